Background: an optimization exercise with open tools, aiming at small area. Do not read the settings as production practice. At most, simulation tests tie the RTL to the original design; equivalence was not proved. The runs stand in the order in which they began. Some may have run side by side, so a run need not build on the results above it, and the first need not be the original design. Some runs may be left out. An edit can pass the tests and still lose a function that they never use. The RTL of runs 1 and 3 to 6 was laid out without a check of its function. Power is estimated from default activity; no workload was simulated.

===== flow/config.mk =====
export PLATFORM = sky130hd
export DESIGN_NAME = cpsd_top
export DESIGN_NICKNAME = cpsd_top
export VERILOG_FILES = /design/flow/design.v
export SDC_FILE = /design/flow/constraint.sdc
export NUM_CORES = 4
export LEC_CHECK = 0
export CAP_MARGIN = 20
export CORE_MARGIN = 2
export CORE_UTILIZATION = 30
export PLACE_DENSITY = 0.4
export SLEW_MARGIN = 20

===== flow/constraint.sdc =====
create_clock -name core_clock -period 120.0 [get_ports {clk}]
set_input_delay 24.0000 -clock core_clock [delete_from_list [all_inputs] [get_ports {clk}]]
set_output_delay 24.0000 -clock core_clock [all_outputs]
set_load 0.01 [all_outputs]

===== flow/design.v =====
module shift_register
 #(parameter DATA_WIDTH = 16,
   parameter NB_OF_REGS = 1)
 (
  input rstn,
  input en,
  input clk,
  input [DATA_WIDTH - 1 : 0] xin,
  output [DATA_WIDTH - 1 : 0] y
 );
  reg [DATA_WIDTH - 1 : 0] sr [NB_OF_REGS - 1 : 0];
  integer i;
  always @(posedge clk or negedge rstn)
  begin
    if (!rstn)
    begin
      for (i = 0; i < NB_OF_REGS; i++)
        sr[i] <= 0;
    end
    else if(rstn && en)
    begin
      sr[0] <= xin;
      for (i = 0; i < NB_OF_REGS - 1; i++)
        sr[i + 1] <= sr[i];
    end
  end
  assign y = (rstn && en) ? sr[NB_OF_REGS - 1] : {DATA_WIDTH{1'b0}};
endmodule
module space_vector
  #(parameter DATA_WIDTH = 16,
    parameter d = 5
  )
  (
    input rstn,
    input en,
    input clk,
    input [DATA_WIDTH - 1 : 0] xin,
    input qrs,
    output [DATA_WIDTH - 1 : 0] vx,
    output [DATA_WIDTH - 1 : 0] vy
  );
  reg [DATA_WIDTH - 1 : 0] sr [d - 1 : 0];
  integer i;
  always @(posedge clk or negedge rstn)
  begin
    if (!rstn)
    begin
      for (i = 0; i < d; i++)
        sr[i] <= 0;
    end
    else if (rstn && en)
    begin
      sr[0] <= xin;
      for (i = 0; i < d - 1; i++)
        sr[i + 1] <= sr[i];
    end
  end
  assign vx = (rstn && en) ? sr[d - 1] : {DATA_WIDTH{1'b0}};
  assign vy = (rstn && en) ? sr[0] : {DATA_WIDTH{1'b0}};
endmodule
module quantization
  #(parameter DATA_WIDTH = 16,
    parameter d = 5,
    parameter L = 6
  )
  (
    input rstn,
    input en,
    input clk,
    input signed [DATA_WIDTH - 1 : 0] M,
    input signed [DATA_WIDTH - 1 : 0] vx,
    input signed [DATA_WIDTH - 1 : 0] vy,
    output [DATA_WIDTH - 1 : 0] vqx,
    output [DATA_WIDTH - 1 : 0] vqy
  );
  wire signed [DATA_WIDTH - 1 : 0] xin_array [1 : 0];
  reg signed [DATA_WIDTH - 1 : 0] y_array [1 : 0];
  integer i;
  wire signed [DATA_WIDTH - 1 : 0] vx_sat = (vx > M) ? M : ((vx < -M) ? -M : vx);
  wire signed [DATA_WIDTH - 1 : 0] vy_sat = (vy > M) ? M : ((vy < -M) ? -M : vy);
  assign {xin_array[1], xin_array[0]} = {vx_sat, vy_sat};
  wire signed [DATA_WIDTH - 1 : 0] xin_array_0 = xin_array[0];
  wire signed [DATA_WIDTH - 1 : 0] xin_array_1 = xin_array[1];
  wire signed [DATA_WIDTH - 1 : 0] y_array_0 = y_array[0];
  wire signed [DATA_WIDTH - 1 : 0] y_array_1 = y_array[1];
  always @(posedge clk or negedge rstn)
  begin
    if (!rstn)
    begin
      for (i = 0; i < 2; i++)
        y_array[i] <= 0;
    end
    else if (rstn && en)
    begin
      for (i = 0; i < 2; i++)
        y_array[i] <= ((xin_array[i] + M) * L + M) / (2 * (M + 1));
    end
  end
  assign vqx = (rstn && en) ? y_array[0] : {DATA_WIDTH{1'b0}};
  assign vqy = (rstn && en) ? y_array[1] : {DATA_WIDTH{1'b0}};
endmodule
module shiftable_memory
  #(parameter DATA_WIDTH = 16,
    parameter MEM_CAPACITY = 49
  )
  (
    input rstn,
    input en,
    input clk,
    input [DATA_WIDTH - 1 : 0] A,
    input shiftA,
    input [DATA_WIDTH - 1 : 0] WDB,
    input WEB,
    input clrB,
    output reg [DATA_WIDTH - 1 : 0] RDA,
    output reg [DATA_WIDTH - 1 : 0] RDB
  );
  reg [DATA_WIDTH - 1 : 0] memA [MEM_CAPACITY - 1 : 0];
  reg [DATA_WIDTH - 1 : 0] memB [MEM_CAPACITY - 1 : 0];
  integer i;
  always @(posedge clk or negedge rstn)
  begin
    if (!rstn)
    begin
      for (i = 0; i < MEM_CAPACITY; i++)
      begin
        memA[i] <= 0;
        memB[i] <= 0;
      end
    end
    else if (rstn && en)
    begin
      if (shiftA)
      begin
        for (i = 0; i < MEM_CAPACITY; i++)
          memA[i] <= memB[i];
      end
      if (clrB)
      begin
        for (i = 0; i < MEM_CAPACITY; i++)
          memB[i] <= 0;
      end
      else if (WEB)
        memB[A] <= WDB;
    end
  end
  always @(*)
  begin
    RDA = memA[A];
    RDB = memB[A];
  end
endmodule
module memory
  #(parameter DATA_WIDTH = 16,
    parameter L = 6)
  (
    input rstn,
    input en,
    input clk,
    input clr,
    input [DATA_WIDTH - 1 : 0] A,
    input WE,
    input [DATA_WIDTH - 1 : 0] WD,
    output [DATA_WIDTH - 1 : 0] RD
  );
  localparam TOTAL_ELEMENTS = (L + 1) * (L + 1);
  reg [DATA_WIDTH - 1 : 0] mem [TOTAL_ELEMENTS - 1 : 0];
  integer i;
  always @(posedge clk or negedge rstn)
  begin
    if (!rstn)
    begin
      for (i = 0; i < TOTAL_ELEMENTS; i++)
        mem[i] <= 0;
    end
    else if (rstn && en)
    begin
      if (clr)
      begin
        for (i = 0; i < TOTAL_ELEMENTS; i++)
          mem[i] <= 0;
      end
      else if (WE)
        mem[A] <= WD;
    end
  end
  assign RD = (rstn && en) ? mem[A] : {DATA_WIDTH{1'b0}};
endmodule
module adder
  #(parameter DATA_WIDTH = 16)
  (
    input rstn,
    input en,
    input [DATA_WIDTH - 1 : 0] a,
    input [DATA_WIDTH - 1 : 0] b,
    output [DATA_WIDTH - 1 : 0] y
  );
  assign y = (rstn && en) ? (a + b) : {DATA_WIDTH{1'b0}};
endmodule
module sub
  #(parameter DATA_WIDTH = 16)
  (
    input rstn,
    input en,
    input [DATA_WIDTH - 1 : 0] a,
    input [DATA_WIDTH - 1 : 0] b,
    output [DATA_WIDTH - 1 : 0] y
  );
  wire signed [DATA_WIDTH - 1 : 0] c;
  assign c = (rstn && en) ? (a - b) : {DATA_WIDTH{1'b0}};
  assign y = (rstn && en) ? ((c < 0) ? -c : c) : {DATA_WIDTH{1'b0}};
endmodule
module psm
  #(parameter DATA_WIDTH = 16,
    parameter L = 6
  )
  (
    input rstn,
    input en,
    input clk,
    input [DATA_WIDTH - 1 : 0] vqx,
    input [DATA_WIDTH - 1 : 0] vqy,
    input [DATA_WIDTH - 1 : 0] thrh,
    input qrs,
    input cv1_flag,
    input test_phase,
    output reg [DATA_WIDTH - 1 : 0] CPSD
  );
  localparam TOTAL_ELEMENTS = (L + 1) * (L + 1);
  localparam INDEX_BIT_WIDTH = $clog2(TOTAL_ELEMENTS);
  wire [DATA_WIDTH - 1 : 0] A;
  wire shiftA;
  wire [DATA_WIDTH - 1 : 0] RPSM;
  wire [DATA_WIDTH - 1 : 0] EPSM;
  wire [DATA_WIDTH - 1 : 0] DPSM;
  wire [DATA_WIDTH - 1 : 0] EPSM_Next;
  wire [DATA_WIDTH - 1 : 0] DPSM_Next;
  reg signed [DATA_WIDTH - 1 : 0] thr_counter;
  reg signed [DATA_WIDTH - 1 : 0] non_zero_counter;
  reg [DATA_WIDTH - 1 : 0] CV1;
  reg [DATA_WIDTH - 1 : 0] CVn;
  assign A = vqx * (L + 1) + vqy;
  shiftable_memory
  #(.DATA_WIDTH(DATA_WIDTH),
    .MEM_CAPACITY(TOTAL_ELEMENTS)
  )
  MEM_REPSM
  (
    .rstn(rstn),
    .en(en),
    .clk(clk),
    .A(A),
    .shiftA(shiftA),
    .WDB(EPSM_Next),
    .WEB(1'b1),
    .clrB(qrs),
    .RDA(RPSM),
    .RDB(EPSM)
  );
  adder
  #(.DATA_WIDTH(DATA_WIDTH))
  ADDER_EPSM
  (
    .rstn(rstn),
    .en(en),
    .a(EPSM),
    .b({{(DATA_WIDTH - 1){1'b0}} , 1'b1}),
    .y(EPSM_Next)
  );
  sub
  #(.DATA_WIDTH(DATA_WIDTH))
  SUB_DPSM
  (
    .rstn(rstn),
    .en(en),
    .a(RPSM),
    .b(EPSM_Next),
    .y(DPSM_Next)
  );
  memory
  #(.DATA_WIDTH(DATA_WIDTH))
  MEM_DPSM
  (
    .rstn(rstn),
    .en(en),
    .clk(clk),
    .clr(qrs),
    .A(A),
    .WE(1'b1),
    .WD(DPSM_Next),
    .RD(DPSM)
  );
  always @(posedge clk or negedge rstn)
  begin
    if (!rstn)
    begin
      thr_counter <= 0;
    end
    else if (rstn && en)
    begin
      if (!test_phase)
      begin
        if (qrs)
          thr_counter <= 0;
        else if (DPSM >= thrh && DPSM_Next < thrh)
          thr_counter <= thr_counter + 1;
        else if (DPSM < thrh && DPSM_Next >= thrh && thr_counter != 0)
          thr_counter <= thr_counter - 1;
      end
    end
  end
  assign shiftA = (rstn && en && !test_phase && qrs && thr_counter == 0) ? 1 : 0;
  always @(posedge clk or negedge rstn)
  begin
    if (!rstn)
    begin
      non_zero_counter <= 0;
    end
    else if (rstn && en)
    begin
      if (test_phase)
      begin
        if (qrs)
          non_zero_counter <= 0;
        else if (DPSM == 0 && DPSM_Next != 0)
          non_zero_counter <= non_zero_counter + 1;
        else if (DPSM != 0 && DPSM_Next == 0)
          non_zero_counter <= non_zero_counter - 1;
      end
    end
  end
  always @(posedge clk or negedge rstn)
  begin
    if (!rstn)
    begin
      CV1 <= 1;
      CVn <= 0;
    end
    else if (rstn && en)
    begin
      if (test_phase)
        if (qrs)
          if (cv1_flag)
            CV1 <= (non_zero_counter == 0) ? (non_zero_counter + 1) : non_zero_counter;
          else
            CVn <= non_zero_counter;
    end
  end
  always @(posedge clk or negedge rstn)
  begin
    if (!rstn)
    begin
      CPSD <= {DATA_WIDTH{1'b0}};
    end
    else if (rstn && en)
    begin
      if (!cv1_flag)
        if (qrs)
          CPSD <= CVn / CV1;
    end
  end
endmodule
module thresholding
  #(parameter DATA_WIDTH = 16)
  (
    input rstn,
    input en,
    input clk,
    input [DATA_WIDTH - 1 : 0] xin,
    input [DATA_WIDTH - 1 : 0] thr1,
    input [DATA_WIDTH - 1 : 0] thr2,
    output normal,
    output AF,
    output VF
  );
  assign normal = (rstn && en) ? ((xin <= thr1 ? 1'b1 : 1'b0)) : 1'b0;
  assign AF = (rstn && en) ? (((xin > thr1 && xin <= thr2) ? 1'b1 : 1'b0)) : 1'b0;
  assign VF = (rstn && en) ? ((xin > thr2 ? 1'b1 : 1'b0)) : 1'b0;
endmodule
module timer
  #(parameter PERIOD = 8000)
  (
    input rstn,
    input en,
    input clk,
    input start,
    output update_flag
  );
  reg [31 : 0] counter;
  always @(posedge clk or negedge rstn)
  begin
    if (!rstn)
    begin
      counter <= 0;
    end
    else if (rstn && en)
    begin
      if (start == 1)
        counter <= 1;
      if (counter != 0)
        counter <= counter + 1;
      if (counter == PERIOD)
        counter <= 0;
    end
  end
  assign update_flag = (rstn && en && (counter == PERIOD)) ? 1'b1 : 1'b0;
endmodule
module control_unit
  #(parameter DATA_WIDTH = 16)
  (
    input rstn,
    input en,
    input clk,
    input qrs,
    input start,
    input timer_update_flag,
    output reg timer_trigger,
    output reg [1 : 0] which_phase,
    output reg cv1_flag
  );
  localparam STATE_START = 2'b00;
  localparam STATE_TRAINING = 2'b01;
  localparam STATE_TEST = 2'b10;
  localparam STATE_BIT_WIDTH = 2;
  reg [STATE_BIT_WIDTH - 1 : 0] state;
  reg [1 : 0] qrs_counter;
  always @(posedge clk or negedge rstn)
  begin
    if (!rstn)
    begin
      state <= STATE_START;
    end
    else if (rstn && en)
    begin
      case (state)
        STATE_START:
        begin
          if (start == 1)
          begin
            state <= STATE_TRAINING;
          end
        end
        STATE_TRAINING:
        begin
          if (timer_update_flag == 1)
            state <= STATE_TEST;
        end
        STATE_TEST:
        begin
        end
      endcase
    end
  end
  always @(posedge clk or negedge rstn)
  begin
    if (!rstn)
    begin
      timer_trigger <= 0;
    end
    else if (rstn && en)
    begin
      case (state)
        STATE_START:
        begin
          if (start == 1)
          begin
            timer_trigger <= 1;
          end
        end
        default:
          timer_trigger <= 0;
      endcase
    end
  end
  always @(*)
  begin
    case (state)
      STATE_TRAINING: which_phase = 2'b10;
      STATE_TEST:     which_phase = 2'b01;
      default:        which_phase = 2'b00;
    endcase
  end
  always @(posedge clk or negedge rstn)
  begin
    if (!rstn)
    begin
      cv1_flag <= 1;
    end
    else if (rstn && en)
    begin
      case (state)
      STATE_TEST:
      begin
        if (qrs)
          cv1_flag <= 0;
      end
      endcase
    end
  end
endmodule
module cpsd_top
  #(parameter DATA_WIDTH = 16)
  (
    input rstn,
    input en,
    input clk,
    input start,
    input [DATA_WIDTH - 1 : 0] xin,
    input [DATA_WIDTH - 1 : 0] max,
    input qrs,
    output normal,
    output AF,
    output VF,
    output [DATA_WIDTH - 1 : 0] cpsd
  );
  parameter ALIGNED_SHIFT = 30;
  parameter D = 6;
  parameter L = 6;
  parameter NB_DEMUX_OUPUTS = 2;
  parameter PERIOD_8000MS = 1600;
  wire [DATA_WIDTH - 1 : 0] sr_out;
  wire [DATA_WIDTH - 1 : 0] vector_x;
  wire [DATA_WIDTH - 1 : 0] vector_y;
  wire [DATA_WIDTH - 1 : 0] vector_norm_x;
  wire [DATA_WIDTH - 1 : 0] vector_norm_y;
  wire [NB_DEMUX_OUPUTS - 1 : 0] which_phase;
  wire cv1_flag;
  wire [DATA_WIDTH - 1 : 0] cpsd_n;
  wire [DATA_WIDTH - 1 : 0] thr1 = 5;
  wire [DATA_WIDTH - 1 : 0] thr2 = 10;
  wire [DATA_WIDTH - 1 : 0] thrh = 3;
  wire timer_trigger;
  wire timer_update_flag;
  shift_register
  #(
    .DATA_WIDTH(DATA_WIDTH),
    .NB_OF_REGS(ALIGNED_SHIFT)
  )
  SR1
  (
    .rstn(rstn),
    .en(en),
    .clk(clk),
    .xin(xin),
    .y(sr_out)
  );
  space_vector
  #(.DATA_WIDTH(DATA_WIDTH),
    .d(D)
  )
  SV
  (
    .rstn(rstn),
    .en(en),
    .clk(clk),
    .xin(sr_out),
    .qrs(qrs),
    .vx(vector_x),
    .vy(vector_y)
  );
  quantization
  #(.DATA_WIDTH(DATA_WIDTH),
    .d(D),
    .L(L)
  )
  NORM
  (
    .rstn(rstn),
    .en(en),
    .clk(clk),
    .M(max),
    .vx(vector_x),
    .vy(vector_y),
    .vqx(vector_norm_x),
    .vqy(vector_norm_y)
  );
  psm
  #(.DATA_WIDTH(DATA_WIDTH),
    .L(L)
  )
  PSM
  (
    .rstn(rstn),
    .en(en),
    .clk(clk),
    .vqx(vector_norm_x),
    .vqy(vector_norm_y),
    .thrh(thrh),
    .qrs(qrs),
    .cv1_flag(cv1_flag),
    .test_phase(which_phase[0]),
    .CPSD(cpsd_n)
  );
  thresholding
  #(.DATA_WIDTH(DATA_WIDTH))
  THR
  (
    .rstn(rstn),
    .en(en),
    .clk(clk),
    .xin(cpsd_n),
    .thr1(thr1),
    .thr2(thr2),
    .normal(normal),
    .AF(AF),
    .VF(VF)
  );
  assign cpsd = cpsd_n;
  timer
  #(.PERIOD(PERIOD_8000MS))
  TIMER_8S
  (
    .rstn(rstn),
    .en(en),
    .clk(clk),
    .start(timer_trigger),
    .update_flag(timer_update_flag)
  );
  control_unit
  #(.DATA_WIDTH(DATA_WIDTH))
  CU
  (
    .rstn(rstn),
    .en(en),
    .clk(clk),
    .qrs(qrs),
    .start(start),
    .timer_update_flag(timer_update_flag),
    .timer_trigger(timer_trigger),
    .which_phase(which_phase),
    .cv1_flag(cv1_flag)
  );
endmodule

===== flow/run.sh =====
#!/bin/bash
# synth_recipe.tcl (not shown) runs the flow's synth.tcl, then flattens the netlist and writes it again
# the make line also repeats each setting of config.mk as NAME=value (left out here)
make -C /OpenROAD-flow-scripts/flow DESIGN_CONFIG=/design/flow/config.mk WORK_HOME=/design/flow/orfs CLKGATE_MAP_FILE= SYNTH_SCRIPT=/design/flow/synth_recipe.tcl finish

==> results of run 1 <==
==> final cells by class <==
type,count,share of cell area [%]
clock inverter,94,0.595
tap,8642,4.74
inverter,450,0.743
multi-input combinational,17590,50.5
timing repair buffer,1443,4.99
clock buffer,553,4.80
sequential,3056,33.5
antenna,37,0.0406
==> critical path, delay by kind of cell <==
kind                     cells  cell delay [ps]
buffers and inverters       46             7730
AO/OA/AOI/OAI              282            56190
AND/OR/NAND/NOR             70            12130
adder cells (fa/ha/maj)     40            12280
XOR/XNOR                     2              470
multiplexers                 4             1080
==> cell families after synthesis <==
kind of cell	Yosys count	synth area share [%]
fa+ha+maj	1412	9.10
mux	1109	6.33
xor+xnor	753	3.41
simple gates	7964	18.3
buf+inv	1724	3.37
other cells	1	0.00192
compound gates	6109	20.3
flops	3056	39.2
==> registers in the layout, indices dropped and copies added (netlist names), 32 cells and up <==
signal / cells
PSM.MEM_DPSM.mem: 784
SR1.sr: 480
SV.sr: 96
PSM.MEM_REPSM.memA: 784
PSM.MEM_REPSM.memB: 784
TIMER_8S.counter: 32
==> timing repair <==
| action | 4_1_cts | 5_1_grt |
|---|---|---|
| setup endpoints to repair | 0 | 12 |
| buffers inserted | 0 | 19 |
| gates resized for setup | 0 | 166 |
==> worst min path at each step <==
stage	startpoint	end	slack, ps	cells after the start
finish	SR1.sr[19][6]$_DFFE_PN0N_	SR1.sr[20][6]$_DFFE_PN0N_	440	2
global route	SR1.sr[23][11]$_DFFE_PN0N_	SR1.sr[24][11]$_DFFE_PN0N_	460	2
CTS	SR1.sr[23][0]$_DFFE_PN0N_	SR1.sr[24][0]$_DFFE_PN0N_	440	2
detailed placement	SR1.sr[16][2]$_DFFE_PN0N_	SR1.sr[17][2]$_DFFE_PN0N_	450	2
global placement	SR1.sr[17][15]$_DFFE_PN0N_	SR1.sr[18][15]$_DFFE_PN0N_	450	2
floorplan	SR1.sr[9][0]$_DFFE_PN0N_	SR1.sr[10][0]$_DFFE_PN0N_	440	2
==> cell usage in the layout (no fill, tap or decap), types with 161 or more instances in the layout <==
cell | netlist | layout
dfrtp_1 | 3054 | 3054
a22o_1 | 368 | 368
inv_1 | 446 | 437
conb_1 | 1 | 240
nand2_1 | 4051 | 4025
nor2b_1 | 161 | 161
mux2_2 | 996 | 996
nor2_1 | 1140 | 1084
a21o_1 | 318 | 316
xor2_1 | 269 | 267
a21oi_1 | 911 | 858
nand3_1 | 693 | 688
ha_1 | 1394 | 1393
nand4_1 | 291 | 291
xnor2_1 | 478 | 467
buf_4 | 12 | 1352
and3_1 | 168 | 165
nor3_1 | 645 | 617
a22oi_1 | 555 | 554
clkbuf_16 | 0 | 370
o21a_1 | 510 | 509
o31ai_1 | 179 | 169
o21ai_0 | 2094 | 2066
==> routing by layer <==
layer | up-vias | routed length [um]
li1 | 81455 | -
met1 | 90532 | 415000
met2 | 6302 | 397000
met3 | 1340 | 61400
met4 | 24 | 34900
met5 | - | 145
==> metrics by stage <==
step,util [%],std cells
2_1_floorplan,-,22367
3_3_place_gp,33.1,31156
3_5_place_dp,33.1,31159
4_1_cts,35.0,31806
5_1_grt,35.1,31830
6_report,35.1,31865
==> notes.md, run 1 <==
DR WL/cell=28.5 um; reg2reg start=SV.sr[0][1]$_DFFE_PN0N_; Setup crit end kind=flop; count leader, synth=nand2_1; CP max FO=33; Post-Syn Area=195000 sq um; Mapped Avg Cell Area=8.82 sq um; gpl congestion=0.915; CP arrival=114260 ps; crit path capture=NORM.y_array[0][4]$_DFFE_PN0N_; Max clock buf depth=4; port buffer count=55; number of global-route vias before repair=173349; pre-CTS setup slack=267 ps; CP max stage cell=or4b_2; Placed Area=215000 sq um; top cell type's share of synthesized area=39.1%; largest cells by area after synthesis=dfrtp_1 39%, ha_1 8.9%, nand2_1 7.8%; filler instances=67379; initial antenna violation count=100; clock latency (worst-skew pair)=1040 ps; TritonCTS Buffers=362; Setup violations, final=0; first-pass GRT wire length=1300000 um; Design Area, Final=228000 sq um; Yosys reg bits=3056; status=no timing/DRC/antenna violations; Most Crowded Layer GR=met2; Post-DRT Antenna Nets=0; hold crit path type=reg2reg; CTS Root Cell=clkbuf_16; register area=76500 sq um; critical path class=in2reg; Die W=811 um; core area=649000 sq um; Vias/cell=5.64; Vias=179653; sequential-to-total area share from yosys stat=39.2%; crit path from=max[1]; area occupied by multi-input gates=115000 sq um; Distinct cells, synth=117; layout cell share with drive strength beyond 1=15.0%; die area=657000 sq um; EDFF count, synth=0; # DRC=0; worst setup margin=6560 ps; setup TNS=0 ps; Hold Buf Count CTS=0; period utilization=94.5%; Worst slew margin=14.4%; Peak Freq=8.82 MHz; CP Data Required Time=120820 ps; Setup Skew=128 ps; Slew Limit Fails=0; GR Util met1=38.2%; Reg2Reg Capture Point=NORM.y_array[0][4]$_DFFE_PN0N_; drt total wl=908000 um; HPWL after detailed placement=623000 um; CP max stage delay=740 ps; Yosys top cell by area=dfrtp_1; Congestion Overflow GR=0; ys async rst share=100%; 1st-pass router iterations=6; row cnt=296; H-tree depth=5; largest net degree at the start of global routing=209; Initial Util=30.1%; Final Net Count=24349; r2r setup slk=30360 ps; Sink Count=3056; CTS tree=built; Most used DFF post-synth=dfrtp_1; synth-to-layout area growth=16.8%; Tmin final=113440 ps; synth cell count leaders=4051 x nand2_1, 3054 x dfrtp_1, 2094 x o21ai_0; final hold vios=0; global-route usage over all layers=26.7%; final hold slack=439 ps; Worst Max-Slew Pin Slew=1270 ps; drt initial violations=18305; IO Pins=56; R2R cell count=441; Post-Synthesis Cells=22128; met2 GRT Util=41.3%; maxcap violations=0; crit-path most repeated cell=o21a_1; CP Launch Type=primary input; Worst-path clk slew=60 ps; met3 Resource Use GR=3.63%; die height=811 um; number of synthesis warnings=14
Power of run 1 is not shown: default switching activity piles up to over one toggle a cycle in this logic, so the estimate is an artifact.
==> run 2, diff against run 1 <==
==> flow/design.v (replaced) <==
module cpsd_top
  #(parameter DATA_WIDTH = 16)
  (
    input rstn,
    input en,
    input clk,
    input start,
    input [DATA_WIDTH - 1 : 0] xin,
    input [DATA_WIDTH - 1 : 0] max,
    input qrs,
    output normal,
    output AF,
    output VF,
    output [DATA_WIDTH - 1 : 0] cpsd
  );
  localparam DL = 36;    
  localparam KW = 10;    
  localparam NC = 49;    
  integer i;
  reg [15:0] dl [0 : DL - 1];
  always @(posedge clk)
  begin
    if (en)
    begin
      dl[0] <= xin;
      for (i = 1; i < DL; i = i + 1)
        dl[i] <= dl[i - 1];
    end
  end
  reg [5:0] vcnt;
  always @(posedge clk or negedge rstn)
  begin
    if (!rstn)
      vcnt <= 0;
    else if (en && vcnt != DL)
      vcnt <= vcnt + 1'b1;
  end
  wire vy_valid = (vcnt >= DL - 5);
  wire vx_valid = (vcnt == DL);
  function [18:0] add19;    
    input [18:0] a;
    input [18:0] b;
    input ci;
    integer n;
    reg cy;
    begin
      cy = ci;
      for (n = 0; n < 19; n = n + 1)
      begin
        add19[n] = a[n] ^ b[n] ^ cy;
        cy = (a[n] & b[n]) | (a[n] & cy) | (b[n] & cy);
      end
    end
  endfunction
  function gt18;            
    input [17:0] a;
    input [17:0] b;
    integer n;
    reg cy;
    begin
      cy = 1'b0;
      for (n = 0; n < 18; n = n + 1)
        cy = (a[n] & ~b[n]) | (a[n] & cy) | (~b[n] & cy);
      gt18 = cy;
    end
  endfunction
  wire [14:0] m = max[14:0];
  wire [18:0] t1 = {4'b0, m};                                   
  wire [18:0] t3 = add19({3'b0, m, 1'b1}, {4'b0, m}, 1'b1);     
  wire [18:0] t5 = add19({2'b0, m, 2'b11}, {4'b0, m}, 1'b1);    
  wire [2:0] qm = (m == 0) ? 3'd0 : (m == 1) ? 3'd3 : (m < 4) ? 3'd4 :
                  (m < 12) ? 3'd5 : 3'd6;                       
  function [2:0] quant;
    input [15:0] x;
    input [18:0] t1, t3, t5;
    input [2:0] qm;
    reg [18:0] x19, z;
    reg [17:0] v;
    reg [1:0] n;
    reg [2:0] qc;
    begin
      x19 = {{3{x[15]}}, x};
      z = add19({x19[16:0], 2'b00}, add19({x19[17:0], 1'b0}, 19'h7fff9, 1'b0), 1'b0);
      v = z[17:0] ^ {18{z[18]}};
      n[1] = gt18(v, t3[17:0]);
      n[0] = gt18(v, n[1] ? t5[17:0] : t1[17:0]);
      qc = z[18] ? 3'd3 - n : 3'd3 + n;
      quant = (qc < qm) ? qc : qm;
    end
  endfunction
  wire [2:0] q0 = quant(16'd0, t1, t3, t5, qm);
  wire [2:0] qy_n = vy_valid ? quant(dl[DL - 6], t1, t3, t5, qm) : q0;
  wire [2:0] qx_n = vx_valid ? quant(dl[DL - 1], t1, t3, t5, qm) : q0;
  reg [2:0] qa;    
  reg [2:0] qb;    
  always @(posedge clk or negedge rstn)
  begin
    if (!rstn)
    begin
      qa <= 0;
      qb <= 0;
    end
    else if (en)
    begin
      qa <= qy_n;
      qb <= qx_n;
    end
  end
  reg [10:0] c;
  wire test = (c == 11'd1602);
  always @(posedge clk or negedge rstn)
  begin
    if (!rstn)
      c <= 0;
    else if (en)
    begin
      if (c == 0)
      begin
        if (start)
          c <= 1;
      end
      else if (!test)
        c <= c + 1'b1;
    end
  end
  reg cv1_flag;
  always @(posedge clk or negedge rstn)
  begin
    if (!rstn)
      cv1_flag <= 1'b1;
    else if (en && test && qrs)
      cv1_flag <= 1'b0;
  end
  reg kpend;       
  reg rvalid;      
  reg [KW - 1 : 0] km [0 : NC - 1];
  reg [KW - 1 : 0] rm [0 : NC - 1];
  reg [KW - 1 : 0] krow [0 : 6];
  reg [KW - 1 : 0] rrow [0 : 6];
  reg [KW - 1 : 0] kA_raw;
  reg [KW - 1 : 0] rA_raw;
  integer r, s;
  always @(*)
  begin
    for (r = 0; r < 7; r = r + 1)
    begin
      krow[r] = {KW{1'bx}};
      rrow[r] = {KW{1'bx}};
      for (s = 0; s < 7; s = s + 1)
        if (qb == s)
        begin
          krow[r] = km[r * 7 + s];
          rrow[r] = rm[r * 7 + s];
        end
    end
    kA_raw = {KW{1'bx}};
    rA_raw = {KW{1'bx}};
    for (r = 0; r < 7; r = r + 1)
      if (qa == r)
      begin
        kA_raw = krow[r];
        rA_raw = rrow[r];
      end
  end
  wire [KW - 1 : 0] kA = kpend ? {KW{1'b0}} : kA_raw;
  wire [KW - 1 : 0] rA = rvalid ? rA_raw : {KW{1'b0}};
  wire [KW - 1 : 0] kN = kA + 1'b1;
  wire [KW : 0] e = {1'b0, rA} - {1'b0, kA};
  wire k0 = (kA == 0);
  wire thr_fall = !k0 && (e == 3);
  wire thr_rise = (k0 && rA >= 4) || (e == {(KW + 1){1'b1}} - 1'b1);
  wire nz_inc = (k0 && rA != 1) || (e == 0);
  wire nz_dec = !k0 && (e == 1);
  reg [5:0] thr;
  wire copy = !test && qrs && (thr == 0);
  always @(posedge clk or negedge rstn)
  begin
    if (!rstn)
      thr <= 0;
    else if (en && !test)
    begin
      if (qrs)
        thr <= 0;
      else if (thr_fall)
        thr <= thr + 1'b1;
      else if (thr_rise && thr != 0)
        thr <= thr - 1'b1;
    end
  end
  always @(posedge clk or negedge rstn)
  begin
    if (!rstn)
    begin
      kpend <= 1'b1;
      rvalid <= 1'b0;
    end
    else if (en)
    begin
      kpend <= 1'b0;
      if (copy)
        rvalid <= !kpend;
    end
  end
  wire kclr = qrs || kpend;
  wire [5:0] a = qa * 7 + qb;
  always @(posedge clk)
  begin
    if (en)
    begin
      for (i = 0; i < NC; i = i + 1)
      begin
        if (!qrs && a == i)
          km[i] <= kN;
        else if (kclr)
          km[i] <= 0;
        if (copy)
          rm[i] <= km[i];
      end
    end
  end
  reg signed [6:0] nz;
  reg [6:0] cv1;         
  reg [5:0] cvn;
  reg [5:0] cpsd_r;
  always @(posedge clk or negedge rstn)
  begin
    if (!rstn)
      nz <= 0;
    else if (en && test)
    begin
      if (qrs)
        nz <= 0;
      else if (nz_inc)
        nz <= nz + 1'b1;
      else if (nz_dec)
        nz <= nz - 1'b1;
    end
  end
  always @(posedge clk or negedge rstn)
  begin
    if (!rstn)
    begin
      cv1 <= 7'd1;
      cvn <= 6'd0;
    end
    else if (en && test && qrs)
    begin
      if (cv1_flag)
        cv1 <= (nz == 0) ? 7'd1 : nz;
      else
        cvn <= nz[5:0];
    end
  end
  wire [5:0] quo = cv1[6] ? 6'd0 : (cvn / cv1[5:0]);
  always @(posedge clk or negedge rstn)
  begin
    if (!rstn)
      cpsd_r <= 0;
    else if (en && !cv1_flag && qrs)
      cpsd_r <= quo;
  end
  assign cpsd = {10'd0, cpsd_r};
  wire act = rstn && en;
  assign normal = act && (cpsd_r <= 5);
  assign AF = act && (cpsd_r > 5) && (cpsd_r <= 10);
  assign VF = act && (cpsd_r > 10);
endmodule
--- a/flow/config.mk
+++ b/flow/config.mk
@@ -7,2 +7,3 @@
 export LEC_CHECK = 0
+export ABC_AREA = 1
 export CAP_MARGIN = 20
==> notes.md, run 2 <==
top cell type's share of synthesized area=68.3% (was 39.1%); die height=481 um (was 811 um); DR WL/cell=19.5 um (was 28.5 um); VDD IR max=0.0000390 V; # DRC=0 (unchanged); 1st-pass router iterations=5 (was 6); drt total wl=168000 um (was 908000 um); CP arrival=25710 ps (was 114260 ps); Die W=481 um (was 811 um); hold crit path type=reg2reg (unchanged); Initial Util=30.1% (about the same); maxcap violations=0 (unchanged); Post-Synthesis Cells=5440 (was 22128); clock latency (worst-skew pair)=840 ps (was 1040 ps); synth cell count leaders=1556 x edfxtp_1, 792 x nand2_1, 767 x nor2_1 (was 4051 x nand2_1, 3054 x dfrtp_1, 2094 x o21ai_0); total chip power=1700 uW; critical path class=in2out (was in2reg); Most used DFF post-synth=edfxtp_1 (was dfrtp_1); combinational family with the most area after synthesis=simple AND/OR/NAND/NOR gates (was compound AO/OA/AOI/OAI gates); Vias/cell=4.65 (was 5.64); Sink Count=1614 (was 3056); Worst slew margin=25.5% (was 14.4%); H-tree depth=4 (was 5); setup TNS=0 ps (unchanged); Yosys top cell by area=edfxtp_1 (was dfrtp_1); Final Net Count=5635 (was 24349); largest net degree at the start of global routing=172 (was 209); number of global-route vias before repair=39405 (was 173349); ys async rst share=3.59% (was 100%); Post-Syn Area=68400 sq um (was 195000 sq um); Synth Area in Simple Gates=11.0% (was 18.3%); count leader, synth=edfxtp_1 (was nand2_1); Vias=40000 (was 179653); HPWL after detailed placement=103000 um (was 623000 um); Worst-path clk slew=60 ps (about the same); Peak Freq=20.1 MHz (was 8.82 MHz); Post-DRT Antenna Nets=0 (unchanged); Sw Ratio=35.6%; Worst Max-Slew Pin Slew=1110 ps (was 1270 ps); CTS Root Cell=clkbuf_16 (unchanged); Largest Register=dl; initial antenna violation count=1 (was 100); post-synthesis xor/xnor area fraction=1.58% (was 3.41%); drt initial violations=2830 (was 18305); Slew Limit Fails=0 (unchanged); row cnt=175 (was 296); gpl congestion=0.815 (was 0.915); Max clock buf depth=3 (was 4); most frequent cells in the layout=1556 x edfxtp_1, 788 x nand2_1, 763 x nor2_1, 453 x o21ai_0, 253 x inv_1 (was 4025 x nand2_1, 3054 x dfrtp_1, 2066 x o21ai_0, 1393 x ha_1, 1352 x buf_4); switching power=607 uW; Setup violations, final=0 (unchanged); status=no timing/DRC/antenna violations (unchanged); RSZ-0062 raised after global routing=no; post-CTS setup repair buffer count=0 (unchanged); global-route usage over all layers=14.4% (was 26.7%); sequential share of power=41.1%; synth-to-layout area growth=14.3% (was 16.8%); compound-gate portion of the synthesized area=8.75% (was 20.3%); Comb power frac=26.9%; Hold Buf Count CTS=0 (unchanged); Yosys reg bits=1614 (was 3056); largest cells by area after synthesis=edfxtp_1 68%, nand2_1 4.3%, nor2_1 4.2% (was dfrtp_1 39%, ha_1 8.9%, nand2_1 7.8%); Synth Area in Adders=3.32% (was 9.10%); first-pass GRT wire length=253000 um (was 1300000 um); CP max FO=59 (was 33); final hold vios=0 (unchanged); IO Pins=56 (unchanged); utilization after layout=34.4% (was 35.1%); CP Launch Type=primary input (unchanged); CTS-repair resized insts=0 (unchanged); sequential-to-total area share from yosys stat=70.5% (was 39.2%); number of synthesis warnings=6 (was 14); period utilization=41.4% (was 94.5%); P_leak=0.0279 uW; TritonCTS Buffers=182 (was 362); Setup Skew=49.8 ps (was 128 ps); die area=232000 sq um (was 657000 sq um); Distinct cells, synth=63 (was 117); filler instances=22213 (was 67379); core area=227000 sq um (was 649000 sq um); port buffer count=44 (was 55); Congestion Overflow GR=0 (unchanged); biggest regs=dl (576), km (490), rm (490) (was PSM.MEM_DPSM.mem (784), PSM.MEM_REPSM.memA (784), PSM.MEM_REPSM.memB (784)); max FFs per register=576; CTS tree=built (unchanged); EDFF count, synth=1556 (was 0); Mapped Avg Cell Area=12.6 sq um (was 8.82 sq um); Setup crit end kind=output port (was flop); Tmin final=49710 ps (was 113440 ps); commonest non-fill, non-tap cell in the layout=edfxtp_1 (was nand2_1); Power per Cell Area=21.8 nW/um^2; power share of the clock group=32.0%; CP Data Required Time=96000 ps (was 120820 ps); layout cell share with drive strength beyond 1=8.48% (was 15.0%); internal power=1100 uW; final hold slack=406 ps (was 439 ps); multiplexer share of the synthesized area=1.45% (was 6.33%)
run 2: metrics by stage:
stage | instances | cell area, sq um | setup WS [ps]
after global routing | 8602 | 78100 | 70080
after detailed placement | 8260 | 72200 | 70250
final | 8602 | 78100 | 70290
after floorplan | 5449 | 68400 | 71020
after CTS | 8599 | 78100 | 70230
after global placement | 8260 | 72200 | 70240
run 2: logic make-up after synthesis:
family / count (synthesis)
simple gates: 1839
flops: 1614
compound gates: 1000
buf+inv: 604
fa+ha+maj: 162
xor+xnor: 121
mux: 99
other cells: 1
run 2: worst paths after layout:
path / start / endpoint / slack [ps] / cells past startpoint
min in group asynchronous: rstn / thr[2]$_DFFE_PN0P_ / 23340 / 2
hold / removal: dl[1][1]$_DFFE_PP_ / dl[2][1]$_DFFE_PP_ / 410 / 0
setup / recovery: rstn / AF / 70290 / 5
setup reg to reg: qb[0]$_DFFE_PN0P_ / km[4][8]$_SDFFCE_PN0P_ / 110190 / 27
hold reg to reg: dl[1][1]$_DFFE_PP_ / dl[2][1]$_DFFE_PP_ / 410 / 0
max in group asynchronous: rstn / cpsd_r[1]$_DFFE_PN0P_ / 96140 / 2
run 2: layout make-up:
| type | instances | area [sq um] | area share [%] |
|---|---|---|---|
| Clock inverter | 115 | 1150 | 1.48 |
| Inverter | 273 | 1040 | 1.33 |
| Antenna cell | 2 | 5.00 | 0.00640 |
| Tap cell | 3009 | 3760 | 4.82 |
| Timing Repair Buffer | 134 | 1200 | 1.53 |
| Clock buffer | 224 | 4740 | 6.07 |
| Sequential cell | 1614 | 48200 | 61.7 |
| Multi-Input combinational cell | 3231 | 18100 | 23.1 |
run 2: per-layer routing:
| layer | wire, um | part of all wire (%) | global-route usage (%) | vias to the layer above |
|---|---|---|---|---|
| met2 | 77200 | 46 | 23.0 | 672 |
| met1 | 80200 | 48 | 20.3 | 19730 |
| li1 | - | - | - | 19396 |
| met4 | 3580 | 2.1 | 3.90 | 0 |
| met3 | 6590 | 3.9 | 2.26 | 202 |
| met5 | 0 | 0 | 0 | - |
run 2: worst max-delay path, cell delays in order:
cell	delay, ps
buf_2	80
buf_4	590
nand2_1	210
nor3b_1	230
clkdlybuf4s50_1	560
run 2: power by group through the flow:
stage	Combinational [uW]	Sequential, uW	Clock (uW)
2_1_floorplan	263	713	0
3_3_place_gp	460	710	0
3_5_place_dp	462	712	0
4_1_cts	464	700	566
5_1_grt	501	705	587
6_report	458	700	545
==> run 3, diff against run 2 <==
--- a/flow/design.v
+++ b/flow/design.v
@@ -135,8 +135,13 @@
   reg rvalid;      
-  reg [KW - 1 : 0] km [0 : NC - 1];
-  reg [KW - 1 : 0] rm [0 : NC - 1];
-  reg [KW - 1 : 0] krow [0 : 6];
-  reg [KW - 1 : 0] rrow [0 : 6];
-  reg [KW - 1 : 0] kA_raw;
-  reg [KW - 1 : 0] rA_raw;
+  reg [7:0] klo [0 : NC - 1];
+  reg [5:0] ksa [0 : 2];
+  reg [1:0] ksh [0 : 2];
+  reg [7:0] rlo [0 : NC - 1];
+  reg [5:0] rsa [0 : 2];
+  reg [1:0] rsh [0 : 2];
+  wire [5:0] qab = {qa, qb};
+  reg [7:0] krow [0 : 6];
+  reg [7:0] rrow [0 : 6];
+  reg [7:0] kloA;
+  reg [7:0] rloA;
   integer r, s;
@@ -146,4 +151,4 @@
     begin
-      krow[r] = {KW{1'bx}};
-      rrow[r] = {KW{1'bx}};
+      krow[r] = 8'bx;
+      rrow[r] = 8'bx;
       for (s = 0; s < 7; s = s + 1)
@@ -151,8 +156,8 @@
         begin
-          krow[r] = km[r * 7 + s];
-          rrow[r] = rm[r * 7 + s];
+          krow[r] = klo[r * 7 + s];
+          rrow[r] = rlo[r * 7 + s];
         end
     end
-    kA_raw = {KW{1'bx}};
-    rA_raw = {KW{1'bx}};
+    kloA = 8'bx;
+    rloA = 8'bx;
     for (r = 0; r < 7; r = r + 1)
@@ -160,8 +165,22 @@
       begin
-        kA_raw = krow[r];
-        rA_raw = rrow[r];
-      end
-  end
-  wire [KW - 1 : 0] kA = kpend ? {KW{1'b0}} : kA_raw;
-  wire [KW - 1 : 0] rA = rvalid ? rA_raw : {KW{1'b0}};
+        kloA = krow[r];
+        rloA = rrow[r];
+      end
+  end
+  wire [2:0] kmatch;
+  wire [2:0] rmatch;
+  genvar g;
+  generate
+    for (g = 0; g < 3; g = g + 1)
+    begin : slot_match
+      assign kmatch[g] = (ksh[g] != 0) && (ksa[g] == qab);
+      assign rmatch[g] = (rsh[g] != 0) && (rsa[g] == qab);
+    end
+  endgenerate
+  wire [1:0] khA = (kmatch[0] ? ksh[0] : 2'd0) | (kmatch[1] ? ksh[1] : 2'd0) |
+                   (kmatch[2] ? ksh[2] : 2'd0);
+  wire [1:0] rhA = (rmatch[0] ? rsh[0] : 2'd0) | (rmatch[1] ? rsh[1] : 2'd0) |
+                   (rmatch[2] ? rsh[2] : 2'd0);
+  wire [KW - 1 : 0] kA = kpend ? {KW{1'b0}} : {khA, kloA};
+  wire [KW - 1 : 0] rA = rvalid ? {rhA, rloA} : {KW{1'b0}};
   wire [KW - 1 : 0] kN = kA + 1'b1;
@@ -204,3 +223,7 @@
   wire kclr = qrs || kpend;
-  wire [5:0] a = qa * 7 + qb;
+  wire [7:0] wbus = kclr ? 8'd0 : kN[7:0];
+  wire wrap = !kclr && (kloA == 8'hff);
+  wire [2:0] kfree = {ksh[2] == 0, ksh[1] == 0, ksh[0] == 0};
+  wire [2:0] kalloc = (kmatch != 0) ? 3'b000 :
+                      kfree[0] ? 3'b001 : kfree[1] ? 3'b010 : kfree[2] ? 3'b100 : 3'b000;
   always @(posedge clk)
@@ -211,8 +234,23 @@
       begin
-        if (!qrs && a == i)
-          km[i] <= kN;
-        else if (kclr)
-          km[i] <= 0;
+        if (kclr || qab == (i / 7) * 8 + (i % 7))
+          klo[i] <= (i == 0) ? (wbus | {7'd0, kpend && !qrs}) : wbus;
         if (copy)
-          rm[i] <= km[i];
+          rlo[i] <= klo[i];
+      end
+      for (i = 0; i < 3; i = i + 1)
+      begin
+        if (kclr)
+          ksh[i] <= 2'd0;
+        else if (wrap && kmatch[i])
+          ksh[i] <= ksh[i] + 1'b1;
+        else if (wrap && kalloc[i])
+        begin
+          ksh[i] <= 2'd1;
+          ksa[i] <= qab;
+        end
+        if (copy)
+        begin
+          rsh[i] <= ksh[i];
+          rsa[i] <= ksa[i];
+        end
       end
--- a/flow/config.mk
+++ b/flow/config.mk
@@ -10,4 +10,6 @@
 export CORE_MARGIN = 2
-export CORE_UTILIZATION = 30
-export PLACE_DENSITY = 0.4
+export CORE_UTILIZATION = 45
+export CTS_BUF_LIST = sky130_fd_sc_hd__clkbuf_2
+export CTS_CLUSTER_SIZE = 40
+export PLACE_DENSITY = 0.55
 export SLEW_MARGIN = 20
==> notes.md, run 3 <==
status=no timing/DRC/antenna violations (unchanged); drt total wl=127000 um (was 168000 um); core area=133000 sq um (was 227000 sq um); Sink Count=1466 (was 1614); # DRC=0 (unchanged); Peak Freq=20.1 MHz (about the same); synth cell count leaders=1408 x edfxtp_1, 812 x nand2_1, 316 x o21ai_0 (was 1556 x edfxtp_1, 792 x nand2_1, 767 x nor2_1); maxcap violations=0 (unchanged); hold_sp=dl[5][3]$_DFFE_PP_ (was dl[1][1]$_DFFE_PP_); CTS tree=built (unchanged); Placed Area=62700 sq um (was 72200 sq um); setup TNS=0 ps (unchanged); final hold slack=310 ps (was 406 ps); Setup crit end kind=output port (unchanged); clock latency (worst-skew pair)=1670 ps (was 840 ps); CTS Root Cell=clkbuf_2 (was clkbuf_16); Die W=370 um (was 481 um); global-route usage over all layers=18.6% (was 14.4%); Reg2Reg Capture Point=thr[5]$_DFFE_PN0P_ (was km[4][8]$_SDFFCE_PN0P_); Largest Register=dl (unchanged); CP max FO=59 (unchanged); layout cell share with drive strength beyond 1=16.0% (was 8.48%); Max clock buf depth=4 (was 3); EDFF count, synth=1408 (was 1556); Placed Cells=6168 (was 8260); CP Data Required Time=96000 ps (about the same); max FFs per register=576 (unchanged); critical path class=in2out (unchanged); DR WL/cell=18.6 um (was 19.5 um); Hold EP=dl[6][3]$_DFFE_PP_ (was dl[2][1]$_DFFE_PP_); Post-Syn Area=60200 sq um (was 68400 sq um); period utilization=41.4% (about the same); largest net degree at the start of global routing=179 (was 172); Setup violations, final=0 (unchanged); CTS-repair resized insts=0 (unchanged); Yosys reg bits=1466 (was 1614); top cell type's share of synthesized area=70.3% (was 68.3%); Worst-path clk slew=100 ps (was 60 ps); count leader, synth=edfxtp_1 (unchanged); P_leak=0.0245 uW (was 0.0279 uW); IO Pins=56 (unchanged); Post-DRT Antenna Nets=0 (unchanged); Design Area, Final=65900 sq um (was 78100 sq um); number of synthesis warnings=10 (was 6); biggest regs=dl (576), klo (392), rlo (392) (was dl (576), km (490), rm (490)); die height=370 um (was 481 um); Initial Util=45.2% (was 30.1%); CP Launch Type=primary input (unchanged); Vias=35682 (was 40000); initial antenna violation count=3 (was 1); Yosys top cell by area=edfxtp_1 (unchanged); Vias/cell=5.24 (was 4.65); most frequent cells in the layout=1408 x edfxtp_1, 812 x nand2_1, 562 x clkbuf_2, 316 x o21ai_0, 265 x nand3_1 (was 1556 x edfxtp_1, 788 x nand2_1, 763 x nor2_1, 453 x o21ai_0, 253 x inv_1); sequential-to-total area share from yosys stat=72.7% (was 70.5%); largest cells by area after synthesis=edfxtp_1 70%, nand2_1 5.1%, o21ai_0 2.6% (was edfxtp_1 68%, nand2_1 4.3%, nor2_1 4.2%); CP arrival=25700 ps (was 25710 ps); H-tree depth=5 (was 4); 1st-pass router iterations=7 (was 5); Post-Synthesis Cells=4478 (was 5440); Distinct cells, synth=66 (was 63); hold crit path type=reg2reg (unchanged); Worst Max-Slew Pin Slew=1140 ps (was 1110 ps); Worst slew margin=24.0% (was 25.5%); Slew Limit Fails=0 (unchanged); Setup Skew=208 ps (was 49.8 ps); synth-to-layout area growth=9.60% (was 14.3%); hold path depth=0 (unchanged); final hold vios=0 (unchanged); post-route insts no fill=6814 (was 8602); die area=137000 sq um (was 232000 sq um); r2r setup slk=109980 ps (was 110190 ps); filler instances=11715 (was 22213); total chip power=1300 uW (was 1700 uW); drt initial violations=2918 (was 2830); R2R cell count=42 (was 27); row cnt=134 (was 175); ys async rst share=3.96% (was 3.59%); Final Net Count=4971 (was 5635); first-pass GRT wire length=197000 um (was 253000 um); TritonCTS Buffers=385 (was 182); Power per Cell Area=19.7 nW/um^2 (was 21.8 nW/um^2); Tmin final=49700 ps (was 49710 ps); Congestion Overflow GR=0 (unchanged); gpl congestion=0.868 (was 0.815); Hold Buf Count CTS=0 (unchanged); Most used DFF post-synth=edfxtp_1 (unchanged); Mapped Avg Cell Area=13.4 sq um (was 12.6 sq um); VDD IR max=0.0000178 V (was 0.0000390 V); port buffer count=44 (unchanged); number of global-route vias before repair=35503 (was 39405); reg2reg start=qb[0]$_DFFE_PN0P_ (unchanged); commonest non-fill, non-tap cell in the layout=edfxtp_1 (unchanged); RSZ-0062 raised after global routing=no (unchanged); post-CTS setup repair buffer count=0 (unchanged); HPWL after detailed placement=73900 um (was 103000 um)
## run 3: changes by cell type after synthesis, moves of 37 or more
cell / previous run / this run
mux2i_1: 99 / 3
nor2_1: 767 / 168
o21ai_0: 453 / 316
a311oi_1: 41 / 4
nand3_1: 143 / 265
a211oi_1: 74 / 30
edfxtp_1: 1556 / 1408
clkbuf_1: 274 / 161
## run 3: where the power goes
part	switching [uW]	internal [uW]	leakage, uW
combinational	206	78.2	0.00791
clock	193	129	0.00253
sequential	23.2	669	0.0141
## run 3: layout make-up
| type | count | area, sq um | area share (%) |
|---|---|---|---|
| multi-input combinational | 2529 | 14600 | 22.2 |
| inverter | 286 | 1090 | 1.66 |
| clock inverter | 74 | 368 | 0.558 |
| tap | 1768 | 2210 | 3.35 |
| timing repair buffer | 119 | 1050 | 1.60 |
| sequential | 1466 | 43700 | 66.3 |
| antenna | 10 | 25.0 | 0.0379 |
| clock buffer | 562 | 2810 | 4.26 |
## run 3: worst max-delay path by stage
stage          cells past startpoint  to  slack (ps)  from
2_1_floorplan                      3  AF       71270    en
3_3_place_gp                       5  AF       70270  rstn
3_5_place_dp                       5  AF       70240  rstn
4_1_cts                            5  AF       70230  rstn
5_1_grt                            5  AF       70070  rstn
6_report                           5  AF       70300  rstn
## run 3: metal layers
layer | share of wire (%) | up-vias | global-route usage [%]
met1 | 44 | 17166 | 25.4
met4 | 2.7 | 0 | 7.27
met5 | 0 | - | 0
li1 | - | 17120 | -
met2 | 47 | 1131 | 29.3
met3 | 6.7 | 265 | 4.00
## run 3: critical path, cell delays in order
cell and delay (ps):
buf_2 70, buf_4 590, nand2_1 200, nor3b_1 250, clkdlybuf4s50_1 570
## run 3: per-stage QoR
stage / utilization [%] / worst slack, ps
global route: 49.5 / 70070
CTS: 49.5 / 70230
finish: 49.5 / 70300
detailed placement: 47.1 / 70240
floorplan: - / 71270
global placement: 47.1 / 70270
## run 3: cells by family (layout without fill, tap and decap cells)
kind of cell	after synthesis	after routing	synth area share, %
other	1	20	0.00623
DFF	1466	1466	72.7
AOI/OAI and AO/OA	827	827	8.37
xor gates and xnor gates	135	135	2.14
adders and majority gates	147	147	3.41
and+or+nand+nor	1406	1406	10.1
muxes	4	4	0.0686
buffers and inverters	492	1041	3.26
==> run 4, diff against run 3 <==
--- a/flow/config.mk
+++ b/flow/config.mk
@@ -10,6 +10,5 @@
 export CORE_MARGIN = 2
-export CORE_UTILIZATION = 45
-export CTS_BUF_LIST = sky130_fd_sc_hd__clkbuf_2
-export CTS_CLUSTER_SIZE = 40
-export PLACE_DENSITY = 0.55
+export CORE_UTILIZATION = 60
+export CTS_BUF_LIST = sky130_fd_sc_hd__clkbuf_4
+export PLACE_DENSITY = 0.7
 export SLEW_MARGIN = 20
==> notes.md, run 4 <==
CP max FO=59 (unchanged); Initial Util=60.3% (was 45.2%); status=no timing/DRC/antenna violations (unchanged); EDFF count, synth=1408 (unchanged); die height=321 um (was 370 um); Congestion Overflow GR=0 (unchanged); Most used DFF post-synth=edfxtp_1 (unchanged); initial antenna violation count=4 (was 3); row cnt=116 (was 134); Post-DRT Antenna Nets=0 (unchanged); largest net degree at the start of global routing=113 (was 179); CP Launch Type=primary input (unchanged); die area=103000 sq um (was 137000 sq um); critical path class=in2out (unchanged); Worst-path clk slew=60 ps (was 100 ps); Distinct cells, synth=66 (unchanged); sequential-to-total area share from yosys stat=72.7% (unchanged); max FFs per register=576 (unchanged); Worst Max-Slew Pin Slew=1180 ps (was 1140 ps); layout cell share with drive strength beyond 1=15.7% (was 16.0%); CTS-repair resized insts=0 (unchanged); ys async rst share=3.96% (unchanged); Die W=321 um (was 370 um); Tmin final=49650 ps (was 49700 ps); port buffer count=44 (unchanged); Cell Chain, Critical Path=buf_2 > buf_4 > nand2_1 > nor3b_1 > clkdlybuf4s50_1 (unchanged); VDD IR max=0.0000202 V (was 0.0000178 V); number of synthesis warnings=10 (unchanged); Setup crit end kind=output port (unchanged); CTS tree=built (unchanged); Yosys top cell by area=edfxtp_1 (unchanged); final hold vios=0 (unchanged); Design Area, Final=66700 sq um (was 65900 sq um); synth cell count leaders=1408 x edfxtp_1, 812 x nand2_1, 316 x o21ai_0 (unchanged); setup TNS=0 ps (unchanged); drt initial violations=3872 (was 2918); Peak Freq=20.1 MHz (about the same); Mapped Avg Cell Area=13.4 sq um (unchanged); Final Net Count=4957 (was 4971); H-tree depth=5 (unchanged); IO Pins=56 (unchanged); Setup Skew=169 ps (was 208 ps); global-route usage over all layers=23.9% (was 18.6%); TritonCTS Buffers=380 (was 385); Hold Buf Count CTS=0 (unchanged); Slew Limit Fails=0 (unchanged); CTS Root Cell=clkbuf_4 (was clkbuf_2); RSZ-0062 raised after global routing=no (unchanged); Power per Cell Area=20.7 nW/um^2 (was 19.7 nW/um^2); Largest Register=dl (unchanged); CP arrival=25650 ps (was 25700 ps); Sink Count=1466 (unchanged); # DRC=0 (unchanged); largest cells by area after synthesis=edfxtp_1 70%, nand2_1 5.1%, o21ai_0 2.6% (unchanged); Placed Area=62100 sq um (was 62700 sq um); Max clock buf depth=4 (unchanged); maxcap violations=0 (unchanged); CP Data Required Time=96000 ps (about the same); biggest regs=dl (576), klo (392), rlo (392) (unchanged); Setup violations, final=0 (unchanged); commonest non-fill, non-tap cell in the layout=edfxtp_1 (unchanged); P_leak=0.0247 uW (was 0.0245 uW); DR WL/cell=19.2 um (was 18.6 um); clock latency (worst-skew pair)=1240 ps (was 1670 ps); HPWL after detailed placement=72000 um (was 73900 um); first-pass GRT wire length=190000 um (was 197000 um); Worst slew margin=21.4% (was 24.0%); 1st-pass router iterations=6 (was 7); Vias=35883 (was 35682); synth-to-layout area growth=10.8% (was 9.60%); Post-Syn Area=60200 sq um (unchanged); most frequent cells in the layout=1408 x edfxtp_1, 812 x nand2_1, 551 x clkbuf_4, 316 x o21ai_0, 265 x nand3_1 (was 1408 x edfxtp_1, 812 x nand2_1, 562 x clkbuf_2, 316 x o21ai_0, 265 x nand3_1); period utilization=41.4% (about the same); hold crit path type=reg2reg (unchanged); Vias/cell=5.68 (was 5.24); post-CTS setup repair buffer count=0 (unchanged); CP max stage cell=buf_4 (unchanged); top cell type's share of synthesized area=70.3% (unchanged); CP max stage delay=570 ps (was 590 ps); core area=99700 sq um (was 133000 sq um); count leader, synth=edfxtp_1 (unchanged); Yosys reg bits=1466 (unchanged); number of global-route vias before repair=35822 (was 35503); drt total wl=121000 um (was 127000 um); Post-Synthesis Cells=4478 (unchanged); gpl congestion=0.888 (was 0.868)
-- run 4: cell types whose count changed in the layout (fill, tap and decap cells not counted), sizes merged --
cell / delta
bufinv: +2
clkbuf: -11
buf: -9
diode: +1
clkinv: -8
-- run 4: kinds of logic after synthesis --
kind of cell	synth area share, %
AND/OR/NAND/NOR	10.1
adder cells (fa/ha/maj)	3.41
other	0.00623
buffers and inverters	3.26
XOR/XNOR	2.14
flip-flops	72.7
AO/OA/AOI/OAI	8.37
multiplexers	0.0686
-- run 4: stage by stage --
stage / utilization (%) / total power, uW / setup slack (ps) / hold slack, ps / std cells
floorplan: - / 878 / 71270 / 400 / 4487
global placement: 62.2 / 971 / 70300 / 400 / 5686
detailed placement: 62.2 / 981 / 70290 / 405 / 5687
CTS: 66.8 / 1390 / 70280 / 340 / 6306
global route: 66.9 / 1450 / 70080 / 346 / 6318
finish: 66.9 / 1380 / 70350 / 355 / 6319
-- run 4: report_power, final --
| group | leakage (uW) | internal, uW | switching [uW] | total (uW) |
|---|---|---|---|---|
| logic | 0.00786 | 77.8 | 203 | 281 |
| registers | 0.0141 | 670 | 24.3 | 695 |
| clock network | 0.00274 | 219 | 184 | 402 |
-- run 4: final cells by class --
cell class / instances / area, sq um
repair buffers: 110 / 990
fillers: 7086 / 33000
clock buffers: 551 / 4140
well taps: 1298 / 1620
diodes: 11 / 27.5
multi-input cells: 2529 / 14700
clock inverters: 68 / 415
inverters: 286 / 1090
flip-flops and latches: 1466 / 43700
-- run 4: path summary, 6_finish.rpt --
check                                          from             endpoint  slack [ps]  cells after the start
worst min register to register  dl[24][7]$_DFFE_PP_  dl[25][7]$_DFFE_PP_         350                      0
worst min-delay path            dl[24][7]$_DFFE_PP_  dl[25][7]$_DFFE_PP_         350                      0
min in group asynchronous                      rstn    nz[6]$_DFFE_PN0P_       23010                      2
max in group asynchronous                      rstn    nz[0]$_DFFE_PN0P_       96490                      2
worst max-delay path                           rstn                   AF       70350                      5
worst max register to register    qb[1]$_DFFE_PN0P_   thr[5]$_DFFE_PN0P_      110480                     43
-- run 4: critical path, delay by kind of cell --
family,cells,cell delay (ps)
buffers and inverters,3,1210
and+or+nand+nor,2,430
-- run 4: layer usage --
layer | vias to the layer above | GRT usage [%] | part of all wire (%)
met5 | - | 0 | 0
met4 | 0 | 10.3 | 2.9
met2 | 1350 | 37.8 | 47
met1 | 17207 | 32.0 | 41
met3 | 242 | 5.75 | 8.3
li1 | 17084 | - | -
==> run 5, diff against run 4 <==
--- a/flow/design.v
+++ b/flow/design.v
@@ -19,3 +19,32 @@
   integer i;
-  reg [15:0] dl [0 : DL - 1];
+  function [15:0] add16;
+    input [15:0] a;
+    input [15:0] b;
+    input ci;
+    integer n;
+    reg cy;
+    begin
+      cy = ci;
+      for (n = 0; n < 16; n = n + 1)
+      begin
+        add16[n] = a[n] ^ b[n] ^ cy;
+        cy = (a[n] & b[n]) | (a[n] & cy) | (b[n] & cy);
+      end
+    end
+  endfunction
+  function [15:0] inc16;
+    input [15:0] a;
+    integer n;
+    reg cy;
+    begin
+      cy = 1'b1;
+      for (n = 0; n < 16; n = n + 1)
+      begin
+        inc16[n] = a[n] ^ cy;
+        cy = a[n] & cy;
+      end
+    end
+  endfunction
+  reg [15:0] dl [0 : DL - 6];
+  reg [18:0] zl [0 : 4];
   always @(posedge clk)
@@ -25,4 +54,7 @@
       dl[0] <= xin;
-      for (i = 1; i < DL; i = i + 1)
+      for (i = 1; i < DL - 5; i = i + 1)
         dl[i] <= dl[i - 1];
+      zl[0] <= zv(dl[DL - 6]);
+      for (i = 1; i < 5; i = i + 1)
+        zl[i] <= zl[i - 1];
     end
@@ -35,5 +67,5 @@
     else if (en && vcnt != DL)
-      vcnt <= vcnt + 1'b1;
+      vcnt <= inc16({10'd0, vcnt});
   end
-  wire vy_valid = (vcnt >= DL - 5);
+  wire vy_valid = vcnt[5] | (&vcnt[4:0]);    
   wire vx_valid = (vcnt == DL);
@@ -72,8 +104,15 @@
                   (m < 12) ? 3'd5 : 3'd6;                       
-  function [2:0] quant;
+  function [18:0] zv;
     input [15:0] x;
+    reg [18:0] x19, z;
+    begin
+      x19 = {{3{x[15]}}, x};
+      z = add19({x19[16:0], 2'b00}, add19({x19[17:0], 1'b0}, 19'h7fff9, 1'b0), 1'b0);
+      zv = {z[18], z[17:0] ^ {18{z[18]}}};
+    end
+  endfunction
+  function [2:0] quant;
+    input [18:0] sv;
     input [18:0] t1, t3, t5;
     input [2:0] qm;
-    reg [18:0] x19, z;
-    reg [17:0] v;
     reg [1:0] n;
@@ -81,8 +120,5 @@
     begin
-      x19 = {{3{x[15]}}, x};
-      z = add19({x19[16:0], 2'b00}, add19({x19[17:0], 1'b0}, 19'h7fff9, 1'b0), 1'b0);
-      v = z[17:0] ^ {18{z[18]}};
-      n[1] = gt18(v, t3[17:0]);
-      n[0] = gt18(v, n[1] ? t5[17:0] : t1[17:0]);
-      qc = z[18] ? 3'd3 - n : 3'd3 + n;
+      n[1] = gt18(sv[17:0], t3[17:0]);
+      n[0] = gt18(sv[17:0], n[1] ? t5[17:0] : t1[17:0]);
+      qc = sv[18] ? 3'd3 - n : 3'd3 + n;
       quant = (qc < qm) ? qc : qm;
@@ -90,5 +126,5 @@
   endfunction
-  wire [2:0] q0 = quant(16'd0, t1, t3, t5, qm);
-  wire [2:0] qy_n = vy_valid ? quant(dl[DL - 6], t1, t3, t5, qm) : q0;
-  wire [2:0] qx_n = vx_valid ? quant(dl[DL - 1], t1, t3, t5, qm) : q0;
+  wire [2:0] q0 = quant({1'b1, 18'd6}, t1, t3, t5, qm);    
+  wire [2:0] qy_n = vy_valid ? quant(zv(dl[DL - 6]), t1, t3, t5, qm) : q0;
+  wire [2:0] qx_n = vx_valid ? quant(zl[4], t1, t3, t5, qm) : q0;
   reg [2:0] qa;    
@@ -122,3 +158,3 @@
       else if (!test)
-        c <= c + 1'b1;
+        c <= inc16({5'd0, c});
     end
@@ -142,28 +178,15 @@
   wire [5:0] qab = {qa, qb};
-  reg [7:0] krow [0 : 6];
-  reg [7:0] rrow [0 : 6];
+  reg [NC - 1 : 0] sel;
   reg [7:0] kloA;
   reg [7:0] rloA;
-  integer r, s;
   always @(*)
   begin
-    for (r = 0; r < 7; r = r + 1)
-    begin
-      krow[r] = 8'bx;
-      rrow[r] = 8'bx;
-      for (s = 0; s < 7; s = s + 1)
-        if (qb == s)
-        begin
-          krow[r] = klo[r * 7 + s];
-          rrow[r] = rlo[r * 7 + s];
-        end
+    kloA = 8'd0;
+    rloA = 8'd0;
+    for (i = 0; i < NC; i = i + 1)
+    begin
+      sel[i] = (qa == i / 7) && (qb == i % 7);
+      kloA = kloA | (klo[i] & {8{sel[i]}});
+      rloA = rloA | (rlo[i] & {8{sel[i]}});
     end
-    kloA = 8'bx;
-    rloA = 8'bx;
-    for (r = 0; r < 7; r = r + 1)
-      if (qa == r)
-      begin
-        kloA = krow[r];
-        rloA = rrow[r];
-      end
   end
@@ -185,7 +208,7 @@
   wire [KW - 1 : 0] rA = rvalid ? {rhA, rloA} : {KW{1'b0}};
-  wire [KW - 1 : 0] kN = kA + 1'b1;
-  wire [KW : 0] e = {1'b0, rA} - {1'b0, kA};
+  wire [KW - 1 : 0] kN = inc16({6'd0, kA});
+  wire [KW : 0] e = add16({5'd0, rA}, ~{5'd0, kA}, 1'b1);
   wire k0 = (kA == 0);
   wire thr_fall = !k0 && (e == 3);
-  wire thr_rise = (k0 && rA >= 4) || (e == {(KW + 1){1'b1}} - 1'b1);
+  wire thr_rise = (k0 && rA[KW - 1 : 2] != 0) || (e == {(KW + 1){1'b1}} - 1'b1);
   wire nz_inc = (k0 && rA != 1) || (e == 0);
@@ -203,5 +226,5 @@
       else if (thr_fall)
-        thr <= thr + 1'b1;
+        thr <= inc16({10'd0, thr});
       else if (thr_rise && thr != 0)
-        thr <= thr - 1'b1;
+        thr <= add16({10'd0, thr}, 16'hffff, 1'b0);
     end
@@ -234,3 +257,3 @@
       begin
-        if (kclr || qab == (i / 7) * 8 + (i % 7))
+        if (kclr || sel[i])
           klo[i] <= (i == 0) ? (wbus | {7'd0, kpend && !qrs}) : wbus;
@@ -258,6 +281,11 @@
   end
-  reg signed [6:0] nz;
-  reg [6:0] cv1;         
-  reg [5:0] cvn;
+  reg [6:0] nz;
+  reg [5:0] nq;
+  reg [5:0] cv1m1;       
+  reg cv1neg;
+  reg [5:0] cvq;         
   reg [5:0] cpsd_r;
+  wire nz0 = (nz == 0);
+  wire nwrap = !cv1_flag && !cv1neg && (nz[5:0] == cv1m1);
+  wire nborrow = !cv1_flag && nz0;
   always @(posedge clk or negedge rstn)
@@ -265,3 +293,6 @@
     if (!rstn)
+    begin
       nz <= 0;
+      nq <= 0;
+    end
     else if (en && test)
@@ -269,7 +300,18 @@
       if (qrs)
+      begin
         nz <= 0;
+        nq <= 0;
+      end
       else if (nz_inc)
-        nz <= nz + 1'b1;
+      begin
+        nz <= nwrap ? 7'd0 : inc16({9'd0, nz});
+        if (nwrap)
+          nq <= inc16({10'd0, nq});
+      end
       else if (nz_dec)
-        nz <= nz - 1'b1;
+      begin
+        nz <= nborrow ? {1'b0, cv1m1} : add16({9'd0, nz}, 16'hffff, 1'b0);
+        if (nborrow)
+          nq <= add16({10'd0, nq}, 16'hffff, 1'b0);
+      end
     end
@@ -280,4 +322,5 @@
     begin
-      cv1 <= 7'd1;
-      cvn <= 6'd0;
+      cv1m1 <= 6'd0;
+      cv1neg <= 1'b0;
+      cvq <= 6'd0;
     end
@@ -286,8 +329,10 @@
       if (cv1_flag)
-        cv1 <= (nz == 0) ? 7'd1 : nz;
+      begin
+        cv1neg <= nz[6];
+        cv1m1 <= nz0 ? 6'd0 : add16({10'd0, nz[5:0]}, 16'hffff, 1'b0);
+      end
       else
-        cvn <= nz[5:0];
+        cvq <= nq;
     end
   end
-  wire [5:0] quo = cv1[6] ? 6'd0 : (cvn / cv1[5:0]);
   always @(posedge clk or negedge rstn)
@@ -297,3 +342,3 @@
     else if (en && !cv1_flag && qrs)
-      cpsd_r <= quo;
+      cpsd_r <= cvq;
   end
@@ -301,5 +346,7 @@
   wire act = rstn && en;
-  assign normal = act && (cpsd_r <= 5);
-  assign AF = act && (cpsd_r > 5) && (cpsd_r <= 10);
-  assign VF = act && (cpsd_r > 10);
+  wire le5 = (cpsd_r[5:3] == 0) && !(cpsd_r[2] && cpsd_r[1]);
+  wire gt10 = (cpsd_r[5:4] != 0) || (cpsd_r[3] && (cpsd_r[2] || (cpsd_r[1] && cpsd_r[0])));
+  assign normal = act && le5;
+  assign AF = act && !le5 && !gt10;
+  assign VF = act && gt10;
 endmodule
--- a/flow/config.mk
+++ b/flow/config.mk
@@ -10,5 +10,7 @@
 export CORE_MARGIN = 2
-export CORE_UTILIZATION = 60
-export CTS_BUF_LIST = sky130_fd_sc_hd__clkbuf_4
-export PLACE_DENSITY = 0.7
+export CORE_UTILIZATION = 55
+export CTS_BUF_LIST = sky130_fd_sc_hd__clkbuf_8
+export CTS_CLUSTER_DIAMETER = 60
+export CTS_CLUSTER_SIZE = 16
+export PLACE_DENSITY = 0.65
 export SLEW_MARGIN = 20
==> notes.md, run 5 <==
CP max FO=65 (was 59); P_leak=0.0220 uW (was 0.0247 uW); 1st-pass router iterations=6 (unchanged); RSZ-0062 raised after global routing=no (unchanged); HPWL after detailed placement=76800 um (was 72000 um); Worst-path clk slew=90 ps (was 60 ps); DR WL/cell=22.2 um (was 19.2 um); register area=44300 sq um (was 43700 sq um); die height=326 um (was 321 um); Final Net Count=4060 (was 4957); reg2reg start=qb[0]$_DFFE_PN0P_ (was qb[1]$_DFFE_PN0P_); CTS-repair resized insts=0 (unchanged); Vias=30536 (was 35883); port buffer count=44 (unchanged); Tmin final=49820 ps (was 49650 ps); hold_sp=dl[9][15]$_DFFE_PP_ (was dl[24][7]$_DFFE_PP_); Cell Chain, Critical Path=buf_2 > buf_4 > nand2_1 > nor4_1 > clkdlybuf4s50_1 (was buf_2 > buf_4 > nand2_1 > nor3b_1 > clkdlybuf4s50_1); Initial Util=55.7% (was 60.3%); Worst slew margin=17.8% (was 21.4%); synth-to-layout area growth=7.83% (was 10.8%); count leader, synth=edfxtp_1 (unchanged); CP Data Required Time=96000 ps (about the same); initial antenna violation count=1 (was 4); Reg2Reg Capture Point=nz[5]$_DFFE_PN0P_ (was thr[5]$_DFFE_PN0P_); Die W=326 um (was 321 um); synth cell count leaders=1423 x edfxtp_1, 708 x nand2_1, 228 x inv_1 (was 1408 x edfxtp_1, 812 x nand2_1, 316 x o21ai_0); Most used DFF post-synth=edfxtp_1 (unchanged); Vias/cell=5.75 (was 5.68); CP max stage cell=buf_4 (unchanged); number of synthesis warnings=9 (was 10); VDD IR max=0.0000168 V (was 0.0000202 V); layout cell share with drive strength beyond 1=8.43% (was 15.7%); Setup Skew=51.6 ps (was 169 ps); Worst Max-Slew Pin Slew=1220 ps (was 1180 ps); ys async rst share=4.30% (was 3.96%); first-pass GRT wire length=177000 um (was 190000 um); commonest non-fill, non-tap cell in the layout=edfxtp_1 (unchanged); core area=102000 sq um (was 99700 sq um); largest net degree at the start of global routing=179 (was 113); sequential-to-total area share from yosys stat=77.9% (was 72.7%); biggest regs=dl (496), klo (392), rlo (392) (was dl (576), klo (392), rlo (392)); critical path class=in2out (unchanged); TritonCTS Buffers=111 (was 380); gpl congestion=0.952 (was 0.888); Congestion Overflow GR=0 (unchanged); # DRC=0 (unchanged); die area=106000 sq um (was 103000 sq um); Post-Synthesis Cells=3733 (was 4478); largest cells by area after synthesis=edfxtp_1 75%, nand2_1 4.7%, dfrtp_1 2.7% (was edfxtp_1 70%, nand2_1 5.1%, o21ai_0 2.6%); CTS tree=built (unchanged); Peak Freq=20.1 MHz (about the same); status=no timing/DRC/antenna violations (unchanged); number of global-route vias before repair=28969 (was 35822); period utilization=41.5% (was 41.4%); Hold Buf Count CTS=0 (unchanged); Sink Count=1487 (was 1466); Hold EP=dl[10][15]$_DFFE_PP_ (was dl[25][7]$_DFFE_PP_); Design Area, Final=61400 sq um (was 66700 sq um); CP arrival=25820 ps (was 25650 ps); Yosys top cell by area=edfxtp_1 (unchanged); CP max stage delay=630 ps (was 570 ps); area occupied by multi-input gates=11300 sq um (was 14700 sq um); R2R cell count=34 (was 43); hold crit path type=reg2reg (unchanged); row cnt=117 (was 116); Post-Syn Area=56900 sq um (was 60200 sq um); filler instances=7744 (was 7086); drt total wl=118000 um (was 121000 um); maxcap violations=0 (unchanged); final hold vios=0 (unchanged); Crit path max-delay family=buffers and inverters (unchanged); top cell type's share of synthesized area=75.1% (was 70.3%); r2r setup slk=109130 ps (was 110480 ps); hold path depth=0 (unchanged); H-tree depth=3 (was 5); post-CTS setup repair buffer count=0 (unchanged); clock latency (worst-skew pair)=820 ps (was 1240 ps); Buffers & Inverters on Critical Path=3 (unchanged); setup TNS=0 ps (unchanged); Slew Limit Fails=0 (unchanged); Placed Area=59400 sq um (was 62100 sq um); Largest Register=dl (unchanged); Mapped Avg Cell Area=15.2 sq um (was 13.4 sq um); max FFs per register=496 (was 576); drt initial violations=3415 (was 3872); Setup violations, final=0 (unchanged); Max clock buf depth=3 (was 4); global-route usage over all layers=22.1% (was 23.9%); EDFF count, synth=1423 (was 1408); utilization after layout=60.1% (was 66.9%); CTS Root Cell=clkbuf_8 (was clkbuf_4); Post-DRT Antenna Nets=0 (unchanged); most frequent cells in the layout=1423 x edfxtp_1, 708 x nand2_1, 239 x inv_1, 208 x nor2_1, 114 x clkbuf_8 (was 1408 x edfxtp_1, 812 x nand2_1, 551 x clkbuf_4, 316 x o21ai_0, 265 x nand3_1); CP Launch Type=primary input (unchanged); Setup crit end kind=output port (unchanged); IO Pins=56 (unchanged); Distinct cells, synth=63 (was 66); Power per Cell Area=18.6 nW/um^2 (was 20.7 nW/um^2); Yosys reg bits=1487 (was 1466)
-- run 5: report_power, final --
group	switching [uW]	internal, uW	total [uW]	leakage (uW)
sequential	27.0	668	695	0.0143
clock	156	93.4	250	0.00101
combinational	144	54.5	198	0.00662
-- run 5: worst reg2reg max path: cells and delay by family, from the launching register on --
family | cells | cell delay [ps]
AOI/OAI and AO/OA | 11 | 3810
adders and majority gates | 7 | 3170
and+or+nand+nor | 10 | 2090
buffers and inverters | 6 | 1190
DFF | 1 | 530
-- run 5: how the worst max path moves through the flow --
| stage | slack, ps | end | from | cells past startpoint |
|---|---|---|---|---|
| 2_1_floorplan | 65350 | rvalid$_DFFE_PN0P_ | en | 4 |
| 5_1_grt | 69920 | normal | rstn | 5 |
| 6_report | 70180 | normal | rstn | 5 |
| 3_5_place_dp | 70110 | normal | rstn | 5 |
| 3_3_place_gp | 70150 | normal | rstn | 5 |
| 4_1_cts | 70110 | normal | rstn | 5 |
-- run 5: per-stage QoR --
stage               setup slack (ps)  power, uW  std cells  hold WS (ps)
floorplan                      65350        831       3742           400
global placement               70150        893       5144           400
detailed placement             70110        902       5146           405
CTS                            70110       1150       5302           412
global route                   69920       1190       5305           409
finish                         70180       1140       5306           402
-- run 5: area by class of cell --
cell class / count / area share, %
flip-flops and latches: 1487 / 72.3
multi-input cells: 1902 / 18.4
well taps: 1368 / 2.79
clock buffers: 114 / 2.56
repair buffers: 130 / 1.87
inverters: 261 / 1.60
clock inverters: 42 / 0.546
diodes: 2 / 0.00816
-- run 5: kinds of logic after synthesis --
group,Yosys count,share of synthesized area [%]
AO/OA/AOI/OAI,432,5.46
buffers and inverters,353,2.49
adder cells (fa/ha/maj),130,3.31
other,1,0.00659
XOR/XNOR,70,1.25
flip-flops,1487,77.9
multiplexers,2,0.0396
AND/OR/NAND/NOR,1258,9.53
-- run 5: layer usage --
layer / GRT usage, % / vias to the layer above / wire, um
met5: 0 / - / 0
met4: 6.22 / 0 / 3290
met3: 4.18 / 198 / 9920
met2: 33.8 / 1143 / 53600
met1: 32.7 / 15186 / 51100
li1: - / 14009 / -
==> run 6, diff against run 5 <==
--- a/flow/config.mk
+++ b/flow/config.mk
@@ -11,5 +11,5 @@
 export CORE_UTILIZATION = 55
-export CTS_BUF_LIST = sky130_fd_sc_hd__clkbuf_8
-export CTS_CLUSTER_DIAMETER = 60
-export CTS_CLUSTER_SIZE = 16
+export CTS_BUF_LIST = sky130_fd_sc_hd__clkbuf_16
+export CTS_CLUSTER_DIAMETER = 80
+export CTS_CLUSTER_SIZE = 26
 export PLACE_DENSITY = 0.65
==> notes.md, run 6 <==
VDD IR max=0.0000166 V (was 0.0000168 V); Mapped Avg Cell Area=15.2 sq um (unchanged); met2 WL=54200 um (was 53600 um); gpl congestion=0.952 (unchanged); status=no timing/DRC/antenna violations (unchanged); CTS-repair resized insts=0 (unchanged); Routed met1 length=50800 um (was 51100 um); row cnt=117 (unchanged); Worst Max-Slew Pin Slew=1210 ps (was 1220 ps); routed length on met3=9570 um (was 9920 um); ys async rst share=4.30% (unchanged); CTS Root Cell=clkbuf_16 (was clkbuf_8); EDFF count, synth=1423 (unchanged); die area=106000 sq um (unchanged); most frequent cells in the layout=1423 x edfxtp_1, 708 x nand2_1, 230 x inv_1, 208 x nor2_1, 113 x nand3_1 (was 1423 x edfxtp_1, 708 x nand2_1, 239 x inv_1, 208 x nor2_1, 114 x clkbuf_8); maxcap violations=0 (unchanged); Setup crit end kind=output port (unchanged); number of synthesis warnings=9 (unchanged); Placed Cells=5146 (unchanged); Final Net Count=4020 (was 4060); biggest regs=dl (496), klo (392), rlo (392) (unchanged); CP Launch Type=primary input (unchanged); # DRC=0 (unchanged); top cell type's share of synthesized area=75.1% (unchanged); CP arrival=25830 ps (was 25820 ps); Yosys reg bits=1487 (unchanged); ANT cells=0 (was 2); max FFs per register=496 (unchanged); commonest non-fill, non-tap cell in the layout=edfxtp_1 (unchanged); critical path class=in2out (unchanged); port buffer count=44 (unchanged); Most used DFF post-synth=edfxtp_1 (unchanged); hold crit path type=reg2reg (unchanged); initial antenna violation count=2 (was 1); R2R cell count=34 (unchanged); largest net degree at the start of global routing=179 (unchanged); Die W=326 um (unchanged); largest cells by area after synthesis=edfxtp_1 75%, nand2_1 4.7%, dfrtp_1 2.7% (unchanged); Vias/cell=5.82 (was 5.75); filler instances=7695 (was 7744); reg2reg start=qb[0]$_DFFE_PN0P_ (unchanged); core area=102000 sq um (unchanged); Sink Count=1487 (unchanged); Slew Limit Fails=0 (unchanged); synth-to-layout area growth=8.09% (was 7.83%); hold path depth=0 (unchanged); first-pass GRT wire length=176000 um (was 177000 um); Tmin final=49830 ps (was 49820 ps); count leader, synth=edfxtp_1 (unchanged); final hold vios=0 (unchanged); Vias=30517 (was 30536); Distinct cells, synth=63 (unchanged); post-CTS setup repair buffer count=0 (unchanged); RSZ-0062 raised after global routing=no (unchanged); global-route usage over all layers=22.0% (was 22.1%); CP max stage cell=buf_4 (unchanged); Post-DRT Antenna Nets=0 (unchanged); IO Pins=56 (unchanged); Post-Synthesis Cells=3733 (unchanged); Hold EP=dl[5][2]$_DFFE_PP_ (was dl[10][15]$_DFFE_PP_); period utilization=41.5% (about the same); Worst slew margin=18.4% (was 17.8%); Cell Chain, Critical Path=buf_2 > buf_4 > nand2_1 > nor4_1 > clkdlybuf4s50_1 (unchanged); CTS tree=built (unchanged); Crit path max-delay family=buffers and inverters (unchanged); Hold Buf Count CTS=0 (unchanged); die height=326 um (unchanged); Design Area, Final=61500 sq um (was 61400 sq um); layout cell share with drive strength beyond 1=7.30% (was 8.43%); Max clock buf depth=3 (unchanged); Reg2Reg Capture Point=nz[5]$_DFFE_PN0P_ (unchanged); P_leak=0.0220 uW (about the same); CP Data Required Time=96000 ps (about the same); Setup Skew=36.4 ps (was 51.6 ps); Worst-path clk slew=90 ps (about the same); HPWL after detailed placement=76800 um (unchanged); setup TNS=0 ps (unchanged); Peak Freq=20.1 MHz (about the same); number of global-route vias before repair=28579 (was 28969); Placed Area=59400 sq um (unchanged); Largest Register=dl (unchanged); Setup violations, final=0 (unchanged); DR top layer=met4 (unchanged); CP max FO=65 (unchanged); clock latency (worst-skew pair)=690 ps (was 820 ps); DR WL/cell=22.4 um (was 22.2 um); Post-Syn Area=56900 sq um (unchanged); total chip power=1160 uW (was 1140 uW); CP max stage delay=640 ps (was 630 ps); post-route insts no fill=5243 (was 5306); Yosys top cell by area=edfxtp_1 (unchanged); drt initial violations=3602 (was 3415); Congestion Overflow GR=0 (unchanged); sequential-to-total area share from yosys stat=77.9% (unchanged); r2r setup slk=109170 ps (was 109130 ps); 1st-pass router iterations=6 (unchanged); Buffers & Inverters on Critical Path=3 (unchanged); drt total wl=118000 um (about the same); Initial Util=55.7% (unchanged); Power per Cell Area=18.9 nW/um^2 (was 18.6 nW/um^2); TritonCTS Buffers=71 (was 111); H-tree depth=3 (unchanged); synth cell count leaders=1423 x edfxtp_1, 708 x nand2_1, 228 x inv_1 (unchanged); final hold slack=413 ps (was 402 ps); hold_sp=dl[4][2]$_DFFE_PP_ (was dl[9][15]$_DFFE_PP_)
[run 6: cell counts after synthesis]
Identical to the previous run, type by type.
[run 6: logic make-up (layout without fill, tap and decap cells)]
logic type	Yosys count	count (layout)	synth area share [%]
flip-flops	1487	1487	77.9
adder cells (fa/ha/maj)	130	130	3.31
multiplexers	2	2	0.0396
other	1	10	0.00659
XOR/XNOR	70	70	1.25
buffers and inverters	353	486	2.49
AO/OA/AOI/OAI	432	432	5.46
AND/OR/NAND/NOR	1258	1258	9.53
[run 6: final cells by class]
| class | count | area, sq um | share of cell area, % |
|---|---|---|---|
| clock buffer | 72 | 1800 | 2.93 |
| timing repair buffer | 130 | 1150 | 1.87 |
| clock inverter | 23 | 255 | 0.415 |
| inverter | 261 | 980 | 1.59 |
| tap | 1368 | 1710 | 2.78 |
| sequential | 1487 | 44300 | 72.1 |
| multi-input combinational | 1902 | 11300 | 18.3 |
[run 6: per-layer routing]
metal / vias to the layer above / GRT usage (%)
li1: 13917 / -
met1: 15281 / 33.3
met2: 1153 / 34.1
met3: 166 / 3.01
met4: 0 / 5.74
met5: - / 0
[run 6: how the worst max path moves through the flow]
stage	from	end	slack [ps]	depth (start not counted)
6_report	rstn	normal	70170	5
5_1_grt	rstn	normal	69920	5
4_1_cts	rstn	normal	70110	5
3_5_place_dp	rstn	normal	70110	5
3_3_place_gp	rstn	normal	70150	5
2_1_floorplan	en	rvalid$_DFFE_PN0P_	65350	4
[run 6: power breakdown]
part | leakage [uW] | total [uW] | internal [uW] | switching, uW
combinational | 0.00662 | 198 | 54.4 | 143
sequential | 0.0143 | 695 | 668 | 27.0
clock | 0.00101 | 269 | 112 | 157
total | 0.0220 | 1160 | 834 | 327
[run 6: stage by stage]
stage / setup WS [ps] / util (%)
global route: 69920 / 60.2
floorplan: 65350 / -
global placement: 70150 / 58.1
detailed placement: 70110 / 58.2
finish: 70170 / 60.2
CTS: 70110 / 60.2
==> run 7, diff against run 6 <==
--- a/flow/design.v
+++ b/flow/design.v
@@ -48,3 +48,3 @@
   reg [15:0] dl [0 : DL - 6];
-  reg [18:0] zl [0 : 4];
+  reg [17:0] zl [0 : 4];
   always @(posedge clk)
@@ -56,3 +56,3 @@
         dl[i] <= dl[i - 1];
-      zl[0] <= zv(dl[DL - 6]);
+      zl[0] <= zvq[18:1];
       for (i = 1; i < 5; i = i + 1)
@@ -127,4 +127,5 @@
   wire [2:0] q0 = quant({1'b1, 18'd6}, t1, t3, t5, qm);    
-  wire [2:0] qy_n = vy_valid ? quant(zv(dl[DL - 6]), t1, t3, t5, qm) : q0;
-  wire [2:0] qx_n = vx_valid ? quant(zl[4], t1, t3, t5, qm) : q0;
+  wire [18:0] zvq = zv(dl[DL - 6]);
+  wire [2:0] qy_n = vy_valid ? quant(zvq, t1, t3, t5, qm) : q0;
+  wire [2:0] qx_n = vx_valid ? quant({zl[4], !zl[4][17]}, t1, t3, t5, qm) : q0;
   reg [2:0] qa;    
@@ -215,3 +216,4 @@
   wire nz_dec = !k0 && (e == 1);
-  reg [5:0] thr;
+  reg [6:0] cnt;
+  wire [5:0] thr = cnt[5:0];
   wire copy = !test && qrs && (thr == 0);
@@ -220,16 +222,2 @@
     if (!rstn)
-      thr <= 0;
-    else if (en && !test)
-    begin
-      if (qrs)
-        thr <= 0;
-      else if (thr_fall)
-        thr <= inc16({10'd0, thr});
-      else if (thr_rise && thr != 0)
-        thr <= add16({10'd0, thr}, 16'hffff, 1'b0);
-    end
-  end
-  always @(posedge clk or negedge rstn)
-  begin
-    if (!rstn)
     begin
@@ -281,3 +269,3 @@
   end
-  reg [6:0] nz;
+  wire [6:0] nz = cnt;
   reg [5:0] nq;
@@ -288,4 +276,6 @@
   wire nz0 = (nz == 0);
-  wire nwrap = !cv1_flag && !cv1neg && (nz[5:0] == cv1m1);
-  wire nborrow = !cv1_flag && nz0;
+  wire nwrap = test && !cv1_flag && !cv1neg && (nz[5:0] == cv1m1);
+  wire nborrow = test && !cv1_flag && nz0;
+  wire cinc = test ? nz_inc : thr_fall;
+  wire cdec = test ? nz_dec : (thr_rise && thr != 0);
   always @(posedge clk or negedge rstn)
@@ -293,6 +283,17 @@
     if (!rstn)
+      cnt <= 0;
+    else if (en)
     begin
-      nz <= 0;
-      nq <= 0;
+      if (qrs || c == 11'd1601)
+        cnt <= 0;
+      else if (cinc)
+        cnt <= nwrap ? 7'd0 : inc16({9'd0, cnt});
+      else if (cdec)
+        cnt <= nborrow ? {1'b0, cv1m1} : add16({9'd0, cnt}, 16'hffff, 1'b0);
     end
+  end
+  always @(posedge clk or negedge rstn)
+  begin
+    if (!rstn)
+      nq <= 0;
     else if (en && test)
@@ -300,18 +301,7 @@
       if (qrs)
-      begin
-        nz <= 0;
         nq <= 0;
-      end
-      else if (nz_inc)
-      begin
-        nz <= nwrap ? 7'd0 : inc16({9'd0, nz});
-        if (nwrap)
-          nq <= inc16({10'd0, nq});
-      end
-      else if (nz_dec)
-      begin
-        nz <= nborrow ? {1'b0, cv1m1} : add16({9'd0, nz}, 16'hffff, 1'b0);
-        if (nborrow)
-          nq <= add16({10'd0, nq}, 16'hffff, 1'b0);
-      end
+      else if (nz_inc && nwrap)
+        nq <= inc16({10'd0, nq});
+      else if (nz_dec && nborrow)
+        nq <= add16({10'd0, nq}, 16'hffff, 1'b0);
     end
--- a/flow/config.mk
+++ b/flow/config.mk
@@ -11,5 +11,5 @@
 export CORE_UTILIZATION = 55
-export CTS_BUF_LIST = sky130_fd_sc_hd__clkbuf_16
-export CTS_CLUSTER_DIAMETER = 80
-export CTS_CLUSTER_SIZE = 26
+export CTS_BUF_LIST = sky130_fd_sc_hd__clkbuf_8
+export CTS_CLUSTER_DIAMETER = 60
+export CTS_CLUSTER_SIZE = 16
 export PLACE_DENSITY = 0.65
==> notes.md, run 7 <==
Hold Buf Count CTS=0 (unchanged); Peak Freq=20.1 MHz (about the same); max FFs per register=496 (unchanged); Post-Syn Area=56500 sq um (was 56900 sq um); CP arrival=25780 ps (was 25830 ps); drt initial violations=2982 (was 3602); met3 Resource Use GR=5.77% (was 3.01%); core area=102000 sq um (about the same); Initial Util=55.5% (was 55.7%); drt total wl=112000 um (was 118000 um); maxcap violations=0 (unchanged); Final Net Count=4007 (was 4020); hold_sp=dl[25][0]$_DFFE_PP_ (was dl[4][2]$_DFFE_PP_); R2R cell count=44 (was 34); layout cell share with drive strength beyond 1=8.23% (was 7.30%); CP max FO=59 (was 65); Worst Max-Slew Pin Slew=1170 ps (was 1210 ps); CTS-repair resized insts=0 (unchanged); Most used DFF post-synth=edfxtp_1 (unchanged); period utilization=41.5% (about the same); Most Crowded Layer GR=met2 (unchanged); most frequent cells in the layout=1418 x edfxtp_1, 670 x nand2_1, 234 x inv_1, 206 x nor2_1, 122 x nand3_1 (was 1423 x edfxtp_1, 708 x nand2_1, 230 x inv_1, 208 x nor2_1, 113 x nand3_1); H-tree depth=3 (unchanged); synth-to-layout area growth=8.22% (was 8.09%); Mapped Avg Cell Area=15.3 sq um (was 15.2 sq um); Hold EP=dl[26][0]$_DFFE_PP_ (was dl[5][2]$_DFFE_PP_); top cell type's share of synthesized area=75.4% (was 75.1%); sequential share of power=60.3% (was 59.8%); sequential-to-total area share from yosys stat=77.9% (about the same); largest net degree at the start of global routing=182 (was 179); # DRC=0 (unchanged); Die W=325 um (was 326 um); Vias=29887 (was 30517); count leader, synth=edfxtp_1 (unchanged); Slew Limit Fails=0 (unchanged); Worst-path clk slew=90 ps (about the same); die area=105000 sq um (was 106000 sq um); ys async rst share=3.93% (was 4.30%); number of synthesis warnings=9 (unchanged); Sw Ratio=27.8% (was 28.2%); Power per Cell Area=18.5 nW/um^2 (was 18.9 nW/um^2); largest cells by area after synthesis=edfxtp_1 75%, nand2_1 4.5%, dfrtp_1 2.5% (was edfxtp_1 75%, nand2_1 4.7%, dfrtp_1 2.7%); Setup Skew=59.6 ps (was 36.4 ps); Setup crit end kind=output port (unchanged); Yosys reg bits=1476 (was 1487); filler instances=7707 (was 7695); Sink Count=1476 (was 1487); TritonCTS Buffers=113 (was 71); Max clock buf depth=3 (unchanged); biggest regs=dl (496), klo (392), rlo (392) (unchanged); die height=325 um (was 326 um); Tmin final=49780 ps (was 49830 ps); Reg2Reg Capture Point=cnt[0]$_DFFE_PN0P_ (was nz[5]$_DFFE_PN0P_); power share of the clock group=23.6% (was 23.2%); GR Util met1=29.5% (was 33.3%); reg2reg start=qb[0]$_DFFE_PN0P_ (unchanged); final hold vios=0 (unchanged); P_leak=0.0219 uW (was 0.0220 uW); EDFF count, synth=1418 (was 1423); Comb power frac=16.1% (was 17.0%); met2 GRT Util=33.0% (was 34.1%); switching power=314 uW (was 327 uW); port buffer count=44 (unchanged); first-pass GRT wire length=170000 um (was 176000 um); total chip power=1130 uW (was 1160 uW); Setup violations, final=0 (unchanged); hold path depth=0 (unchanged); CTS tree=built (unchanged); status=no timing/DRC/antenna violations (unchanged); commonest non-fill, non-tap cell in the layout=edfxtp_1 (unchanged); CP Data Required Time=96000 ps (about the same); row cnt=117 (unchanged); Post-DRT Antenna Nets=0 (unchanged); Distinct cells, synth=64 (was 63); global-route usage over all layers=21.2% (was 22.0%); critical path class=in2out (unchanged); IO Pins=56 (unchanged); number of global-route vias before repair=29010 (was 28579); DR WL/cell=21.4 um (was 22.4 um); internal power=815 uW (was 834 uW); setup TNS=0 ps (unchanged); 1st-pass router iterations=6 (unchanged); Post-Synthesis Cells=3690 (was 3733); hold crit path type=reg2reg (unchanged); initial antenna violation count=3 (was 2); post-CTS setup repair buffer count=0 (unchanged); RSZ-0062 raised after global routing=no (unchanged); HPWL after detailed placement=72100 um (was 76800 um); synth cell count leaders=1418 x edfxtp_1, 670 x nand2_1, 232 x inv_1 (was 1423 x edfxtp_1, 708 x nand2_1, 228 x inv_1); VDD IR max=0.0000117 V (was 0.0000166 V); CTS Root Cell=clkbuf_8 (was clkbuf_16); Yosys top cell by area=edfxtp_1 (unchanged); Worst slew margin=21.4% (was 18.4%); gpl congestion=0.869 (was 0.952); Vias/cell=5.68 (was 5.82); clock latency (worst-skew pair)=820 ps (was 690 ps); Largest Register=dl (unchanged); CP Launch Type=primary input (unchanged); Congestion Overflow GR=0 (unchanged); r2r setup slk=107520 ps (was 109170 ps)
run 7: cell count changes in the layout (fill, tap and decap cells not counted), moves of 9 or more:
cell	before	now
a21oi_1	78	67
a221oi_1	92	102
buf_4	81	71
clkbuf_16	72	0
clkbuf_8	0	113
inv_2	23	8
nand2_1	708	670
nand3_1	113	122
nand4_1	93	78
run 7: per-layer routing:
metal,share of wire (%),up-vias,wire [um]
met4,3.0,4,3350
met1,42,14774,47200
met5,0.029,-,32
li1,-,13891,-
met2,46,1033,51700
met3,9.0,185,10100
run 7: power groups by stage:
stage	clock, uW	combinational [uW]	sequential (uW)
after floorplan	0	110	692
after global placement	0	175	690
after detailed placement	0	180	693
after CTS	274	181	681
after global routing	291	202	687
final	266	182	681
run 7: area by class of cell:
class,count,area [sq um],share of cell area (%)
antenna,1,2.50,0.00409
clock inverter,49,566,0.925
multi-input combinational,1876,11200,18.3
clock buffer,113,1560,2.54
timing repair buffer,124,1130,1.86
sequential,1476,44000,72.0
inverter,252,953,1.56
tap,1368,1710,2.80
run 7: per-stage QoR:
| stage | util, % | worst slack (ps) | cells | cell area, sq um | hold WS (ps) |
|---|---|---|---|---|---|
| floorplan | - | 71160 | 3699 | 56500 | 400 |
| global placement | 57.8 | 70180 | 5090 | 58900 | 400 |
| finish | 60.0 | 70220 | 5259 | 61100 | 400 |
| detailed placement | 57.9 | 70170 | 5093 | 59000 | 405 |
| CTS | 60.0 | 70170 | 5255 | 61100 | 393 |
| global route | 60.0 | 69930 | 5259 | 61100 | 398 |
run 7: kinds of logic after synthesis:
logic type      synth area share, %
mux                          0.0554
compound gates                 5.78
flops                          77.9
simple gates                   9.31
fa+ha+maj                      3.26
buf+inv                        2.46
xor+xnor                       1.18
other cells                 0.00664
run 7: worst max-delay path, stage by stage:
cell,delay (ps)
buf_2,70
buf_4,610
nand2_1,200
nor4_1,290
clkdlybuf4s50_1,590
run 7: worst max-delay path by stage:
| stage | startpoint | endpoint | slack [ps] | cells past startpoint |
|---|---|---|---|---|
| floorplan | en | normal | 71160 | 3 |
| global placement | rstn | normal | 70180 | 5 |
| detailed placement | rstn | normal | 70170 | 5 |
| CTS | rstn | normal | 70170 | 5 |
| global route | rstn | normal | 69930 | 5 |
| finish | rstn | normal | 70220 | 5 |
==> run 8, diff against run 7 <==
==> flow/flow/run.sh (new file) <==
#!/bin/bash
# Own layout flow: the standard flow (standard.sh) with three changes.
#  1. Technology mapping: ABC maps the logic with an area-oriented script
#     (flow/abc_map.script) instead of the default one. Everything before
#     that step is the standard synthesis, so the registers are the same.
#  2. Clock tree: leaf clusters of up to 16 sinks driven by clkbuf_8, and no
#     dummy loads.
#  3. Port buffers: buf_1 instead of the default delay buffer.
# Each tool's output goes to its own log: flow_make.log (make), and ORFS's
# per-step logs under orfs/logs.
set -euo pipefail
W=$(pwd)
ORIG=$(grep -o 'SYNTH_SCRIPT=[^ ]*' standard.sh | head -1 | cut -d= -f2 | tr -d "'")
cat > "$W/own_synth.tcl" <<EOF
proc abc {args} {
  set i [lsearch -exact \$args -script]
  if {\$i >= 0} { lset args [expr {\$i + 1}] $W/flow/abc_map.script }
  yosys abc {*}\$args
}
source $ORIG
EOF
bash standard.sh \
  "SYNTH_SCRIPT=$W/own_synth.tcl" \
  "CTS_ARGS=-sink_clustering_enable -repair_clock_nets -sink_clustering_size 16 -sink_clustering_max_diameter 60 -buf_list sky130_fd_sc_hd__clkbuf_8 -dont_use_dummy_load" \
  "BUFFER_PORTS_ARGS=-buffer_cell sky130_fd_sc_hd__buf_1" \
  finish > "$W/flow_make.log" 2>&1
==> flow/flow/abc_map.script (new file) <==
strash
dc2
dc2
&get -n
&dch -f
&nf -a -R 1000
&put
==> flow/standard.sh (new file) <==
#!/bin/bash
# synth_recipe.tcl (not shown) runs the flow's synth.tcl, then flattens the netlist and writes it again
# the make line also repeats each setting of config.mk as NAME=value (left out here)
make -C /OpenROAD-flow-scripts/flow DESIGN_CONFIG=/design/flow/config.mk WORK_HOME=/design/flow/orfs CLKGATE_MAP_FILE= SYNTH_SCRIPT=/design/flow/synth_recipe.tcl "${@:-finish}"
removed: flow/run.sh
==> notes.md, run 8 <==
status=no timing/DRC/antenna violations (unchanged); Worst Max-Slew Pin Slew=1290 ps (was 1170 ps); HPWL after detailed placement=83600 um (was 72100 um); crit path capture=normal (unchanged); Yosys top cell by area=edfxtp_1 (unchanged); IO Pins=56 (unchanged); maxcap violations=0 (unchanged); # DRC=0 (unchanged); Worst-path clk slew=90 ps (about the same); Peak Freq=20.1 MHz (about the same); RSZ-0062 raised after global routing=no (unchanged); internal power=801 uW (was 815 uW); sequential-to-total area share from yosys stat=81.3% (was 77.9%); post-CTS setup repair buffer count=0 (unchanged); Sw Ratio=28.1% (was 27.8%); Post-DRT Antenna Nets=0 (unchanged); Initial Util=55.3% (was 55.5%); Hold Buf Count CTS=0 (unchanged); biggest regs=dl (496), klo (392), rlo (392) (unchanged); commonest non-fill, non-tap cell in the layout=edfxtp_1 (unchanged); Slew Limit Fails=0 (unchanged); layout cell share with drive strength beyond 1=6.92% (was 8.23%); H-tree depth=3 (unchanged); Setup crit end kind=output port (unchanged); synth-to-layout area growth=7.45% (was 8.22%); drt total wl=141000 um (was 112000 um); Tmin final=49640 ps (was 49780 ps); Distinct cells, synth=63 (was 64); EDFF count, synth=1418 (unchanged); r2r setup slk=108250 ps (was 107520 ps); setup TNS=0 ps (unchanged); global-route usage over all layers=27.7% (was 21.2%); Final Net Count=3274 (was 4007); CTS tree=built (unchanged); Setup Skew=109 ps (was 59.6 ps); switching power=313 uW (was 314 uW); TritonCTS Buffers=114 (was 113); Congestion Overflow GR=0 (unchanged); ys async rst share=3.93% (unchanged); Die W=318 um (was 325 um); Power per Cell Area=19.1 nW/um^2 (was 18.5 nW/um^2); CTS-repair resized insts=0 (unchanged); first-pass GRT wire length=200000 um (was 170000 um); Worst slew margin=14.1% (was 21.4%); number of global-route vias before repair=29197 (was 29010); Setup violations, final=0 (unchanged); final hold vios=0 (unchanged); P_leak=0.0192 uW (was 0.0219 uW); gpl congestion=0.959 (was 0.869); initial antenna violation count=3 (unchanged); 1st-pass router iterations=9 (was 6); row cnt=115 (was 117); crit path from=en (was rstn); Largest Register=dl (unchanged); Vias/cell=6.79 (was 5.68); count leader, synth=edfxtp_1 (unchanged); Most used DFF post-synth=edfxtp_1 (unchanged); CP Launch Type=primary input (unchanged); CP max FO=56 (was 59); synth cell count leaders=1418 x edfxtp_1, 176 x a222oi_1, 132 x nor2_1 (was 1418 x edfxtp_1, 670 x nand2_1, 232 x inv_1); number of synthesis warnings=9 (unchanged); drt initial violations=6017 (was 2982); sequential share of power=62.5% (was 60.3%); most frequent cells in the layout=1418 x edfxtp_1, 176 x a222oi_1, 128 x nor2_1, 126 x nand2_1, 114 x clkbuf_8 (was 1418 x edfxtp_1, 670 x nand2_1, 234 x inv_1, 206 x nor2_1, 122 x nand3_1); power share of the clock group=20.9% (was 23.6%); Sink Count=1476 (unchanged); period utilization=41.4% (was 41.5%); clock latency (worst-skew pair)=830 ps (was 820 ps); final hold slack=360 ps (was 400 ps); CP arrival=25640 ps (was 25780 ps); largest net degree at the start of global routing=197 (was 182); largest cells by area after synthesis=edfxtp_1 79%, a222oi_1 3.3%, dfrtp_1 2.6% (was edfxtp_1 75%, nand2_1 4.5%, dfrtp_1 2.5%); Mapped Avg Cell Area=18.9 sq um (was 15.3 sq um); core area=98000 sq um (was 102000 sq um); Comb power frac=16.6% (was 16.1%); CP Data Required Time=96000 ps (about the same); Max clock buf depth=3 (unchanged); die height=318 um (was 325 um); VDD IR max=0.0000103 V (was 0.0000117 V); CTS Root Cell=clkbuf_8 (unchanged); Yosys reg bits=1476 (unchanged); Reg2Reg Capture Point=qa[0]$_DFFE_PN0P_ (was cnt[0]$_DFFE_PN0P_); hold crit path type=reg2reg (unchanged); die area=101000 sq um (was 105000 sq um); critical path class=in2out (unchanged); max FFs per register=496 (unchanged); Vias=29871 (was 29887); Post-Synthesis Cells=2870 (was 3690); R2R cell count=62 (was 44); DR WL/cell=32.0 um (was 21.4 um); reg2reg start=dl[30][2]$_DFFE_PP_ (was qb[0]$_DFFE_PN0P_); Post-Syn Area=54200 sq um (was 56500 sq um); top cell type's share of synthesized area=78.6% (was 75.4%); port buffer count=44 (unchanged)
[run 8: cell count changes after synthesis, moves of 34 or more]
| cell | delta |
|---|---|
| a221oi_1 | -74 |
| a222oi_1 | +176 |
| a22o_1 | -57 |
| a22oi_1 | +101 |
| clkbuf_1 | -76 |
| clkinv_1 | +79 |
| inv_1 | -232 |
| nand2_1 | -544 |
| nand3_1 | -76 |
| nor2_1 | -83 |
| o21a_1 | +53 |
| o21ai_0 | -34 |
[run 8: routing by layer]
layer  wire (um)  global-route usage, %  part of all wire, %  vias to the layer above
met2       59700                   39.9                   42                     2289
li1            -                      -                    -                    12291
met1       49700                   36.9                   35                    14771
met5           0                      0                    0                        -
met3       22500                   10.6                   16                      520
met4        8580                   14.0                  6.1                        0
[run 8: metrics by stage]
stage                     power, uW  worst slack [ps]  cells  cell area (sq um)  util, %
after global placement          875             70410   4278              56600     57.7
after floorplan                 819             65690   2879              54200        -
after CTS                      1110             70390   4392              58200     59.3
after detailed placement        884             70370   4278              56600     57.7
final                          1110             70360   4399              58200     59.4
after global routing           1150             70300   4397              58200     59.4
[run 8: how the worst min path moves through the flow]
stage,end,cells after the start,start,slack [ps]
2_1_floorplan,dl[10][0]$_DFFE_PP_,0,dl[9][0]$_DFFE_PP_,400
3_3_place_gp,zl[2][8]$_DFFE_PP_,0,zl[1][8]$_DFFE_PP_,400
3_5_place_dp,dl[10][6]$_DFFE_PP_,0,dl[9][6]$_DFFE_PP_,400
4_1_cts,dl[5][2]$_DFFE_PP_,0,dl[4][2]$_DFFE_PP_,360
5_1_grt,dl[5][2]$_DFFE_PP_,0,dl[4][2]$_DFFE_PP_,360
6_report,dl[5][2]$_DFFE_PP_,0,dl[4][2]$_DFFE_PP_,360
[run 8: critical path, cell delays in order]
cell and delay (ps):
clkbuf_4 520, buf_4 630, and3_1 270, buf_1 150
[run 8: area by class of cell]
type | instances | area, sq um
well taps | 1287 | 1610
inverters | 92 | 345
diodes | 4 | 10.0
flip-flops and latches | 1476 | 44000
multi-input cells | 1301 | 9820
repair buffers | 125 | 836
fillers | 7066 | 39800
clock buffers | 114 | 1570
[run 8: power groups by stage]
| stage | clock network (uW) | logic, uW | registers (uW) |
|---|---|---|---|
| global placement | 0 | 172 | 703 |
| CTS | 238 | 178 | 695 |
| global route | 255 | 198 | 702 |
| detailed placement | 0 | 178 | 706 |
| floorplan | 0 | 104 | 714 |
| finish | 232 | 185 | 696 |
[run 8: kinds of logic (layout without fill, tap and decap cells)]
family	after synthesis	in the layout	synth area share [%]
flip-flops	1476	1476	81.3
AO/OA/AOI/OAI	610	610	8.91
AND/OR/NAND/NOR	464	464	4.11
adder cells (fa/ha/maj)	134	134	3.53
buffers and inverters	102	331	0.776
XOR/XNOR	67	67	1.08
multiplexers	16	16	0.323
other	1	14	0.00692
==> run 9, diff against run 8 <==
--- a/flow/flow/run.sh
+++ b/flow/flow/run.sh
@@ -8,2 +8,4 @@
 #  3. Port buffers: buf_1 instead of the default delay buffer.
+#  4. No separate full/half-adder extraction before ABC (ADDER_MAP_FILE
+#     empty): ABC maps the adders with the rest of the logic.
 # Each tool's output goes to its own log: flow_make.log (make), and ORFS's
@@ -25,2 +27,3 @@
   "BUFFER_PORTS_ARGS=-buffer_cell sky130_fd_sc_hd__buf_1" \
+  "ADDER_MAP_FILE=" \
   finish > "$W/flow_make.log" 2>&1
==> notes.md, run 9 <==
status=no timing/DRC/antenna violations (unchanged); Crit path max-delay family=buffers and inverters (unchanged); RSZ-0062 raised after global routing=no (unchanged); hold path depth=0 (unchanged); clock latency (worst-skew pair)=820 ps (was 830 ps); Setup crit end kind=output port (unchanged); final hold slack=396 ps (was 360 ps); 1st-pass router iterations=9 (unchanged); Distinct cells, synth=60 (was 63); Peak Freq=20.3 MHz (was 20.1 MHz); Setup Skew=124 ps (was 109 ps); Max clock buf depth=3 (unchanged); Hold EP=zl[3][10]$_DFFE_PP_ (was dl[5][2]$_DFFE_PP_); post-route insts no fill=4487 (was 4399); CP arrival=25280 ps (was 25640 ps); Post-Synthesis Cells=2957 (was 2870); Post-DRT Antenna Nets=0 (unchanged); Cell Chain, Critical Path=clkbuf_2 > buf_4 > nand2_1 > nor3_1 > buf_1 (was clkbuf_4 > buf_4 > and3_1 > buf_1); CTS tree=built (unchanged); largest cells by area after synthesis=edfxtp_1 79%, a222oi_1 3.2%, dfrtp_1 2.6% (was edfxtp_1 79%, a222oi_1 3.3%, dfrtp_1 2.6%); hold_sp=zl[2][10]$_DFFE_PP_ (was dl[4][2]$_DFFE_PP_); biggest regs=dl (496), klo (392), rlo (392) (unchanged); hold crit path type=reg2reg (unchanged); Initial Util=55.5% (was 55.3%); Vias/cell=6.71 (was 6.79); pre-CTS setup slack=70670 ps (was 70370 ps); sequential-to-total area share from yosys stat=82.1% (was 81.3%); R2R cell count=62 (unchanged); Tmin final=49280 ps (was 49640 ps); TritonCTS Buffers=110 (was 114); period utilization=41.1% (was 41.4%); CP max stage cell=buf_4 (unchanged); Congestion Overflow GR=0 (unchanged); Final Net Count=3247 (was 3274); count leader, synth=edfxtp_1 (unchanged); core area=96700 sq um (was 98000 sq um); CP Launch Type=primary input (unchanged); ys async rst share=3.93% (unchanged); drt total wl=136000 um (was 141000 um); EDFF count, synth=1418 (unchanged); port buffer count=44 (unchanged); VDD IR max=0.0000131 V (was 0.0000103 V); gpl congestion=0.934 (was 0.959); Sink Count=1476 (unchanged); number of global-route vias before repair=28463 (was 29197); CP Data Required Time=96000 ps (about the same); reg2reg start=dl[30][2]$_DFFE_PP_ (unchanged); HPWL after detailed placement=81100 um (was 83600 um); top cell type's share of synthesized area=79.4% (was 78.6%); filler instances=6962 (was 7066); CTS-repair resized insts=0 (unchanged); drt initial violations=5769 (was 6017); worst setup margin=70720 ps (was 70360 ps); Die W=316 um (was 318 um); post-CTS setup repair buffer count=0 (unchanged); Hold Buf Count CTS=0 (unchanged); commonest non-fill, non-tap cell in the layout=edfxtp_1 (unchanged); Slew Limit Fails=0 (unchanged); Most used DFF post-synth=edfxtp_1 (unchanged); crit path from=rstn (was en); Power per Cell Area=19.3 nW/um^2 (was 19.1 nW/um^2); Setup violations, final=0 (unchanged); DR WL/cell=30.4 um (was 32.0 um); P_leak=0.0189 uW (was 0.0192 uW); Vias=30098 (was 29871); first-pass GRT wire length=194000 um (was 200000 um); CP max stage delay=550 ps (was 630 ps); global-route usage over all layers=27.2% (was 27.7%); Largest Register=dl (unchanged); Worst Max-Slew Pin Slew=1260 ps (was 1290 ps); maxcap violations=0 (unchanged); number of synthesis warnings=9 (unchanged); max FFs per register=496 (unchanged); Buffers & Inverters on Critical Path=3 (unchanged); Reg2Reg Capture Point=qa[0]$_DFFE_PN0P_ (unchanged); IO Pins=56 (unchanged); CP max FO=60 (was 56); Worst slew margin=16.0% (was 14.1%); synth-to-layout area growth=7.97% (was 7.45%); synth cell count leaders=1418 x edfxtp_1, 242 x nor2_1, 169 x a222oi_1 (was 1418 x edfxtp_1, 176 x a222oi_1, 132 x nor2_1); Placed Area=56400 sq um (was 56600 sq um); critical path class=in2out (unchanged); die area=100000 sq um (was 101000 sq um); largest net degree at the start of global routing=204 (was 197); Mapped Avg Cell Area=18.1 sq um (was 18.9 sq um); Design Area, Final=57900 sq um (was 58200 sq um); Post-Syn Area=53600 sq um (was 54200 sq um); CTS Root Cell=clkbuf_8 (unchanged); H-tree depth=3 (unchanged); Worst-path clk slew=90 ps (about the same); layout cell share with drive strength beyond 1=8.48% (was 6.92%); final hold vios=0 (unchanged); # DRC=0 (unchanged); row cnt=114 (was 115); Yosys reg bits=1476 (unchanged); initial antenna violation count=3 (unchanged); die height=316 um (was 318 um); Yosys top cell by area=edfxtp_1 (unchanged); Placed Cells=4374 (was 4278); r2r setup slk=108540 ps (was 108250 ps); most frequent cells in the layout=1418 x edfxtp_1, 194 x nor2_1, 169 x a222oi_1, 139 x nand2_1, 110 x clkbuf_8 (was 1418 x edfxtp_1, 176 x a222oi_1, 128 x nor2_1, 126 x nand2_1, 114 x clkbuf_8); setup TNS=0 ps (unchanged)
==> run 9: cell types whose count changed in the layout (fill, tap and decap cells not counted), sizes merged, moves of 25 or more <==
| cell | change |
|---|---|
| clkinv | -47 |
| o21a | -43 |
| nor2 | +110 |
| ha | -93 |
| xnor2 | +38 |
| fa | -34 |
| maj3 | +25 |
==> run 9: report_power, final <==
group	switching, uW	internal, uW	leakage [uW]
sequential	32.6	663	0.0143
clock	146	81.6	0.000791
combinational	139	57.5	0.00387
==> run 9: metrics by stage <==
stage          utilization [%]  total power, uW
6_report                  59.9             1120
5_1_grt                   59.9             1160
4_1_cts                   59.9             1120
3_5_place_dp              58.3              896
3_3_place_gp              58.2              887
2_1_floorplan                -              837
==> run 9: layout make-up <==
cell class              instances  area (sq um)  area share [%]
diodes                          3          7.51          0.0130
clock buffers                 110          1510            2.61
inverters                      45           169           0.292
multi-input cells            1435          9650            16.7
flip-flops and latches       1476         44000            76.0
well taps                    1276          1600            2.76
repair buffers                142           955            1.65
==> run 9: cell families after synthesis <==
kind of cell / count (synthesis) / share of synthesized area, %
AO/OA/AOI/OAI: 588 / 8.47
XOR/XNOR: 123 / 2.01
AND/OR/NAND/NOR: 643 / 5.62
flip-flops: 1476 / 82.1
other: 1 / 0.00699
buffers and inverters: 55 / 0.455
adder cells (fa/ha/maj): 32 / 0.597
multiplexers: 39 / 0.760
==> run 9: worst max path at each step <==
| stage | cells past startpoint | endpoint |
|---|---|---|
| 5_1_grt | 5 | AF |
| 4_1_cts | 5 | AF |
| 6_report | 5 | AF |
| 3_3_place_gp | 5 | AF |
| 3_5_place_dp | 5 | AF |
| 2_1_floorplan | 3 | rvalid$_DFFE_PN0P_ |
==> run 9: metal layers <==
layer,vias to the layer above,global-route usage (%),part of all wire [%],wire length (um)
met5,-,0,0.020,27
met4,4,12.3,5.6,7580
met3,449,10.1,15,20800
met2,2146,40.2,44,59700
met1,14950,36.4,35,48400
li1,12549,-,-,-
==> run 10, diff against run 9 <==
--- a/flow/design.v
+++ b/flow/design.v
@@ -102,4 +102,6 @@
   wire [18:0] t5 = add19({2'b0, m, 2'b11}, {4'b0, m}, 1'b1);    
-  wire [2:0] qm = (m == 0) ? 3'd0 : (m == 1) ? 3'd3 : (m < 4) ? 3'd4 :
-                  (m < 12) ? 3'd5 : 3'd6;                       
+  wire m_lt4 = (m[14:2] == 0);
+  wire m_lt12 = (m[14:4] == 0) && !(m[3] && m[2]);
+  wire [2:0] qm = (m == 0) ? 3'd0 : (m == 1) ? 3'd3 : m_lt4 ? 3'd4 :
+                  m_lt12 ? 3'd5 : 3'd6;                         
   function [18:0] zv;
==> notes.md, run 10 <==
final hold vios=0 (unchanged); filler instances=7079 (was 6962); row cnt=114 (unchanged); internal power=787 uW (was 802 uW); sequential share of power=62.8% (was 62.1%); clock latency (worst-skew pair)=840 ps (was 820 ps); initial antenna violation count=1 (was 3); Final Net Count=3209 (was 3247); CP max FO=60 (unchanged); Yosys top cell by area=edfxtp_1 (unchanged); layout cell share with drive strength beyond 1=8.55% (was 8.48%); Initial Util=55.4% (was 55.5%); CP max stage delay=580 ps (was 550 ps); max FFs per register=496 (unchanged); sequential-to-total area share from yosys stat=82.4% (was 82.1%); drt total wl=135000 um (was 136000 um); CP Launch Type=primary input (unchanged); Max clock buf depth=3 (unchanged); power share of the clock group=21.1% (was 20.3%); synth-to-layout area growth=8.03% (was 7.97%); Sw Ratio=27.5% (was 28.4%); post-route insts no fill=4451 (was 4487); Peak Freq=20.3 MHz (about the same); critical path class=in2out (unchanged); hold crit path type=reg2reg (unchanged); Yosys reg bits=1476 (unchanged); core area=96400 sq um (was 96700 sq um); Power per Cell Area=18.8 nW/um^2 (was 19.3 nW/um^2); Vias=29993 (was 30098); 1st-pass router iterations=10 (was 9); number of synthesis warnings=9 (unchanged); compound-gate portion of the synthesized area=8.27% (was 8.47%); global-route usage over all layers=27.0% (was 27.2%); setup TNS=0 ps (unchanged); Worst Max-Slew Pin Slew=1360 ps (was 1260 ps); Vias/cell=6.74 (was 6.71); Sink Count=1476 (unchanged); GR Util met1=36.6% (was 36.4%); ys async rst share=3.93% (unchanged); biggest regs=dl (496), klo (392), rlo (392) (unchanged); top cell type's share of synthesized area=79.7% (was 79.4%); post-synthesis xor/xnor area fraction=2.08% (was 2.01%); port buffer count=44 (unchanged); CTS-repair resized insts=0 (unchanged); Crit path max-delay family=buffers and inverters (unchanged); synth cell count leaders=1418 x edfxtp_1, 263 x nor2_1, 170 x a222oi_1 (was 1418 x edfxtp_1, 242 x nor2_1, 169 x a222oi_1); P_leak=0.0189 uW (about the same); Worst-path clk slew=90 ps (about the same); most frequent cells in the layout=1418 x edfxtp_1, 212 x nor2_1, 170 x a222oi_1, 121 x nand2_1, 111 x clkbuf_8 (was 1418 x edfxtp_1, 194 x nor2_1, 169 x a222oi_1, 139 x nand2_1, 110 x clkbuf_8); count leader, synth=edfxtp_1 (unchanged); die area=99600 sq um (was 100000 sq um); die height=316 um (about the same); Placed Cells=4334 (was 4374); CTS Root Cell=clkbuf_8 (unchanged); Post-Synthesis Cells=2920 (was 2957); period utilization=41.0% (was 41.1%); IO Pins=56 (unchanged); status=no timing/DRC/antenna violations (unchanged); area occupied by multi-input gates=9460 sq um (was 9650 sq um); pre-CTS setup slack=70730 ps (was 70670 ps); HPWL after detailed placement=79700 um (was 81100 um); combinational family with the most area after synthesis=compound AO/OA/AOI/OAI gates (unchanged); Setup Skew=148 ps (was 124 ps); Die W=316 um (about the same); worst setup margin=70770 ps (was 70720 ps); met3 Resource Use GR=8.63% (was 10.1%); multiplexer share of the synthesized area=0.801% (was 0.760%); Cell Chain, Critical Path=clkbuf_2 > buf_4 > nand2_1 > nor3_1 > buf_1 (unchanged); CP Data Required Time=96000 ps (about the same); register area=44000 sq um (unchanged); TritonCTS Buffers=111 (was 110); first-pass GRT wire length=192000 um (was 194000 um); Worst slew margin=9.10% (was 16.0%); DR WL/cell=30.3 um (was 30.4 um); H-tree depth=3 (unchanged); met2 GRT Util=40.0% (was 40.2%); Design Area, Final=57700 sq um (was 57900 sq um); Placed Area=56100 sq um (was 56400 sq um); CTS tree=built (unchanged); largest net degree at the start of global routing=193 (was 204); CP arrival=25230 ps (was 25280 ps); Comb power frac=16.1% (was 17.6%); RSZ-0062 raised after global routing=no (unchanged); drt initial violations=6038 (was 5769); Synth Area in Simple Gates=5.41% (was 5.62%); CP max stage cell=buf_4 (unchanged); # DRC=0 (unchanged); number of global-route vias before repair=28499 (was 28463); maxcap violations=0 (unchanged); Most Crowded Layer GR=met2 (unchanged); Mapped Avg Cell Area=18.3 sq um (was 18.1 sq um); Hold Buf Count CTS=0 (unchanged); Congestion Overflow GR=0 (unchanged); Distinct cells, synth=58 (was 60); Tmin final=49230 ps (was 49280 ps); Post-Syn Area=53400 sq um (was 53600 sq um); VDD IR max=0.0000132 V (was 0.0000131 V); Synth Area in Adders=0.581% (was 0.597%); Setup crit end kind=output port (unchanged); Buffers & Inverters on Critical Path=3 (unchanged); Slew Limit Fails=0 (unchanged); largest cells by area after synthesis=edfxtp_1 80%, a222oi_1 3.2%, dfrtp_1 2.6% (was edfxtp_1 79%, a222oi_1 3.2%, dfrtp_1 2.6%); Post-DRT Antenna Nets=0 (unchanged); Largest Register=dl (unchanged); switching power=298 uW (was 318 uW); gpl congestion=0.944 (was 0.934); EDFF count, synth=1418 (unchanged); Most used DFF post-synth=edfxtp_1 (unchanged); post-CTS setup repair buffer count=0 (unchanged); Setup violations, final=0 (unchanged); commonest non-fill, non-tap cell in the layout=edfxtp_1 (unchanged)
[run 10: logic make-up after synthesis]
logic type,Yosys count
flip-flops,1476
XOR/XNOR,127
multiplexers,41
buffers and inverters,50
AO/OA/AOI/OAI,568
other,1
adder cells (fa/ha/maj),31
AND/OR/NAND/NOR,626
[run 10: layer usage]
metal / wire, um / up-vias
met5: 136 / -
met4: 8240 / 2
met3: 20000 / 461
met2: 58600 / 2180
met1: 47900 / 14924
li1: - / 12426
[run 10: path summary, 6_finish.rpt]
check,startpoint,depth (start not counted),slack [ps],endpoint
setup / recovery,rstn,5,70770,AF
hold / removal,dl[25][15]$_DFFE_PP_,0,310,dl[26][15]$_DFFE_PP_
setup reg to reg,dl[30][2]$_DFFE_PP_,60,108120,qa[1]$_DFFE_PN0P_
hold reg to reg,dl[25][15]$_DFFE_PP_,0,310,dl[26][15]$_DFFE_PP_
max in group asynchronous,rstn,2,96060,cnt[5]$_DFFE_PN0P_
min in group asynchronous,rstn,2,23380,vcnt[4]$_DFFE_PN0P_
[run 10: stage by stage]
| step | utilization (%) | power, uW | hold slack (ps) |
|---|---|---|---|
| after floorplan | - | 810 | 400 |
| after CTS | 59.8 | 1080 | 291 |
| final | 59.9 | 1080 | 310 |
| after global placement | 58.1 | 853 | 400 |
| after global routing | 59.8 | 1120 | 304 |
| after detailed placement | 58.2 | 861 | 405 |
[run 10: final cells by class]
class | instances | area share (%)
diodes | 5 | 0.0217
multi-input cells | 1403 | 16.4
repair buffers | 140 | 1.62
clock buffers | 111 | 2.65
well taps | 1276 | 2.77
flip-flops and latches | 1476 | 76.3
inverters | 40 | 0.260
[run 10: power by group through the flow]
stage | Combinational [uW] | Sequential [uW] | Clock [uW]
floorplan | 105 | 704 | 0
global placement | 165 | 688 | 0
detailed placement | 170 | 691 | 0
CTS | 171 | 680 | 234
global route | 186 | 686 | 251
finish | 175 | 681 | 229
==> run 11, diff against run 10 <==
--- a/flow/config.mk
+++ b/flow/config.mk
@@ -14,2 +14,3 @@
 export CTS_CLUSTER_SIZE = 16
+export GPL_TIMING_DRIVEN = 0
 export PLACE_DENSITY = 0.65
==> notes.md, run 11 <==
maxcap violations=0 (unchanged); CP arrival=25990 ps (was 25230 ps); Post-Syn Area=53400 sq um (unchanged); Most used DFF post-synth=edfxtp_1 (unchanged); DR WL/cell=30.6 um (was 30.3 um); clock latency (worst-skew pair)=850 ps (was 840 ps); Mapped Avg Cell Area=18.3 sq um (unchanged); final hold vios=0 (unchanged); CP Data Required Time=96000 ps (about the same); r2r setup slk=108320 ps (was 108120 ps); global-route usage over all layers=27.7% (was 27.0%); crit path capture=AF (unchanged); post-CTS setup repair buffer count=0 (unchanged); P_leak=0.0197 uW (was 0.0189 uW); Distinct cells, synth=58 (unchanged); Sink Count=1476 (unchanged); largest cells by area after synthesis=edfxtp_1 80%, a222oi_1 3.2%, dfrtp_1 2.6% (unchanged); Yosys top cell by area=edfxtp_1 (unchanged); Final Net Count=3280 (was 3209); Buffers & Inverters on Critical Path=6 (was 3); layout cell share with drive strength beyond 1=12.3% (was 8.55%); Congestion Overflow GR=0 (unchanged); Hold Buf Count CTS=0 (unchanged); number of global-route vias before repair=29233 (was 28499); H-tree depth=3 (unchanged); gpl congestion=0.907 (was 0.944); 1st-pass router iterations=9 (was 10); pre-CTS setup slack=69940 ps (was 70730 ps); port buffer count=44 (unchanged); Post-Synthesis Cells=2920 (unchanged); Setup Skew=127 ps (was 148 ps); Slew Limit Fails=0 (unchanged); TritonCTS Buffers=110 (was 111); Yosys reg bits=1476 (unchanged); Vias/cell=6.73 (was 6.74); setup TNS=0 ps (unchanged); hold crit path type=reg2reg (unchanged); most frequent cells in the layout=1418 x edfxtp_1, 170 x a222oi_1, 162 x nor2_1, 121 x nand2_1, 110 x clkbuf_8 (was 1418 x edfxtp_1, 212 x nor2_1, 170 x a222oi_1, 121 x nand2_1, 111 x clkbuf_8); Worst Max-Slew Pin Slew=1160 ps (was 1360 ps); drt initial violations=6325 (was 6038); die height=316 um (unchanged); crit path from=en (was rstn); commonest non-fill, non-tap cell in the layout=edfxtp_1 (unchanged); CTS tree=built (unchanged); EDFF count, synth=1418 (unchanged); Power per Cell Area=18.4 nW/um^2 (was 18.8 nW/um^2); Largest Register=dl (unchanged); CTS Root Cell=clkbuf_8 (unchanged); CP max FO=39 (was 60); largest net degree at the start of global routing=61 (was 193); Worst-path clk slew=90 ps (about the same); hold path depth=0 (unchanged); VDD IR max=0.0000122 V (was 0.0000132 V); CP Launch Type=primary input (unchanged); period utilization=41.7% (was 41.0%); IO Pins=56 (unchanged); Peak Freq=20.0 MHz (was 20.3 MHz); synth cell count leaders=1418 x edfxtp_1, 263 x nor2_1, 170 x a222oi_1 (unchanged); Die W=316 um (unchanged); Reg2Reg Capture Point=qa[1]$_DFFE_PN0P_ (unchanged); die area=99600 sq um (unchanged); Crit path max-delay family=buffers and inverters (unchanged); HPWL after detailed placement=91100 um (was 79700 um); R2R cell count=60 (unchanged); # DRC=0 (unchanged); RSZ-0062 raised after global routing=no (unchanged); status=no timing/DRC/antenna violations (unchanged); critical path class=in2out (unchanged); Tmin final=49990 ps (was 49230 ps); row cnt=114 (unchanged); synth-to-layout area growth=12.3% (was 8.03%); number of synthesis warnings=9 (unchanged); ys async rst share=3.93% (unchanged); Setup crit end kind=output port (unchanged); reg2reg start=dl[30][2]$_DFFE_PP_ (unchanged); initial antenna violation count=1 (unchanged); drt total wl=138000 um (was 135000 um); Worst path depth=8 (was 5); CP max stage cell=buf_2 (was buf_4); Initial Util=55.4% (unchanged); Setup violations, final=0 (unchanged); Max clock buf depth=3 (unchanged); worst setup margin=70010 ps (was 70770 ps); first-pass GRT wire length=197000 um (was 192000 um); core area=96400 sq um (unchanged); biggest regs=dl (496), klo (392), rlo (392) (unchanged); CTS-repair resized insts=0 (unchanged); Vias=30421 (was 29993); filler instances=6710 (was 7079); Cell Chain, Critical Path=buf_2 > buf_16 > buf_12 > buf_12 > buf_12 > nand2_1 > nor3_1 > buf_1 (was clkbuf_2 > buf_4 > nand2_1 > nor3_1 > buf_1); top cell type's share of synthesized area=79.7% (unchanged); crit-path most repeated cell=buf_12; Worst slew margin=22.2% (was 9.10%); CP max stage delay=450 ps (was 580 ps); count leader, synth=edfxtp_1 (unchanged); max FFs per register=496 (unchanged); Post-DRT Antenna Nets=0 (unchanged); sequential-to-total area share from yosys stat=82.4% (unchanged); utilization after layout=62.2% (was 59.9%)
[run 11: cell types whose count changed in the layout (fill, tap and decap cells not counted), moves of 16 or more]
cell    previous run  this run
buf_12             2        31
buf_8              2        23
buf_4             89        55
nor2_1           212       162
buf_6              2        18
nor2_4            16        75
buf_16             0        38
[run 11: cells by family after synthesis]
logic type,count (synthesis),share of synthesized area (%)
xor gates and xnor gates,127,2.08
and+or+nand+nor,626,5.41
DFF,1476,82.4
buffers and inverters,50,0.422
AOI/OAI and AO/OA,568,8.27
other,1,0.00702
adders and majority gates,31,0.581
muxes,41,0.801
[run 11: per-layer routing]
| metal | vias up | part of all wire, % | GRT usage, % |
|---|---|---|---|
| li1 | 12599 | - | - |
| met1 | 14963 | 35 | 36.5 |
| met2 | 2360 | 44 | 41.0 |
| met3 | 499 | 16 | 10.1 |
| met4 | 0 | 6.0 | 13.9 |
| met5 | - | 0 | 0 |
[run 11: how the worst min path moves through the flow]
stage,startpoint,endpoint,slack [ps]
finish,dl[11][2]$_DFFE_PP_,dl[12][2]$_DFFE_PP_,350
global route,klo[39][7]$_DFFE_PP_,rlo[39][7]$_DFFE_PP_,370
CTS,klo[39][7]$_DFFE_PP_,rlo[39][7]$_DFFE_PP_,340
detailed placement,dl[9][6]$_DFFE_PP_,dl[10][6]$_DFFE_PP_,400
global placement,dl[1][3]$_DFFE_PP_,dl[2][3]$_DFFE_PP_,400
floorplan,dl[9][0]$_DFFE_PP_,dl[10][0]$_DFFE_PP_,400
[run 11: power breakdown]
part | internal [uW] | switching, uW
Clock | 81.6 | 148
Combinational | 64.4 | 131
Sequential | 652 | 29.2
Total | 798 | 308
[run 11: area by class of cell]
cell class | instances | area, sq um | share of cell area, %
timing repair buffer | 202 | 2740 | 4.56
multi-input combinational | 1403 | 9900 | 16.5
sequential | 1476 | 44000 | 73.4
tap | 1276 | 1600 | 2.66
buffer | 10 | 75.1 | 0.125
clock buffer | 110 | 1510 | 2.52
antenna | 2 | 5.00 | 0.00834
inverter | 40 | 155 | 0.259
[run 11: metrics by stage]
step	hold slack [ps]	instances	total power, uW	instance area [sq um]
final	355	4519	1110	60000
after global routing	369	4518	1140	60000
after CTS	345	4517	1100	60000
after detailed placement	405	4407	881	58500
after global placement	400	4249	899	55200
after floorplan	400	2929	810	53500
==> run 12, diff against run 11 <==
--- a/flow/config.mk
+++ b/flow/config.mk
@@ -10,3 +10,3 @@
 export CORE_MARGIN = 2
-export CORE_UTILIZATION = 55
+export CORE_UTILIZATION = 48
 export CTS_BUF_LIST = sky130_fd_sc_hd__clkbuf_8
@@ -14,4 +14,3 @@
 export CTS_CLUSTER_SIZE = 16
-export GPL_TIMING_DRIVEN = 0
-export PLACE_DENSITY = 0.65
+export PLACE_DENSITY = 0.6
 export SLEW_MARGIN = 20
==> notes.md, run 12 <==
status=no timing/DRC/antenna violations (unchanged); critical path class=in2out (unchanged); pre-CTS setup slack=70730 ps (was 69940 ps); Sink Count=1476 (unchanged); number of global-route vias before repair=28299 (was 29233); Vias=29624 (was 30421); drt total wl=139000 um (was 138000 um); RSZ-0062 raised after global routing=no (unchanged); Cell Chain, Critical Path=clkbuf_2 > buf_4 > nand2_1 > nor3_1 > buf_1 (was buf_2 > buf_16 > buf_12 > buf_12 > buf_12 > nand2_1 > nor3_1 > buf_1); row cnt=122 (was 114); core area=111000 sq um (was 96400 sq um); Largest Register=dl (unchanged); Worst-path clk slew=90 ps (about the same); internal power=790 uW (was 798 uW); # DRC=0 (unchanged); gpl congestion=0.939 (was 0.907); Yosys top cell by area=edfxtp_1 (unchanged); initial antenna violation count=4 (was 1); Setup Skew=133 ps (was 127 ps); sequential share of power=62.4% (was 61.6%); Max clock buf depth=3 (unchanged); Mapped Avg Cell Area=18.3 sq um (unchanged); drt initial violations=5453 (was 6325); Design Area, Final=58200 sq um (was 60000 sq um); port buffer count=44 (unchanged); Vias/cell=6.33 (was 6.73); Setup violations, final=0 (unchanged); Congestion Overflow GR=0 (unchanged); Post-Syn Area=53400 sq um (unchanged); hold crit path type=reg2reg (unchanged); maxcap violations=0 (unchanged); TritonCTS Buffers=114 (was 110); CP max stage cell=buf_4 (was buf_2); count leader, synth=edfxtp_1 (unchanged); worst setup margin=70800 ps (was 70010 ps); Tmin final=49200 ps (was 49990 ps); Worst Max-Slew Pin Slew=1290 ps (was 1160 ps); die height=338 um (was 316 um); Yosys reg bits=1476 (unchanged); P_leak=0.0191 uW (was 0.0197 uW); CP Launch Type=primary input (unchanged); clock latency (worst-skew pair)=860 ps (was 850 ps); IO Pins=56 (unchanged); Synth Area in Simple Gates=5.41% (unchanged); Worst slew margin=13.9% (was 22.2%); H-tree depth=3 (unchanged); switching power=302 uW (was 308 uW); compound-gate portion of the synthesized area=8.27% (unchanged); synth cell count leaders=1418 x edfxtp_1, 263 x nor2_1, 170 x a222oi_1 (unchanged); most frequent cells in the layout=1418 x edfxtp_1, 213 x nor2_1, 170 x a222oi_1, 121 x nand2_1, 114 x clkbuf_8 (was 1418 x edfxtp_1, 170 x a222oi_1, 162 x nor2_1, 121 x nand2_1, 110 x clkbuf_8); Die W=338 um (was 316 um); Comb power frac=16.3% (was 17.7%); post-CTS setup repair buffer count=0 (unchanged); post-synthesis xor/xnor area fraction=2.08% (unchanged); HPWL after detailed placement=83400 um (was 91100 um); max FFs per register=496 (unchanged); Distinct cells, synth=58 (unchanged); top cell type's share of synthesized area=79.7% (unchanged); Most used DFF post-synth=edfxtp_1 (unchanged); CTS tree=built (unchanged); final hold vios=0 (unchanged); biggest regs=dl (496), klo (392), rlo (392) (unchanged); multiplexer share of the synthesized area=0.801% (unchanged); largest net degree at the start of global routing=198 (was 61); synth-to-layout area growth=8.87% (was 12.3%); die area=114000 sq um (was 99600 sq um); number of synthesis warnings=9 (unchanged); Hold Buf Count CTS=0 (unchanged); Slew Limit Fails=0 (unchanged); power share of the clock group=21.4% (was 20.7%); global-route usage over all layers=24.2% (was 27.7%); Setup crit end kind=output port (unchanged); 1st-pass router iterations=11 (was 9); first-pass GRT wire length=196000 um (was 197000 um); Placed Area=56500 sq um (was 58500 sq um); CTS-repair resized insts=0 (unchanged); CP max FO=60 (was 39); CP arrival=25200 ps (was 25990 ps); Buffers & Inverters on Critical Path=3 (was 6); period utilization=41.0% (was 41.7%); CP Data Required Time=96000 ps (about the same); Crit path max-delay family=buffers and inverters (unchanged); Power per Cell Area=18.8 nW/um^2 (was 18.4 nW/um^2); Sw Ratio=27.6% (was 27.8%); combinational family with the most area after synthesis=compound AO/OA/AOI/OAI gates (unchanged); sequential-to-total area share from yosys stat=82.4% (unchanged); EDFF count, synth=1418 (unchanged); Peak Freq=20.3 MHz (was 20.0 MHz); Post-Synthesis Cells=2920 (unchanged); CP max stage delay=580 ps (was 450 ps); VDD IR max=0.0000103 V (was 0.0000122 V); Initial Util=48.3% (was 55.4%); commonest non-fill, non-tap cell in the layout=edfxtp_1 (unchanged); DR WL/cell=29.7 um (was 30.6 um); largest cells by area after synthesis=edfxtp_1 80%, a222oi_1 3.2%, dfrtp_1 2.6% (unchanged); Post-DRT Antenna Nets=0 (unchanged); CTS Root Cell=clkbuf_8 (unchanged); setup TNS=0 ps (unchanged); layout cell share with drive strength beyond 1=9.15% (was 12.3%); Synth Area in Adders=0.581% (unchanged); ys async rst share=3.93% (unchanged); Final Net Count=3229 (was 3280)
run 12: path summary, 6_finish.rpt:
check | slack (ps) | depth (start not counted) | end | start
worst max-delay path | 70800 | 5 | AF | rstn
worst min-delay path | 360 | 0 | dl[1][7]$_DFFE_PP_ | dl[0][7]$_DFFE_PP_
worst max register to register | 108540 | 58 | qa[1]$_DFFE_PN0P_ | dl[30][2]$_DFFE_PP_
worst min register to register | 360 | 0 | dl[1][7]$_DFFE_PP_ | dl[0][7]$_DFFE_PP_
max in group asynchronous | 96090 | 2 | cnt[2]$_DFFE_PN0P_ | rstn
min in group asynchronous | 23360 | 2 | vcnt[4]$_DFFE_PN0P_ | rstn
run 12: logic make-up (layout without fill, tap and decap cells):
kind of cell             after synthesis  count (layout)
flip-flops                          1476            1476
AND/OR/NAND/NOR                      626             626
AO/OA/AOI/OAI                        568             568
XOR/XNOR                             127             127
buffers and inverters                 50             311
multiplexers                          41              41
adder cells (fa/ha/maj)               31              31
other                                  1              13
run 12: power by group through the flow:
stage / Sequential [uW] / Combinational (uW) / Clock (uW)
2_1_floorplan: 704 / 105 / 0
3_3_place_gp: 689 / 168 / 0
3_5_place_dp: 692 / 172 / 0
4_1_cts: 680 / 173 / 240
5_1_grt: 686 / 190 / 256
6_report: 681 / 177 / 233
run 12: worst reg2reg max path, delay by kind of cell, from the launching register on:
family          cells  cell delay [ps]
fa+ha+maj           6             2110
flops               1              490
simple gates       13             2120
buf+inv             2              540
compound gates     35             5380
xor+xnor            2              740
run 12: metrics by stage:
stage               std cells  utilization [%]  power (uW)  hold WS [ps]
floorplan                2929                -         810           400
global placement         4559             51.1         857           400
detailed placement       4560             51.1         864           405
CTS                      4674             52.5        1090           360
global route             4679             52.6        1130           358
finish                   4681             52.6        1090           360
run 12: routing by layer:
metal  global-route usage (%)  vias to the layer above  part of all wire [%]
li1                         -                    12458                     -
met1                     31.9                    14730                    37
met2                     36.4                     2040                    44
met3                     8.47                      392                    14
met4                     10.6                        4                   5.1
met5                        0                        -                 0.018
run 12: area by class of cell:
type                       instances  area, sq um
multi-input combinational       1403         9430
antenna                            3         7.51
timing repair buffer             157         1110
clock buffer                     114         1570
tap                             1488         1860
fill                            8790        52400
inverter                          40          150
sequential                      1476        44000
==> run 13, diff against run 12 <==
==> flow/flow/abc_map.script (replaced) <==
strash
dc2
dc2
&get -n
&dch -f
&nf -a -R 1000
&put
topo
stime -c
buffer -c
upsize -c
dnsize -c
--- a/flow/config.mk
+++ b/flow/config.mk
@@ -10,3 +10,3 @@
 export CORE_MARGIN = 2
-export CORE_UTILIZATION = 48
+export CORE_UTILIZATION = 55
 export CTS_BUF_LIST = sky130_fd_sc_hd__clkbuf_8
@@ -14,3 +14,3 @@
 export CTS_CLUSTER_SIZE = 16
-export PLACE_DENSITY = 0.6
+export PLACE_DENSITY = 0.65
 export SLEW_MARGIN = 20
==> notes.md, run 13 <==
reg2reg start=dl[30][2]$_DFFE_PP_ (unchanged); commonest non-fill, non-tap cell in the layout=edfxtp_1 (unchanged); Distinct cells, synth=83 (was 58); Crit path max-delay family=buffers and inverters (unchanged); 1st-pass router iterations=8 (was 11); # DRC=0 (unchanged); initial antenna violation count=5 (was 4); pre-CTS setup slack=70680 ps (was 70730 ps); drt initial violations=5708 (was 5453); CP Data Required Time=96000 ps (about the same); Vias/cell=6.67 (was 6.33); H-tree depth=3 (unchanged); Yosys top cell by area=edfxtp_1 (unchanged); post-CTS setup repair buffer count=0 (unchanged); Placed Cells=4349 (was 4560); layout cell share with drive strength beyond 1=11.1% (was 9.15%); filler instances=6991 (was 8790); drt total wl=137000 um (was 139000 um); Congestion Overflow GR=0 (unchanged); Tmin final=49280 ps (was 49200 ps); count leader, synth=edfxtp_1 (unchanged); Post-Synthesis Cells=3028 (was 2920); post-route insts no fill=4467 (was 4681); Vias=29794 (was 29624); most frequent cells in the layout=1418 x edfxtp_1, 209 x nor2_1, 170 x a222oi_1, 121 x nand2_1, 112 x clkbuf_8 (was 1418 x edfxtp_1, 213 x nor2_1, 170 x a222oi_1, 121 x nand2_1, 114 x clkbuf_8); largest net degree at the start of global routing=87 (was 198); HPWL after detailed placement=84900 um (was 83400 um); Hold Buf Count CTS=0 (unchanged); synth-to-layout area growth=7.34% (was 8.87%); largest cells by area after synthesis=edfxtp_1 79%, a222oi_1 3.2%, dfrtp_1 2.6% (was edfxtp_1 80%, a222oi_1 3.2%, dfrtp_1 2.6%); P_leak=0.0192 uW (was 0.0191 uW); Power per Cell Area=18.8 nW/um^2 (about the same); TritonCTS Buffers=112 (was 114); Final Net Count=3227 (was 3229); Yosys reg bits=1476 (unchanged); biggest regs=dl (496), klo (392), rlo (392) (unchanged); EDFF count, synth=1418 (unchanged); number of synthesis warnings=9 (unchanged); Cell Chain, Critical Path=clkbuf_2 > buf_4 > nand2_1 > nor3_1 > buf_1 (unchanged); CP Launch Type=primary input (unchanged); Slew Limit Fails=0 (unchanged); clock latency (worst-skew pair)=820 ps (was 860 ps); first-pass GRT wire length=193000 um (was 196000 um); Setup crit end kind=output port (unchanged); register area=44000 sq um (unchanged); RSZ-0062 raised after global routing=no (unchanged); core area=97000 sq um (was 111000 sq um); hold_sp=dl[0][5]$_DFFE_PP_ (was dl[0][7]$_DFFE_PP_); Max clock buf depth=3 (unchanged); CTS Root Cell=clkbuf_8 (unchanged); gpl congestion=0.961 (was 0.939); hold crit path type=reg2reg (unchanged); number of global-route vias before repair=28113 (was 28299); Post-Syn Area=54000 sq um (was 53400 sq um); period utilization=41.1% (was 41.0%); Worst Max-Slew Pin Slew=1300 ps (was 1290 ps); VDD IR max=0.0000112 V (was 0.0000103 V); port buffer count=44 (unchanged); worst setup margin=70720 ps (was 70800 ps); CP arrival=25280 ps (was 25200 ps); max FFs per register=496 (unchanged); CP max stage cell=buf_4 (unchanged); Sink Count=1476 (unchanged); Post-DRT Antenna Nets=0 (unchanged); DR WL/cell=30.8 um (was 29.7 um); Mapped Avg Cell Area=17.8 sq um (was 18.3 sq um); setup TNS=0 ps (unchanged); Peak Freq=20.3 MHz (about the same); row cnt=114 (was 122); Buffers & Inverters on Critical Path=3 (unchanged); Worst-path clk slew=90 ps (about the same); Initial Util=55.7% (was 48.3%); Largest Register=dl (unchanged); die area=101000 sq um (was 114000 sq um); die height=317 um (was 338 um); ys async rst share=3.93% (unchanged); CTS-repair resized insts=0 (unchanged); Die W=317 um (was 338 um); synth cell count leaders=1418 x edfxtp_1, 259 x nor2_1, 170 x a222oi_1 (was 1418 x edfxtp_1, 263 x nor2_1, 170 x a222oi_1); maxcap violations=0 (unchanged); status=no timing/DRC/antenna violations (unchanged); Setup Skew=83.5 ps (was 133 ps); final hold vios=0 (unchanged); CP max stage delay=610 ps (was 580 ps); top cell type's share of synthesized area=78.8% (was 79.7%); CP max FO=60 (unchanged); area occupied by multi-input gates=9550 sq um (was 9430 sq um); IO Pins=56 (unchanged); global-route usage over all layers=27.1% (was 24.2%); sequential-to-total area share from yosys stat=81.5% (was 82.4%); crit path from=rstn (unchanged); CTS tree=built (unchanged); Most used DFF post-synth=edfxtp_1 (unchanged); Worst slew margin=13.4% (was 13.9%); Setup violations, final=0 (unchanged); critical path class=in2out (unchanged)
-- run 13: cell count changes in the layout (fill, tap and decap cells not counted), sizes merged --
cell and change:
clkbuf -2, inv +39, and2b +1, clkinv -39, nor2b -1
-- run 13: path summary, 6_finish.rpt --
kind                       cells past startpoint  slack [ps]            endpoint
max in group asynchronous                      2       96070   qb[0]$_DFFE_PN0P_
max reg2reg                                   61      109550   qa[1]$_DFFE_PN0P_
min                                            0         370  dl[1][5]$_DFFE_PP_
max                                            5       70720                  AF
min in group asynchronous                      2       23400   nq[5]$_DFFE_PN0P_
min reg2reg                                    0         370  dl[1][5]$_DFFE_PP_
-- run 13: layout make-up --
type	instances	area share [%]
flip-flops and latches	1476	76.0
multi-input cells	1403	16.5
well taps	1276	2.75
clock buffers	112	2.66
repair buffers	157	1.88
inverters	40	0.259
diodes	3	0.0130
-- run 13: cells by family after synthesis --
kind of cell | share of synthesized area (%)
flops | 81.5
simple gates | 5.41
compound gates | 8.29
buf+inv | 1.27
xor+xnor | 2.07
mux | 0.792
fa+ha+maj | 0.607
other cells | 0.00694
-- run 13: worst reg2reg max path, delay by kind of cell (launching register included) --
| family | cells | cell delay [ps] |
|---|---|---|
| DFF | 1 | 500 |
| xor gates and xnor gates | 2 | 430 |
| buffers and inverters | 2 | 330 |
| adders and majority gates | 6 | 1970 |
| and+or+nand+nor | 12 | 1690 |
| AOI/OAI and AO/OA | 39 | 5430 |
-- run 13: metrics by stage --
stage / hold WS (ps) / instance area [sq um] / total power (uW) / utilization [%]
final: 372 / 58000 / 1090 / 59.8
after global routing: 375 / 58000 / 1130 / 59.8
after CTS: 370 / 57900 / 1090 / 59.7
after detailed placement: 405 / 56300 / 865 / 58.1
after global placement: 400 / 56200 / 857 / 58.0
after floorplan: 400 / 54000 / 813 / -
-- run 13: metal layers --
layer  global-route usage, %  share of wire [%]  wire, um  vias to the layer above
li1                        -                  -         -                    12449
met1                    36.1                 35     48500                    14669
met2                    40.7                 44     60700                     2231
met3                    9.44                 15     20900                      443
met4                    11.8                5.4      7360                        2
met5                       0             0.0095        13                        -
-- run 13: power by group --
group	internal, uW	switching [uW]	total (uW)	leakage, uW
clock	82.9	146	229	0.000805
combinational	54.2	126	180	0.00414
sequential	653	28.6	682	0.0143
total	790	300	1090	0.0192
==> run 14, diff against run 13 <==
--- a/flow/flow/run.sh
+++ b/flow/flow/run.sh
@@ -5,3 +5,3 @@
 #     that step is the standard synthesis, so the registers are the same.
-#  2. Clock tree: leaf clusters of up to 16 sinks driven by clkbuf_8, and no
+#  2. Clock tree: leaf clusters of up to 18 sinks driven by clkbuf_8, and no
 #     dummy loads.
@@ -25,3 +25,3 @@
   "SYNTH_SCRIPT=$W/own_synth.tcl" \
-  "CTS_ARGS=-sink_clustering_enable -repair_clock_nets -sink_clustering_size 16 -sink_clustering_max_diameter 60 -buf_list sky130_fd_sc_hd__clkbuf_8 -dont_use_dummy_load" \
+  "CTS_ARGS=-sink_clustering_enable -repair_clock_nets -sink_clustering_size 18 -sink_clustering_max_diameter 45 -buf_list sky130_fd_sc_hd__clkbuf_8 -dont_use_dummy_load" \
   "BUFFER_PORTS_ARGS=-buffer_cell sky130_fd_sc_hd__buf_1" \
==> flow/flow/abc_map.script (replaced) <==
strash
dc2
dc2
&get -n
&dch -f
&nf -a -R 1000
&put
==> notes.md, run 14 <==
status=no timing/DRC/antenna violations (unchanged); CTS tree=built (unchanged); Tmin final=49230 ps (was 49280 ps); H-tree depth=4 (was 3); Cell Chain, Critical Path=clkbuf_2 > buf_4 > nand2_1 > nor3_1 > buf_1 (unchanged); Power per Cell Area=19.1 nW/um^2 (was 18.8 nW/um^2); Worst Max-Slew Pin Slew=1240 ps (was 1300 ps); Hold Buf Count CTS=0 (unchanged); number of synthesis warnings=9 (unchanged); Yosys reg bits=1476 (unchanged); total chip power=1110 uW (was 1090 uW); HPWL after detailed placement=79700 um (was 84900 um); TritonCTS Buffers=140 (was 112); Setup crit end kind=output port (unchanged); final hold vios=0 (unchanged); R2R cell count=60 (was 61); initial antenna violation count=1 (was 5); layout cell share with drive strength beyond 1=9.32% (was 11.1%); RSZ-0062 raised after global routing=no (unchanged); max FFs per register=496 (unchanged); Worst-path clk slew=80 ps (was 90 ps); CP Launch Type=primary input (unchanged); Initial Util=55.4% (was 55.7%); most frequent cells in the layout=1418 x edfxtp_1, 212 x nor2_1, 170 x a222oi_1, 140 x clkbuf_8, 121 x nand2_1 (was 1418 x edfxtp_1, 209 x nor2_1, 170 x a222oi_1, 121 x nand2_1, 112 x clkbuf_8); CP max stage delay=590 ps (was 610 ps); reg2reg start=dl[30][2]$_DFFE_PP_ (unchanged); critical path class=in2out (unchanged); gpl congestion=0.944 (was 0.961); Post-Syn Area=53400 sq um (was 54000 sq um); EDFF count, synth=1418 (unchanged); clock latency (worst-skew pair)=870 ps (was 820 ps); VDD IR max=0.0000102 V (was 0.0000112 V); drt initial violations=5702 (was 5708); Final Net Count=3237 (was 3227); Worst slew margin=16.9% (was 13.4%); CP max FO=60 (unchanged); CTS-repair resized insts=0 (unchanged); largest net degree at the start of global routing=193 (was 87); setup TNS=0 ps (unchanged); # DRC=0 (unchanged); die height=316 um (was 317 um); Setup Skew=97.5 ps (was 83.5 ps); CP arrival=25230 ps (was 25280 ps); port buffer count=44 (unchanged); largest cells by area after synthesis=edfxtp_1 80%, a222oi_1 3.2%, dfrtp_1 2.6% (was edfxtp_1 79%, a222oi_1 3.2%, dfrtp_1 2.6%); ys async rst share=3.93% (unchanged); count leader, synth=edfxtp_1 (unchanged); synth cell count leaders=1418 x edfxtp_1, 263 x nor2_1, 170 x a222oi_1 (was 1418 x edfxtp_1, 259 x nor2_1, 170 x a222oi_1); commonest non-fill, non-tap cell in the layout=edfxtp_1 (unchanged); Congestion Overflow GR=0 (unchanged); global-route usage over all layers=27.2% (was 27.1%); synth-to-layout area growth=8.73% (was 7.34%); Sink Count=1476 (unchanged); hold crit path type=reg2reg (unchanged); Post-Synthesis Cells=2920 (was 3028); Setup violations, final=0 (unchanged); core area=96400 sq um (was 97000 sq um); maxcap violations=0 (unchanged); Vias=29981 (was 29794); Most used DFF post-synth=edfxtp_1 (unchanged); Mapped Avg Cell Area=18.3 sq um (was 17.8 sq um); Largest Register=dl (unchanged); die area=99600 sq um (was 101000 sq um); post-CTS setup repair buffer count=0 (unchanged); Max clock buf depth=3 (unchanged); Distinct cells, synth=58 (was 83); CP max stage cell=buf_4 (unchanged); DR WL/cell=30.1 um (was 30.8 um); row cnt=114 (unchanged); biggest regs=dl (496), klo (392), rlo (392) (unchanged); Peak Freq=20.3 MHz (about the same); period utilization=41.0% (was 41.1%); Slew Limit Fails=0 (unchanged); 1st-pass router iterations=10 (was 8); Die W=316 um (was 317 um); drt total wl=135000 um (was 137000 um); IO Pins=56 (unchanged); Yosys top cell by area=edfxtp_1 (unchanged); crit path from=rstn (unchanged); Vias/cell=6.70 (was 6.67); sequential-to-total area share from yosys stat=82.4% (was 81.5%); P_leak=0.0191 uW (was 0.0192 uW); CTS Root Cell=clkbuf_8 (unchanged); CP Data Required Time=96000 ps (about the same); top cell type's share of synthesized area=79.7% (was 78.8%); Post-DRT Antenna Nets=0 (unchanged); first-pass GRT wire length=193000 um (about the same); Reg2Reg Capture Point=qa[1]$_DFFE_PN0P_ (unchanged); crit path capture=AF (unchanged); r2r setup slk=108130 ps (was 109550 ps); number of global-route vias before repair=28902 (was 28113)
run 14: cell types whose count changed after synthesis, moves of 14 or more:
| cell | before | now |
|---|---|---|
| maj3_1 | 17 | 31 |
| maj3_2 | 14 | 0 |
| clkbuf_1 | 91 | 0 |
| mux2_2 | 14 | 0 |
| mux2_1 | 0 | 14 |
| clkinv_1 | 0 | 40 |
| inv_1 | 36 | 0 |
run 14: routing by layer:
metal	GRT usage [%]	vias up	wire length (um)
met5	0	-	0
met1	36.5	14730	47300
met2	40.3	2301	59000
li1	-	12493	-
met4	14.3	0	7870
met3	8.59	457	20700
run 14: cell type report:
cell class | instances | area, sq um
flip-flops and latches | 1476 | 44000
well taps | 1276 | 1600
clock buffers | 140 | 1930
fillers | 7040 | 38300
repair buffers | 139 | 925
diodes | 1 | 2.50
multi-input cells | 1403 | 9450
inverters | 40 | 150
run 14: stage by stage:
stage	area (sq um)	hold slack [ps]	instances	utilization (%)	setup slack, ps
3_3_place_gp	56000	400	4330	58.1	70720
2_1_floorplan	53500	400	2929	-	65630
3_5_place_dp	56100	405	4334	58.2	70730
6_report	58100	354	4475	60.2	70770
4_1_cts	58100	360	4474	60.2	70730
5_1_grt	58100	364	4475	60.2	70560
run 14: cell families after synthesis:
logic type | count (synthesis) | share of synthesized area [%]
adders and majority gates | 31 | 0.581
xor gates and xnor gates | 127 | 2.08
DFF | 1476 | 82.4
other | 1 | 0.00702
AOI/OAI and AO/OA | 568 | 8.27
muxes | 41 | 0.801
and+or+nand+nor | 626 | 5.41
buffers and inverters | 50 | 0.422
run 14: how the worst min path moves through the flow:
stage | startpoint | cells past startpoint | slack [ps] | to
floorplan | dl[9][0]$_DFFE_PP_ | 0 | 400 | dl[10][0]$_DFFE_PP_
global placement | dl[27][5]$_DFFE_PP_ | 0 | 400 | dl[28][5]$_DFFE_PP_
detailed placement | dl[9][9]$_DFFE_PP_ | 0 | 400 | dl[10][9]$_DFFE_PP_
CTS | dl[25][12]$_DFFE_PP_ | 0 | 360 | dl[26][12]$_DFFE_PP_
global route | dl[25][12]$_DFFE_PP_ | 0 | 360 | dl[26][12]$_DFFE_PP_
finish | dl[25][12]$_DFFE_PP_ | 0 | 350 | dl[26][12]$_DFFE_PP_
run 14: power by group:
group          internal [uW]  total [uW]  switching (uW)
Clock                    104         255             151
Sequential               654         681            27.6
Combinational           51.2         175             124
Total                    809        1110             302
run 14: critical path, delay by kind of cell:
family	cells	cell delay, ps
buffers and inverters	3	850
AND/OR/NAND/NOR	2	360

-- port drivers added, routing unchanged --
The flow's constraints put no driver on any port. The routed layouts listed below were extracted and timed again, unchanged, in two steps. Step 1 sets driving cells, clkbuf_16 on the clock port and buf_2 on the other inputs (assumed; they add their load-dependent delay and slew). Step 2 times the ports against the registers' clock, not the clock port: input delays grow and output delays shrink by t, the midpoint of the rising clock arrivals with the driver on. Slacks: ideal / step 1 / step 2; pairs: ideal / step 1.
| run | shift t [ns] | setup WS [ns] | pins driven straight from the clock port |
|---|---|---|---|
| run 1 | 1.079 | 6.561 / 6.640 / 5.561 | 1 |
| run 2 | 0.893 | 70.288 / 70.268 / 70.268 | 1 |
| run 3 | 1.655 | 70.302 / 70.279 / 70.279 | 1 |
| run 4 | 1.223 | 70.348 / 70.323 / 70.323 | 1 |
| run 5 | 0.855 | 70.178 / 70.153 / 70.153 | 1 |
| run 6 | 0.735 | 70.171 / 70.147 / 70.147 | 1 |
| run 7 | 0.855 | 70.217 / 70.197 / 70.197 | 1 |
| run 8 | 0.830 | 70.356 / 70.329 / 70.329 | 1 |
| run 9 | 0.818 | 70.721 / 70.695 / 70.695 | 1 |
| run 10 | 0.832 | 70.769 / 70.746 / 70.746 | 1 |
| run 11 | 0.841 | 70.011 / 69.991 / 69.991 | 1 |
| run 12 | 0.857 | 70.800 / 70.773 / 70.773 | 1 |
| run 13 | 0.812 | 70.724 / 70.696 / 70.696 | 1 |
| run 14 | 0.877 | 70.768 / 70.746 / 70.746 | 1 |
After both steps setup and hold are still met in every run listed. The setup slack of run 1, which loses most, moves by +0.079 ns with the drivers and by -1.000 ns with both steps.
